From an optimization exercise on the open Yosys and OpenROAD flow, aimed at small area; shortcuts taken in it are not production practice.
At most, simulation tests tie the RTL to the original design; equivalence was not proved.
The runs stand in the order in which they began. Some may have run side by side, so a run need not build on the results above it, and the first need not be the original design.
Not every run is shown, and edits may drop behaviour that the tests do not exercise.
Only the layout flow was run in runs 2 to 7; the RTL was not checked for function there.
In runs 7 to 10 and 12 to 16 the design's own scripts or RTL, not TritonCTS, make the clock network.
The flow treats the clock pin as an ideal source. Dropping or thinning the clock tree relies on that and would not hold on a real chip.
Power and IR drop assume default switching activity.

`design.v`:
```
`timescale 1ns / 1ps
module sr_flop(clk, reset, S, R, Q);
   input      clk, reset, S, R;
   output reg Q;
   always @ (posedge clk, posedge reset)
      if (reset)
         Q <= 1'b0; else 
      if (S)
         Q <= 1'b1; else
      if (R)
         Q <= 1'b0; else 
         Q <= Q;
endmodule
`timescale 1ns / 1ps
module sr_flop_txrdy(clk, reset, S, R, Q);
   input      clk, reset, S, R;
   output reg Q;
   always @ (posedge clk, posedge reset)
      if (reset)
         Q <= 1'b1; else 
      if (S)
         Q <= 1'b1; else
      if (R)
         Q <= 1'b0;
endmodule
`timescale 1ns / 1ps
module ld_reg_8bit(clk, reset, ld, D, Q);
   input            clk, reset, ld;
   input      [7:0] D;
   output reg [7:0] Q;
   always @(posedge clk, posedge reset)
      if (reset)
         Q <= 8'b0; else
      if (ld)
         Q <= D;
endmodule
`timescale 1ns / 1ps
module bit_9_10_decoder(ldata, eight, pen, ohel, bit_nine, bit_ten);
   input       eight, pen, ohel;
   input [7:0] ldata;
   output reg  bit_nine, bit_ten;
   wire        ep7, op7, ep8, op8;
   assign ep7 = (^ldata[6:0]);
   assign op7 = ~(^ldata[6:0]);
   assign ep8 = (^ldata);
   assign op8 = ~(^ldata);
   always @ (*)
      case ({eight,pen,ohel})
         3'b000: {bit_ten, bit_nine} = {1'b1, 1'b1};
         3'b001: {bit_ten, bit_nine} = {1'b1, 1'b1};
         3'b010: {bit_ten, bit_nine} = {1'b1, ep7};
         3'b011: {bit_ten, bit_nine} = {1'b1, op7};
         3'b100: {bit_ten, bit_nine} = {1'b1, ldata[7]};
         3'b101: {bit_ten, bit_nine} = {1'b1, ldata[7]};
         3'b110: {bit_ten, bit_nine} = {ep8, ldata[7]};
         3'b111: {bit_ten, bit_nine} = {op8, ldata[7]};
      endcase
endmodule
`timescale 1ns / 1ps
module shift_reg_11bit(clk, reset, data, ld, sh, sdi, sdo);
   input        clk, reset, ld, sh, sdi;
   input [10:0] data;
   output       sdo;
   reg   [10:0] sr;
   always @(posedge clk, posedge reset)
      if (reset)
         sr <= 11'b11111111111; else
      if (ld)
         sr <= data; else
      if (sh)
         sr <= {sdi,sr[10:1]};
      else
         sr <= sr;
   assign sdo = sr[0];
endmodule
`timescale 1ns / 1ps
module shift_reg_10bit(clk, reset, sh, sdi, sr);
   input            clk, reset, sh, sdi;
   output reg [9:0] sr;
   always @(posedge clk, posedge reset)
      if (reset)
         sr <= 10'b1111111111; else
      if (sh)
         sr <= {sdi,sr[9:1]};
      else
         sr <= sr;
endmodule
`timescale 1ns / 1ps
module remap_combo(eight, pen, data_in, remap7, remap8, remap9, remap_out);   
   input       eight, pen;
   input [9:0] data_in;
   output reg remap7, remap8, remap9;
   output reg [7:0] remap_out;
   always @(*)
      case ({eight, pen})
         2'b00:{remap9, remap8 ,remap7, remap_out} = {2'b0, data_in[9], {1'b0, data_in[8:2]}};
         2'b01:{remap9, remap8 ,remap7, remap_out} = {1'b0, data_in[9], data_in[8], {1'b0, data_in[7:1]}};
         2'b10:{remap9, remap8 ,remap7, remap_out} = {1'b0, data_in[9], data_in[8], data_in[7:1]};
         2'b11:{remap9, remap8 ,remap7, remap_out} = {data_in[9:7], data_in[7:0]};
      endcase
endmodule
`timescale 1ns / 1ps
module PED(clk, reset, in, out);
   input  clk, reset, in;
   output out;
   reg    edge_detect;
   always @ (posedge clk, posedge reset)
      if (reset)
         edge_detect <= 1'b0;
      else
         edge_detect <= in;
   assign out = (in & ~edge_detect);
endmodule
`timescale 1ns / 1ps
module baud_decoder(baud, k);
    input       [3:0] baud;
    output reg [18:0] k;
    always@(*)
      case (baud)
         4'b0000: k = 19'd333333;
         4'b0001: k = 19'd83333;
         4'b0010: k = 19'd41667;
         4'b0011: k = 19'd20833;
         4'b0100: k = 19'd10417;
         4'b0101: k = 19'd5208;
         4'b0110: k = 19'd2604;
         4'b0111: k = 19'd1736;
         4'b1000: k = 19'd868;
         4'b1001: k = 19'd434;
         4'b1010: k = 19'd217;
         4'b1011: k = 19'd109;
         default: k = 19'd109;
      endcase
endmodule
`timescale 1ns / 1ps
module tx(clk, reset, load, out_port, eight, pen, ohel, k, txrdy, tx);
   input        clk, reset, load, eight, pen, ohel;
   input  [7:0] out_port;
   input [18:0] k;                                   
   output       txrdy, tx;
   wire         btu,          done,    doit,   bit_nine, bit_ten , sr_to_tx;
   wire   [7:0] ldata;
   reg          loaddi;
   reg    [3:0] bit_counter_d, bit_counter_q;
   reg   [18:0] bit_time_counter_d, bit_time_counter_q;
   sr_flop_txrdy                                     
      TXRDY(.clk(clk), 
            .reset(reset), 
            .S(done), 
            .R(load), 
            .Q(txrdy));
   sr_flop      
      DOIT( .clk(clk), 
            .reset(reset), 
            .S(loaddi), 
            .R(done), 
            .Q(doit));
   ld_reg_8bit
      LR1(  .clk(clk), 
            .reset(reset), 
            .ld(load), 
            .D(out_port), 
            .Q(ldata));
   bit_9_10_decoder
      BDC(  .ldata(ldata), 
            .eight(eight), 
            .pen(pen), 
            .ohel(ohel), 
            .bit_nine(bit_nine), 
            .bit_ten(bit_ten));
   shift_reg_11bit
      SHR(  .clk(clk), 
            .reset(reset), 
            .data({bit_ten, bit_nine, ldata[6:0], 1'b0, 1'b1}),
            .ld(loaddi),
            .sh(btu),   
            .sdi(1'b1), 
            .sdo(sr_to_tx));
   always @ (posedge clk, posedge reset)
      if (reset)
         begin
         loaddi <= 1'b0;
         bit_time_counter_q <= 19'b0;
         bit_counter_q <= 4'b0;
         end
      else
         begin
         loaddi <= load;
         bit_time_counter_q <= bit_time_counter_d;
         bit_counter_q <= bit_counter_d;
         end
   always @(*)
      case({doit,btu})
         2'b00: {bit_time_counter_d, bit_counter_d} = {19'b0, 4'b0};
         2'b01: {bit_time_counter_d, bit_counter_d} = {19'b0, 4'b0};
         2'b10: {bit_time_counter_d, bit_counter_d} = {bit_time_counter_q + 19'b1,
                                                            bit_counter_q};
         2'b11: {bit_time_counter_d, bit_counter_d} = {19'b0, 
                                                      bit_counter_q + 4'b1};
      endcase
   assign btu = (bit_time_counter_q == k);           
   assign done = (bit_counter_q == 11);              
   assign tx = sr_to_tx;                             
endmodule
`timescale 1ns / 1ps
module rx(clk, reset, rx, eight, pen, ohel, reset_errors, k, kd2, uart_rdata, rx_status);
   input        clk, reset, rx, eight, pen, ohel, reset_errors;
   input  [18:0] k, kd2;
   output  [7:0] uart_rdata;
   output  [3:0] rx_status;
   wire          btu, done, ovf, ferr, perr, rxrdy, 
                 eighth_bit_parity, parity_bit, stop_bit_err, full_parity_data,
                 remap7, remap8, remap9;
   wire    [3:0] num_bits;
   wire    [9:0] remap_combo;
   wire    [7:0] remap_out;
   wire   [18:0] start_k;
   reg           start, doit;
   reg     [1:0] p_state, n_state, n_output;
   reg     [3:0] bit_counter_d, bit_counter_q;
   reg    [18:0] bit_time_counter_d, bit_time_counter_q;
   always @ (posedge clk, posedge reset)
      if (reset)
         begin
         {p_state, start, doit} <= 4'b0;
         bit_time_counter_q <= 19'b0;
         bit_counter_q <= 4'b0;
         end
      else
         begin
         {p_state, start, doit} <= {n_state, n_output};
         bit_time_counter_q <= bit_time_counter_d;
         bit_counter_q <= bit_counter_d;
         end
   always @(*)
      begin
      casex ({p_state, rx, btu, done})
         5'b00_1_x_x: {n_state, n_output} = {2'b00, 2'b00};
         5'b00_0_x_x: {n_state, n_output} = {2'b01, 2'b11};
         5'b01_1_x_x: {n_state, n_output} = {2'b00, 2'b00};
         5'b01_0_0_x: {n_state, n_output} = {2'b01, 2'b11};
         5'b01_0_1_x: {n_state, n_output} = {2'b10, 2'b01};
         5'b10_x_x_0: {n_state, n_output} = {2'b10, 2'b01};
         5'b10_x_x_1: {n_state, n_output} = {2'b00, 2'b00};
             default: {n_state, n_output} = {2'b00, 2'b00};
      endcase
      case({doit,btu})
            2'b00: {bit_time_counter_d, bit_counter_d} = {19'b0, 4'b0};
            2'b01: {bit_time_counter_d, bit_counter_d} = {19'b0, 4'b0};
            2'b10: {bit_time_counter_d, bit_counter_d} = {bit_time_counter_q + 19'b1,
                                                               bit_counter_q};
            2'b11: {bit_time_counter_d, bit_counter_d} = {19'b0, 
                                                         bit_counter_q + 4'b1};
      endcase
      end
   assign start_k = (start) ? kd2 : k;   
   assign btu = (bit_time_counter_q == start_k);           
   assign num_bits = ({eight, pen} == 2'b00) ?  4'b1001 :
                     ({eight, pen} == 2'b11) ?  4'b1011 :
                                                4'b1010;
   assign done = (bit_counter_q == num_bits);              
   shift_reg_10bit
      sr10b(.clk(clk), 
            .reset(reset), 
            .sh(btu && ~start),
            .sdi(rx),
            .sr(remap_combo));
   remap_combo
      rmpc (.eight(eight),
            .pen(pen),
            .data_in(remap_combo), 
            .remap7(remap7), 
            .remap8(remap8), 
            .remap9(remap9), 
            .remap_out(remap_out));   
   assign uart_rdata = remap_out;
   assign eighth_bit_parity = (eight) ? remap7 : 0;
   assign parity_bit = (eight) ? remap8 : remap7;
   assign full_parity_data = ((ohel == 1'b0)) ? 
  (^{eighth_bit_parity,remap_out[6:0]}) : ~((^{eighth_bit_parity,remap_out[6:0]}));
   assign stop_bit_err = ({eight,pen} == 2'b00) ? remap7 :
                         ({eight,pen} == 2'b11) ? remap9 : remap8;
   assign rx_status = {ovf, ferr, perr, rxrdy};
   sr_flop  
      RXRDY(.clk(clk), 
            .reset(reset), 
            .S(done), 
            .R(reset_errors), 
            .Q(rxrdy)),
      PERR (.clk(clk), 
            .reset(reset), 
            .S((pen & done & (parity_bit ^ full_parity_data))), 
            .R(reset_errors), 
            .Q(perr)),
      FERR (.clk(clk), 
            .reset(reset), 
            .S((done & ~stop_bit_err)), 
            .R(reset_errors), 
            .Q(ferr)),
      OVFER(.clk(clk), 
            .reset(reset), 
            .S((done & rxrdy)), 
            .R(reset_errors), 
            .Q(ovf));
endmodule
`timescale 1ns / 1ps
module UART(clk, reset, load, out_port, eight, pen, ohel, 
            baud, tx, rx, r_status, r_data, uart_int, uart_ds);
   input        clk, reset, load, eight, pen, ohel, rx, r_status, r_data;
   input  [3:0] baud;
   input  [7:0] out_port;
   output       tx, uart_int;
   output [7:0] uart_ds;
   wire         tx_rdy, txrdy, tx_rdy_PED, rx_rdy_PED;
   wire  [18:0] k, kd2;
   wire   [7:0] uart_rdata;
   wire   [3:0] rx_status;
   wire   [7:0] status;
   baud_decoder
      bd(.baud(baud), 
         .k(k));
   assign kd2 = k >> 1;              
   tx
      transmit(.clk(clk), 
               .reset(reset), 
               .load(load), 
               .out_port(out_port), 
               .eight(eight), 
               .pen(pen), 
               .ohel(ohel), 
               .k(k), 
               .txrdy(txrdy), 
               .tx(tx));
   rx
      receive (.clk(clk), 
               .reset(reset), 
               .rx(rx), 
               .eight(eight), 
               .pen(pen), 
               .ohel(ohel), 
               .reset_errors(r_data), 
               .k(k), 
               .kd2(kd2), 
               .uart_rdata(uart_rdata), 
               .rx_status(rx_status));
   assign status = {3'b0, rx_status[3:1], txrdy, rx_status[0]};
   PED
      TX_RDY(.clk(clk), 
             .reset(reset), 
             .in(txrdy), 
             .out(tx_rdy_PED)),
      RX_RDY(.clk(clk), 
             .reset(reset), 
             .in(rx_status[0]), 
             .out(rx_rdy_PED));
   assign uart_ds = (r_status) ? status : uart_rdata;    
   assign uart_int = tx_rdy_PED | rx_rdy_PED;
endmodule
```
`run.sh`:
```
#!/bin/bash
# synth_recipe.tcl (not shown) runs the flow's synth.tcl, then flattens the netlist and writes it again
# the make line also repeats each setting of config.mk as NAME=value (left out here)
make -C /OpenROAD-flow-scripts/flow DESIGN_CONFIG=/design/flow/config.mk WORK_HOME=/design/flow/orfs CLKGATE_MAP_FILE= SYNTH_SCRIPT=/design/flow/synth_recipe.tcl finish
```
`config.mk`:
```
export PLATFORM = sky130hd
export DESIGN_NAME = UART
export DESIGN_NICKNAME = UART
export VERILOG_FILES = /design/flow/design.v
export SDC_FILE = /design/flow/constraint.sdc
export NUM_CORES = 4
export LEC_CHECK = 0
export CAP_MARGIN = 20
export CORE_MARGIN = 2
export CORE_UTILIZATION = 40
export PLACE_DENSITY = 0.6
export SLEW_MARGIN = 20
```
`constraint.sdc`:
```
create_clock -name core_clock -period 10.0 [get_ports {clk}]
set_input_delay 2.0000 -clock core_clock [delete_from_list [all_inputs] [get_ports {clk}]]
set_output_delay 2.0000 -clock core_clock [all_outputs]
set_load 0.01 [all_outputs]
```
==> results by group, run 1 <==
Layout
  • # diodes: 0
  • Share of cells above drive strength 1: 0.119
  • Syn-to-layout area delta: 11.3%
  • Final Util: 0.450
  • Layout Nets: 702

Global route
  • Final global-route overflow total: 0
  • Vias in the first global route: 4728
  • First-pass GRT wire length: 23100 um
  • Largest net degree at the start of global routing: 74
  • GRT Total Usage: 0.174
  • Initial antenna violation count: 0

Logic synthesis
  • Post-synth EDFFs: 0
  • Leading area contributor after synthesis: dfrtp_1
  • Yosys reg bits: 87
  • Post-Syn Instances: 665
  • Largest cells by area after synthesis: dfrtp_1 (27%), dfstp_2 (9.5%), xnor2_1 (6.8%)
  • Cell Area, Synth: 6070 sq um
  • Post-synth top flop: dfrtp_1
  • Share of the synthesized area in the top cell type: 0.268
  • Post-Syn Area per Cell: 9.13 sq um
  • Register area share after synthesis: 0.363
  • Post-synth ARST share: 1.00
  • Yosys warnings: 11
  • Synthesized Nets: 699
  • Post-synthesis cell type count: 73

Timing
  • Hold Fails Final Rpt: 0
  • Worst-Margin Slew: 1.11 ns
  • Tcrit/Tclk final: 0.653
  • Minimum hold slack: 0.414 ns
  • Slew HR: 0.259
  • Min Tclk post-route: 6.53 ns
  • Setup violations, final: 0
  • Setup TNS: 0 ns
  • Slew Limit Fails: 0
  • Clk_skew: 0.00706 ns
  • Max Fclk: 0.153 GHz
  • Unrepaired setup endpoints after global routing: false

Floorplan
  • FP Rows: 45
  • Initial Util: 0.404
  • Core area: 15000 sq um
  • DIE AREA: 16200 sq um
  • Die W: 127 um
  • Die H: 127 um
  • Ports: 31

Pwr
  • Lkg Pwr: 0.00268 uW
  • Power per cell area: 144 nW/um^2
  • Worst ir drop on vdd: 0.0000853 V

Clock tree
  • Clock transition at path regs: 0.07 ns
  • # H-tree levels: 3
  • Clk Latency, worst-skew pair: 0.34 ns
  • Clock Root Buffer: clkbuf_16
  • Bufs on Longest Clock Path: 2
  • Post-cts gate resize count: 0
  • Postcts setup bufs: 0
  • CTS tree: done
  • Hold_buf cts: 0
  • CTS Buf Count: 9
  • Clock Sinks: 87

Critical path
  • CP max stage cell: clkdlybuf4s50_1
  • WS Path Type: input pin to primary output
  • WP data required: 8.00 ns
  • Buffers and inverters on the worst path: 3
  • Startpoint types: input pin
  • Cells along the critical path: clkdlybuf4s50_1 > inv_1 > ha_1 > or2_2 > a22oi_1 > nor2b_1 > a21oi_1 > nor2_1 > a21oi_1 > clkdlybuf4s50_1
  • Slowest stage delay, CP: 0.54 ns
  • Largest delay contributor family on the critical path: buffers and inverters
  • Instance count on the critical path: 10
  • Worst Path Arrival: 4.53 ns
  • Reg2reg path depth: 6
  • Worst setup EP type: primary output
  • Max FO, Critical Path: 8

Route
  • Met2 wire length: 6460 um
  • Wire per inst: 15.8 um
  • DR vias/cell: 5.61
  • DRT met1 WL: 6450 um
  • Routed wire length: 13600 um
  • Total length of routed met3 wires: 363 um
  • Total number of vias: 4827
  • 1st-pass router iterations: 5
  • DRC Markers: 0
  • Antenna viol nets, final: 0
  • Top Layer Used: met4
  • Detailed router's first-iteration violation count: 389

Job
  • Max-Cap Viols: 0

Placed design
  • Hpwl dp: 9640 um
  • Number of port buffers: 30
  • Gp weighted congestion: 0.830

Run status
  • Outcome: timing/DRC/antenna clean

Min path
  • Hold depth: 0
  • Hold Path Class: flip-flop to flip-flop
-- cells in the final DEF (no fill, tap or decap), drive strengths merged, types with 4 or more instances in the layout --
| cell type | synthesis | final |
|---|---|---|
| inv | 21 | 23 |
| a21oi | 17 | 17 |
| and4b | 6 | 6 |
| dfstp | 22 | 22 |
| a22oi | 13 | 13 |
| nand4 | 14 | 14 |
| o22ai | 4 | 4 |
| nor2b | 16 | 16 |
| or3 | 8 | 8 |
| nand3b | 4 | 4 |
| buf | 17 | 5 |
| ha | 13 | 13 |
| nand2 | 45 | 45 |
| a211oi | 4 | 4 |
| and2 | 6 | 6 |
| and3b | 4 | 4 |
| o21ai | 34 | 34 |
| and3 | 9 | 9 |
| mux2 | 21 | 21 |
| nor2 | 63 | 63 |
| nand3 | 18 | 18 |
| xnor2 | 47 | 47 |
| clkbuf | 26 | 10 |
| nand2b | 18 | 18 |
| o31ai | 4 | 4 |
| dfrtp | 65 | 65 |
| clkdlybuf4s50 | 0 | 30 |
| mux2i | 20 | 20 |
| a31oi | 6 | 6 |
| nor3 | 12 | 12 |
| nor3b | 18 | 18 |
| nor4 | 8 | 8 |
| or2 | 4 | 4 |
| xor2 | 28 | 28 |
-- state kept, by name, summed over array words and instances (netlist names) --
signal / count
RX_RDY.edge_detect: 1
TX_RDY.edge_detect: 1
receive.FERR.Q: 1
receive.OVFER.Q: 1
receive.PERR.Q: 1
receive.RXRDY.Q: 1
receive.bit_counter_q: 4
receive.bit_time_counter_q: 19
receive.doit: 1
receive.p_state: 2
receive.sr10b.sr: 10
transmit.DOIT.Q: 1
transmit.LR1.Q: 8
transmit.SHR.sr: 11
transmit.TXRDY.Q: 1
transmit.bit_counter_q: 4
transmit.bit_time_counter_q: 19
transmit.loaddi: 1
-- worst reg2reg max path, stage by stage (launching register included) --
cell and delay (ns):
dfrtp_1 0.93, inv_1 0.55, mux4_2 0.63, o32ai_1 0.31, o32ai_1 0.30, nor4_4 0.66, mux2_2 0.41
-- power breakdown --
group,total [uW],internal [uW],switching (uW)
combinational,197,89.2,107
clock,355,205,150
sequential,424,389,34.7
total,975,683,292
-- final timing paths --
kind                                              start                                        to  slack [ns]
max in group asynchronous                         reset  receive.bit_time_counter_q[13]$_DFF_PP0_        6.89
max                                               eight                                uart_ds[3]        3.47
min                        transmit.TXRDY.Q$_DFFE_PP1P_              TX_RDY.edge_detect$_DFF_PP0_        0.41
min in group asynchronous                         reset             transmit.LR1.Q[6]$_DFFE_PP0P_        1.91
max reg2reg                receive.p_state[0]$_DFF_PP0_           receive.sr10b.sr[3]$_DFFE_PP1P_        6.16
min reg2reg                transmit.TXRDY.Q$_DFFE_PP1P_              TX_RDY.edge_detect$_DFF_PP0_        0.41
-- layer usage --
metal	GRT usage	up-vias
li1	-	2358
met1	0.236	2361
met2	0.283	82
met3	0.0251	26
met4	0.0711	0
met5	0	-
-- cells by family after synthesis --
kind of cell               after synthesis  synth area share
and+or+nand+nor                        266             0.244
AOI/OAI and AO/OA                      116             0.127
DFF                                     87             0.363
xor gates and xnor gates                76             0.112
buffers and inverters                   64            0.0476
muxes                                   43            0.0793
adders and majority gates               13            0.0268
-- layout make-up --
type / instances / area (sq um)
flip-flops and latches: 87 / 2200
clock inverters: 6 / 76.3
well taps: 188 / 235
inverters: 21 / 80.1
repair buffers: 35 / 338
multi-input cells: 514 / 3590
fillers: 1448 / 8270
clock buffers: 10 / 239
-- per-stage QoR --
step                cells  power, uW  instance area, sq um  worst slack [ns]
detailed placement    845        626                  6440              3.51
global route          861       1030                  6760              3.30
floorplan             665        575                  6070              4.54
finish                861        975                  6760              3.47
global placement      845        619                  6440              3.59
CTS                   861        984                  6760              3.51
-- cells in the mapped netlist (all sizes together), types with 3 or more instances --
cell    number
and2         6
o32ai        3
dfrtp       65
mux2        21
and3         9
inv         21
nor4         8
nand4b       3
nand4       14
buf         17
a221oi       3
nand2       45
or3b         3
o31ai        4
and3b        4
xnor2       47
a211oi       4
nor3        12
o31a         3
nor2        63
and4b        6
nor3b       18
or2          4
a22oi       13
dfstp       22
a31oi        6
o22ai        4
o21ai       34
a21oi       17
xor2        28
nor2b       16
ha          13
nand2b      18
clkbuf      26
nor4bb       3
or3          8
nand3b       4
mux2i       20
nand3       18
==> run 2: changes to the inputs <==
==> design.v (replaced) <==
module UART(clk, reset, load, out_port, eight, pen, ohel,
            baud, tx, rx, r_status, r_data, uart_int, uart_ds);
   input        clk, reset, load, eight, pen, ohel, rx, r_status, r_data;
   input  [3:0] baud;
   input  [7:0] out_port;
   output       tx, uart_int;
   output [7:0] uart_ds;
   reg [18:0] k;
   always @(*)
      case (baud)
         4'd0:    k = 19'd333333;
         4'd1:    k = 19'd83333;
         4'd2:    k = 19'd41667;
         4'd3:    k = 19'd20833;
         4'd4:    k = 19'd10417;
         4'd5:    k = 19'd5208;
         4'd6:    k = 19'd2604;
         4'd7:    k = 19'd1736;
         4'd8:    k = 19'd868;
         4'd9:    k = 19'd434;
         4'd10:   k = 19'd217;
         default: k = 19'd109;
      endcase
   reg        loaddi, tdoit, txrdy;
   reg [11:0] tsr;             
   reg [18:0] tcnt;
   reg  [3:0] tbc;
   wire tbtu  = &(tcnt | ~k);
   wire tdone = (tbc == 4'd11);
   wire tsh   = loaddi | tbtu;
   wire p7    = ^out_port[6:0];
   wire p8    = p7 ^ out_port[7];
   wire b9    = eight ? out_port[7] : (pen ? p7 ^ ohel : 1'b1);
   wire b10   = (eight & pen) ? p8 ^ ohel : 1'b1;
   always @(posedge clk, posedge reset)
      if (reset) begin
         loaddi <= 1'b0;
         tdoit  <= 1'b0;
         txrdy  <= 1'b1;
         tsr    <= 12'hfff;
      end else begin
         loaddi <= load;
         if (loaddi)     tdoit <= 1'b1;
         else if (tdone) tdoit <= 1'b0;
         if (tdone)      txrdy <= 1'b1;
         else if (load)  txrdy <= 1'b0;
         if (tsh)        tsr[0] <= tsr[1];
         if (load)       tsr[11:1] <= {b10, b9, out_port[6:0], 2'b01};
         else if (tsh)   tsr[11:1] <= {1'b1, tsr[11:2]};
      end
   always @(posedge clk)
      if (!tdoit) begin
         tcnt <= 19'd0;
         tbc  <= 4'd0;
      end else if (tbtu) begin
         tcnt <= 19'd0;
         tbc  <= tbc + 4'd1;
      end else
         tcnt <= tcnt + 19'd1;
   assign tx = tsr[0];
   reg        rstart, rdoit;
   reg [18:0] rcnt;
   reg  [3:0] rbc;
   reg  [9:0] rsr;
   reg        rxrdy, perr, ferr, ovf;
   wire        rbtu = rdoit & (&(rcnt | ~{k[18:1], k[0] & ~rstart}));
   wire  [3:0] nbits = (eight & pen) ? 4'd11 : (eight | pen) ? 4'd10 : 4'd9;
   wire        rdone = (rbc == nbits);
   always @(posedge clk, posedge reset)
      if (reset) begin
         rstart <= 1'b0;
         rdoit  <= 1'b0;
      end else if (!rdoit) begin
         rstart <= ~rx;
         rdoit  <= ~rx;
      end else if (rstart) begin
         rstart <= ~rx & ~rbtu;
         rdoit  <= ~rx;
      end else if (rdone)
         rdoit  <= 1'b0;
   always @(posedge clk)
      if (!rdoit) begin
         rcnt <= 19'd0;
         rbc  <= 4'd0;
      end else if (rbtu) begin
         rcnt <= 19'd0;
         rbc  <= rbc + 4'd1;
      end else
         rcnt <= rcnt + {rstart, ~rstart};
   always @(posedge clk, posedge reset)
      if (reset)
         rsr <= 10'h3ff;
      else if (rbtu & ~rstart)
         rsr <= {rx, rsr[9:1]};
   wire [7:0] rdata = eight ? (pen ? rsr[7:0] : rsr[8:1])
                            : (pen ? {1'b0, rsr[7:1]} : {1'b0, rsr[8:2]});
   wire       perr_s = pen & rdone & (rsr[8] ^ ohel ^ (^rdata));
   wire       ferr_s = rdone & ~(rsr[9] & ~(eight & ~pen));
   always @(posedge clk, posedge reset)
      if (reset) begin
         rxrdy <= 1'b0;
         perr  <= 1'b0;
         ferr  <= 1'b0;
         ovf   <= 1'b0;
      end else begin
         if (rdone)              rxrdy <= 1'b1;
         else if (r_data)        rxrdy <= 1'b0;
         if (perr_s)             perr  <= 1'b1;
         else if (r_data)        perr  <= 1'b0;
         if (ferr_s)             ferr  <= 1'b1;
         else if (r_data)        ferr  <= 1'b0;
         if (rdone & rxrdy)      ovf   <= 1'b1;
         else if (r_data)        ovf   <= 1'b0;
      end
   reg ed_t, ed_r;
   always @(posedge clk, posedge reset)
      if (reset) begin
         ed_t <= 1'b0;
         ed_r <= 1'b0;
      end else begin
         ed_t <= txrdy;
         ed_r <= rxrdy;
      end
   assign uart_int = (txrdy & ~ed_t) | (rxrdy & ~ed_r);
   assign uart_ds  = r_status ? {3'b0, ovf, ferr, perr, txrdy, rxrdy} : rdata;
endmodule
==> run 2 against run 1 <==
  * Still clean on timing, DRC and antenna
  * Synthesized area is 27% lower
  * Die area is 26% lower
  * Fmax is 4.8% higher
  * Cell count is 26% lower
  * Synthesized cell count is 30% lower
  * Sequential power is 5.7% lower
  * Critical path depth is 5 lower
  * Combinational power is about 20% lower
  * Global-route usage is 1.7 points lower
  * Core utilization is 1.9 points higher
==> results by group, run 2 <==
Run status
  • Outcome: timing/DRC/antenna clean (unchanged)

Layout
  • Most frequent cells in the layout: nor2_1 (57), dfxtp_1 (46), mux2_2 (32), clkdlybuf4s50_1 (30), xnor2_1 (26) (was dfrtp_1 (65), nor2_1 (62), xnor2_1 (47), nand2_1 (45), o21ai_0 (32))
  • Syn-to-layout area delta: 14.0% (was 11.3%)
  • Share of cells above drive strength 1: 0.158 (was 0.119)
  • # diodes: 0 (unchanged)
  • Fillers: 1054 (was 1448)
  • Biggest regs: rcnt: 19 flops, tcnt: 19 flops, tsr: 12 flops (was receive.bit_time_counter_q: 19 flops, transmit.bit_time_counter_q: 19 flops, transmit.SHR.sr: 11 flops)
  • Reg area: 1780 sq um (was 2200 sq um)
  • Commonest non-fill, non-tap cell in the layout: nor2_1 (was dfrtp_1)
  • Multi-input logic area: 2500 sq um (was 3590 sq um)
  • Layout Nets: 525 (was 702)

Global route
  • First-pass GRT wire length: 15000 um (was 23100 um)
  • Initial antenna violation count: 0 (unchanged)
  • GRT Total Usage: 0.158 (was 0.174)
  • Vias in the first global route: 3117 (was 4728)
  • Largest net degree at the start of global routing: 34 (was 74)
  • Final global-route overflow total: 0 (unchanged)

Min path
  • Hold depth: 0 (unchanged)
  • Worst hold path startpoint: txrdy$_DFFE_PP1P_ (was transmit.TXRDY.Q$_DFFE_PP1P_)
  • Hold Path Class: flip-flop to flip-flop (unchanged)
  • Hold Path Sink: ed_t$_DFF_PP0_ (was TX_RDY.edge_detect$_DFF_PP0_)

Logic synthesis
  • Post-Syn Area per Cell: 9.54 sq um (was 9.13 sq um)
  • Share of the synthesized area in the top cell type: 0.207 (was 0.268)
  • Yosys warnings: 1 (was 11)
  • Cell Area, Synth: 4450 sq um (was 6070 sq um)
  • Leading area contributor after synthesis: dfxtp_1 (was dfrtp_1)
  • Post-synth top flop: dfxtp_1 (was dfrtp_1)
  • Yosys reg bits: 79 (was 87)
  • Post-synthesis cell type count: 64 (was 73)
  • Synth cell count leaders: nor2_1 (57), dfxtp_1 (46), mux2_2 (32) (was dfrtp_1 (65), nor2_1 (62), xnor2_1 (47))
  • Post-Syn Instances: 467 (was 665)
  • Post-synth EDFFs: 0 (unchanged)
  • Cell with the most instances after synthesis: nor2_1 (was dfrtp_1)
  • Synthesized Nets: 502 (was 699)
  • Post-synth ARST share: 0.418 (was 1.00)
  • Register area share after synthesis: 0.399 (was 0.363)
  • Largest cells by area after synthesis: dfxtp_1 (21%), dfstp_2 (14%), mux2_2 (8.1%) (was dfrtp_1 (27%), dfstp_2 (9.5%), xnor2_1 (6.8%))

Floorplan
  • Initial Util: 0.411 (was 0.404)
  • DIE AREA: 12000 sq um (was 16200 sq um)
  • FP Rows: 38 (was 45)
  • Ports: 31 (unchanged)
  • Die W: 110 um (was 127 um)
  • Die H: 110 um (was 127 um)
  • Core area: 10800 sq um (was 15000 sq um)

Clock tree
  • Clock Sinks: 79 (was 87)
  • Post-cts gate resize count: 0 (unchanged)
  • Clk Latency, worst-skew pair: 0.36 ns (was 0.34 ns)
  • Postcts setup bufs: 0 (unchanged)
  • Bufs on Longest Clock Path: 2 (unchanged)
  • Hold_buf cts: 0 (unchanged)
  • Clock transition at path regs: 0.09 ns (was 0.07 ns)
  • CTS Buf Count: 9 (unchanged)
  • CTS tree: done (unchanged)
  • # H-tree levels: 3 (unchanged)
  • Clock Root Buffer: clkbuf_8 (was clkbuf_16)

Critical path
  • Slowest stage delay, CP: 0.77 ns (was 0.54 ns)
  • Worst reg2reg path startpoint: tcnt[14]$_SDFF_PP0_ (was receive.p_state[0]$_DFF_PP0_)
  • Startpoint types: input pin (unchanged)
  • WP data required: 8.00 ns (about the same)
  • Worst Path Arrival: 4.23 ns (was 4.53 ns)
  • Reg2Reg Capture Point: tsr[4]$_DFFE_PP1P_ (was receive.sr10b.sr[3]$_DFFE_PP1P_)
  • WS Path Type: input pin to primary output (unchanged)
  • Reg2reg path depth: 6 (unchanged)
  • Register-to-Register Setup Slack: 7.30 ns (was 6.16 ns)
  • Cells along the critical path: clkdlybuf4s50_1 > clkinv_1 > mux2i_1 > mux2_2 > clkdlybuf4s50_1 (was clkdlybuf4s50_1 > inv_1 > ha_1 > or2_2 > a22oi_1 > nor2b_1 > a21oi_1 > nor2_1 > a21oi_1 > clkdlybuf4s50_1)
  • Buffers and inverters on the worst path: 3 (unchanged)
  • CP max stage cell: clkdlybuf4s50_1 (unchanged)
  • Worst setup EP type: primary output (unchanged)
  • Largest delay contributor family on the critical path: buffers and inverters (unchanged)
  • Max FO, Critical Path: 12 (was 8)
  • Critical path's most frequent cell: clkdlybuf4s50_1

Job
  • Max-Cap Viols: 0 (unchanged)

Route
  • Routed wire length: 8900 um (was 13600 um)
  • Total number of vias: 3294 (was 4827)
  • 1st-pass router iterations: 4 (was 5)
  • DRC Markers: 0 (unchanged)
  • DR vias/cell: 5.19 (was 5.61)
  • Antenna viol nets, final: 0 (unchanged)
  • Detailed router's first-iteration violation count: 129 (was 389)
  • Wire per inst: 14.0 um (was 15.8 um)

Pwr
  • Lkg Pwr: 0.00201 uW (was 0.00268 uW)
  • Power per cell area: 163 nW/um^2 (was 144 nW/um^2)
  • Worst ir drop on vdd: 0.0000617 V (was 0.0000853 V)

Placed design
  • Hpwl dp: 6460 um (was 9640 um)
  • Gp weighted congestion: 0.868 (was 0.830)
  • Number of port buffers: 30 (unchanged)

Timing
  • Tcrit/Tclk final: 0.623 (was 0.653)
  • Min Tclk post-route: 6.23 ns (was 6.53 ns)
  • Max Fclk: 0.161 GHz (was 0.153 GHz)
  • Slew Limit Fails: 0 (unchanged)
  • Clk_skew: 0.0149 ns (was 0.00706 ns)
  • Setup violations, final: 0 (unchanged)
  • Minimum hold slack: 0.439 ns (was 0.414 ns)
  • Unrepaired setup endpoints after global routing: false (unchanged)
  • Slew HR: 0.336 (was 0.259)
  • Hold Fails Final Rpt: 0 (unchanged)
  • Worst-Margin Slew: 0.993 ns (was 1.11 ns)
  • Setup TNS: 0 ns (unchanged)
-- run 2: stage by stage --
step	total power (uW)	utilization	setup WS (ns)	std cells	cell area [sq um]
3_5_place_dp	563	0.447	3.76	619	4850
2_1_floorplan	518	-	4.97	467	4450
3_3_place_gp	558	0.447	3.82	619	4850
4_1_cts	837	0.468	3.76	635	5080
6_report	828	0.468	3.77	635	5080
5_1_grt	879	0.468	3.66	635	5080
-- run 2: per-layer routing --
| metal | part of all wire | track usage | wire [um] | vias to the layer above |
|---|---|---|---|---|
| met5 | 0 | 0 | 0 | - |
| met4 | 0.0066 | 0.0497 | 59 | 0 |
| met3 | 0.027 | 0.0379 | 240 | 4 |
| met2 | 0.46 | 0.238 | 4100 | 29 |
| met1 | 0.51 | 0.223 | 4500 | 1571 |
| li1 | - | - | - | 1690 |
-- run 2: cell type report --
type                    instances  area share
clock buffers                  10      0.0271
clock inverters                 6      0.0182
well taps                     140      0.0345
repair buffers                 31      0.0606
flip-flops and latches         79       0.350
inverters                      24      0.0177
multi-input cells             345       0.492
-- run 2: power breakdown --
| part | switching [uW] | leakage [uW] | internal [uW] |
|---|---|---|---|
| clock network | 122 | 0.000109 | 149 |
| registers | 41.0 | 0.000741 | 359 |
| logic | 80.6 | 0.00116 | 76.1 |
-- run 2: worst max path at each step --
stage,start,endpoint,slack (ns),cells past startpoint
6_report,pen,uart_ds[2],3.77,5
3_3_place_gp,pen,uart_ds[6],3.82,5
3_5_place_dp,pen,uart_ds[2],3.76,5
4_1_cts,pen,uart_ds[2],3.76,5
5_1_grt,pen,uart_ds[6],3.66,5
2_1_floorplan,eight,uart_ds[1],4.97,4
-- run 2: kinds of logic (layout without fill, tap and decap cells) --
logic type               count (synthesis)  after routing  synth area share
AND/OR/NAND/NOR                        155            155             0.178
flip-flops                              79             79             0.399
AO/OA/AOI/OAI                           71             71             0.109
multiplexers                            53             53             0.128
XOR/XNOR                                52             52             0.105
buffers and inverters                   43             71            0.0404
adder cells (fa/ha/maj)                 14             14            0.0410
==> run 3: changes to the inputs <==
--- a/design.v
+++ b/design.v
@@ -37,7 +37,7 @@
          loaddi <= 1'b0;
          tdoit  <= 1'b0;
          txrdy  <= 1'b1;
-         tsr    <= 12'hfff;
+         tsr[0] <= 1'b1;
       end else begin
          loaddi <= load;
          if (loaddi)     tdoit <= 1'b1;
@@ -45,9 +45,10 @@
          if (tdone)      txrdy <= 1'b1;
          else if (load)  txrdy <= 1'b0;
          if (tsh)        tsr[0] <= tsr[1];
-         if (load)       tsr[11:1] <= {b10, b9, out_port[6:0], 2'b01};
-         else if (tsh)   tsr[11:1] <= {1'b1, tsr[11:2]};
       end
+   always @(posedge clk)
+      if (load)          tsr[11:1] <= {b10, b9, out_port[6:0], 2'b01};
+      else if (tsh)      tsr[11:1] <= {1'b1, tsr[11:2]};
    always @(posedge clk)
       if (!tdoit) begin
          tcnt <= 19'd0;
@@ -87,15 +88,22 @@
          rbc  <= rbc + 4'd1;
       end else
          rcnt <= rcnt + {rstart, ~rstart};
+   wire       e9 = eight & pen;
+   wire       e8 = eight ^ pen;
+   wire       rsh = rbtu & ~rstart;
    always @(posedge clk, posedge reset)
       if (reset)
          rsr <= 10'h3ff;
-      else if (rbtu & ~rstart)
-         rsr <= {rx, rsr[9:1]};
-   wire [7:0] rdata = eight ? (pen ? rsr[7:0] : rsr[8:1])
-                            : (pen ? {1'b0, rsr[7:1]} : {1'b0, rsr[8:2]});
-   wire       perr_s = pen & rdone & (rsr[8] ^ ohel ^ (^rdata));
-   wire       ferr_s = rdone & ~(rsr[9] & ~(eight & ~pen));
+      else if (rsh) begin
+         rsr[9]   <= rx;
+         rsr[8]   <= e9 ? rsr[9] : rx;
+         rsr[7]   <= (e9 | e8) ? rsr[8] : rx;
+         rsr[6:0] <= rsr[7:1];
+      end
+   wire [7:0] rdata  = {eight & rsr[7], rsr[6:0]};
+   wire       stopb  = e9 ? rsr[9] : (pen | ~eight) ? ((e8) ? rsr[8] : rsr[7]) : 1'b0;
+   wire       perr_s = pen & rdone & (ohel ^ (^rsr[7:0]) ^ (eight & rsr[8]));
+   wire       ferr_s = rdone & ~stopb;
    always @(posedge clk, posedge reset)
       if (reset) begin
          rxrdy <= 1'b0;
==> run 3 against run 2 <==
  * Highest routed layer unchanged
  * Via count is 4.9% lower
  * Critical path depth down 2
  * Sequential share of layout area is 1.7 points higher
  * First-iteration DRC count increased by 45%
  * Combinational power down 5%
  * Core utilization increased by 0.42 points
  * Routed wire length shrank 5.1%
  * Sequential power hardly changed
==> results by group, run 3 <==
Global route
  • Initial antenna violation count: 0 (unchanged)
  • Vias in the first global route: 3066 (was 3117)
  • Largest net degree at the start of global routing: 30 (was 34)
  • First-pass GRT wire length: 14600 um (was 15000 um)
  • GRT Total Usage: 0.158 (about the same)
  • Final global-route overflow total: 0 (unchanged)

Timing
  • Slew HR: 0.382 (was 0.336)
  • Setup TNS: 0 ns (unchanged)
  • Unrepaired setup endpoints after global routing: false (unchanged)
  • Min Tclk post-route: 5.51 ns (was 6.23 ns)
  • Max Fclk: 0.182 GHz (was 0.161 GHz)
  • Final WS setup: 4.49 ns (was 3.77 ns)
  • Worst-Margin Slew: 0.921 ns (was 0.993 ns)
  • Hold Fails Final Rpt: 0 (unchanged)
  • Clk_skew: 0.0138 ns (was 0.0149 ns)
  • Slew Limit Fails: 0 (unchanged)
  • Setup violations, final: 0 (unchanged)
  • Tcrit/Tclk final: 0.551 (was 0.623)

Critical path
  • Worst setup EP type: primary output (unchanged)
  • Slowest stage delay, CP: 0.65 ns (was 0.77 ns)
  • Buffers and inverters on the worst path: 2 (was 3)
  • Max FO, Critical Path: 8 (was 12)
  • Startpoint types: input pin (unchanged)
  • WS Path Type: input pin to primary output (unchanged)
  • CP max stage cell: clkdlybuf4s50_1 (unchanged)
  • Largest delay contributor family on the critical path: buffers and inverters (unchanged)
  • Reg2reg path depth: 6 (unchanged)
  • Worst Path Arrival: 3.51 ns (was 4.23 ns)
  • Instance count on the critical path: 3 (was 5)
  • Cells along the critical path: clkdlybuf4s50_1 > mux2_2 > clkdlybuf4s50_1 (was clkdlybuf4s50_1 > clkinv_1 > mux2i_1 > mux2_2 > clkdlybuf4s50_1)
  • Critical path's most frequent cell: clkdlybuf4s50_1 (unchanged)
  • WP data required: 8.00 ns (about the same)

Floorplan
  • Die W: 108 um (was 110 um)
  • Die H: 108 um (was 110 um)
  • FP Rows: 37 (was 38)
  • DIE AREA: 11600 sq um (was 12000 sq um)
  • Initial Util: 0.413 (was 0.411)
  • Core area: 10400 sq um (was 10800 sq um)
  • Ports: 31 (unchanged)

Placed design
  • Cell Area, Placed: 4680 sq um (was 4850 sq um)
  • Setup WS pre-CTS: 4.28 ns (was 3.76 ns)
  • Hpwl dp: 6270 um (was 6460 um)
  • Placed cell count: 608 (was 619)
  • Number of port buffers: 30 (unchanged)
  • Gp weighted congestion: 0.805 (was 0.868)

Logic synthesis
  • Post-synthesis simple-gate area fraction: 0.223 (was 0.178)
  • Compound-cell area share of the yosys netlist: 0.0805 (was 0.109)
  • Synthesized Nets: 491 (was 502)
  • Post-synth EDFFs: 9 (was 0)
  • Post-synth ARST share: 0.278 (was 0.418)
  • Post-Syn Instances: 456 (was 467)
  • Largest cells by area after synthesis: dfxtp_1 (22%), dfstp_2 (7.4%), xnor2_1 (6.7%) (was dfxtp_1 (21%), dfstp_2 (14%), mux2_2 (8.1%))
  • Yosys warnings: 1 (unchanged)
  • Synth cell count leaders: nor2_1 (70), dfxtp_1 (48), xnor2_1 (33) (was nor2_1 (57), dfxtp_1 (46), mux2_2 (32))
  • Multiplexer area fraction after synthesis: 0.0893 (was 0.128)
  • Post-Syn Area per Cell: 9.40 sq um (was 9.54 sq um)
  • Share of the synthesized area in the top cell type: 0.224 (was 0.207)
  • Leading area contributor after synthesis: dfxtp_1 (unchanged)
  • Register area share after synthesis: 0.419 (was 0.399)
  • Cell with the most instances after synthesis: nor2_1 (unchanged)
  • Post-synth top flop: dfxtp_1 (unchanged)
  • Yosys reg bits: 79 (unchanged)
  • Synth Area in XOR/XNOR: 0.108 (was 0.105)
  • Adder-Cell Fraction of Synth Area: 0.0426 (was 0.0410)
  • Largest family of logic cells by synthesized area: simple AND/OR/NAND/NOR gates (unchanged)
  • Cell Area, Synth: 4290 sq um (was 4450 sq um)
  • Post-synthesis cell type count: 59 (was 64)

Pwr
  • Worst ir drop on vdd: 0.000124 V (was 0.0000617 V)
  • Lkg Pwr: 0.00195 uW (was 0.00201 uW)
  • Power per cell area: 165 nW/um^2 (was 163 nW/um^2)
  • Power Total: 808 uW (was 828 uW)

Clock tree
  • CTS Buf Count: 9 (unchanged)
  • Clock Root Buffer: clkbuf_8 (unchanged)
  • Hold_buf cts: 0 (unchanged)
  • Bufs on Longest Clock Path: 2 (unchanged)
  • CTS tree: done (unchanged)
  • Post-cts gate resize count: 0 (unchanged)
  • Clk Latency, worst-skew pair: 0.36 ns (about the same)
  • Postcts setup bufs: 0 (unchanged)
  • Clock transition at path regs: 0.09 ns (about the same)
  • # H-tree levels: 3 (unchanged)
  • Clock Sinks: 79 (unchanged)

Layout
  • Layout Nets: 518 (was 525)
  • Commonest non-fill, non-tap cell in the layout: nor2_1 (unchanged)
  • Syn-to-layout area delta: 14.3% (was 14.0%)
  • Biggest regs: rcnt: 19 flops, tcnt: 19 flops, tsr: 12 flops (unchanged)
  • Fillers: 1003 (was 1054)
  • # diodes: 0 (unchanged)
  • Final Non-Filler Cells: 624 (was 635)
  • Share of cells above drive strength 1: 0.109 (was 0.158)
  • Final Cell Area: 4900 sq um (was 5080 sq um)
  • Most frequent cells in the layout: nor2_1 (70), dfxtp_1 (48), xnor2_1 (33), clkdlybuf4s50_1 (30), nand2_1 (25) (was nor2_1 (57), dfxtp_1 (46), mux2_2 (32), clkdlybuf4s50_1 (30), xnor2_1 (26))

Route
  • 1st-pass router iterations: 4 (unchanged)
  • Antenna viol nets, final: 0 (unchanged)
  • DR vias/cell: 5.02 (was 5.19)
  • Wire per inst: 13.5 um (was 14.0 um)
  • Total number of vias: 3131 (was 3294)
  • DRC Markers: 0 (unchanged)
  • Detailed router's first-iteration violation count: 187 (was 129)
  • Routed wire length: 8450 um (was 8900 um)

Job
  • Max-Cap Viols: 0 (unchanged)

Run status
  • Outcome: timing/DRC/antenna clean (unchanged)

Min path
  • Hold Path Class: flip-flop to flip-flop (unchanged)
  • Hold depth: 0 (unchanged)
-- run 3: changes by cell type after synthesis, moves of 4 or more --
cell	before	now
o22ai_1	6	2
o21ai_0	15	9
edfxtp_1	0	9
nand4_1	8	3
clkbuf_1	10	5
nor2_1	57	70
dfstp_2	23	12
xor2_1	25	20
mux2_2	32	18
nor2b_1	7	14
xnor2_1	26	33
nor4_1	2	7
nand2b_1	5	10
-- run 3: stage by stage --
step	utilization	hold slack, ns
2_1_floorplan	-	0.394
3_3_place_gp	0.451	0.408
3_5_place_dp	0.451	0.410
4_1_cts	0.473	0.422
5_1_grt	0.473	0.435
6_report	0.473	0.418
-- run 3: cell type report --
cell class | instances | area [sq um] | area share
tap | 136 | 170 | 0.0347
clock inverter | 6 | 71.3 | 0.0146
timing repair buffer | 31 | 308 | 0.0628
multi-input combinational | 342 | 2330 | 0.476
clock buffer | 10 | 149 | 0.0304
inverter | 20 | 75.1 | 0.0153
sequential | 79 | 1800 | 0.367
-- run 3: metal layers --
layer / part of all wire / track usage
met1: 0.51 / 0.226
met2: 0.45 / 0.239
met3: 0.027 / 0.0278
met4: 0.014 / 0.0568
met5: 0 / 0
-- run 3: kinds of logic after synthesis --
family | after synthesis
AOI/OAI and AO/OA | 50
xor gates and xnor gates | 53
adders and majority gates | 14
buffers and inverters | 35
DFF | 79
muxes | 36
and+or+nand+nor | 189
-- run 3: final timing paths --
path | start | to | slack [ns]
max | r_status | uart_ds[1] | 4.49
min | txrdy$_DFFE_PP1P_ | ed_t$_DFF_PP0_ | 0.42
max reg2reg | tcnt[16]$_SDFF_PP0_ | tsr[7]$_DFFE_PP_ | 7.35
min reg2reg | txrdy$_DFFE_PP1P_ | ed_t$_DFF_PP0_ | 0.42
max in group asynchronous | reset | tdoit$_DFFE_PP0P_ | 7.38
min in group asynchronous | reset | ed_r$_DFF_PP0_ | 2.10
-- run 3: worst register-to-register path: cells and delay by family, from the launching register on --
family,cells,cell delay [ns]
DFF,1,0.39
buffers and inverters,1,0.36
AOI/OAI and AO/OA,3,0.86
and+or+nand+nor,2,0.72
-- run 3: where the power goes --
group / switching [uW] / internal (uW) / leakage (uW)
logic: 76.7 / 72.8 / 0.00110
clock network: 127 / 134 / 0.000110
registers: 39.4 / 359 / 0.000737
total: 243 / 565 / 0.00195
==> run 4: changes to the inputs <==
--- a/design.v
+++ b/design.v
@@ -22,12 +22,11 @@
          default: k = 19'd109;
       endcase
    reg        loaddi, tdoit, txrdy;
-   reg [11:0] tsr;             
+   reg [10:0] tsr;             
    reg [18:0] tcnt;
    reg  [3:0] tbc;
    wire tbtu  = &(tcnt | ~k);
    wire tdone = (tbc == 4'd11);
-   wire tsh   = loaddi | tbtu;
    wire p7    = ^out_port[6:0];
    wire p8    = p7 ^ out_port[7];
    wire b9    = eight ? out_port[7] : (pen ? p7 ^ ohel : 1'b1);
@@ -44,11 +43,12 @@
          else if (tdone) tdoit <= 1'b0;
          if (tdone)      txrdy <= 1'b1;
          else if (load)  txrdy <= 1'b0;
-         if (tsh)        tsr[0] <= tsr[1];
+         if (loaddi)     tsr[0] <= 1'b1;
+         else if (tbtu)  tsr[0] <= tsr[1];
       end
    always @(posedge clk)
-      if (load)          tsr[11:1] <= {b10, b9, out_port[6:0], 2'b01};
-      else if (tsh)      tsr[11:1] <= {1'b1, tsr[11:2]};
+      if (load)                  tsr[10:1] <= {b10, b9, out_port[6:0], 1'b0};
+      else if (tbtu & ~loaddi)   tsr[10:1] <= {1'b1, tsr[10:2]};
    always @(posedge clk)
       if (!tdoit) begin
          tcnt <= 19'd0;
==> flow/run.sh (new file) <==
#!/bin/bash
# Layout flow: the standard flow (standard.sh) with
#  - ABC mapping the logic with an area script (flow/my_synth.tcl),
#  - the smallest buffer on the ports,
#  - a clock tree of small clock buffers without dummy loads.
set -euo pipefail
HERE=$(pwd)
export AREA_ABC_SCRIPT=$HERE/flow/abc_area.script
export FLOW_SYNTH_TCL=$HERE/synth_recipe.tcl
export BUFFER_PORTS_ARGS="-buffer_cell sky130_fd_sc_hd__buf_1"
export CTS_ARGS="-sink_clustering_enable -repair_clock_nets -buf_list {sky130_fd_sc_hd__clkbuf_8} -root_buf sky130_fd_sc_hd__clkbuf_8 -sink_clustering_size 25 -dont_use_dummy_load"
bash standard.sh SYNTH_SCRIPT=$HERE/flow/my_synth.tcl finish > $HERE/flow_make.log 2>&1
==> flow/abc_area.script (new file) <==
strash
scorr
balance -l
 resub -K 6 -l
 rewrite -l
 resub -K 6 -N 2 -l
 refactor -l
 resub -K 8 -l
 balance -l
 resub -K 8 -N 2 -l
 rewrite -l
 resub -K 10 -l
 rewrite -z -l
 resub -K 10 -N 2 -l
 balance -l
 resub -K 12 -l
 refactor -z -l
 resub -K 12 -N 2 -l
 rewrite -z -l
 balance -l
balance -l
 resub -K 6 -l
 rewrite -l
 resub -K 6 -N 2 -l
 refactor -l
 resub -K 8 -l
 balance -l
 resub -K 8 -N 2 -l
 rewrite -l
 resub -K 10 -l
 rewrite -z -l
 resub -K 10 -N 2 -l
 balance -l
 resub -K 12 -l
 refactor -z -l
 resub -K 12 -N 2 -l
 rewrite -z -l
 balance -l
dch -f
amap
==> flow/my_synth.tcl (new file) <==
# The standard flow's synthesis script (synth_recipe.tcl, unchanged), with ABC mapping the
# combinational logic by an area-oriented script. Registers are mapped by
# dfflibmap before ABC runs, so they are the standard synthesis's.
proc abc {args} {
  set i [lsearch -exact $args -script]
  if { $i >= 0 } { lset args [expr {$i + 1}] $::env(AREA_ABC_SCRIPT) }
  puts "abc (area script): $args"
  yosys abc {*}$args
}
source $::env(FLOW_SYNTH_TCL)
==> standard.sh (new file) <==
#!/bin/bash
# synth_recipe.tcl (not shown) runs the flow's synth.tcl, then flattens the netlist and writes it again
# the make line also repeats each setting of config.mk as NAME=value (left out here)
make -C /OpenROAD-flow-scripts/flow DESIGN_CONFIG=/design/flow/config.mk WORK_HOME=/design/flow/orfs CLKGATE_MAP_FILE= SYNTH_SCRIPT=/design/flow/synth_recipe.tcl "${@:-finish}"
removed: run.sh
==> run 4 against run 3 <==
  * Critical endpoint is now rsr[9]$_DFFE_PP1P_
  * Routed wire length is 3.3% lower
  * Sequential power grew 6.8%
  * First-iteration DRC count decreased by 30%
  * Critical path type is now input pin to flip-flop
  * Sequential share of layout area increased by 6.6 points
  * Register-to-register slack got worse by 0.59 ns
==> results by group, run 4 <==
Run status
  • Outcome: timing/DRC/antenna clean (unchanged)

Layout
  • Commonest non-fill, non-tap cell in the layout: nor2_1 (unchanged)
  • Layout Nets: 515 (was 518)
  • Biggest regs: rcnt: 19 flops, tcnt: 19 flops, tsr: 11 flops (was rcnt: 19 flops, tcnt: 19 flops, tsr: 12 flops)
  • Share of cells above drive strength 1: 0.0481 (was 0.109)
  • # diodes: 0 (unchanged)
  • Final Util: 0.449 (was 0.473)
  • Syn-to-layout area delta: 10.5% (was 14.3%)
  • Most frequent cells in the layout: nor2_1 (75), clkinv_1 (70), dfxtp_1 (47), nand2_1 (32), o22ai_1 (32) (was nor2_1 (70), dfxtp_1 (48), xnor2_1 (33), clkdlybuf4s50_1 (30), nand2_1 (25))

Critical path
  • Reg2reg path depth: 20 (was 6)
  • Startpoint types: input pin (unchanged)
  • WP data required: 10.28 ns (was 8.00 ns)
  • WS Path Type: input pin to flip-flop (was input pin to primary output)
  • Worst reg2reg path startpoint: rstart$_DFF_PP0_ (was tcnt[16]$_SDFF_PP0_)
  • Max FO, Critical Path: 11 (was 8)
  • Reg2Reg Capture Point: rcnt[18]$_SDFF_PP0_ (was tsr[7]$_DFFE_PP_)
  • Worst Path Arrival: 5.38 ns (was 3.51 ns)
  • Register-to-Register Setup Slack: 6.76 ns (was 7.35 ns)
  • Worst setup EP type: flip-flop (was primary output)
  • Worst setup endpoint: rsr[9]$_DFFE_PP1P_ (was uart_ds[1])
  • Critical Path Start: baud[3] (was r_status)

Global route
  • First-pass GRT wire length: 13800 um (was 14600 um)
  • Final global-route overflow total: 0 (unchanged)
  • Met3 usage: 0.0326 (was 0.0278)
  • Met1 Use GR: 0.230 (was 0.226)
  • Met2 GRT Util: 0.274 (was 0.239)
  • GR peak layer: met2 (unchanged)
  • Vias in the first global route: 3013 (was 3066)
  • GRT Total Usage: 0.172 (was 0.158)
  • Largest net degree at the start of global routing: 23 (was 30)
  • Initial antenna violation count: 0 (unchanged)

Clock tree
  • Bufs on Longest Clock Path: 2 (unchanged)
  • CTS Buf Count: 9 (unchanged)
  • Clock Root Buffer: clkbuf_8 (unchanged)
  • Postcts setup bufs: 0 (unchanged)
  • Hold_buf cts: 0 (unchanged)
  • # H-tree levels: 3 (unchanged)
  • Clock Sinks: 78 (was 79)
  • Clk Latency, worst-skew pair: 0.36 ns (about the same)
  • Clock transition at path regs: 0.08 ns (was 0.09 ns)
  • Post-cts gate resize count: 0 (unchanged)
  • CTS tree: done (unchanged)

Timing
  • Slew Limit Fails: 0 (unchanged)
  • Slew HR: 0.474 (was 0.382)
  • Minimum hold slack: 0.387 ns (was 0.418 ns)
  • Worst-Margin Slew: 0.784 ns (was 0.921 ns)
  • Min Tclk post-route: 5.10 ns (was 5.51 ns)
  • Final WS setup: 4.90 ns (was 4.49 ns)
  • Unrepaired setup endpoints after global routing: false (unchanged)
  • Hold Fails Final Rpt: 0 (unchanged)
  • Tcrit/Tclk final: 0.510 (was 0.551)
  • Clk_skew: 0.0239 ns (was 0.0138 ns)
  • Max Fclk: 0.196 GHz (was 0.182 GHz)
  • Setup TNS: 0 ns (unchanged)
  • Setup violations, final: 0 (unchanged)

Logic synthesis
  • Cell Area, Synth: 3720 sq um (was 4290 sq um)
  • Post-Syn Instances: 438 (was 456)
  • Yosys reg bits: 78 (was 79)
  • Yosys warnings: 1 (unchanged)
  • Leading area contributor after synthesis: dfxtp_1 (unchanged)
  • Cell with the most instances after synthesis: nor2_1 (unchanged)
  • Post-Syn Area per Cell: 8.50 sq um (was 9.40 sq um)
  • Register area share after synthesis: 0.477 (was 0.419)
  • Share of the synthesized area in the top cell type: 0.253 (was 0.224)
  • Post-synth top flop: dfxtp_1 (unchanged)
  • Synthesized Nets: 473 (was 491)
  • Post-synth ARST share: 0.282 (was 0.278)
  • Post-synth EDFFs: 9 (unchanged)
  • Largest cells by area after synthesis: dfxtp_1 (25%), dfstp_2 (8.5%), nor2_1 (7.6%) (was dfxtp_1 (22%), dfstp_2 (7.4%), xnor2_1 (6.7%))
  • Post-synthesis cell type count: 38 (was 59)
  • Synth cell count leaders: nor2_1 (75), clkinv_1 (70), dfxtp_1 (47) (was nor2_1 (70), dfxtp_1 (48), xnor2_1 (33))

Pwr
  • Power Total: 840 uW (was 808 uW)
  • Cell-internal power: 560 uW (was 565 uW)
  • Worst ir drop on vdd: 0.000114 V (was 0.000124 V)
  • Sw Ratio: 0.334 (was 0.300)
  • Clock power share: 0.216 (was 0.322)
  • Power per cell area: 204 nW/um^2 (was 165 nW/um^2)
  • Lkg Pwr: 0.00147 uW (was 0.00195 uW)
  • Comb power frac: 0.276 (was 0.185)
  • P_sw: 280 uW (was 243 uW)
  • Sequential cell fraction of total power: 0.508 (was 0.493)

Floorplan
  • Die W: 100 um (was 108 um)
  • DIE AREA: 10100 sq um (was 11600 sq um)
  • Ports: 31 (unchanged)
  • FP Rows: 35 (was 37)
  • Die H: 100 um (was 108 um)
  • Core area: 9150 sq um (was 10400 sq um)
  • Initial Util: 0.407 (was 0.413)

Placed design
  • Hpwl dp: 6140 um (was 6270 um)
  • Setup WS pre-CTS: 4.25 ns (was 4.28 ns)
  • Gp weighted congestion: 0.846 (was 0.805)
  • Number of port buffers: 30 (unchanged)

Route
  • Routed wire length: 8160 um (was 8450 um)
  • DR vias/cell: 5.37 (was 5.02)
  • Antenna viol nets, final: 0 (unchanged)
  • Wire per inst: 13.9 um (was 13.5 um)
  • DRC Markers: 0 (unchanged)
  • Total number of vias: 3161 (was 3131)
  • Detailed router's first-iteration violation count: 131 (was 187)
  • 1st-pass router iterations: 4 (unchanged)

Min path
  • Hold Path Class: flip-flop to flip-flop (unchanged)

Job
  • Max-Cap Viols: 0 (unchanged)
[run 4: changes by cell type in the layout (fill, tap and decap cells not counted), sizes merged, moves of 11 or more]
cell           change
clkinv            +69
xnor2             -33
buf               +30
clkdlybuf4s50     -30
o22ai             +30
inv               -23
mux2              -18
mux2i             -18
xor2              -16
a211oi            +13
a21oi             +13
nand3             -13
o21ai             +13
nand2b            -11
[run 4: routing by layer]
layer  vias up  wire, um
met5         -         0
met4         0       138
met3        12       246
met2        60      3710
met1      1450      4070
li1       1639         -
[run 4: kinds of logic after synthesis]
logic type / share of synthesized area
xor+xnor: 0.00941
flops: 0.477
compound gates: 0.229
fa+ha+maj: 0.0491
simple gates: 0.165
buf+inv: 0.0706
[run 4: how the worst min path moves through the flow]
stage	start	end	slack, ns	cells past startpoint
2_1_floorplan	rxrdy$_DFFE_PP0P_	ed_r$_DFF_PP0_	0.36	0
3_3_place_gp	rxrdy$_DFFE_PP0P_	ed_r$_DFF_PP0_	0.37	0
3_5_place_dp	rxrdy$_DFFE_PP0P_	ed_r$_DFF_PP0_	0.37	0
4_1_cts	rxrdy$_DFFE_PP0P_	ed_r$_DFF_PP0_	0.39	0
5_1_grt	rxrdy$_DFFE_PP0P_	ed_r$_DFF_PP0_	0.41	0
6_report	rxrdy$_DFFE_PP0P_	ed_r$_DFF_PP0_	0.39	0
[run 4: final cells by class]
type,instances,area [sq um]
Timing Repair Buffer,31,120
Fill cell,880,5040
Inverter,70,263
Clock buffer,9,124
Sequential cell,78,1780
Tap cell,111,139
Multi-Input combinational cell,290,1690
[run 4: power by group through the flow]
stage	logic (uW)	registers, uW	clock network (uW)
floorplan	180	422	0
global placement	227	433	0
detailed placement	231	434	0
CTS	233	427	186
global route	264	433	199
finish	232	426	182
[run 4: through the flow]
step / cell area (sq um) / instances
floorplan: 3720 / 438
global placement: 3980 / 580
detailed placement: 3980 / 580
CTS: 4110 / 589
global route: 4110 / 589
finish: 4110 / 589
[run 4: worst max-delay path: stages]
cell,delay (ns)
buf_1,0.33
clkinv_1,0.35
o21ai_0,0.21
clkinv_1,0.09
o21ai_0,0.28
nor2_1,0.07
nor4_1,0.18
o2111ai_1,0.14
nor3_1,0.26
nand2_1,0.17
nor2_1,0.56
clkinv_1,0.46
o22ai_1,0.27
==> run 5: changes to the inputs <==
--- a/flow/run.sh
+++ b/flow/run.sh
@@ -8,5 +8,5 @@
 export AREA_ABC_SCRIPT=$HERE/flow/abc_area.script
 export FLOW_SYNTH_TCL=$HERE/synth_recipe.tcl
 export BUFFER_PORTS_ARGS="-buffer_cell sky130_fd_sc_hd__buf_1"
-export CTS_ARGS="-sink_clustering_enable -repair_clock_nets -buf_list {sky130_fd_sc_hd__clkbuf_8} -root_buf sky130_fd_sc_hd__clkbuf_8 -sink_clustering_size 25 -dont_use_dummy_load"
+export CTS_ARGS="-sink_clustering_enable -repair_clock_nets -buf_list {sky130_fd_sc_hd__clkbuf_2 sky130_fd_sc_hd__clkbuf_4} -root_buf sky130_fd_sc_hd__clkbuf_8 -dont_use_dummy_load"
 bash standard.sh SYNTH_SCRIPT=$HERE/flow/my_synth.tcl finish > $HERE/flow_make.log 2>&1
==> run 5 against run 4 <==
  * Flip-flop and latch count did not move
  * Largest cell class unchanged
  * Critical path depth did not move
  * Still clean
  * Via count did not move
  * Core utilization did not move
  * Clock-buffer cell count did not move
  * First-iteration DRC count did not move
  * Total power did not move
  * Critical endpoint unchanged
  * Design area did not move
  * Synthesized area did not move
  * Highest routed layer unchanged
  * Hold slack did not move
  * Synthesized cell count did not move
==> results by group, run 5 <==
Run status
  • Outcome: timing/DRC/antenna clean (unchanged)

Timing
  • Final WS setup: 4.90 ns (unchanged)
  • Hold Fails Final Rpt: 0 (unchanged)
  • Slew HR: 0.474 (unchanged)
  • Setup TNS: 0 ns (unchanged)
  • Max Fclk: 0.196 GHz (unchanged)
  • Tcrit/Tclk final: 0.510 (unchanged)
  • Worst-Margin Slew: 0.784 ns (unchanged)
  • Unrepaired setup endpoints after global routing: false (unchanged)
  • Setup violations, final: 0 (unchanged)
  • Minimum hold slack: 0.387 ns (unchanged)
  • Clk_skew: 0.0239 ns (unchanged)
  • Min Tclk post-route: 5.10 ns (unchanged)
  • Slew Limit Fails: 0 (unchanged)

Route
  • Antenna viol nets, final: 0 (unchanged)
  • Detailed router's first-iteration violation count: 131 (unchanged)
  • DRC Markers: 0 (unchanged)
  • 1st-pass router iterations: 4 (unchanged)
  • DR vias/cell: 5.37 (unchanged)
  • Total number of vias: 3161 (unchanged)
  • Routed wire length: 8160 um (unchanged)
  • Wire per inst: 13.9 um (unchanged)

Logic synthesis
  • Post-synth EDFFs: 9 (unchanged)
  • Post-synthesis cell type count: 38 (unchanged)
  • Post-Syn Instances: 438 (unchanged)
  • Post-synth ARST share: 0.282 (unchanged)
  • Register area share after synthesis: 0.477 (unchanged)
  • Share of the synthesized area in the top cell type: 0.253 (unchanged)
  • Yosys reg bits: 78 (unchanged)
  • Yosys warnings: 1 (unchanged)
  • Synthesized Nets: 473 (unchanged)
  • Post-synth top flop: dfxtp_1 (unchanged)
  • Leading area contributor after synthesis: dfxtp_1 (unchanged)
  • Cell with the most instances after synthesis: nor2_1 (unchanged)
  • Synth cell count leaders: nor2_1 (75), clkinv_1 (70), dfxtp_1 (47) (unchanged)
  • Cell Area, Synth: 3720 sq um (unchanged)
  • Largest cells by area after synthesis: dfxtp_1 (25%), dfstp_2 (8.5%), nor2_1 (7.6%) (unchanged)
  • Post-Syn Area per Cell: 8.50 sq um (unchanged)

Layout
  • Share of cells above drive strength 1: 0.0481 (unchanged)
  • Final Non-Filler Cells: 589 (unchanged)
  • Fillers: 880 (unchanged)
  • Layout Nets: 515 (unchanged)
  • Biggest regs: rcnt: 19 flops, tcnt: 19 flops, tsr: 11 flops (unchanged)
  • # diodes: 0 (unchanged)
  • Most frequent cells in the layout: nor2_1 (75), clkinv_1 (70), dfxtp_1 (47), nand2_1 (32), o22ai_1 (32) (unchanged)
  • Commonest non-fill, non-tap cell in the layout: nor2_1 (unchanged)
  • Syn-to-layout area delta: 10.5% (unchanged)

Clock tree
  • Bufs on Longest Clock Path: 2 (unchanged)
  • Post-cts gate resize count: 0 (unchanged)
  • CTS Buf Count: 9 (unchanged)
  • Clk Latency, worst-skew pair: 0.36 ns (about the same)
  • Clock Sinks: 78 (unchanged)
  • CTS tree: done (unchanged)
  • Postcts setup bufs: 0 (unchanged)
  • Clock transition at path regs: 0.08 ns (about the same)
  • # H-tree levels: 3 (unchanged)
  • Clock Root Buffer: clkbuf_8 (unchanged)
  • Hold_buf cts: 0 (unchanged)

Pwr
  • Sw Ratio: 0.334 (unchanged)
  • Power per cell area: 204 nW/um^2 (unchanged)
  • P_sw: 280 uW (unchanged)
  • Sequential cell fraction of total power: 0.508 (about the same)
  • Cell-internal power: 560 uW (unchanged)
  • Comb power frac: 0.276 (about the same)
  • Power Total: 840 uW (unchanged)
  • Lkg Pwr: 0.00147 uW (unchanged)
  • Clock power share: 0.216 (about the same)
  • Worst ir drop on vdd: 0.000114 V (unchanged)

Critical path
  • WP data required: 10.28 ns (about the same)
  • Reg2reg path depth: 20 (unchanged)
  • WS Path Type: input pin to flip-flop (unchanged)
  • Worst Path Arrival: 5.38 ns (about the same)
  • Critical Path Start: baud[3] (unchanged)
  • Worst setup EP type: flip-flop (unchanged)
  • Worst reg2reg path startpoint: rstart$_DFF_PP0_ (unchanged)
  • Max FO, Critical Path: 11 (unchanged)
  • Startpoint types: input pin (unchanged)

Placed design
  • Setup WS pre-CTS: 4.25 ns (unchanged)
  • Hpwl dp: 6140 um (unchanged)
  • Number of port buffers: 30 (unchanged)
  • Placed cell count: 580 (unchanged)
  • Gp weighted congestion: 0.846 (unchanged)

Global route
  • Largest net degree at the start of global routing: 23 (unchanged)
  • Vias in the first global route: 3013 (unchanged)
  • First-pass GRT wire length: 13800 um (unchanged)
  • Final global-route overflow total: 0 (unchanged)
  • GRT Total Usage: 0.172 (unchanged)
  • Initial antenna violation count: 0 (unchanged)

Min path
  • Hold Path Class: flip-flop to flip-flop (unchanged)
  • Worst hold path startpoint: rxrdy$_DFFE_PP0P_ (unchanged)
  • Hold depth: 0 (unchanged)

Floorplan
  • Core area: 9150 sq um (unchanged)
  • Die W: 100 um (unchanged)
  • FP Rows: 35 (unchanged)
  • Ports: 31 (unchanged)
  • Die H: 100 um (unchanged)
  • Initial Util: 0.407 (unchanged)
  • DIE AREA: 10100 sq um (unchanged)

Job
  • Max-Cap Viols: 0 (unchanged)
## run 5: cell counts in the layout (fill, tap and decap cells not counted)
No cell type changed its count.
## run 5: stage by stage
| stage | instance area, sq um | utilization |
|---|---|---|
| final | 4110 | 0.449 |
| after global routing | 4110 | 0.449 |
| after CTS | 4110 | 0.449 |
| after detailed placement | 3980 | 0.435 |
| after global placement | 3980 | 0.435 |
| after floorplan | 3720 | - |
## run 5: cells by family (layout without fill, tap and decap cells)
family          Yosys count  count (layout)  synth area share
simple gates            144             144             0.165
compound gates          128             128             0.229
flops                    78              78             0.477
buf+inv                  70             110            0.0706
fa+ha+maj                14              14            0.0491
xor+xnor                  4               4           0.00941
## run 5: path summary, 6_finish.rpt
kind	endpoint	slack, ns
worst max register to register	rcnt[18]$_SDFF_PP0_	6.76
min in group asynchronous	rstart$_DFF_PP0_	1.66
worst min-delay path	ed_r$_DFF_PP0_	0.39
worst max-delay path	rsr[9]$_DFFE_PP1P_	4.90
max in group asynchronous	perr$_DFFE_PP0P_	7.96
worst min register to register	ed_r$_DFF_PP0_	0.39
## run 5: layout make-up
cell class | instances | area (sq um) | area share
clock buffers | 9 | 124 | 0.0301
inverters | 70 | 263 | 0.0639
multi-input cells | 290 | 1690 | 0.411
flip-flops and latches | 78 | 1780 | 0.432
well taps | 111 | 139 | 0.0338
repair buffers | 31 | 120 | 0.0292
## run 5: power by group through the flow
stage,Combinational (uW),Clock [uW],Sequential [uW]
2_1_floorplan,180,0,422
3_3_place_gp,227,0,433
3_5_place_dp,231,0,434
4_1_cts,233,186,427
5_1_grt,264,199,433
6_report,232,182,426
## run 5: layer usage
layer | GRT usage | up-vias | wire length, um
li1 | - | 1639 | -
met1 | 0.230 | 1450 | 4070
met2 | 0.274 | 60 | 3710
met3 | 0.0326 | 12 | 246
met4 | 0.0717 | 0 | 138
met5 | 0 | - | 0
## run 5: worst max-delay path: stages
cell and delay (ns):
buf_1 0.33, clkinv_1 0.35, o21ai_0 0.21, clkinv_1 0.09, o21ai_0 0.28, nor2_1 0.07, nor4_1 0.18, o2111ai_1 0.14
nor3_1 0.26, nand2_1 0.17, nor2_1 0.56, clkinv_1 0.46, o22ai_1 0.27
==> run 6: changes to the inputs <==
--- a/flow/run.sh
+++ b/flow/run.sh
@@ -8,5 +8,5 @@
 export AREA_ABC_SCRIPT=$HERE/flow/abc_area.script
 export FLOW_SYNTH_TCL=$HERE/synth_recipe.tcl
 export BUFFER_PORTS_ARGS="-buffer_cell sky130_fd_sc_hd__buf_1"
-export CTS_ARGS="-sink_clustering_enable -repair_clock_nets -buf_list {sky130_fd_sc_hd__clkbuf_2 sky130_fd_sc_hd__clkbuf_4} -root_buf sky130_fd_sc_hd__clkbuf_8 -dont_use_dummy_load"
+export CTS_ARGS="-sink_clustering_enable -repair_clock_nets -buf_list {sky130_fd_sc_hd__clkbuf_16} -root_buf sky130_fd_sc_hd__clkbuf_16 -sink_clustering_size 40 -sink_clustering_max_diameter 200 -dont_use_dummy_load"
 bash standard.sh SYNTH_SCRIPT=$HERE/flow/my_synth.tcl finish > $HERE/flow_make.log 2>&1
==> run 6 against run 5 <==
  * Still clean on timing, DRC and antenna
  * Non-clock buffer count is the same
  * Sequential share of layout area shrank 1.0 points
  * Clock-buffer cell count is the same
  * Register-to-register slack is essentially flat
  * Via count is essentially flat
==> results by group, run 6 <==
Logic synthesis
  • Largest cells by area after synthesis: dfxtp_1 (25%), dfstp_2 (8.5%), nor2_1 (7.6%) (unchanged)
  • Cell Area, Synth: 3720 sq um (unchanged)
  • Synthesized Nets: 473 (unchanged)
  • Yosys reg bits: 78 (unchanged)
  • Synth cell count leaders: nor2_1 (75), clkinv_1 (70), dfxtp_1 (47) (unchanged)
  • Post-synth EDFFs: 9 (unchanged)
  • Post-synth ARST share: 0.282 (unchanged)
  • Post-Syn Instances: 438 (unchanged)
  • Post-synthesis cell type count: 38 (unchanged)
  • Post-synth top flop: dfxtp_1 (unchanged)
  • Cell with the most instances after synthesis: nor2_1 (unchanged)
  • Share of the synthesized area in the top cell type: 0.253 (unchanged)
  • Yosys warnings: 1 (unchanged)
  • Register area share after synthesis: 0.477 (unchanged)
  • Post-Syn Area per Cell: 8.50 sq um (unchanged)
  • Leading area contributor after synthesis: dfxtp_1 (unchanged)

Pwr
  • Power per cell area: 220 nW/um^2 (was 204 nW/um^2)
  • Lkg Pwr: 0.00151 uW (was 0.00147 uW)
  • Worst ir drop on vdd: 0.000133 V (was 0.000114 V)

Route
  • Detailed router's first-iteration violation count: 145 (was 131)
  • DRT met1 WL: 4070 um (about the same)
  • DR vias/cell: 5.36 (was 5.37)
  • Wire per inst: 13.8 um (was 13.9 um)
  • DRC Markers: 0 (unchanged)
  • 1st-pass router iterations: 4 (unchanged)
  • Routed wire length: 8140 um (was 8160 um)
  • Total length of routed met3 wires: 264 um (was 246 um)
  • Top Layer Used: met4 (unchanged)
  • Antenna viol nets, final: 0 (unchanged)
  • Total number of vias: 3158 (was 3161)
  • Met2 wire length: 3740 um (was 3710 um)

Global route
  • Largest net degree at the start of global routing: 23 (unchanged)
  • Initial antenna violation count: 0 (unchanged)
  • GRT Total Usage: 0.172 (about the same)
  • First-pass GRT wire length: 13900 um (was 13800 um)
  • Vias in the first global route: 3014 (was 3013)
  • Final global-route overflow total: 0 (unchanged)

Critical path
  • WS Path Type: input pin to flip-flop (unchanged)
  • Startpoint types: input pin (unchanged)
  • Critical path's most frequent cell: clkinv_1 (unchanged)
  • Max FO, Critical Path: 11 (unchanged)
  • Worst Path Arrival: 5.38 ns (about the same)
  • Slowest stage delay, CP: 0.55 ns (was 0.56 ns)
  • Cells along the critical path: buf_1 > clkinv_1 > o21ai_0 > clkinv_1 > o21ai_0 > nor2_1 > nor4_1 > o2111ai_1 > nor3_1 > nand2_1 > nor2_1 > clkinv_1 > o22ai_1 (unchanged)
  • Register-to-Register Setup Slack: 6.76 ns (about the same)
  • Worst setup EP type: flip-flop (unchanged)
  • CP max stage cell: nor2_1 (unchanged)
  • WP data required: 10.25 ns (was 10.28 ns)

Job
  • Max-Cap Viols: 0 (unchanged)

Clock tree
  • CTS tree: done (unchanged)
  • Clk Latency, worst-skew pair: 0.33 ns (was 0.36 ns)
  • Bufs on Longest Clock Path: 2 (unchanged)
  • Clock Sinks: 78 (unchanged)
  • Clock transition at path regs: 0.06 ns (was 0.08 ns)
  • Post-cts gate resize count: 0 (unchanged)
  • # H-tree levels: 3 (unchanged)
  • CTS Buf Count: 9 (unchanged)
  • Clock Root Buffer: clkbuf_16 (was clkbuf_8)
  • Postcts setup bufs: 0 (unchanged)
  • Hold_buf cts: 0 (unchanged)

Layout
  • Final Cell Area: 4210 sq um (was 4110 sq um)
  • Most frequent cells in the layout: nor2_1 (75), clkinv_1 (70), dfxtp_1 (47), nand2_1 (32), o22ai_1 (32) (unchanged)
  • Biggest regs: rcnt: 19 flops, tcnt: 19 flops, tsr: 11 flops (unchanged)
  • Syn-to-layout area delta: 13.2% (was 10.5%)
  • Reg area: 1780 sq um (unchanged)
  • Share of cells above drive strength 1: 0.0481 (unchanged)
  • Final Util: 0.460 (was 0.449)
  • # diodes: 0 (unchanged)
  • Multi-input logic area: 1690 sq um (unchanged)
  • Commonest non-fill, non-tap cell in the layout: nor2_1 (unchanged)
  • Fillers: 874 (was 880)
  • Layout Nets: 515 (unchanged)

Floorplan
  • Die H: 100 um (unchanged)
  • Ports: 31 (unchanged)
  • FP Rows: 35 (unchanged)
  • Initial Util: 0.407 (unchanged)
  • DIE AREA: 10100 sq um (unchanged)
  • Die W: 100 um (unchanged)
  • Core area: 9150 sq um (unchanged)

Timing
  • Tcrit/Tclk final: 0.513 (was 0.510)
  • Slew HR: 0.475 (was 0.474)
  • Clk_skew: 0.0178 ns (was 0.0239 ns)
  • Worst-Margin Slew: 0.783 ns (was 0.784 ns)
  • Setup violations, final: 0 (unchanged)
  • Setup TNS: 0 ns (unchanged)
  • Unrepaired setup endpoints after global routing: false (unchanged)
  • Max Fclk: 0.195 GHz (was 0.196 GHz)
  • Min Tclk post-route: 5.13 ns (was 5.10 ns)
  • Slew Limit Fails: 0 (unchanged)
  • Hold Fails Final Rpt: 0 (unchanged)

Placed design
  • Gp weighted congestion: 0.846 (unchanged)
  • Cell Area, Placed: 3980 sq um (unchanged)
  • Hpwl dp: 6140 um (unchanged)
  • Number of port buffers: 30 (unchanged)

Run status
  • Outcome: timing/DRC/antenna clean (unchanged)

Min path
  • Hold Path Class: flip-flop to flip-flop (unchanged)
## run 6: cell type report
cell class,instances,share of cell area
well taps,111,0.0330
multi-input cells,290,0.401
flip-flops and latches,78,0.422
repair buffers,31,0.0285
inverters,70,0.0624
clock buffers,9,0.0535
## run 6: worst max-delay path: cells and delay by family
kind,cells,cell delay (ns)
compound gates,4,0.90
simple gates,5,1.24
buf+inv,4,1.22
## run 6: where the power goes
part           switching [uW]  internal (uW)
Clock                     109            158
Combinational             140           91.6
Sequential               39.0            388
Total                     289            638
## run 6: per-stage QoR
| step | setup WS [ns] | std cells | total power, uW | hold WS, ns |
|---|---|---|---|---|
| 3_3_place_gp | 4.47 | 580 | 660 | 0.365 |
| 2_1_floorplan | 4.96 | 438 | 601 | 0.361 |
| 4_1_cts | 4.55 | 589 | 934 | 0.387 |
| 6_report | 4.87 | 589 | 926 | 0.383 |
| 3_5_place_dp | 4.25 | 580 | 665 | 0.375 |
| 5_1_grt | 4.21 | 589 | 985 | 0.400 |
## run 6: cells by family (layout without fill, tap and decap cells)
logic type | count (synthesis) | in the layout | synth area share
AO/OA/AOI/OAI | 128 | 128 | 0.229
XOR/XNOR | 4 | 4 | 0.00941
adder cells (fa/ha/maj) | 14 | 14 | 0.0491
buffers and inverters | 70 | 110 | 0.0706
flip-flops | 78 | 78 | 0.477
AND/OR/NAND/NOR | 144 | 144 | 0.165
## run 6: routing by layer
layer	global-route usage	up-vias
li1	-	1638
met1	0.229	1454
met2	0.277	60
met3	0.0388	6
met4	0.0558	0
met5	0	-
## run 6: path summary, 6_finish.rpt
kind	endpoint	start	cells past startpoint
min in group asynchronous	rstart$_DFF_PP0_	reset	2
hold / removal	ed_r$_DFF_PP0_	rxrdy$_DFFE_PP0P_	0
hold reg to reg	ed_r$_DFF_PP0_	rxrdy$_DFFE_PP0P_	0
setup reg to reg	rcnt[18]$_SDFF_PP0_	rstart$_DFF_PP0_	20
setup / recovery	rsr[9]$_DFFE_PP1P_	baud[3]	13
max in group asynchronous	perr$_DFFE_PP0P_	reset	2
==> run 7: changes to the inputs <==
==> flow/run.sh (replaced) <==
#!/bin/bash
# Layout flow: the standard flow (standard.sh) with
#  - ABC mapping the logic with an area script (flow/my_synth.tcl),
#  - the smallest buffer on the ports,
#  - a one-level clock tree placed by hand (flow/clock_buffers.tcl).
set -euo pipefail
HERE=$(pwd)
export AREA_ABC_SCRIPT=$HERE/flow/abc_area.script
export FLOW_SYNTH_TCL=$HERE/synth_recipe.tcl
export BUFFER_PORTS_ARGS="-buffer_cell sky130_fd_sc_hd__buf_1"
export PRE_CTS_TCL=$HERE/flow/clock_buffers.tcl
export CLK_BUF=${CLK_BUF:-sky130_fd_sc_hd__clkbuf_8}
export CLK_GROUPS=${CLK_GROUPS:-4}
bash standard.sh SYNTH_SCRIPT=$HERE/flow/my_synth.tcl finish > $HERE/flow_make.log 2>&1
==> flow/clock_buffers.tcl (new file) <==
# Sourced before CTS (PRE_CTS_TCL). Builds a one-level clock tree by hand:
# the registers are split by position into $::env(CLK_GROUPS) groups, each
# driven by one $::env(CLK_BUF) placed at the group's centre and fed by the
# clock port. TritonCTS is then skipped; the rest of the CTS step (legalizing,
# timing repair) runs as usual.
set block [ord::get_db_block]
set db [ord::get_db]
set clk_net [$block findNet clk]
set master [$db findMaster $::env(CLK_BUF)]
set ngroups $::env(CLK_GROUPS)

set sinks {}
foreach it [$clk_net getITerms] {
  set box [[$it getInst] getBBox]
  set x [expr {([$box xMin] + [$box xMax]) / 2}]
  set y [expr {([$box yMin] + [$box yMax]) / 2}]
  lappend sinks [list $it $x $y]
}
set n [llength $sinks]
puts "clock_buffers: $n clock sinks, $ngroups groups of $::env(CLK_BUF)"

# split along the longer side of the sinks' bounding box, then the other
set xs [lmap s $sinks {lindex $s 1}]
set ys [lmap s $sinks {lindex $s 2}]
set w [expr {[tcl::mathfunc::max {*}$xs] - [tcl::mathfunc::min {*}$xs]}]
set h [expr {[tcl::mathfunc::max {*}$ys] - [tcl::mathfunc::min {*}$ys]}]

proc split_groups {sinks k axis} {
  if {$k <= 1} { return [list $sinks] }
  set sorted [lsort -real -index $axis $sinks]
  set k1 [expr {$k / 2}]
  set cut [expr {([llength $sorted] * $k1) / $k}]
  set other [expr {$axis == 1 ? 2 : 1}]
  return [concat [split_groups [lrange $sorted 0 [expr {$cut - 1}]] $k1 $other] \
                 [split_groups [lrange $sorted $cut end] [expr {$k - $k1}] $other]]
}
set groups [split_groups $sinks $ngroups [expr {$w >= $h ? 1 : 2}]]

set gi 0
foreach g $groups {
  set sx 0; set sy 0
  foreach s $g { set sx [expr {$sx + [lindex $s 1]}]; set sy [expr {$sy + [lindex $s 2]}] }
  set cx [expr {int($sx / [llength $g])}]
  set cy [expr {int($sy / [llength $g])}]
  set inst [odb::dbInst_create $block $master "clkbuf_hand_$gi"]
  set net [odb::dbNet_create $block "clknet_hand_$gi"]
  $net setSigType CLOCK
  [$inst findITerm A] connect $clk_net
  [$inst findITerm X] connect $net
  foreach s $g {
    set it [lindex $s 0]
    $it disconnect
    $it connect $net
  }
  $inst setLocation $cx $cy
  $inst setPlacementStatus PLACED
  puts "clock_buffers: clkbuf_hand_$gi at ($cx, $cy) drives [llength $g] sinks"
  incr gi
}

proc clock_tree_synthesis {args} {
  puts "clock_tree_synthesis skipped: the clock buffers were placed by clock_buffers.tcl"
}
==> run 7 against run 6 <==
  * Routed wire length shrank 2.2%
  * Clock skew shrank 0.012 ns
  * Sequential power is essentially flat
  * Core utilization shrank 1.9 points
  * Clock power shrank 57%
  * Setup slack lost 0.17 ns
  * Still clean
  * Fmax shrank 3.2%
  * Combinational power is essentially flat
==> results by group, run 7 <==
Global route
  • First-pass GRT wire length: 13500 um (was 13900 um)
  • Largest net degree at the start of global routing: 23 (unchanged)
  • Initial antenna violation count: 0 (unchanged)
  • Final global-route overflow total: 0 (unchanged)
  • Vias in the first global route: 2967 (was 3014)
  • GRT Total Usage: 0.157 (was 0.172)

Layout
  • Fillers: 894 (was 874)
  • Final Non-Filler Cells: 584 (was 589)
  • Multi-input logic area: 1690 sq um (unchanged)
  • Final Util: 0.442 (was 0.460)
  • Reg area: 1780 sq um (unchanged)
  • Syn-to-layout area delta: 8.61% (was 13.2%)
  • # diodes: 0 (unchanged)
  • Share of cells above drive strength 1: 0.0381 (was 0.0481)
  • Layout Nets: 510 (was 515)
  • Most frequent cells in the layout: nor2_1 (75), clkinv_1 (70), dfxtp_1 (47), nand2_1 (32), o22ai_1 (32) (unchanged)
  • Commonest non-fill, non-tap cell in the layout: nor2_1 (unchanged)
  • Biggest regs: rcnt: 19 flops, tcnt: 19 flops, tsr: 11 flops (unchanged)

Clock tree
  • Clock transition at path regs: 0.12 ns (was 0.06 ns)
  • Hold_buf cts: 0 (unchanged)
  • Post-cts gate resize count: 0 (unchanged)
  • Clk Latency, worst-skew pair: 0.17 ns (was 0.33 ns)
  • Postcts setup bufs: 0 (unchanged)

Timing
  • Tcrit/Tclk final: 0.530 (was 0.513)
  • Clk_skew: 0.00538 ns (was 0.0178 ns)
  • Setup TNS: 0 ns (unchanged)
  • Unrepaired setup endpoints after global routing: false (unchanged)
  • Setup violations, final: 0 (unchanged)
  • Slew HR: 0.474 (was 0.475)
  • Min Tclk post-route: 5.30 ns (was 5.13 ns)
  • Hold Fails Final Rpt: 0 (unchanged)
  • Slew Limit Fails: 0 (unchanged)
  • Minimum hold slack: 0.395 ns (was 0.383 ns)
  • Worst-Margin Slew: 0.784 ns (was 0.783 ns)
  • Max Fclk: 0.189 GHz (was 0.195 GHz)

Route
  • DR vias/cell: 5.31 (was 5.36)
  • Antenna viol nets, final: 0 (unchanged)
  • 1st-pass router iterations: 4 (unchanged)
  • Routed wire length: 7960 um (was 8140 um)
  • Detailed router's first-iteration violation count: 122 (was 145)
  • Wire per inst: 13.6 um (was 13.8 um)
  • Total number of vias: 3100 (was 3158)
  • DRC Markers: 0 (unchanged)

Logic synthesis
  • Synthesized Nets: 473 (unchanged)
  • Compound-cell area share of the yosys netlist: 0.229 (unchanged)
  • Post-synth EDFFs: 9 (unchanged)
  • Synth Area in XOR/XNOR: 0.00941 (unchanged)
  • Share of the synthesized area in the top cell type: 0.253 (unchanged)
  • Largest family of logic cells by synthesized area: compound AO/OA/AOI/OAI gates (unchanged)
  • Post-synth top flop: dfxtp_1 (unchanged)
  • Post-Syn Instances: 438 (unchanged)
  • Register area share after synthesis: 0.477 (unchanged)
  • Cell with the most instances after synthesis: nor2_1 (unchanged)
  • Post-synth ARST share: 0.282 (unchanged)
  • Post-Syn Area per Cell: 8.50 sq um (unchanged)
  • Largest cells by area after synthesis: dfxtp_1 (25%), dfstp_2 (8.5%), nor2_1 (7.6%) (unchanged)
  • Yosys reg bits: 78 (unchanged)
  • Yosys warnings: 1 (unchanged)
  • Adder-Cell Fraction of Synth Area: 0.0491 (unchanged)
  • Multiplexer area fraction after synthesis: 0 (unchanged)
  • Leading area contributor after synthesis: dfxtp_1 (unchanged)
  • Cell Area, Synth: 3720 sq um (unchanged)
  • Synth cell count leaders: nor2_1 (75), clkinv_1 (70), dfxtp_1 (47) (unchanged)
  • Post-synthesis cell type count: 38 (unchanged)
  • Post-synthesis simple-gate area fraction: 0.165 (unchanged)

Critical path
  • Worst reg2reg path startpoint: rstart$_DFF_PP0_ (unchanged)
  • Slowest stage delay, CP: 0.56 ns (was 0.55 ns)
  • Critical Path Start: baud[3] (unchanged)
  • Reg2reg path depth: 20 (unchanged)
  • Worst Path Arrival: 5.40 ns (was 5.38 ns)
  • WS Path Type: input pin to flip-flop (unchanged)
  • Max FO, Critical Path: 11 (unchanged)
  • Cells along the critical path: buf_1 > clkinv_1 > o21ai_0 > clkinv_1 > o21ai_0 > nor2_1 > nor4_1 > o2111ai_1 > nor3_1 > nand2_1 > nor2_1 > clkinv_1 > o22ai_1 (unchanged)
  • Critical path's most frequent cell: clkinv_1 (unchanged)
  • Register-to-Register Setup Slack: 6.73 ns (was 6.76 ns)
  • Worst setup EP type: flip-flop (unchanged)
  • Startpoint types: input pin (unchanged)
  • Reg2Reg Capture Point: rcnt[18]$_SDFF_PP0_ (unchanged)
  • CP max stage cell: nor2_1 (unchanged)
  • WP data required: 10.10 ns (was 10.25 ns)

Min path
  • Hold Path Sink: ed_r$_DFF_PP0_ (unchanged)
  • Hold depth: 0 (unchanged)
  • Hold Path Class: flip-flop to flip-flop (unchanged)
  • Worst hold path startpoint: rxrdy$_DFFE_PP0P_ (unchanged)

Floorplan
  • DIE AREA: 10100 sq um (unchanged)
  • Die H: 100 um (unchanged)
  • Initial Util: 0.407 (unchanged)
  • Core area: 9150 sq um (unchanged)
  • FP Rows: 35 (unchanged)
  • Die W: 100 um (unchanged)
  • Ports: 31 (unchanged)

Job
  • Max-Cap Viols: 0 (unchanged)

Placed design
  • Gp weighted congestion: 0.846 (unchanged)
  • Placed cell count: 580 (unchanged)
  • Hpwl dp: 6140 um (unchanged)
  • Number of port buffers: 30 (unchanged)

Pwr
  • Lkg Pwr: 0.00143 uW (was 0.00151 uW)
  • Worst ir drop on vdd: 0.000110 V (was 0.000133 V)
  • Power per cell area: 191 nW/um^2 (was 220 nW/um^2)

Run status
  • Outcome: timing/DRC/antenna clean (unchanged)
-- run 7: cell counts after synthesis --
No cell type changed its count.
-- run 7: through the flow --
step           area (sq um)  total power [uW]  setup slack, ns
2_1_floorplan          3720               601             4.96
3_3_place_gp           3980               660             4.47
3_5_place_dp           3980               665             4.25
4_1_cts                4040               750             4.21
5_1_grt                4040               826             4.05
6_report               4040               773             4.70
-- run 7: area by class of cell --
cell class,instances,area share
multi-input combinational,290,0.418
tap,111,0.0344
timing repair buffer,31,0.0297
sequential,78,0.439
buffer,4,0.0136
inverter,70,0.0650
-- run 7: how the worst max path moves through the flow --
stage,endpoint,slack (ns),depth (start not counted)
CTS,tsr[2]$_DFFE_PP_,4.21,10
global route,rsr[9]$_DFFE_PP1P_,4.05,13
finish,rsr[9]$_DFFE_PP1P_,4.70,13
global placement,tsr[9]$_DFFE_PP_,4.47,13
floorplan,tsr[10]$_DFFE_PP_,4.96,11
detailed placement,tsr[8]$_DFFE_PP_,4.25,10
-- run 7: report_power, final --
part,internal [uW],switching [uW]
sequential,387,38.9
clock,37.5,78.1
combinational,91.6,140
total,516,257
-- run 7: cells by family after synthesis --
| kind of cell | Yosys count |
|---|---|
| xor gates and xnor gates | 4 |
| adders and majority gates | 14 |
| and+or+nand+nor | 144 |
| AOI/OAI and AO/OA | 128 |
| DFF | 78 |
| buffers and inverters | 70 |
-- run 7: metal layers --
| layer | vias up | global-route usage | share of wire |
|---|---|---|---|
| li1 | 1628 | - | - |
| met1 | 1413 | 0.222 | 0.51 |
| met2 | 50 | 0.271 | 0.45 |
| met3 | 9 | 0.0139 | 0.032 |
| met4 | 0 | 0.0148 | 0.0096 |
| met5 | - | 0 | 0 |
-- run 7: critical path, delay by kind of cell --
kind            cells  cell delay (ns)
compound gates      4             0.90
buf+inv             4             1.25
simple gates        5             1.24
==> run 8: changes to the inputs <==
--- a/design.v
+++ b/design.v
@@ -21,7 +21,8 @@
          4'd10:   k = 19'd217;
          default: k = 19'd109;
       endcase
-   reg        loaddi, tdoit, txrdy;
+   reg        loaddi, tdoit, txbusy;    
+   wire       txrdy = ~txbusy;
    reg [10:0] tsr;             
    reg [18:0] tcnt;
    reg  [3:0] tbc;
@@ -35,14 +36,14 @@
       if (reset) begin
          loaddi <= 1'b0;
          tdoit  <= 1'b0;
-         txrdy  <= 1'b1;
+         txbusy <= 1'b0;
          tsr[0] <= 1'b1;
       end else begin
          loaddi <= load;
          if (loaddi)     tdoit <= 1'b1;
          else if (tdone) tdoit <= 1'b0;
-         if (tdone)      txrdy <= 1'b1;
-         else if (load)  txrdy <= 1'b0;
+         if (tdone)      txbusy <= 1'b0;
+         else if (load)  txbusy <= 1'b1;
          if (loaddi)     tsr[0] <= 1'b1;
          else if (tbtu)  tsr[0] <= tsr[1];
       end
@@ -91,15 +92,17 @@
    wire       e9 = eight & pen;
    wire       e8 = eight ^ pen;
    wire       rsh = rbtu & ~rstart;
+   reg  [9:0] rsr_n;
    always @(posedge clk, posedge reset)
       if (reset)
-         rsr <= 10'h3ff;
+         rsr_n <= 10'h000;
       else if (rsh) begin
-         rsr[9]   <= rx;
-         rsr[8]   <= e9 ? rsr[9] : rx;
-         rsr[7]   <= (e9 | e8) ? rsr[8] : rx;
-         rsr[6:0] <= rsr[7:1];
+         rsr_n[9]   <= ~rx;
+         rsr_n[8]   <= e9 ? rsr_n[9] : ~rx;
+         rsr_n[7]   <= (e9 | e8) ? rsr_n[8] : ~rx;
+         rsr_n[6:0] <= rsr_n[7:1];
       end
+   always @(*) rsr = ~rsr_n;
    wire [7:0] rdata  = {eight & rsr[7], rsr[6:0]};
    wire       stopb  = e9 ? rsr[9] : (pen | ~eight) ? ((e8) ? rsr[8] : rsr[7]) : 1'b0;
    wire       perr_s = pen & rdone & (ohel ^ (^rsr[7:0]) ^ (eight & rsr[8]));
--- a/flow/abc_area.script
+++ b/flow/abc_area.script
@@ -36,5 +36,7 @@
  resub -K 12 -N 2 -l
  rewrite -z -l
  balance -l
-dch -f
-amap
+&get -n
+&dch -f
+&nf -p -a -R 1000
+&put
==> run 8 against run 7 <==
  * Still clean
  * Total power down 12%
  * Combinational power down 34%
  * Global-route usage about the same
  * Routed wire length down 3.5%
  * Register-to-register slack better by 0.16 ns
  * Flip-flop and latch count unchanged
  * First-iteration DRC count down 25%
  * Clock skew up 0.00098 ns
  * Synthesized area down 1.5%
==> results by group, run 8 <==
Placed design
  • Number of port buffers: 30 (unchanged)
  • Hpwl dp: 5800 um (was 6140 um)
  • Gp weighted congestion: 0.894 (was 0.846)
  • Setup WS pre-CTS: 4.49 ns (was 4.25 ns)
  • Cell Area, Placed: 3920 sq um (was 3980 sq um)

Timing
  • Hold Fails Final Rpt: 0 (unchanged)
  • Setup TNS: 0 ns (unchanged)
  • Min Tclk post-route: 5.37 ns (was 5.30 ns)
  • Unrepaired setup endpoints after global routing: false (unchanged)
  • Final WS setup: 4.63 ns (was 4.70 ns)
  • Clk_skew: 0.00636 ns (was 0.00538 ns)
  • Max Fclk: 0.186 GHz (was 0.189 GHz)
  • Setup violations, final: 0 (unchanged)
  • Slew HR: 0.380 (was 0.474)
  • Tcrit/Tclk final: 0.537 (was 0.530)
  • Worst-Margin Slew: 0.918 ns (was 0.784 ns)
  • Slew Limit Fails: 0 (unchanged)

Floorplan
  • Initial Util: 0.416 (was 0.407)
  • Core area: 8810 sq um (was 9150 sq um)
  • FP Rows: 34 (was 35)
  • Die H: 99.7 um (was 100 um)
  • DIE AREA: 9950 sq um (was 10100 sq um)
  • Die W: 99.7 um (was 100 um)
  • Ports: 31 (unchanged)

Clock tree
  • Postcts setup bufs: 0 (unchanged)
  • Clk Latency, worst-skew pair: 0.17 ns (about the same)
  • Hold_buf cts: 0 (unchanged)
  • Post-cts gate resize count: 0 (unchanged)
  • Clock transition at path regs: 0.12 ns (about the same)

Layout
  • Final Cell Area: 3980 sq um (was 4040 sq um)
  • Share of cells above drive strength 1: 0.0144 (was 0.0381)
  • # diodes: 0 (unchanged)
  • Layout Nets: 455 (was 510)
  • Fillers: 877 (was 894)
  • Biggest regs: rcnt: 19 flops, tcnt: 19 flops, tsr: 11 flops (unchanged)
  • Commonest non-fill, non-tap cell in the layout: dfxtp_1 (was nor2_1)
  • Syn-to-layout area delta: 8.46% (was 8.61%)
  • Most frequent cells in the layout: dfxtp_1 (47), a21oi_1 (41), nor3_1 (39), and3_1 (30), buf_1 (30) (was nor2_1 (75), clkinv_1 (70), dfxtp_1 (47), nand2_1 (32), o22ai_1 (32))

Logic synthesis
  • Post-Syn Area per Cell: 9.57 sq um (was 8.50 sq um)
  • Largest cells by area after synthesis: dfxtp_1 (26%), dfrtp_1 (14%), edfxtp_1 (7.4%) (was dfxtp_1 (25%), dfstp_2 (8.5%), nor2_1 (7.6%))
  • Yosys reg bits: 78 (unchanged)
  • Post-synth top flop: dfxtp_1 (unchanged)
  • Cell with the most instances after synthesis: dfxtp_1 (was nor2_1)
  • Yosys warnings: 1 (unchanged)
  • Register area share after synthesis: 0.481 (was 0.477)
  • Cell Area, Synth: 3670 sq um (was 3720 sq um)
  • Synthesized Nets: 418 (was 473)
  • Synth cell count leaders: dfxtp_1 (47), a21oi_1 (41), nor3_1 (39) (was nor2_1 (75), clkinv_1 (70), dfxtp_1 (47))
  • Post-synthesis cell type count: 41 (was 38)
  • Leading area contributor after synthesis: dfxtp_1 (unchanged)
  • Post-synth EDFFs: 9 (unchanged)
  • Share of the synthesized area in the top cell type: 0.257 (was 0.253)
  • Post-Syn Instances: 383 (was 438)
  • Post-synth ARST share: 0.282 (unchanged)

Route
  • Antenna viol nets, final: 0 (unchanged)
  • DRC Markers: 0 (unchanged)
  • 1st-pass router iterations: 4 (unchanged)
  • Detailed router's first-iteration violation count: 92 (was 122)
  • Wire per inst: 14.6 um (was 13.6 um)
  • DR vias/cell: 5.56 (was 5.31)
  • Routed wire length: 7680 um (was 7960 um)
  • Total number of vias: 2927 (was 3100)

Run status
  • Outcome: timing/DRC/antenna clean (unchanged)

Min path
  • Hold depth: 1 (was 0)
  • Hold Path Class: flip-flop to flip-flop (unchanged)
  • Worst hold path startpoint: tbc[3]$_SDFFE_PN0P_ (was rxrdy$_DFFE_PP0P_)
  • Hold Path Sink: tbc[3]$_SDFFE_PN0P_ (was ed_r$_DFF_PP0_)

Critical path
  • Reg2reg path depth: 14 (was 20)
  • Worst Path Arrival: 5.43 ns (was 5.40 ns)
  • Slowest stage delay, CP: 0.67 ns (was 0.56 ns)
  • Buffers and inverters on the worst path: 2 (was 4)
  • Critical path's most frequent cell: nor3_1 (was clkinv_1)
  • Max FO, Critical Path: 16 (was 11)
  • Register-to-Register Setup Slack: 6.89 ns (was 6.73 ns)
  • Worst reg2reg path startpoint: rstart$_DFF_PP0_ (unchanged)
  • Reg2Reg Capture Point: rcnt[18]$_SDFF_PP0_ (unchanged)
  • Startpoint types: input pin (unchanged)
  • Worst setup EP type: flip-flop (unchanged)
  • CP max stage cell: nor2_1 (unchanged)
  • WS Path Type: input pin to flip-flop (unchanged)
  • Cells along the critical path: buf_1 > clkinv_1 > nand3_1 > and2_0 > o22ai_1 > nor3_1 > o2111ai_1 > nor3_1 > nand2_1 > nor2_1 > mux2_1 (was buf_1 > clkinv_1 > o21ai_0 > clkinv_1 > o21ai_0 > nor2_1 > nor4_1 > o2111ai_1 > nor3_1 > nand2_1 > nor2_1 > clkinv_1 > o22ai_1)
  • WP data required: 10.06 ns (was 10.10 ns)
  • Largest delay contributor family on the critical path: simple AND/OR/NAND/NOR gates (was buffers and inverters)

Global route
  • GRT Total Usage: 0.156 (was 0.157)
  • Initial antenna violation count: 0 (unchanged)
  • Vias in the first global route: 2748 (was 2967)
  • Largest net degree at the start of global routing: 23 (unchanged)
  • Final global-route overflow total: 0 (unchanged)
  • First-pass GRT wire length: 13200 um (was 13500 um)

Pwr
  • Worst ir drop on vdd: 0.0000856 V (was 0.000110 V)
  • Power per cell area: 172 nW/um^2 (was 191 nW/um^2)
  • Lkg Pwr: 0.00167 uW (was 0.00143 uW)

Job
  • Max-Cap Viols: 0 (unchanged)
[run 8: cell count changes after synthesis, sizes merged, moves of 10 or more]
cell,previous run,this run
nor3,12,39
clkinv,70,17
o22ai,32,12
dfstp,12,1
and3,6,30
a21oi,22,41
a22o,0,10
nand2,32,22
a211oi,17,1
nor2,75,20
dfrtp,10,21
xnor2,0,16
[run 8: cells by family after synthesis]
logic type               Yosys count  synth area share
AND/OR/NAND/NOR                  137             0.193
flip-flops                        78             0.481
buffers and inverters             17            0.0174
adder cells (fa/ha/maj)           14            0.0498
multiplexers                      11            0.0328
AO/OA/AOI/OAI                    104             0.173
XOR/XNOR                          22            0.0526
[run 8: worst max path at each step]
stage | cells past startpoint | end | startpoint
global route | 11 | rsr_n[1]$_DFFE_PP0P_ | baud[3]
CTS | 11 | rsr_n[1]$_DFFE_PP0P_ | baud[3]
finish | 11 | rsr_n[1]$_DFFE_PP0P_ | baud[3]
detailed placement | 11 | rsr_n[1]$_DFFE_PP0P_ | baud[3]
global placement | 11 | rsr_n[3]$_DFFE_PP0P_ | baud[3]
floorplan | 11 | tsr[2]$_DFFE_PP_ | baud[0]
[run 8: area by class of cell]
class | instances | area [sq um] | area share
multi-input combinational | 288 | 1840 | 0.463
inverter | 17 | 63.8 | 0.0160
tap | 108 | 135 | 0.0340
timing repair buffer | 31 | 120 | 0.0302
buffer | 4 | 55.1 | 0.0138
sequential | 78 | 1760 | 0.443
[run 8: stage by stage]
step,utilization,hold WS (ns),power [uW],cells
6_report,0.452,0.468,683,526
2_1_floorplan,-,0.421,529,383
3_3_place_gp,0.445,0.444,567,522
3_5_place_dp,0.445,0.450,574,522
5_1_grt,0.452,0.503,731,526
4_1_cts,0.452,0.450,659,526
[run 8: layer usage]
layer / part of all wire / track usage
met1: 0.52 / 0.243
met2: 0.44 / 0.248
met3: 0.025 / 0.00703
met4: 0.020 / 0.0200
met5: 0 / 0
[run 8: power by group]
group / total (uW) / internal, uW / switching, uW / leakage [uW]
Sequential: 415 / 365 / 49.6 / 0.000756
Combinational: 152 / 73.1 / 79.1 / 0.000890
Clock: 116 / 37.5 / 78.5 / 0.0000288
Total: 683 / 476 / 207 / 0.00167
==> run 9: changes to the inputs <==
--- a/flow/abc_area.script
+++ b/flow/abc_area.script
@@ -36,7 +36,6 @@
  resub -K 12 -N 2 -l
  rewrite -z -l
  balance -l
-&get -n
-&dch -f
-&nf -p -a -R 1000
-&put
+dc2
+dch -f
+amap
==> run 9 against run 8 <==
  * Still clean on timing, DRC and antenna
  * Global-route usage down 0.26 points
  * Clock skew down 0.00072 ns
  * Synthesized area up 0.14%
  * Cell count up 9.1%
  * Total power down 4.4%
  * Design area about the same
  * Sequential power down 6.3%
  * Critical path type unchanged
  * Largest power group unchanged
==> results by group, run 9 <==
Floorplan
  • Ports: 31 (unchanged)
  • DIE AREA: 9960 sq um (was 9950 sq um)
  • FP Rows: 34 (unchanged)
  • Die H: 99.8 um (was 99.7 um)
  • Die W: 99.8 um (was 99.7 um)
  • Initial Util: 0.417 (was 0.416)
  • Core area: 8810 sq um (unchanged)

Clock tree
  • Hold_buf cts: 0 (unchanged)
  • Clk Latency, worst-skew pair: 0.17 ns (about the same)
  • Postcts setup bufs: 0 (unchanged)
  • Post-cts gate resize count: 0 (unchanged)
  • Clock transition at path regs: 0.12 ns (about the same)

Global route
  • Vias in the first global route: 2787 (was 2748)
  • Initial antenna violation count: 0 (unchanged)
  • Final global-route overflow total: 0 (unchanged)
  • Largest net degree at the start of global routing: 23 (unchanged)
  • GRT Total Usage: 0.154 (was 0.156)
  • First-pass GRT wire length: 13100 um (was 13200 um)

Timing
  • Setup TNS: 0 ns (unchanged)
  • Slew Limit Fails: 0 (unchanged)
  • Tcrit/Tclk final: 0.533 (was 0.537)
  • Unrepaired setup endpoints after global routing: false (unchanged)
  • Min Tclk post-route: 5.33 ns (was 5.37 ns)
  • Max Fclk: 0.188 GHz (was 0.186 GHz)
  • Clk_skew: 0.00565 ns (was 0.00636 ns)
  • Slew HR: 0.465 (was 0.380)
  • Worst-Margin Slew: 0.797 ns (was 0.918 ns)
  • Hold Fails Final Rpt: 0 (unchanged)
  • Setup violations, final: 0 (unchanged)
  • Minimum hold slack: 0.395 ns (was 0.468 ns)

Critical path
  • Worst setup EP type: flip-flop (unchanged)
  • Cells along the critical path: buf_1 > clkinv_1 > ha_1 > nand2_1 > clkinv_1 > nor2_1 > o22ai_1 > nor4_1 > nand4b_1 > nor3_1 > nand2_1 > nor2_1 > clkinv_1 > o22ai_1 (was buf_1 > clkinv_1 > nand3_1 > and2_0 > o22ai_1 > nor3_1 > o2111ai_1 > nor3_1 > nand2_1 > nor2_1 > mux2_1)
  • Buffers and inverters on the worst path: 4 (was 2)
  • Startpoint types: input pin (unchanged)
  • Critical path's most frequent cell: clkinv_1 (was nor3_1)
  • Largest delay contributor family on the critical path: simple AND/OR/NAND/NOR gates (unchanged)
  • WS Path Type: input pin to flip-flop (unchanged)
  • WP data required: 10.09 ns (was 10.06 ns)
  • Worst Path Arrival: 5.42 ns (was 5.43 ns)
  • Slowest stage delay, CP: 0.51 ns (was 0.67 ns)
  • Max FO, Critical Path: 12 (was 16)
  • CP max stage cell: nor2_1 (unchanged)

Route
  • DRC Markers: 0 (unchanged)
  • Total number of vias: 3094 (was 2927)
  • Wire per inst: 13.4 um (was 14.6 um)
  • Top Layer Used: met4 (unchanged)
  • DR vias/cell: 5.39 (was 5.56)
  • Met2 wire length: 3370 um (was 3360 um)
  • Antenna viol nets, final: 0 (unchanged)
  • Total length of routed met3 wires: 356 um (was 190 um)
  • Detailed router's first-iteration violation count: 119 (was 92)
  • Routed wire length: 7690 um (was 7680 um)
  • DRT met1 WL: 3860 um (was 3990 um)
  • 1st-pass router iterations: 4 (unchanged)

Placed design
  • Hpwl dp: 5990 um (was 5800 um)
  • Gp weighted congestion: 0.840 (was 0.894)
  • Cell Area, Placed: 3920 sq um (about the same)
  • Number of port buffers: 30 (unchanged)

Logic synthesis
  • Synthesized Nets: 467 (was 418)
  • Post-synth top flop: dfxtp_1 (unchanged)
  • Share of the synthesized area in the top cell type: 0.256 (was 0.257)
  • Leading area contributor after synthesis: dfxtp_1 (unchanged)
  • Post-Syn Instances: 432 (was 383)
  • Cell Area, Synth: 3670 sq um (about the same)
  • Largest cells by area after synthesis: dfxtp_1 (26%), dfrtp_1 (14%), nor2_1 (8.2%) (was dfxtp_1 (26%), dfrtp_1 (14%), edfxtp_1 (7.4%))
  • Yosys reg bits: 78 (unchanged)
  • Yosys warnings: 1 (unchanged)
  • Post-synth ARST share: 0.282 (unchanged)
  • Synth cell count leaders: nor2_1 (80), clkinv_1 (54), dfxtp_1 (47) (was dfxtp_1 (47), a21oi_1 (41), nor3_1 (39))
  • Cell with the most instances after synthesis: nor2_1 (was dfxtp_1)
  • Post-synth EDFFs: 9 (unchanged)
  • Post-synthesis cell type count: 39 (was 41)
  • Register area share after synthesis: 0.480 (was 0.481)
  • Post-Syn Area per Cell: 8.50 sq um (was 9.57 sq um)

Run status
  • Outcome: timing/DRC/antenna clean (unchanged)

Layout
  • Final Cell Area: 3970 sq um (was 3980 sq um)
  • Most frequent cells in the layout: nor2_1 (80), clkinv_1 (54), dfxtp_1 (47), nand2_1 (36) (was dfxtp_1 (47), a21oi_1 (41), nor3_1 (39), and3_1 (30), buf_1 (30))
  • Syn-to-layout area delta: 8.25% (was 8.46%)
  • Share of cells above drive strength 1: 0.0107 (was 0.0144)
  • Reg area: 1760 sq um (unchanged)
  • Biggest regs: rcnt: 19 flops, tcnt: 19 flops, tsr: 11 flops (unchanged)
  • Layout Nets: 503 (was 455)
  • Final Util: 0.451 (was 0.452)
  • # diodes: 0 (unchanged)
  • Multi-input logic area: 1710 sq um (was 1840 sq um)
  • Commonest non-fill, non-tap cell in the layout: nor2_1 (was dfxtp_1)
  • Fillers: 869 (was 877)

Pwr
  • Power per cell area: 164 nW/um^2 (was 172 nW/um^2)
  • Lkg Pwr: 0.00141 uW (was 0.00167 uW)
  • Worst ir drop on vdd: 0.0000553 V (was 0.0000856 V)

Job
  • Max-Cap Viols: 0 (unchanged)

Min path
  • Hold Path Class: flip-flop to flip-flop (unchanged)
-- run 9: cell types whose count changed after synthesis, moves of 7 or more --
cell,delta
clkinv_1,+37
o21ai_0,+10
mux2_1,-8
a21oi_1,-16
nand2_1,+14
xnor2_1,-15
a211oi_1,+19
a32o_1,+7
nor2_1,+60
nor3_1,-31
and3_1,-23
a22o_1,-10
o22ai_1,+18
-- run 9: path summary, 6_finish.rpt --
kind                              startpoint                   end  slack [ns]  depth (start not counted)
max reg2reg                 rstart$_DFF_PP0_   rcnt[18]$_SDFF_PP0_        6.68                         21
max                                  baud[0]  rsr_n[5]$_DFFE_PP0P_        4.67                         14
max in group asynchronous              reset  rsr_n[2]$_DFFE_PP0P_        7.79                          2
min in group asynchronous              reset        ed_t$_DFF_PP0_        1.83                          2
min                        rxrdy$_DFFE_PP0P_        ed_r$_DFF_PP0_        0.39                          0
min reg2reg                rxrdy$_DFFE_PP0P_        ed_r$_DFF_PP0_        0.39                          0
-- run 9: cells by family (layout without fill, tap and decap cells) --
family | Yosys count | after routing | share of synthesized area
flops | 78 | 78 | 0.480
buf+inv | 54 | 88 | 0.0552
simple gates | 151 | 151 | 0.175
xor+xnor | 2 | 2 | 0.00477
compound gates | 133 | 133 | 0.235
fa+ha+maj | 14 | 14 | 0.0498
-- run 9: layout make-up --
class,instances,area share
sequential,78,0.444
multi-input combinational,300,0.429
inverter,54,0.0510
tap,108,0.0340
timing repair buffer,30,0.0283
buffer,4,0.0139
-- run 9: worst reg2reg max path: cells and delay by family, from the launching register on --
| kind | cells | cell delay, ns |
|---|---|---|
| buffers and inverters | 2 | 0.19 |
| adder cells (fa/ha/maj) | 2 | 0.57 |
| flip-flops | 1 | 0.44 |
| AND/OR/NAND/NOR | 15 | 1.74 |
| AO/OA/AOI/OAI | 2 | 0.30 |
-- run 9: per-stage QoR --
stage          total power, uW  std cells  setup WS [ns]
2_1_floorplan              500        432           5.50
3_3_place_gp               539        570           4.63
3_5_place_dp               544        570           4.55
4_1_cts                    629        574           4.54
5_1_grt                    696        574           4.23
6_report                   653        574           4.67
-- run 9: where the power goes --
| group | total [uW] | switching (uW) | internal (uW) |
|---|---|---|---|
| clock network | 118 | 80.2 | 37.6 |
| registers | 389 | 31.6 | 357 |
| logic | 147 | 89.8 | 56.8 |
| total | 653 | 202 | 452 |
-- run 9: metal layers --
layer  vias up  global-route usage
met3         7              0.0125
met5         -                   0
met2        64               0.248
li1       1626                   -
met1      1397               0.232
met4         0              0.0211
==> run 10: changes to the inputs <==
--- a/design.v
+++ b/design.v
@@ -105,7 +105,13 @@
    always @(*) rsr = ~rsr_n;
    wire [7:0] rdata  = {eight & rsr[7], rsr[6:0]};
    wire       stopb  = e9 ? rsr[9] : (pen | ~eight) ? ((e8) ? rsr[8] : rsr[7]) : 1'b0;
-   wire       perr_s = pen & rdone & (ohel ^ (^rsr[7:0]) ^ (eight & rsr[8]));
+   reg        rpar;
+   always @(posedge clk, posedge reset)
+      if (reset)
+         rpar <= 1'b0;
+      else if (rsh)
+         rpar <= rpar ^ (e9 ? rsr_n[9] : rsr_n[8]) ^ rsr_n[0];
+   wire       perr_s = pen & rdone & (ohel ^ rpar ^ e9);
    wire       ferr_s = rdone & ~stopb;
    always @(posedge clk, posedge reset)
       if (reset) begin
==> run 10 against run 9 <==
  * Critical path type unchanged
  * Combinational power down 4%
  * Global-route usage down 0.50 points
  * Cell count down 1.2%
  * Critical endpoint is now tsr[8]$_DFFE_PP_
  * First-iteration DRC count down 13%
  * Still clean
==> results by group, run 10 <==
Placed design
  • Gp weighted congestion: 0.943 (was 0.840)
  • Number of port buffers: 30 (unchanged)
  • Hpwl dp: 5620 um (was 5990 um)
  • Cell Area, Placed: 3910 sq um (was 3920 sq um)

Logic synthesis
  • Synth cell count leaders: nor2_1 (71), clkinv_1 (50), dfxtp_1 (47) (was nor2_1 (80), clkinv_1 (54), dfxtp_1 (47))
  • Synthesized Nets: 459 (was 467)
  • Yosys reg bits: 79 (was 78)
  • Post-Syn Area per Cell: 8.61 sq um (was 8.50 sq um)
  • Leading area contributor after synthesis: dfxtp_1 (unchanged)
  • Post-Syn Instances: 424 (was 432)
  • Post-synth EDFFs: 9 (unchanged)
  • Cell with the most instances after synthesis: nor2_1 (unchanged)
  • Post-synth top flop: dfxtp_1 (unchanged)
  • Yosys warnings: 1 (unchanged)
  • Cell Area, Synth: 3650 sq um (was 3670 sq um)
  • Register area share after synthesis: 0.490 (was 0.480)
  • Largest cells by area after synthesis: dfxtp_1 (26%), dfrtp_1 (15%), edfxtp_1 (7.4%) (was dfxtp_1 (26%), dfrtp_1 (14%), nor2_1 (8.2%))
  • Post-synthesis cell type count: 38 (was 39)
  • Post-synth ARST share: 0.291 (was 0.282)
  • Share of the synthesized area in the top cell type: 0.258 (was 0.256)

Layout
  • Biggest regs: rcnt: 19 flops, tcnt: 19 flops, tsr: 11 flops (unchanged)
  • Commonest non-fill, non-tap cell in the layout: nor2_1 (unchanged)
  • Syn-to-layout area delta: 8.54% (was 8.25%)
  • Share of cells above drive strength 1: 0.0131 (was 0.0107)
  • # diodes: 0 (unchanged)
  • Layout Nets: 496 (was 503)
  • Most frequent cells in the layout: nor2_1 (71), clkinv_1 (50), dfxtp_1 (47), nand2_1 (44), o21ai_0 (35) (was nor2_1 (80), clkinv_1 (54), dfxtp_1 (47), nand2_1 (36))
  • Final Cell Area: 3960 sq um (was 3970 sq um)

Critical path
  • Slowest stage delay, CP: 0.50 ns (was 0.51 ns)
  • Worst setup EP type: flip-flop (unchanged)
  • Worst Path Arrival: 5.35 ns (was 5.42 ns)
  • Register-to-Register Setup Slack: 6.73 ns (was 6.68 ns)
  • CP max stage cell: nor2_1 (unchanged)
  • Startpoint types: input pin (unchanged)
  • Cells along the critical path: buf_1 > clkinv_1 > ha_1 > nand2_1 > o211ai_1 > nor2_1 > nor4_1 > o21ai_0 > nor4_1 > o211ai_1 > a2111oi_1 > buf_4 > clkinv_1 > nor2_1 > nor2_1 > clkinv_1 (was buf_1 > clkinv_1 > ha_1 > nand2_1 > clkinv_1 > nor2_1 > o22ai_1 > nor4_1 > nand4b_1 > nor3_1 > nand2_1 > nor2_1 > clkinv_1 > o22ai_1)
  • WP data required: 9.87 ns (was 10.09 ns)
  • WS Path Type: input pin to flip-flop (unchanged)
  • Max FO, Critical Path: 10 (was 12)

Route
  • Antenna viol nets, final: 0 (unchanged)
  • Wire per inst: 13.0 um (was 13.4 um)
  • Detailed router's first-iteration violation count: 104 (was 119)
  • DR vias/cell: 5.34 (was 5.39)
  • 1st-pass router iterations: 4 (unchanged)
  • DRC Markers: 0 (unchanged)
  • Routed wire length: 7390 um (was 7690 um)
  • Total number of vias: 3025 (was 3094)

Pwr
  • Power per cell area: 166 nW/um^2 (was 164 nW/um^2)
  • Worst ir drop on vdd: 0.0000952 V (was 0.0000553 V)
  • Lkg Pwr: 0.00141 uW (about the same)

Min path
  • Hold Path Class: flip-flop to flip-flop (unchanged)

Floorplan
  • DIE AREA: 9900 sq um (was 9960 sq um)
  • Core area: 8810 sq um (unchanged)
  • Die H: 99.5 um (was 99.8 um)
  • Ports: 31 (unchanged)
  • Initial Util: 0.414 (was 0.417)
  • FP Rows: 34 (unchanged)
  • Die W: 99.5 um (was 99.8 um)

Timing
  • Hold Fails Final Rpt: 0 (unchanged)
  • Worst-Margin Slew: 0.820 ns (was 0.797 ns)
  • Unrepaired setup endpoints after global routing: false (unchanged)
  • Max Fclk: 0.183 GHz (was 0.188 GHz)
  • Slew Limit Fails: 0 (unchanged)
  • Setup TNS: 0 ns (unchanged)
  • Min Tclk post-route: 5.48 ns (was 5.33 ns)
  • Slew HR: 0.450 (was 0.465)
  • Clk_skew: 0.00851 ns (was 0.00565 ns)
  • Setup violations, final: 0 (unchanged)
  • Tcrit/Tclk final: 0.548 (was 0.533)

Global route
  • Largest net degree at the start of global routing: 24 (was 23)
  • Initial antenna violation count: 0 (unchanged)
  • First-pass GRT wire length: 12700 um (was 13100 um)
  • Final global-route overflow total: 0 (unchanged)
  • GRT Total Usage: 0.149 (was 0.154)
  • Vias in the first global route: 2816 (was 2787)

Clock tree
  • Hold_buf cts: 0 (unchanged)
  • Post-cts gate resize count: 0 (unchanged)
  • Clk Latency, worst-skew pair: 0.17 ns (about the same)
  • Clock transition at path regs: 0.12 ns (about the same)
  • Postcts setup bufs: 0 (unchanged)

Run status
  • Outcome: timing/DRC/antenna clean (unchanged)

Job
  • Max-Cap Viols: 0 (unchanged)
## run 10: changes by cell type after synthesis, moves of 4 or more
cell,previous run,this run
nand2_1,36,44
o21ai_0,28,35
o22ai_1,30,24
a21oi_1,25,21
clkinv_1,54,50
nor2_1,80,71
## run 10: layout make-up
type	count	area [sq um]
multi-input combinational	295	1680
buffer	4	55.1
timing repair buffer	31	120
sequential	79	1790
tap	108	135
fill	890	4840
inverter	50	188
## run 10: worst max-delay path: cells and delay by family
| kind | cells | cell delay (ns) |
|---|---|---|
| adders and majority gates | 1 | 0.40 |
| buffers and inverters | 5 | 0.93 |
| and+or+nand+nor | 6 | 1.26 |
| AOI/OAI and AO/OA | 4 | 0.75 |
## run 10: worst paths after layout
kind                              startpoint                    to  depth (start not counted)
max reg2reg                 rstart$_DFF_PP0_   rcnt[18]$_SDFF_PP0_                         19
min in group asynchronous              reset  rsr_n[7]$_DFFE_PP0P_                          2
max                                  baud[1]      tsr[8]$_DFFE_PP_                         16
max in group asynchronous              reset        ed_r$_DFF_PP0_                          2
min reg2reg                rxrdy$_DFFE_PP0P_        ed_r$_DFF_PP0_                          0
min                        rxrdy$_DFFE_PP0P_        ed_r$_DFF_PP0_                          0
## run 10: per-layer routing
layer	wire length, um	vias to the layer above	share of wire	GRT usage
met4	171	0	0.023	0.0285
met3	319	17	0.043	0.0148
met1	3710	1342	0.50	0.208
met2	3190	67	0.43	0.252
li1	-	1599	-	-
met5	0	-	0	0
## run 10: through the flow
stage,std cells,util,hold slack (ns),power [uW],setup slack (ns)
final,567,0.450,0.407,657,4.52
after global routing,567,0.450,0.430,701,4.01
after CTS,567,0.450,0.379,634,4.34
after detailed placement,563,0.444,0.379,548,4.35
after global placement,563,0.444,0.378,546,4.49
after floorplan,424,-,0.361,503,4.30
## run 10: where the power goes
| group | switching, uW | leakage (uW) | internal, uW | total (uW) |
|---|---|---|---|---|
| Clock | 79.7 | 0.0000288 | 37.6 | 117 |
| Sequential | 35.6 | 0.000737 | 364 | 399 |
| Combinational | 85.4 | 0.000640 | 55.2 | 141 |
| Total | 201 | 0.00141 | 457 | 657 |
## run 10: kinds of logic after synthesis
kind of cell,share of synthesized area
AND/OR/NAND/NOR,0.174
adder cells (fa/ha/maj),0.0501
buffers and inverters,0.0514
flip-flops,0.490
AO/OA/AOI/OAI,0.232
XOR/XNOR,0.00240
==> run 11: changes to the inputs <==
==> run.sh (new file) <==
#!/bin/bash
# synth_recipe.tcl (not shown) runs the flow's synth.tcl, then flattens the netlist and writes it again
# the make line also repeats each setting of config.mk as NAME=value (left out here)
make -C /OpenROAD-flow-scripts/flow DESIGN_CONFIG=/design/flow/config.mk WORK_HOME=/design/flow/orfs CLKGATE_MAP_FILE= SYNTH_SCRIPT=/design/flow/synth_recipe.tcl finish
removed: flow/run.sh
removed: flow/abc_area.script
removed: flow/clock_buffers.tcl
removed: flow/my_synth.tcl
removed: standard.sh
==> run 11 against run 10 <==
  * Global-route usage rose by 1.8 points
  * Register-to-register slack improved by 0.51 ns
  * Largest cell class is now multi-input gates
  * Critical endpoint is now uart_ds[2]
  * Synthesized area rose by 15%
  * Die area rose by 15%
  * Clock power rose to 2.7 times the previous value
  * Design area rose by 23%
==> results by group, run 11 <==
Timing
  • Minimum hold slack: 0.476 ns (was 0.407 ns)
  • Setup TNS: 0 ns (unchanged)
  • Hold Fails Final Rpt: 0 (unchanged)
  • Unrepaired setup endpoints after global routing: false (unchanged)
  • Slew HR: 0.305 (was 0.450)
  • Setup violations, final: 0 (unchanged)
  • Tcrit/Tclk final: 0.552 (was 0.548)
  • Clk_skew: 0.00830 ns (was 0.00851 ns)
  • Max Fclk: 0.181 GHz (was 0.183 GHz)
  • Slew Limit Fails: 0 (unchanged)
  • Final WS setup: 4.48 ns (was 4.52 ns)
  • Min Tclk post-route: 5.52 ns (was 5.48 ns)
  • Worst-Margin Slew: 1.04 ns (was 0.820 ns)

Pwr
  • Clock power share: 0.364 (was 0.178)
  • Comb power frac: 0.185 (was 0.214)
  • Sequential cell fraction of total power: 0.452 (was 0.608)
  • Cell-internal power: 622 uW (was 457 uW)
  • Sw Ratio: 0.279 (was 0.305)
  • Power per cell area: 176 nW/um^2 (was 166 nW/um^2)
  • Power Total: 863 uW (was 657 uW)
  • Lkg Pwr: 0.00198 uW (was 0.00141 uW)
  • P_sw: 241 uW (was 201 uW)
  • Worst ir drop on vdd: 0.0000777 V (was 0.0000952 V)

Logic synthesis
  • Yosys warnings: 1 (unchanged)
  • Post-synth top flop: dfxtp_1 (unchanged)
  • Register area share after synthesis: 0.425 (was 0.490)
  • Adder-Cell Fraction of Synth Area: 0.0434 (was 0.0501)
  • Synth cell count leaders: nor2_1 (60), dfxtp_1 (47), nand2_1 (26) (was nor2_1 (71), clkinv_1 (50), dfxtp_1 (47))
  • Post-synth EDFFs: 9 (unchanged)
  • Multiplexer area fraction after synthesis: 0.0674 (was 0)
  • Compound-cell area share of the yosys netlist: 0.118 (was 0.232)
  • Yosys reg bits: 79 (unchanged)
  • Post-Syn Instances: 447 (was 424)
  • Post-synthesis cell type count: 55 (was 38)
  • Largest cells by area after synthesis: dfxtp_1 (22%), dfrtp_1 (13%), edfxtp_1 (6.4%) (was dfxtp_1 (26%), dfrtp_1 (15%), edfxtp_1 (7.4%))
  • Synth Area in XOR/XNOR: 0.0998 (was 0.00240)
  • Synthesized Nets: 482 (was 459)
  • Post-synth ARST share: 0.291 (unchanged)
  • Cell with the most instances after synthesis: nor2_1 (unchanged)
  • Largest family of logic cells by synthesized area: simple AND/OR/NAND/NOR gates (was compound AO/OA/AOI/OAI gates)
  • Post-Syn Area per Cell: 9.42 sq um (was 8.61 sq um)
  • Cell Area, Synth: 4210 sq um (was 3650 sq um)
  • Post-synthesis simple-gate area fraction: 0.209 (was 0.174)
  • Share of the synthesized area in the top cell type: 0.223 (was 0.258)
  • Leading area contributor after synthesis: dfxtp_1 (unchanged)

Placed design
  • Gp weighted congestion: 0.801 (was 0.943)
  • Hpwl dp: 6340 um (was 5620 um)
  • Setup WS pre-CTS: 4.33 ns (was 4.35 ns)
  • Cell Area, Placed: 4620 sq um (was 3910 sq um)
  • Number of port buffers: 30 (unchanged)

Critical path
  • WS Path Type: input pin to primary output (was input pin to flip-flop)
  • Register-to-Register Setup Slack: 7.24 ns (was 6.73 ns)
  • Worst setup EP type: primary output (was flip-flop)
  • Max FO, Critical Path: 11 (was 10)
  • Worst reg2reg path startpoint: rcnt[13]$_SDFF_PP0_ (was rstart$_DFF_PP0_)
  • Worst Path Arrival: 3.52 ns (was 5.35 ns)
  • Reg2reg path depth: 6 (was 19)
  • WP data required: 8.00 ns (was 9.87 ns)
  • Startpoint types: input pin (unchanged)
  • Reg2Reg Capture Point: rsr_n[4]$_DFFE_PP0P_ (was rcnt[18]$_SDFF_PP0_)

Clock tree
  • Clock transition at path regs: 0.08 ns (was 0.12 ns)
  • Bufs on Longest Clock Path: 2
  • # H-tree levels: 3
  • CTS tree: done
  • Postcts setup bufs: 0 (unchanged)
  • Clock Sinks: 79
  • Post-cts gate resize count: 0 (unchanged)
  • Hold_buf cts: 0 (unchanged)
  • CTS Buf Count: 9
  • Clk Latency, worst-skew pair: 0.35 ns (was 0.17 ns)
  • Clock Root Buffer: clkbuf_8

Global route
  • Initial antenna violation count: 0 (unchanged)
  • First-pass GRT wire length: 15100 um (was 12700 um)
  • GRT Total Usage: 0.167 (was 0.149)
  • Largest net degree at the start of global routing: 29 (was 24)
  • Final global-route overflow total: 0 (unchanged)
  • Vias in the first global route: 3125 (was 2816)

Route
  • Antenna viol nets, final: 0 (unchanged)
  • DR vias/cell: 5.15 (was 5.34)
  • Wire per inst: 14.3 um (was 13.0 um)
  • Routed wire length: 8800 um (was 7390 um)
  • Total length of routed met3 wires: 269 um (was 319 um)
  • DRT met1 WL: 4470 um (was 3710 um)
  • Total number of vias: 3167 (was 3025)
  • Detailed router's first-iteration violation count: 145 (was 104)
  • Met2 wire length: 3920 um (was 3190 um)
  • 1st-pass router iterations: 4 (unchanged)
  • Top Layer Used: met4 (unchanged)
  • DRC Markers: 0 (unchanged)

Layout
  • Layout Nets: 509 (was 496)
  • Biggest regs: rcnt: 19 flops, tcnt: 19 flops, tsr: 11 flops (unchanged)
  • Multi-input logic area: 2270 sq um (was 1680 sq um)
  • Commonest non-fill, non-tap cell in the layout: nor2_1 (unchanged)
  • # diodes: 0 (unchanged)
  • Reg area: 1790 sq um (unchanged)
  • Final Cell Area: 4890 sq um (was 3960 sq um)
  • Fillers: 1006 (was 890)
  • Syn-to-layout area delta: 16.1% (was 8.54%)
  • Most frequent cells in the layout: nor2_1 (60), dfxtp_1 (47), clkdlybuf4s50_1 (30), nand2_1 (26), xnor2_1 (25) (was nor2_1 (71), clkinv_1 (50), dfxtp_1 (47), nand2_1 (44), o21ai_0 (35))
  • Share of cells above drive strength 1: 0.0793 (was 0.0131)

Floorplan
  • Initial Util: 0.410 (was 0.414)
  • Ports: 31 (unchanged)
  • Die H: 107 um (was 99.5 um)
  • FP Rows: 37 (was 34)
  • DIE AREA: 11400 sq um (was 9900 sq um)
  • Core area: 10300 sq um (was 8810 sq um)
  • Die W: 107 um (was 99.5 um)

Job
  • Max-Cap Viols: 0 (unchanged)

Min path
  • Hold Path Class: flip-flop to flip-flop (unchanged)
  • Hold depth: 1 (was 0)
  • Hold Path Sink: tcnt[0]$_SDFF_PP0_ (was ed_r$_DFF_PP0_)
  • Worst hold path startpoint: tcnt[0]$_SDFF_PP0_ (was rxrdy$_DFFE_PP0P_)

Run status
  • Outcome: timing/DRC/antenna clean (unchanged)
==> run 11: cell types whose count changed after synthesis, moves of 20 or more <==
cell	change
clkinv_1	-50
xnor2_1	+25
inv_1	+23
o21ai_0	-22
xor2_1	+22
o22ai_1	-20
==> run 11: how the worst max path moves through the flow <==
stage               slack [ns]     start                   end
global placement          4.40   baud[0]  rsr_n[6]$_DFFE_PP0P_
floorplan                 5.41   baud[0]  rsr_n[0]$_DFFE_PP0P_
finish                    4.48  r_status            uart_ds[2]
detailed placement        4.33   baud[0]  rsr_n[4]$_DFFE_PP0P_
CTS                       4.47  r_status            uart_ds[2]
global route              4.38  r_status            uart_ds[2]
==> run 11: cell type report <==
class | instances | area share
Clock inverter | 7 | 0.0292
Multi-Input combinational cell | 330 | 0.464
Clock buffer | 9 | 0.0253
Inverter | 23 | 0.0177
Tap cell | 136 | 0.0348
Sequential cell | 79 | 0.366
Timing Repair Buffer | 31 | 0.0630
==> run 11: stage by stage <==
step | util | instances
floorplan | - | 447
global placement | 0.449 | 599
detailed placement | 0.449 | 599
CTS | 0.475 | 615
global route | 0.476 | 615
finish | 0.476 | 615
==> run 11: power by group through the flow <==
stage / clock network, uW / logic, uW / registers, uW
4_1_cts: 321 / 160 / 390
6_report: 314 / 159 / 390
3_5_place_dp: 0 / 158 / 397
3_3_place_gp: 0 / 155 / 396
5_1_grt: 335 / 187 / 394
2_1_floorplan: 0 / 124 / 385
==> run 11: metal layers <==
layer,up-vias,track usage
met1,1500,0.241
li1,1619,-
met3,11,0.0334
met5,-,0
met4,0,0.0594
met2,37,0.248
==> run 11: cells by family after synthesis <==
logic type	count (synthesis)
flops	79
xor+xnor	48
fa+ha+maj	14
buf+inv	38
simple gates	173
mux	27
compound gates	68
==> run 11: critical path, cell delays in order <==
cell and delay (ns):
clkdlybuf4s50_1 0.72, mux2i_1 0.25, clkdlybuf4s50_1 0.56
==> run 12: changes to the inputs <==
--- a/design.v
+++ b/design.v
@@ -129,15 +129,12 @@
          if (rdone & rxrdy)      ovf   <= 1'b1;
          else if (r_data)        ovf   <= 1'b0;
       end
-   reg ed_t, ed_r;
+   reg int_q;
    always @(posedge clk, posedge reset)
-      if (reset) begin
-         ed_t <= 1'b0;
-         ed_r <= 1'b0;
-      end else begin
-         ed_t <= txrdy;
-         ed_r <= rxrdy;
-      end
-   assign uart_int = (txrdy & ~ed_t) | (rxrdy & ~ed_r);
+      if (reset)
+         int_q <= 1'b1;
+      else
+         int_q <= (~txrdy & tdone) | (~rxrdy & rdone);
+   assign uart_int = int_q;
    assign uart_ds  = r_status ? {3'b0, ovf, ferr, perr, txrdy, rxrdy} : rdata;
 endmodule
==> flow/run.sh (new file) <==
#!/bin/bash
# Layout flow: the standard flow (standard.sh) with
#  - ABC mapping the logic with area scripts, keeping the smallest
#    result (flow/my_synth.tcl),
#  - the smallest buffer on the ports,
#  - a one-level clock tree placed by hand (flow/clock_buffers.tcl):
#    four clkbuf_8, each driving the registers of one quarter.
set -euo pipefail
HERE=$(pwd)
export AREA_ABC_SCRIPTS="$HERE/flow/abc_b2.script $HERE/flow/abc_c4.script $HERE/flow/abc_d3.script $HERE/flow/abc_c1.script"
export FLOW_SYNTH_TCL=$HERE/synth_recipe.tcl
export BUFFER_PORTS_ARGS="-buffer_cell sky130_fd_sc_hd__buf_1"
export PRE_CTS_TCL=$HERE/flow/clock_buffers.tcl
export CLK_BUF=sky130_fd_sc_hd__clkbuf_8
export CLK_GROUPS=4
bash standard.sh SYNTH_SCRIPT=$HERE/flow/my_synth.tcl finish > $HERE/flow_make.log 2>&1
==> flow/abc_b2.script (new file) <==
strash
scorr
balance -l
 resub -K 6 -l
 rewrite -l
 resub -K 6 -N 2 -l
 refactor -l
 resub -K 8 -l
 balance -l
 resub -K 8 -N 2 -l
 rewrite -l
 resub -K 10 -l
 rewrite -z -l
 resub -K 10 -N 2 -l
 balance -l
 resub -K 12 -l
 refactor -z -l
 resub -K 12 -N 2 -l
 rewrite -z -l
 balance -l
balance -l
 resub -K 6 -l
 rewrite -l
 resub -K 6 -N 2 -l
 refactor -l
 resub -K 8 -l
 balance -l
 resub -K 8 -N 2 -l
 rewrite -l
 resub -K 10 -l
 rewrite -z -l
 resub -K 10 -N 2 -l
 balance -l
 resub -K 12 -l
 refactor -z -l
 resub -K 12 -N 2 -l
 rewrite -z -l
 balance -l
dch -f
amap
==> flow/abc_c1.script (new file) <==
strash
scorr
balance -l
 resub -K 6 -l
 rewrite -l
 resub -K 6 -N 2 -l
 refactor -l
 resub -K 8 -l
 balance -l
 resub -K 8 -N 2 -l
 rewrite -l
 resub -K 10 -l
 rewrite -z -l
 resub -K 10 -N 2 -l
 balance -l
 resub -K 12 -l
 refactor -z -l
 resub -K 12 -N 2 -l
 rewrite -z -l
 balance -l
balance -l
 resub -K 6 -l
 rewrite -l
 resub -K 6 -N 2 -l
 refactor -l
 resub -K 8 -l
 balance -l
 resub -K 8 -N 2 -l
 rewrite -l
 resub -K 10 -l
 rewrite -z -l
 resub -K 10 -N 2 -l
 balance -l
 resub -K 12 -l
 refactor -z -l
 resub -K 12 -N 2 -l
 rewrite -z -l
 balance -l
balance -l
 resub -K 6 -l
 rewrite -l
 resub -K 6 -N 2 -l
 refactor -l
 resub -K 8 -l
 balance -l
 resub -K 8 -N 2 -l
 rewrite -l
 resub -K 10 -l
 rewrite -z -l
 resub -K 10 -N 2 -l
 balance -l
 resub -K 12 -l
 refactor -z -l
 resub -K 12 -N 2 -l
 rewrite -z -l
 balance -l
balance -l
 resub -K 6 -l
 rewrite -l
 resub -K 6 -N 2 -l
 refactor -l
 resub -K 8 -l
 balance -l
 resub -K 8 -N 2 -l
 rewrite -l
 resub -K 10 -l
 rewrite -z -l
 resub -K 10 -N 2 -l
 balance -l
 resub -K 12 -l
 refactor -z -l
 resub -K 12 -N 2 -l
 rewrite -z -l
 balance -l
dch -f
amap
==> flow/abc_c4.script (new file) <==
strash
scorr
balance -l
 resub -K 6 -l
 rewrite -l
 resub -K 6 -N 2 -l
 refactor -l
 resub -K 8 -l
 balance -l
 resub -K 8 -N 2 -l
 rewrite -l
 resub -K 10 -l
 rewrite -z -l
 resub -K 10 -N 2 -l
 balance -l
 resub -K 12 -l
 refactor -z -l
 resub -K 12 -N 2 -l
 rewrite -z -l
 balance -l
balance -l
 resub -K 6 -l
 rewrite -l
 resub -K 6 -N 2 -l
 refactor -l
 resub -K 8 -l
 balance -l
 resub -K 8 -N 2 -l
 rewrite -l
 resub -K 10 -l
 rewrite -z -l
 resub -K 10 -N 2 -l
 balance -l
 resub -K 12 -l
 refactor -z -l
 resub -K 12 -N 2 -l
 rewrite -z -l
 balance -l
dc2
dch -f
amap
==> flow/abc_d3.script (new file) <==
strash
scorr
balance -l
 resub -K 6 -l
 rewrite -l
 resub -K 6 -N 2 -l
 refactor -l
 resub -K 8 -l
 balance -l
 resub -K 8 -N 2 -l
 rewrite -l
 resub -K 10 -l
 rewrite -z -l
 resub -K 10 -N 2 -l
 balance -l
 resub -K 12 -l
 refactor -z -l
 resub -K 12 -N 2 -l
 rewrite -z -l
 balance -l
balance -l
 resub -K 6 -l
 rewrite -l
 resub -K 6 -N 2 -l
 refactor -l
 resub -K 8 -l
 balance -l
 resub -K 8 -N 2 -l
 rewrite -l
 resub -K 10 -l
 rewrite -z -l
 resub -K 10 -N 2 -l
 balance -l
 resub -K 12 -l
 refactor -z -l
 resub -K 12 -N 2 -l
 rewrite -z -l
 balance -l
&get -n
&dch -f
&nf -p -a -R 1000
&put
==> flow/clock_buffers.tcl (new file) <==
# Sourced before CTS (PRE_CTS_TCL). Builds a one-level clock tree by hand:
# the registers are split by position into $::env(CLK_GROUPS) groups, each
# driven by one $::env(CLK_BUF) placed at the group's centre and fed by the
# clock port. TritonCTS is then skipped; the rest of the CTS step (legalizing,
# timing repair) runs as usual.
set block [ord::get_db_block]
set db [ord::get_db]
set clk_net [$block findNet clk]
set master [$db findMaster $::env(CLK_BUF)]
set ngroups $::env(CLK_GROUPS)

set sinks {}
foreach it [$clk_net getITerms] {
  set box [[$it getInst] getBBox]
  set x [expr {([$box xMin] + [$box xMax]) / 2}]
  set y [expr {([$box yMin] + [$box yMax]) / 2}]
  lappend sinks [list $it $x $y]
}
set n [llength $sinks]
puts "clock_buffers: $n clock sinks, $ngroups groups of $::env(CLK_BUF)"

# split along the longer side of the sinks' bounding box, then the other
set xs [lmap s $sinks {lindex $s 1}]
set ys [lmap s $sinks {lindex $s 2}]
set w [expr {[tcl::mathfunc::max {*}$xs] - [tcl::mathfunc::min {*}$xs]}]
set h [expr {[tcl::mathfunc::max {*}$ys] - [tcl::mathfunc::min {*}$ys]}]

proc split_groups {sinks k axis} {
  if {$k <= 1} { return [list $sinks] }
  set sorted [lsort -real -index $axis $sinks]
  set k1 [expr {$k / 2}]
  set cut [expr {([llength $sorted] * $k1) / $k}]
  set other [expr {$axis == 1 ? 2 : 1}]
  return [concat [split_groups [lrange $sorted 0 [expr {$cut - 1}]] $k1 $other] \
                 [split_groups [lrange $sorted $cut end] [expr {$k - $k1}] $other]]
}
set groups [split_groups $sinks $ngroups [expr {$w >= $h ? 1 : 2}]]

set gi 0
foreach g $groups {
  set sx 0; set sy 0
  foreach s $g { set sx [expr {$sx + [lindex $s 1]}]; set sy [expr {$sy + [lindex $s 2]}] }
  set cx [expr {int($sx / [llength $g])}]
  set cy [expr {int($sy / [llength $g])}]
  set inst [odb::dbInst_create $block $master "clkbuf_hand_$gi"]
  set net [odb::dbNet_create $block "clknet_hand_$gi"]
  $net setSigType CLOCK
  [$inst findITerm A] connect $clk_net
  [$inst findITerm X] connect $net
  foreach s $g {
    set it [lindex $s 0]
    $it disconnect
    $it connect $net
  }
  $inst setLocation $cx $cy
  $inst setPlacementStatus PLACED
  puts "clock_buffers: clkbuf_hand_$gi at ($cx, $cy) drives [llength $g] sinks"
  incr gi
}

proc clock_tree_synthesis {args} {
  puts "clock_tree_synthesis skipped: the clock buffers were placed by clock_buffers.tcl"
}
==> flow/my_synth.tcl (new file) <==
# The standard flow's synthesis script (synth_recipe.tcl, unchanged), with ABC mapping the
# combinational logic by area-oriented scripts: each script in
# AREA_ABC_SCRIPTS maps the same logic and the smallest result is kept.
# Registers are mapped by dfflibmap before ABC runs, so they are the
# standard synthesis's.
proc abc {args} {
  set si [lsearch -exact $args -script]
  set li [lsearch -exact $args -liberty]
  set lib [lindex $args [expr {$li + 1}]]
  yosys design -save pre_abc
  set best_area ""
  set best_script ""
  foreach s $::env(AREA_ABC_SCRIPTS) {
    yosys design -load pre_abc
    lset args [expr {$si + 1}] $s
    puts "abc (area script $s): $args"
    yosys abc {*}$args
    yosys tee -q -o $::env(OBJECTS_DIR)/abc_try_area.txt stat -liberty $lib
    set f [open $::env(OBJECTS_DIR)/abc_try_area.txt r]
    set txt [read $f]
    close $f
    regexp {Chip area for module[^:]*:\s*([0-9.]+)} $txt -> area
    puts "abc script $s: area $area"
    if { $best_area eq "" || $area < $best_area } {
      set best_area $area
      set best_script $s
      yosys design -save best_abc
    }
  }
  puts "abc: keeping $best_script (area $best_area)"
  yosys design -load best_abc
}
source $::env(FLOW_SYNTH_TCL)
==> standard.sh (new file) <==
#!/bin/bash
# synth_recipe.tcl (not shown) runs the flow's synth.tcl, then flattens the netlist and writes it again
# the make line also repeats each setting of config.mk as NAME=value (left out here)
make -C /OpenROAD-flow-scripts/flow DESIGN_CONFIG=/design/flow/config.mk WORK_HOME=/design/flow/orfs CLKGATE_MAP_FILE= SYNTH_SCRIPT=/design/flow/synth_recipe.tcl "${@:-finish}"
removed: run.sh
==> run 12 against run 11 <==
  * Sequential share of layout area is 8.1 points higher
  * Synthesized cell count down 11%
  * Register-to-register slack got worse by 0.39 ns
  * Total power decreased by 24%
  * Fmax is 5.0% higher
  * Design area is 19% lower
  * Critical path type is now input pin to flip-flop
==> results by group, run 12 <==
Run status
  • Outcome: timing/DRC/antenna clean (unchanged)

Layout
  • Commonest non-fill, non-tap cell in the layout: dfxtp_1 (was nor2_1)
  • Share of cells above drive strength 1: 0.0162 (was 0.0793)
  • # diodes: 0 (unchanged)
  • Fillers: 873 (was 1006)
  • Layout Nets: 469 (was 509)
  • Syn-to-layout area delta: 8.52% (was 16.1%)
  • Reg area: 1760 sq um (was 1790 sq um)
  • Biggest regs: rcnt: 19 flops, tcnt: 19 flops, tsr: 11 flops (unchanged)
  • Multi-input logic area: 1810 sq um (was 2270 sq um)
  • Most frequent cells in the layout: dfxtp_1 (47), nor2_1 (42), a21oi_1 (41), nor3_1 (38) (was nor2_1 (60), dfxtp_1 (47), clkdlybuf4s50_1 (30), nand2_1 (26), xnor2_1 (25))

Logic synthesis
  • Share of the synthesized area in the top cell type: 0.258 (was 0.223)
  • Post-synthesis cell type count: 40 (was 55)
  • Yosys warnings: 1 (unchanged)
  • Leading area contributor after synthesis: dfxtp_1 (unchanged)
  • Post-synthesis simple-gate area fraction: 0.220 (was 0.209)
  • Post-synth EDFFs: 9 (unchanged)
  • Largest family of logic cells by synthesized area: simple AND/OR/NAND/NOR gates (unchanged)
  • Yosys reg bits: 78 (was 79)
  • Post-Syn Area per Cell: 9.17 sq um (was 9.42 sq um)
  • Multiplexer area fraction after synthesis: 0.00824 (was 0.0674)
  • Compound-cell area share of the yosys netlist: 0.183 (was 0.118)
  • Post-Syn Instances: 397 (was 447)
  • Post-synth ARST share: 0.282 (was 0.291)
  • Synth cell count leaders: dfxtp_1 (47), nor2_1 (42), a21oi_1 (41) (was nor2_1 (60), dfxtp_1 (47), nand2_1 (26))
  • Cell with the most instances after synthesis: dfxtp_1 (was nor2_1)
  • Register area share after synthesis: 0.484 (was 0.425)
  • Cell Area, Synth: 3640 sq um (was 4210 sq um)
  • Largest cells by area after synthesis: dfxtp_1 (26%), dfrtp_1 (14%), edfxtp_1 (7.4%) (was dfxtp_1 (22%), dfrtp_1 (13%), edfxtp_1 (6.4%))
  • Synth Area in XOR/XNOR: 0.0361 (was 0.0998)
  • Post-synth top flop: dfxtp_1 (unchanged)
  • Synthesized Nets: 432 (was 482)
  • Adder-Cell Fraction of Synth Area: 0.0502 (was 0.0434)

Critical path
  • WP data required: 10.04 ns (was 8.00 ns)
  • WS Path Type: input pin to flip-flop (was input pin to primary output)
  • Worst Path Arrival: 5.30 ns (was 3.52 ns)
  • Critical path's most frequent cell: nor2b_1 (was clkdlybuf4s50_1)
  • Register-to-Register Setup Slack: 6.85 ns (was 7.24 ns)
  • CP max stage cell: nor3_1 (was clkdlybuf4s50_1)
  • Slowest stage delay, CP: 0.70 ns (was 0.72 ns)
  • Worst setup EP type: flip-flop (was primary output)
  • Startpoint types: input pin (unchanged)
  • Cells along the critical path: buf_1 > clkinv_1 > ha_1 > nand2_1 > a21boi_0 > o221ai_1 > nor4_1 > o211ai_1 > nor3_1 > nor2b_1 > nor2b_1 > a22o_1 (was clkdlybuf4s50_1 > mux2i_1 > clkdlybuf4s50_1)
  • Reg2Reg Capture Point: rcnt[18]$_SDFF_PP0_ (was rsr_n[4]$_DFFE_PP0P_)
  • Worst reg2reg path startpoint: rstart$_DFF_PP0_ (was rcnt[13]$_SDFF_PP0_)
  • Max FO, Critical Path: 11 (unchanged)
  • Reg2reg path depth: 14 (was 6)

Timing
  • Setup TNS: 0 ns (unchanged)
  • Slew HR: 0.390 (was 0.305)
  • Unrepaired setup endpoints after global routing: false (unchanged)
  • Worst-Margin Slew: 0.907 ns (was 1.04 ns)
  • Clk_skew: 0.00601 ns (was 0.00830 ns)
  • Tcrit/Tclk final: 0.526 (was 0.552)
  • Setup violations, final: 0 (unchanged)
  • Slew Limit Fails: 0 (unchanged)
  • Max Fclk: 0.190 GHz (was 0.181 GHz)
  • Hold Fails Final Rpt: 0 (unchanged)
  • Min Tclk post-route: 5.26 ns (was 5.52 ns)
  • Minimum hold slack: 0.465 ns (was 0.476 ns)

Min path
  • Worst hold path startpoint: tbc[3]$_SDFFE_PN0P_ (was tcnt[0]$_SDFF_PP0_)
  • Hold Path Class: flip-flop to flip-flop (unchanged)
  • Hold depth: 1 (unchanged)
  • Hold Path Sink: tbc[3]$_SDFFE_PN0P_ (was tcnt[0]$_SDFF_PP0_)

Route
  • Wire per inst: 13.7 um (was 14.3 um)
  • 1st-pass router iterations: 4 (unchanged)
  • Detailed router's first-iteration violation count: 76 (was 145)
  • DR vias/cell: 5.52 (was 5.15)
  • Total number of vias: 2979 (was 3167)
  • DRC Markers: 0 (unchanged)
  • Antenna viol nets, final: 0 (unchanged)
  • Routed wire length: 7400 um (was 8800 um)

Clock tree
  • Clock transition at path regs: 0.11 ns (was 0.08 ns)
  • Post-cts gate resize count: 0 (unchanged)
  • Postcts setup bufs: 0 (unchanged)
  • Clk Latency, worst-skew pair: 0.17 ns (was 0.35 ns)
  • Hold_buf cts: 0 (unchanged)

Pwr
  • Lkg Pwr: 0.00164 uW (was 0.00198 uW)
  • Power per cell area: 166 nW/um^2 (was 176 nW/um^2)
  • Worst ir drop on vdd: 0.0000762 V (was 0.0000777 V)

Job
  • Max-Cap Viols: 0 (unchanged)

Floorplan
  • DIE AREA: 9890 sq um (was 11400 sq um)
  • Die W: 99.4 um (was 107 um)
  • Initial Util: 0.416 (was 0.410)
  • Core area: 8760 sq um (was 10300 sq um)
  • Die H: 99.4 um (was 107 um)
  • FP Rows: 34 (was 37)
  • Ports: 31 (unchanged)

Placed design
  • Number of port buffers: 30 (unchanged)
  • Gp weighted congestion: 0.834 (was 0.801)
  • Hpwl dp: 5520 um (was 6340 um)

Global route
  • First-pass GRT wire length: 12600 um (was 15100 um)
  • Largest net degree at the start of global routing: 23 (was 29)
  • Initial antenna violation count: 0 (unchanged)
  • Vias in the first global route: 2746 (was 3125)
  • Final global-route overflow total: 0 (unchanged)
  • GRT Total Usage: 0.148 (was 0.167)
run 12: layer usage:
metal | global-route usage | share of wire | vias to the layer above
li1 | - | - | 1524
met4 | 0.0200 | 0.017 | 0
met3 | 0.00914 | 0.036 | 11
met1 | 0.208 | 0.47 | 1385
met2 | 0.257 | 0.47 | 59
met5 | 0 | 0 | -
run 12: worst max path at each step:
stage / start / depth (start not counted) / end / slack [ns]
finish: baud[1] / 12 / tsr[6]$_DFFE_PP_ / 4.74
CTS: baud[1] / 12 / tsr[4]$_DFFE_PP_ / 4.57
global route: baud[1] / 12 / tsr[4]$_DFFE_PP_ / 4.29
floorplan: baud[1] / 11 / tsr[2]$_DFFE_PP_ / 5.39
global placement: baud[2] / 11 / tsr[5]$_DFFE_PP_ / 4.70
detailed placement: baud[1] / 12 / tsr[6]$_DFFE_PP_ / 4.58
run 12: report_power, final:
group	switching [uW]	leakage, uW	internal, uW	total [uW]
Sequential	43.1	0.000750	362	405
Combinational	73.4	0.000863	63.2	137
Clock	78.0	0.0000288	37.5	115
run 12: kinds of logic (layout without fill, tap and decap cells):
group | after synthesis | in the layout
DFF | 78 | 78
and+or+nand+nor | 160 | 160
adders and majority gates | 14 | 14
muxes | 3 | 3
AOI/OAI and AO/OA | 109 | 109
buffers and inverters | 18 | 53
xor gates and xnor gates | 15 | 15
run 12: cell type report:
| type | instances | area share |
|---|---|---|
| flip-flops and latches | 78 | 0.446 |
| multi-input cells | 301 | 0.458 |
| well taps | 108 | 0.0342 |
| inverters | 18 | 0.0171 |
| repair buffers | 31 | 0.0304 |
| plain buffers | 4 | 0.0139 |
run 12: worst max-delay path: cells and delay by family:
family / cells / cell delay [ns]
buffers and inverters: 2 / 0.39
adder cells (fa/ha/maj): 1 / 0.37
AND/OR/NAND/NOR: 5 / 1.74
AO/OA/AOI/OAI: 4 / 0.80
run 12: per-stage QoR:
stage,area (sq um),util,power (uW),instances,setup WS [ns]
floorplan,3640,-,506,397,5.39
global placement,3900,0.445,543,536,4.70
detailed placement,3900,0.445,549,536,4.58
CTS,3950,0.451,634,540,4.57
global route,3950,0.451,703,540,4.29
finish,3950,0.451,657,540,4.74
==> run 13: changes to the inputs <==
--- a/flow/run.sh
+++ b/flow/run.sh
@@ -7,7 +7,7 @@
 #    four clkbuf_8, each driving the registers of one quarter.
 set -euo pipefail
 HERE=$(pwd)
-export AREA_ABC_SCRIPTS="$HERE/flow/abc_b2.script $HERE/flow/abc_c4.script $HERE/flow/abc_d3.script $HERE/flow/abc_c1.script"
+export AREA_ABC_SCRIPTS="$(ls $HERE/flow/abc_*.script | tr "\n" " ")"
 export FLOW_SYNTH_TCL=$HERE/synth_recipe.tcl
 export BUFFER_PORTS_ARGS="-buffer_cell sky130_fd_sc_hd__buf_1"
 export PRE_CTS_TCL=$HERE/flow/clock_buffers.tcl
==> flow/abc_e1.script (new file) <==
strash
scorr
balance -l
 resub -K 6 -l
 rewrite -l
 resub -K 6 -N 2 -l
 refactor -l
 resub -K 8 -l
 balance -l
 resub -K 8 -N 2 -l
 rewrite -l
 resub -K 10 -l
 rewrite -z -l
 resub -K 10 -N 2 -l
 balance -l
 resub -K 12 -l
 refactor -z -l
 resub -K 12 -N 2 -l
 rewrite -z -l
 balance -l
balance -l
 resub -K 6 -l
 rewrite -l
 resub -K 6 -N 2 -l
 refactor -l
 resub -K 8 -l
 balance -l
 resub -K 8 -N 2 -l
 rewrite -l
 resub -K 10 -l
 rewrite -z -l
 resub -K 10 -N 2 -l
 balance -l
 resub -K 12 -l
 refactor -z -l
 resub -K 12 -N 2 -l
 rewrite -z -l
 balance -l
balance -l
 resub -K 6 -l
 rewrite -l
 resub -K 6 -N 2 -l
 refactor -l
 resub -K 8 -l
 balance -l
 resub -K 8 -N 2 -l
 rewrite -l
 resub -K 10 -l
 rewrite -z -l
 resub -K 10 -N 2 -l
 balance -l
 resub -K 12 -l
 refactor -z -l
 resub -K 12 -N 2 -l
 rewrite -z -l
 balance -l
&get -n
&dch -f
&nf -p -a -R 1000
&put
==> flow/abc_e5.script (new file) <==
strash
scorr
balance -l
 resub -K 6 -l
 rewrite -l
 resub -K 6 -N 2 -l
 refactor -l
 resub -K 8 -l
 balance -l
 resub -K 8 -N 2 -l
 rewrite -l
 resub -K 10 -l
 rewrite -z -l
 resub -K 10 -N 2 -l
 balance -l
 resub -K 12 -l
 refactor -z -l
 resub -K 12 -N 2 -l
 rewrite -z -l
 balance -l
balance -l
 resub -K 6 -l
 rewrite -l
 resub -K 6 -N 2 -l
 refactor -l
 resub -K 8 -l
 balance -l
 resub -K 8 -N 2 -l
 rewrite -l
 resub -K 10 -l
 rewrite -z -l
 resub -K 10 -N 2 -l
 balance -l
 resub -K 12 -l
 refactor -z -l
 resub -K 12 -N 2 -l
 rewrite -z -l
 balance -l
&get -n
&dch
&nf -p -a -R 1000
&put
==> flow/abc_f1.script (new file) <==
strash
scorr
balance -l
 resub -K 6 -l
 rewrite -l
 resub -K 6 -N 2 -l
 refactor -l
 resub -K 8 -l
 balance -l
 resub -K 8 -N 2 -l
 rewrite -l
 resub -K 10 -l
 rewrite -z -l
 resub -K 10 -N 2 -l
 balance -l
 resub -K 12 -l
 refactor -z -l
 resub -K 12 -N 2 -l
 rewrite -z -l
 balance -l
balance -l
 resub -K 6 -l
 rewrite -l
 resub -K 6 -N 2 -l
 refactor -l
 resub -K 8 -l
 balance -l
 resub -K 8 -N 2 -l
 rewrite -l
 resub -K 10 -l
 rewrite -z -l
 resub -K 10 -N 2 -l
 balance -l
 resub -K 12 -l
 refactor -z -l
 resub -K 12 -N 2 -l
 rewrite -z -l
 balance -l
balance -l
 resub -K 6 -l
 rewrite -l
 resub -K 6 -N 2 -l
 refactor -l
 resub -K 8 -l
 balance -l
 resub -K 8 -N 2 -l
 rewrite -l
 resub -K 10 -l
 rewrite -z -l
 resub -K 10 -N 2 -l
 balance -l
 resub -K 12 -l
 refactor -z -l
 resub -K 12 -N 2 -l
 rewrite -z -l
 balance -l
&get -n
&dch
&nf -p -a -R 1000
&put
==> run 13 against run 12 <==
  * Synthesized area is 0.34% lower
  * Flip-flop and latch count unchanged
  * Hold slack worse by 0.0016 ns
  * Sequential share of layout area grew 0.14 points
  * First-iteration DRC count grew 72%
  * Cell count fell by 0.19%
  * Sequential power decreased by 2%
  * Combinational power shrank 6%
  * Clock power about the same
  * Setup slack improved by 0.10 ns
  * Design area down 0.32%
==> results by group, run 13 <==
Run status
  • Outcome: timing/DRC/antenna clean (unchanged)

Global route
  • Initial antenna violation count: 0 (unchanged)
  • First-pass GRT wire length: 12900 um (was 12600 um)
  • GR peak layer: met2 (unchanged)
  • Vias in the first global route: 2745 (was 2746)
  • Final global-route overflow total: 0 (unchanged)
  • GRT Total Usage: 0.152 (was 0.148)
  • Met3 usage: 0.0105 (was 0.00914)
  • Largest net degree at the start of global routing: 23 (unchanged)
  • Met2 GRT Util: 0.260 (was 0.257)
  • Met1 Use GR: 0.218 (was 0.208)

Floorplan
  • Die W: 99.3 um (was 99.4 um)
  • Ports: 31 (unchanged)
  • Core area: 8760 sq um (unchanged)
  • Die H: 99.3 um (was 99.4 um)
  • FP Rows: 34 (unchanged)
  • Initial Util: 0.414 (was 0.416)
  • DIE AREA: 9850 sq um (was 9890 sq um)

Placed design
  • Hpwl dp: 5620 um (was 5520 um)
  • Setup WS pre-CTS: 4.72 ns (was 4.58 ns)
  • Placed cell count: 535 (was 536)
  • Number of port buffers: 30 (unchanged)
  • Gp weighted congestion: 0.898 (was 0.834)

Layout
  • Syn-to-layout area delta: 8.55% (was 8.52%)
  • Commonest non-fill, non-tap cell in the layout: dfxtp_1 (unchanged)
  • Share of cells above drive strength 1: 0.0162 (about the same)
  • Reg area: 1760 sq um (unchanged)
  • Final Non-Filler Cells: 539 (was 540)
  • Biggest regs: rcnt: 19 flops, tcnt: 19 flops, tsr: 11 flops (unchanged)
  • Fillers: 870 (was 873)
  • Multi-input logic area: 1800 sq um (was 1810 sq um)
  • Most frequent cells in the layout: dfxtp_1 (47), nor2_1 (45), a21oi_1 (40), nor3_1 (36), and3_1 (31) (was dfxtp_1 (47), nor2_1 (42), a21oi_1 (41), nor3_1 (38))
  • Layout Nets: 468 (was 469)
  • # diodes: 0 (unchanged)

Critical path
  • WS Path Type: input pin to flip-flop (unchanged)
  • Reg2reg path depth: 14 (unchanged)
  • WP data required: 10.05 ns (was 10.04 ns)
  • Max FO, Critical Path: 15 (was 11)
  • Startpoint types: input pin (unchanged)
  • Worst Path Arrival: 5.21 ns (was 5.30 ns)
  • Worst setup EP type: flip-flop (unchanged)

Logic synthesis
  • Cell Area, Synth: 3630 sq um (was 3640 sq um)
  • Post-Syn Area per Cell: 9.17 sq um (about the same)
  • Synth cell count leaders: dfxtp_1 (47), nor2_1 (45), a21oi_1 (40) (was dfxtp_1 (47), nor2_1 (42), a21oi_1 (41))
  • Synthesized Nets: 431 (was 432)
  • Post-synth EDFFs: 9 (unchanged)
  • Post-synth ARST share: 0.282 (unchanged)
  • Post-Syn Instances: 396 (was 397)
  • Post-synth top flop: dfxtp_1 (unchanged)
  • Post-synthesis cell type count: 39 (was 40)
  • Largest cells by area after synthesis: dfxtp_1 (26%), dfrtp_1 (14%), edfxtp_1 (7.4%) (unchanged)
  • Leading area contributor after synthesis: dfxtp_1 (unchanged)
  • Share of the synthesized area in the top cell type: 0.259 (was 0.258)
  • Yosys warnings: 1 (unchanged)
  • Register area share after synthesis: 0.486 (was 0.484)
  • Cell with the most instances after synthesis: dfxtp_1 (unchanged)
  • Yosys reg bits: 78 (unchanged)

Timing
  • Min Tclk post-route: 5.16 ns (was 5.26 ns)
  • Worst-Margin Slew: 0.916 ns (was 0.907 ns)
  • Clk_skew: 0.00801 ns (was 0.00601 ns)
  • Unrepaired setup endpoints after global routing: false (unchanged)
  • Slew Limit Fails: 0 (unchanged)
  • Tcrit/Tclk final: 0.516 (was 0.526)
  • Setup violations, final: 0 (unchanged)
  • Hold Fails Final Rpt: 0 (unchanged)
  • Final WS setup: 4.84 ns (was 4.74 ns)
  • Slew HR: 0.385 (was 0.390)
  • Minimum hold slack: 0.463 ns (was 0.465 ns)
  • Max Fclk: 0.194 GHz (was 0.190 GHz)
  • Setup TNS: 0 ns (unchanged)

Clock tree
  • Post-cts gate resize count: 0 (unchanged)
  • Clock transition at path regs: 0.12 ns (was 0.11 ns)
  • Hold_buf cts: 0 (unchanged)
  • Clk Latency, worst-skew pair: 0.17 ns (about the same)
  • Postcts setup bufs: 0 (unchanged)

Pwr
  • Power per cell area: 163 nW/um^2 (was 166 nW/um^2)
  • Power Total: 643 uW (was 657 uW)
  • Lkg Pwr: 0.00165 uW (was 0.00164 uW)
  • Worst ir drop on vdd: 0.0000606 V (was 0.0000762 V)

Min path
  • Hold depth: 1 (unchanged)
  • Hold Path Class: flip-flop to flip-flop (unchanged)

Route
  • DRC Markers: 0 (unchanged)
  • Antenna viol nets, final: 0 (unchanged)
  • Detailed router's first-iteration violation count: 131 (was 76)
  • DR vias/cell: 5.54 (was 5.52)
  • Total number of vias: 2986 (was 2979)
  • 1st-pass router iterations: 4 (unchanged)
  • Routed wire length: 7560 um (was 7400 um)
  • Wire per inst: 14.0 um (was 13.7 um)

Job
  • Max-Cap Viols: 0 (unchanged)
[run 13: cell types whose count changed after synthesis, sizes merged, moves of 2 or more]
cell	previous run	this run
nand3	5	7
and2	3	6
o22a	0	2
nand2	21	19
nor2b	9	7
nor2	42	45
nor3	38	36
[run 13: critical path: stages]
cell      delay, ns
buf_1          0.32
clkinv_1       0.31
nand3_1        0.25
and2_0         0.20
nor2_1         0.05
nor4_1         0.29
o211ai_1       0.13
nor3_1         0.71
nand3_1        0.57
a21oi_1        0.28
o31ai_1        0.10
[run 13: final cells by class]
cell class                 instances  area share
tap                              108      0.0343
buffer                             4      0.0140
timing repair buffer              31      0.0305
inverter                          18      0.0171
multi-input combinational        300       0.456
sequential                        78       0.448
[run 13: per-layer routing]
layer  part of all wire  routed length [um]  vias up
li1                   -                   -     1526
met3              0.040                 302        9
met4              0.015                 114        0
met5                  0                   0        -
met1               0.49                3680     1393
met2               0.46                3470       58
[run 13: stage by stage]
step | util | instance area, sq um
after global routing | 0.450 | 3940
after CTS | 0.450 | 3940
final | 0.450 | 3940
after detailed placement | 0.443 | 3880
after global placement | 0.443 | 3880
after floorplan | - | 3630
[run 13: path summary, 6_finish.rpt]
path | startpoint | end | slack (ns)
min in group asynchronous | reset | rstart$_DFF_PP0_ | 1.84
worst max register to register | rstart$_DFF_PP0_ | rcnt[18]$_SDFF_PP0_ | 6.83
worst min register to register | tbc[3]$_SDFFE_PN0P_ | tbc[3]$_SDFFE_PN0P_ | 0.46
worst max-delay path | baud[3] | rsr_n[8]$_DFFE_PP0P_ | 4.84
worst min-delay path | tbc[3]$_SDFFE_PN0P_ | tbc[3]$_SDFFE_PN0P_ | 0.46
max in group asynchronous | reset | rsr_n[6]$_DFFE_PP0P_ | 7.79
[run 13: report_power, final]
group	switching, uW	internal, uW	leakage (uW)
registers	39.4	358	0.000756
logic	70.2	58.4	0.000868
clock network	79.5	37.6	0.0000288
[run 13: cells by family after synthesis]
family          after synthesis  share of synthesized area
compound gates              108                      0.182
xor+xnor                     15                     0.0362
mux                           2                    0.00552
flops                        78                      0.486
buf+inv                      18                     0.0186
fa+ha+maj                    14                     0.0503
simple gates                161                      0.221
==> run 14: changes to the inputs <==
--- a/design.v
+++ b/design.v
@@ -60,26 +60,22 @@
       end else
          tcnt <= tcnt + 19'd1;
    assign tx = tsr[0];
-   reg        rstart, rdoit;
+   reg        rdoit;
    reg [18:0] rcnt;
    reg  [3:0] rbc;
+   wire       rstart = rdoit & (rbc == 4'd0);
    reg  [9:0] rsr;
    reg        rxrdy, perr, ferr, ovf;
    wire        rbtu = rdoit & (&(rcnt | ~{k[18:1], k[0] & ~rstart}));
    wire  [3:0] nbits = (eight & pen) ? 4'd11 : (eight | pen) ? 4'd10 : 4'd9;
    wire        rdone = (rbc == nbits);
    always @(posedge clk, posedge reset)
-      if (reset) begin
-         rstart <= 1'b0;
-         rdoit  <= 1'b0;
-      end else if (!rdoit) begin
-         rstart <= ~rx;
-         rdoit  <= ~rx;
-      end else if (rstart) begin
-         rstart <= ~rx & ~rbtu;
-         rdoit  <= ~rx;
-      end else if (rdone)
-         rdoit  <= 1'b0;
+      if (reset)
+         rdoit <= 1'b0;
+      else if (!rdoit | rstart)
+         rdoit <= ~rx;
+      else if (rdone)
+         rdoit <= 1'b0;
    always @(posedge clk)
       if (!rdoit) begin
          rcnt <= 19'd0;
--- a/flow/run.sh
+++ b/flow/run.sh
@@ -1,6 +1,7 @@
 #!/bin/bash
 # Layout flow: the standard flow (standard.sh) with
-#  - ABC mapping the logic with area scripts, keeping the smallest
+#  - no separate half/full adder extraction (ADDER_MAP_FILE empty), so
+#    that ABC maps all the logic, with area scripts, keeping the smallest
 #    result (flow/my_synth.tcl),
 #  - the smallest buffer on the ports,
 #  - a one-level clock tree placed by hand (flow/clock_buffers.tcl):
@@ -13,4 +14,4 @@
 export PRE_CTS_TCL=$HERE/flow/clock_buffers.tcl
 export CLK_BUF=sky130_fd_sc_hd__clkbuf_8
 export CLK_GROUPS=4
-bash standard.sh SYNTH_SCRIPT=$HERE/flow/my_synth.tcl finish > $HERE/flow_make.log 2>&1
+bash standard.sh SYNTH_SCRIPT=$HERE/flow/my_synth.tcl ADDER_MAP_FILE= finish > $HERE/flow_make.log 2>&1
==> run 14 against run 13 <==
  * Highest routed layer unchanged
  * Critical path type unchanged
  * Flip-flop and latch count fell by 1
  * Clock skew rose by 0.00060 ns
  * Die area fell by 6.9%
  * First-iteration DRC count rose by 11%
  * Cell count fell by 0.74%
  * Global-route usage rose by 1.2 points
  * Synthesized cell count did not move
  * Combinational power fell by 31%
  * Core utilization fell by 0.10 points
  * Routed wire length fell by 3.5%
==> results by group, run 14 <==
Logic synthesis
  • Synth cell count leaders: nor2_1 (90), dfxtp_1 (47), nor3_1 (40) (was dfxtp_1 (47), nor2_1 (45), a21oi_1 (40))
  • Post-synthesis cell type count: 32 (was 39)
  • Post-Syn Area per Cell: 8.51 sq um (was 9.17 sq um)
  • Cell Area, Synth: 3370 sq um (was 3630 sq um)
  • Post-synth ARST share: 0.273 (was 0.282)
  • Register area share after synthesis: 0.516 (was 0.486)
  • Post-Syn Instances: 396 (unchanged)
  • Yosys warnings: 1 (unchanged)
  • Cell with the most instances after synthesis: nor2_1 (was dfxtp_1)
  • Yosys reg bits: 77 (was 78)
  • Leading area contributor after synthesis: dfxtp_1 (unchanged)
  • Post-synth top flop: dfxtp_1 (unchanged)
  • Post-synth EDFFs: 9 (unchanged)
  • Synthesized Nets: 417 (was 431)
  • Share of the synthesized area in the top cell type: 0.279 (was 0.259)
  • Largest cells by area after synthesis: dfxtp_1 (28%), dfrtp_1 (14%), nor2_1 (10%) (was dfxtp_1 (26%), dfrtp_1 (14%), edfxtp_1 (7.4%))

Layout
  • Fillers: 853 (was 870)
  • # diodes: 0 (unchanged)
  • Syn-to-layout area delta: 8.88% (was 8.55%)
  • Multi-input logic area: 1500 sq um (was 1800 sq um)
  • Share of cells above drive strength 1: 0.0140 (was 0.0162)
  • Reg area: 1740 sq um (was 1760 sq um)
  • Most frequent cells in the layout: nor2_1 (90), dfxtp_1 (47), nor3_1 (40), clkinv_1 (35), buf_1 (30) (was dfxtp_1 (47), nor2_1 (45), a21oi_1 (40), nor3_1 (36), and3_1 (31))
  • Final Cell Area: 3670 sq um (was 3940 sq um)
  • Biggest regs: rcnt: 19 flops, tcnt: 19 flops, tsr: 11 flops (unchanged)
  • Final Non-Filler Cells: 535 (was 539)
  • Layout Nets: 453 (was 468)
  • Commonest non-fill, non-tap cell in the layout: nor2_1 (was dfxtp_1)

Pwr
  • Lkg Pwr: 0.00138 uW (was 0.00165 uW)
  • Worst ir drop on vdd: 0.0000939 V (was 0.0000606 V)
  • Power per cell area: 156 nW/um^2 (was 163 nW/um^2)

Clock tree
  • Post-cts gate resize count: 0 (unchanged)
  • Postcts setup bufs: 0 (unchanged)
  • Hold_buf cts: 0 (unchanged)
  • Clk Latency, worst-skew pair: 0.17 ns (about the same)
  • Clock transition at path regs: 0.11 ns (was 0.12 ns)

Timing
  • Tcrit/Tclk final: 0.547 (was 0.516)
  • Max Fclk: 0.183 GHz (was 0.194 GHz)
  • Slew Limit Fails: 0 (unchanged)
  • Setup TNS: 0 ns (unchanged)
  • Worst-Margin Slew: 0.767 ns (was 0.916 ns)
  • Setup violations, final: 0 (unchanged)
  • Hold Fails Final Rpt: 0 (unchanged)
  • Clk_skew: 0.00861 ns (was 0.00801 ns)
  • Slew HR: 0.486 (was 0.385)
  • Min Tclk post-route: 5.47 ns (was 5.16 ns)
  • Unrepaired setup endpoints after global routing: false (unchanged)

Global route
  • Final global-route overflow total: 0 (unchanged)
  • GRT Total Usage: 0.164 (was 0.152)
  • Vias in the first global route: 2654 (was 2745)
  • Largest net degree at the start of global routing: 22 (was 23)
  • First-pass GRT wire length: 12400 um (was 12900 um)
  • Initial antenna violation count: 0 (unchanged)
  • Met3 usage: 0.00783 (was 0.0105)
  • GR peak layer: met1 (was met2)
  • Met1 Use GR: 0.261 (was 0.218)
  • Met2 GRT Util: 0.255 (was 0.260)

Floorplan
  • DIE AREA: 9170 sq um (was 9850 sq um)
  • Core area: 8180 sq um (was 8760 sq um)
  • Die W: 95.8 um (was 99.3 um)
  • Initial Util: 0.412 (was 0.414)
  • Die H: 95.8 um (was 99.3 um)
  • Ports: 31 (unchanged)
  • FP Rows: 33 (was 34)

Run status
  • Outcome: timing/DRC/antenna clean (unchanged)

Critical path
  • Worst setup EP type: flip-flop (unchanged)
  • Max FO, Critical Path: 12 (was 15)
  • Worst Path Arrival: 5.57 ns (was 5.21 ns)
  • CP max stage cell: nor2_1 (was nor3_1)
  • Cells along the critical path: buf_1 > clkinv_1 > nor2_1 > nor2_1 > o21ai_0 > o22ai_1 > nor2_1 > o2111ai_1 > or4_1 > nor3_1 > nand2_1 > nor2_1 > clkinv_1 > a211oi_1 > nor2_1 > a21oi_1 (was buf_1 > clkinv_1 > nand3_1 > and2_0 > nor2_1 > nor4_1 > o211ai_1 > nor3_1 > nand3_1 > a21oi_1 > o31ai_1)
  • Startpoint types: input pin (unchanged)
  • WP data required: 10.10 ns (was 10.05 ns)
  • Critical path's most frequent cell: nor2_1 (was nand3_1)
  • WS Path Type: input pin to flip-flop (unchanged)
  • Slowest stage delay, CP: 0.49 ns (was 0.71 ns)

Route
  • Routed wire length: 7290 um (was 7560 um)
  • Total number of vias: 2855 (was 2986)
  • Detailed router's first-iteration violation count: 146 (was 131)
  • DR vias/cell: 5.34 (was 5.54)
  • Wire per inst: 13.6 um (was 14.0 um)
  • DRC Markers: 0 (unchanged)
  • Antenna viol nets, final: 0 (unchanged)
  • 1st-pass router iterations: 4 (unchanged)

Placed design
  • Placed cell count: 531 (was 535)
  • Hpwl dp: 5630 um (was 5620 um)
  • Cell Area, Placed: 3610 sq um (was 3880 sq um)
  • Gp weighted congestion: 0.909 (was 0.898)
  • Number of port buffers: 30 (unchanged)

Job
  • Max-Cap Viols: 0 (unchanged)

Min path
  • Hold Path Class: flip-flop to flip-flop (unchanged)
## run 14: cell count changes in the layout (fill, tap and decap cells not counted), sizes merged, moves of 4 or more
| cell | delta |
|---|---|
| o22ai | +10 |
| clkinv | +17 |
| nor2b | -5 |
| ha | -13 |
| and3 | -4 |
| a22o | -11 |
| a32o | +7 |
| xnor2 | -10 |
| nor2 | +45 |
| a21oi | -27 |
| nor3 | +4 |
| or2 | +4 |
## run 14: cell families (layout without fill, tap and decap cells)
family / count (synthesis) / in the layout / share of synthesized area
flops: 77 / 77 / 0.516
xor+xnor: 2 / 2 / 0.00520
buf+inv: 35 / 69 / 0.0390
compound gates: 85 / 85 / 0.171
simple gates: 197 / 197 / 0.269
## run 14: final timing paths
check	slack, ns	cells after the start	endpoint	from
max in group asynchronous	7.80	2	tsr[0]$_DFFE_PP1P_	reset
min reg2reg	0.46	1	tbc[3]$_SDFFE_PN0P_	tbc[3]$_SDFFE_PN0P_
max reg2reg	6.31	12	rpar$_DFFE_PP0P_	rbc[1]$_SDFFE_PN0P_
min	0.46	1	tbc[3]$_SDFFE_PN0P_	tbc[3]$_SDFFE_PN0P_
min in group asynchronous	1.82	2	perr$_DFFE_PP0P_	reset
max	4.53	16	rpar$_DFFE_PP0P_	baud[2]
## run 14: final cells by class
| cell class | count | area share |
|---|---|---|
| tap | 105 | 0.0358 |
| sequential | 77 | 0.474 |
| multi-input combinational | 284 | 0.408 |
| timing repair buffer | 30 | 0.0307 |
| inverter | 35 | 0.0358 |
| buffer | 4 | 0.0150 |
## run 14: metrics by stage
stage,utilization,total power (uW),hold WS (ns),setup WS [ns]
after floorplan,-,434,0.410,5.29
after detailed placement,0.442,464,0.447,4.39
after global placement,0.442,462,0.443,4.46
after global routing,0.449,609,0.499,4.02
final,0.449,571,0.457,4.53
after CTS,0.449,548,0.446,4.38
## run 14: power by group
part | total (uW) | internal [uW] | leakage (uW) | switching (uW)
Clock | 114 | 37.5 | 0.0000288 | 76.6
Sequential | 367 | 344 | 0.000717 | 23.6
Combinational | 89.3 | 37.0 | 0.000631 | 52.3
## run 14: critical path: cells and delay by family
kind / cells / cell delay (ns)
and+or+nand+nor: 8 / 1.77
buffers and inverters: 3 / 0.84
AOI/OAI and AO/OA: 5 / 0.96
## run 14: per-layer routing
metal,up-vias,wire length (um),share of wire
met1,1329,3820,0.52
li1,1497,-,-
met4,0,78,0.011
met5,-,0,0
met3,5,171,0.023
met2,24,3220,0.44
==> run 15: changes to the inputs <==
--- a/design.v
+++ b/design.v
@@ -101,13 +101,7 @@
    always @(*) rsr = ~rsr_n;
    wire [7:0] rdata  = {eight & rsr[7], rsr[6:0]};
    wire       stopb  = e9 ? rsr[9] : (pen | ~eight) ? ((e8) ? rsr[8] : rsr[7]) : 1'b0;
-   reg        rpar;
-   always @(posedge clk, posedge reset)
-      if (reset)
-         rpar <= 1'b0;
-      else if (rsh)
-         rpar <= rpar ^ (e9 ? rsr_n[9] : rsr_n[8]) ^ rsr_n[0];
-   wire       perr_s = pen & rdone & (ohel ^ rpar ^ e9);
+   wire       perr_s = pen & rdone & (ohel ^ (^rsr[7:0]) ^ (eight & rsr[8]));
    wire       ferr_s = rdone & ~stopb;
    always @(posedge clk, posedge reset)
       if (reset) begin
==> run 15 against run 14 <==
  * Cell count increased by 1.5%
  * Synthesized area about the same
  * Largest power group unchanged
  * Critical path type unchanged
  * Total power is 30% higher
  * Highest routed layer unchanged
  * Routed wire length up 1.7%
  * Clock power about the same
  * Flip-flop and latch count shrank 1
  * Setup slack gained 0.14 ns
  * Global-route usage decreased by 0.14 points
==> results by group, run 15 <==
Route
  • Wire per inst: 13.7 um (was 13.6 um)
  • DRC Markers: 0 (unchanged)
  • Detailed router's first-iteration violation count: 134 (was 146)
  • Antenna viol nets, final: 0 (unchanged)
  • Routed wire length: 7420 um (was 7290 um)
  • 1st-pass router iterations: 4 (unchanged)
  • Total number of vias: 2985 (was 2855)
  • DR vias/cell: 5.50 (was 5.34)

Logic synthesis
  • Post-synth top flop: dfxtp_1 (unchanged)
  • Cell Area, Synth: 3370 sq um (about the same)
  • Share of the synthesized area in the top cell type: 0.279 (about the same)
  • Largest cells by area after synthesis: dfxtp_1 (28%), dfrtp_1 (13%), nor2_1 (10%) (was dfxtp_1 (28%), dfrtp_1 (14%), nor2_1 (10%))
  • Post-synth EDFFs: 9 (unchanged)
  • Post-Syn Instances: 404 (was 396)
  • Post-synth ARST share: 0.263 (was 0.273)
  • Cell with the most instances after synthesis: nor2_1 (unchanged)
  • Post-synthesis cell type count: 37 (was 32)
  • Post-Syn Area per Cell: 8.33 sq um (was 8.51 sq um)
  • Leading area contributor after synthesis: dfxtp_1 (unchanged)
  • Register area share after synthesis: 0.509 (was 0.516)
  • Yosys warnings: 1 (unchanged)
  • Yosys reg bits: 76 (was 77)
  • Synth cell count leaders: nor2_1 (93), dfxtp_1 (47), nor3_1 (41) (was nor2_1 (90), dfxtp_1 (47), nor3_1 (40))
  • Synthesized Nets: 425 (was 417)

Pwr
  • Power per cell area: 202 nW/um^2 (was 156 nW/um^2)
  • Worst ir drop on vdd: 0.0000669 V (was 0.0000939 V)
  • Lkg Pwr: 0.00141 uW (was 0.00138 uW)
  • Power Total: 740 uW (was 571 uW)

Critical path
  • CP max stage cell: nor2_1 (unchanged)
  • Slowest stage delay, CP: 0.63 ns (was 0.49 ns)
  • Max FO, Critical Path: 10 (was 12)
  • Cells along the critical path: buf_1 > clkinv_1 > nor2_1 > clkinv_1 > a32oi_1 > nor2_1 > nor4_1 > nand4_1 > nor4_1 > clkinv_1 > nor2_1 > nor2_1 > clkinv_1 (was buf_1 > clkinv_1 > nor2_1 > nor2_1 > o21ai_0 > o22ai_1 > nor2_1 > o2111ai_1 > or4_1 > nor3_1 > nand2_1 > nor2_1 > clkinv_1 > a211oi_1 > nor2_1 > a21oi_1)
  • WS Path Type: input pin to flip-flop (unchanged)
  • WP data required: 9.87 ns (was 10.10 ns)
  • Worst setup EP type: flip-flop (unchanged)
  • Reg2reg path depth: 8 (was 12)
  • Worst reg2reg path startpoint: tcnt[16]$_SDFF_PP0_ (was rbc[1]$_SDFFE_PN0P_)
  • Worst Path Arrival: 5.19 ns (was 5.57 ns)
  • Reg2Reg Capture Point: tsr[2]$_DFFE_PP_ (was rpar$_DFFE_PP0P_)
  • Register-to-Register Setup Slack: 7.12 ns (was 6.31 ns)
  • Startpoint types: input pin (unchanged)

Placed design
  • Hpwl dp: 5600 um (was 5630 um)
  • Number of port buffers: 30 (unchanged)
  • Gp weighted congestion: 0.909 (about the same)
  • Setup WS pre-CTS: 4.46 ns (was 4.39 ns)

Layout
  • Layout Nets: 461 (was 453)
  • # diodes: 0 (unchanged)
  • Syn-to-layout area delta: 8.88% (about the same)
  • Most frequent cells in the layout: nor2_1 (93), dfxtp_1 (47), nor3_1 (41), clkinv_1 (37) (was nor2_1 (90), dfxtp_1 (47), nor3_1 (40), clkinv_1 (35), buf_1 (30))
  • Fillers: 844 (was 853)
  • Commonest non-fill, non-tap cell in the layout: nor2_1 (unchanged)
  • Share of cells above drive strength 1: 0.0137 (was 0.0140)
  • Biggest regs: rcnt: 19 flops, tcnt: 19 flops, tsr: 11 flops (unchanged)

Timing
  • Slew Limit Fails: 0 (unchanged)
  • Clk_skew: 0.00604 ns (was 0.00861 ns)
  • Min Tclk post-route: 5.33 ns (was 5.47 ns)
  • Slew HR: 0.496 (was 0.486)
  • Tcrit/Tclk final: 0.533 (was 0.547)
  • Setup TNS: 0 ns (unchanged)
  • Final WS setup: 4.67 ns (was 4.53 ns)
  • Unrepaired setup endpoints after global routing: false (unchanged)
  • Hold Fails Final Rpt: 0 (unchanged)
  • Minimum hold slack: 0.462 ns (was 0.457 ns)
  • Setup violations, final: 0 (unchanged)
  • Worst-Margin Slew: 0.753 ns (was 0.767 ns)
  • Max Fclk: 0.188 GHz (was 0.183 GHz)

Min path
  • Hold depth: 1 (unchanged)
  • Hold Path Class: flip-flop to flip-flop (unchanged)
  • Hold Path Sink: int_q$_DFF_PP1_ (was tbc[3]$_SDFFE_PN0P_)
  • Worst hold path startpoint: rxrdy$_DFFE_PP0P_ (was tbc[3]$_SDFFE_PN0P_)

Run status
  • Outcome: timing/DRC/antenna clean (unchanged)

Clock tree
  • Clk Latency, worst-skew pair: 0.17 ns (about the same)
  • Post-cts gate resize count: 0 (unchanged)
  • Clock transition at path regs: 0.12 ns (was 0.11 ns)
  • Hold_buf cts: 0 (unchanged)
  • Postcts setup bufs: 0 (unchanged)

Job
  • Max-Cap Viols: 0 (unchanged)

Floorplan
  • DIE AREA: 9170 sq um (about the same)
  • FP Rows: 33 (unchanged)
  • Die H: 95.7 um (was 95.8 um)
  • Die W: 95.7 um (was 95.8 um)
  • Core area: 8180 sq um (unchanged)
  • Ports: 31 (unchanged)
  • Initial Util: 0.412 (about the same)

Global route
  • Final global-route overflow total: 0 (unchanged)
  • GRT Total Usage: 0.162 (was 0.164)
  • Initial antenna violation count: 0 (unchanged)
  • Largest net degree at the start of global routing: 21 (was 22)
  • Vias in the first global route: 2621 (was 2654)
  • First-pass GRT wire length: 12300 um (was 12400 um)
## run 15: cell type report
type / count / area (sq um) / area share
buffer: 4 / 55.1 / 0.0150
inverter: 37 / 139 / 0.0379
multi-input combinational: 291 / 1510 / 0.413
sequential: 76 / 1710 / 0.468
tap: 105 / 131 / 0.0358
timing repair buffer: 30 / 113 / 0.0307
## run 15: cells by family after synthesis
kind of cell    Yosys count  share of synthesized area
simple gates            203                      0.274
compound gates           88                      0.176
flops                    76                      0.509
buf+inv                  37                     0.0412
## run 15: worst max-delay path by stage
stage | cells past startpoint | endpoint | slack, ns | start
floorplan | 2 | uart_ds[7] | 5.54 | eight
global placement | 13 | tsr[7]$_DFFE_PP_ | 4.43 | baud[0]
detailed placement | 13 | tsr[4]$_DFFE_PP_ | 4.46 | baud[0]
CTS | 13 | tsr[4]$_DFFE_PP_ | 4.46 | baud[0]
global route | 13 | tsr[8]$_DFFE_PP_ | 4.35 | baud[0]
finish | 13 | tsr[2]$_DFFE_PP_ | 4.67 | baud[0]
## run 15: worst max-delay path: cells and delay by family
kind                   cells  cell delay [ns]
AO/OA/AOI/OAI              1             0.34
AND/OR/NAND/NOR            7             1.82
buffers and inverters      5             1.03
## run 15: report_power, final
group | switching (uW) | internal, uW
Sequential | 53.8 | 374
Clock | 76.6 | 37.5
Combinational | 113 | 84.7
Total | 244 | 496
## run 15: per-stage QoR
stage	area (sq um)	utilization	instances
after floorplan	3370	-	404
after global placement	3610	0.442	539
after detailed placement	3610	0.442	539
after CTS	3670	0.448	543
after global routing	3670	0.448	543
final	3670	0.448	543
## run 15: layer usage
layer	part of all wire	GRT usage
met1	0.53	0.261
met2	0.41	0.245
met3	0.035	0.00940
met4	0.016	0.0226
met5	0	0
==> run 16: changes to the inputs <==
==> flow/run.sh (replaced) <==
#!/bin/bash
# Layout flow: the standard flow (standard.sh) with
#  - no separate half/full adder extraction (ADDER_MAP_FILE empty), so
#    that ABC maps all the logic, with area scripts, keeping the smallest
#    result (flow/my_synth.tcl),
#  - the standard port buffers,
#  - a one-level clock tree placed by hand (flow/clock_buffers.tcl):
#    four clkbuf_8, each driving the registers of one quarter.
set -euo pipefail
HERE=$(pwd)
export AREA_ABC_SCRIPTS="$(ls $HERE/flow/abc_*.script | tr "\n" " ")"
export FLOW_SYNTH_TCL=$HERE/synth_recipe.tcl
export PRE_CTS_TCL=$HERE/flow/clock_buffers.tcl
export CLK_BUF=sky130_fd_sc_hd__clkbuf_8
export CLK_GROUPS=4
bash standard.sh SYNTH_SCRIPT=$HERE/flow/my_synth.tcl ADDER_MAP_FILE= finish > $HERE/flow_make.log 2>&1
==> run 16 against run 15 <==
  * Design area rose by 5.1%
  * Largest cell class unchanged
  * Combinational power is 7% higher
  * Still clean on timing, DRC and antenna
  * Highest routed layer unchanged
  * Cell count unchanged
  * First-iteration DRC count is 31% higher
==> results by group, run 16 <==
Run status
  • Outcome: timing/DRC/antenna clean (unchanged)

Clock tree
  • Clock transition at path regs: 0.11 ns (was 0.12 ns)
  • Clk Latency, worst-skew pair: 0.17 ns (about the same)
  • Post-cts gate resize count: 0 (unchanged)
  • Hold_buf cts: 0 (unchanged)
  • Postcts setup bufs: 0 (unchanged)

Global route
  • Largest net degree at the start of global routing: 21 (unchanged)
  • Vias in the first global route: 2632 (was 2621)
  • GRT Total Usage: 0.161 (was 0.162)
  • Initial antenna violation count: 0 (unchanged)
  • Final global-route overflow total: 0 (unchanged)
  • First-pass GRT wire length: 12100 um (was 12300 um)

Layout
  • # diodes: 0 (unchanged)
  • Biggest regs: rcnt: 19 flops, tcnt: 19 flops, tsr: 11 flops (unchanged)
  • Final Util: 0.471 (was 0.448)
  • Multi-input logic area: 1510 sq um (unchanged)
  • Fillers: 804 (was 844)
  • Layout Nets: 461 (unchanged)
  • Most frequent cells in the layout: nor2_1 (93), dfxtp_1 (47), nor3_1 (41), clkinv_1 (37) (unchanged)
  • Share of cells above drive strength 1: 0.0137 (unchanged)
  • Commonest non-fill, non-tap cell in the layout: nor2_1 (unchanged)
  • Reg area: 1710 sq um (unchanged)
  • Syn-to-layout area delta: 14.5% (was 8.88%)

Logic synthesis
  • Largest cells by area after synthesis: dfxtp_1 (28%), dfrtp_1 (13%), nor2_1 (10%) (unchanged)
  • Leading area contributor after synthesis: dfxtp_1 (unchanged)
  • Post-Syn Area per Cell: 8.33 sq um (unchanged)
  • Synth cell count leaders: nor2_1 (93), dfxtp_1 (47), nor3_1 (41) (unchanged)
  • Post-synth EDFFs: 9 (unchanged)
  • Yosys warnings: 1 (unchanged)
  • Cell Area, Synth: 3370 sq um (unchanged)
  • Share of the synthesized area in the top cell type: 0.279 (unchanged)
  • Yosys reg bits: 76 (unchanged)
  • Synthesized Nets: 425 (unchanged)
  • Post-Syn Instances: 404 (unchanged)
  • Cell with the most instances after synthesis: nor2_1 (unchanged)
  • Post-synth ARST share: 0.263 (unchanged)
  • Post-synth top flop: dfxtp_1 (unchanged)
  • Post-synthesis cell type count: 37 (unchanged)
  • Register area share after synthesis: 0.509 (unchanged)

Pwr
  • Worst ir drop on vdd: 0.000120 V (was 0.0000669 V)
  • Power per cell area: 195 nW/um^2 (was 202 nW/um^2)
  • Lkg Pwr: 0.00149 uW (was 0.00141 uW)

Floorplan
  • Core area: 8180 sq um (unchanged)
  • Ports: 31 (unchanged)
  • Die H: 95.7 um (unchanged)
  • DIE AREA: 9170 sq um (unchanged)
  • FP Rows: 33 (unchanged)
  • Initial Util: 0.412 (unchanged)
  • Die W: 95.7 um (unchanged)

Timing
  • Slew Limit Fails: 0 (unchanged)
  • Slew HR: 0.518 (was 0.496)
  • Min Tclk post-route: 5.63 ns (was 5.33 ns)
  • Hold Fails Final Rpt: 0 (unchanged)
  • Clk_skew: 0.00714 ns (was 0.00604 ns)
  • Unrepaired setup endpoints after global routing: false (unchanged)
  • Setup TNS: 0 ns (unchanged)
  • Setup violations, final: 0 (unchanged)
  • Max Fclk: 0.177 GHz (was 0.188 GHz)
  • Tcrit/Tclk final: 0.563 (was 0.533)
  • Worst-Margin Slew: 0.720 ns (was 0.753 ns)

Critical path
  • Register-to-Register Setup Slack: 7.12 ns (about the same)
  • Worst Path Arrival: 3.63 ns (was 5.19 ns)
  • Max FO, Critical Path: 9 (was 10)
  • Worst reg2reg path startpoint: rdoit$_DFFE_PP0P_ (was tcnt[16]$_SDFF_PP0_)
  • WS Path Type: input pin to primary output (was input pin to flip-flop)
  • Worst setup endpoint: uart_ds[4] (was tsr[2]$_DFFE_PP_)
  • Critical Path Start: r_status (was baud[0])
  • Reg2reg path depth: 14 (was 8)
  • Reg2Reg Capture Point: rcnt[17]$_SDFF_PP0_ (was tsr[2]$_DFFE_PP_)
  • WP data required: 8.00 ns (was 9.87 ns)
  • Startpoint types: input pin (unchanged)
  • Worst setup EP type: primary output (was flip-flop)

Min path
  • Worst hold path startpoint: rxrdy$_DFFE_PP0P_ (unchanged)
  • Hold Path Class: flip-flop to flip-flop (unchanged)

Route
  • Total number of vias: 2973 (was 2985)
  • DRC Markers: 0 (unchanged)
  • Antenna viol nets, final: 0 (unchanged)
  • Wire per inst: 13.5 um (was 13.7 um)
  • DR vias/cell: 5.48 (was 5.50)
  • 1st-pass router iterations: 5 (was 4)
  • Routed wire length: 7330 um (was 7420 um)
  • Detailed router's first-iteration violation count: 175 (was 134)

Placed design
  • Number of port buffers: 30 (unchanged)
  • Gp weighted congestion: 1.02 (was 0.909)
  • Hpwl dp: 5600 um (about the same)

Job
  • Max-Cap Viols: 0 (unchanged)
-- run 16: where the power goes --
| group | switching, uW | total [uW] | internal [uW] |
|---|---|---|---|
| sequential | 54.5 | 428 | 374 |
| combinational | 114 | 212 | 98.1 |
| clock | 75.4 | 113 | 37.4 |
| total | 244 | 753 | 509 |
-- run 16: area by class of cell --
| class | count | area share |
|---|---|---|
| well taps | 105 | 0.0341 |
| plain buffers | 4 | 0.0143 |
| flip-flops and latches | 76 | 0.445 |
| inverters | 37 | 0.0360 |
| repair buffers | 30 | 0.0779 |
| multi-input cells | 291 | 0.393 |
-- run 16: worst min-delay path by stage --
stage	to	slack, ns	cells after the start
2_1_floorplan	int_q$_DFF_PP1_	0.41	1
5_1_grt	int_q$_DFF_PP1_	0.49	1
3_5_place_dp	tbc[3]$_SDFFE_PN0P_	0.46	1
6_report	int_q$_DFF_PP1_	0.47	1
3_3_place_gp	int_q$_DFF_PP1_	0.44	1
4_1_cts	tbc[3]$_SDFFE_PN0P_	0.46	1
-- run 16: worst max-delay path, stage by stage --
cell and delay, ns:
clkdlybuf4s50_1 0.63, clkinv_1 0.21, o22ai_1 0.23, clkdlybuf4s50_1 0.57
-- run 16: kinds of logic after synthesis --
logic type	count (synthesis)	synth area share
compound gates	88	0.176
buf+inv	37	0.0412
flops	76	0.509
simple gates	203	0.274
-- run 16: stage by stage --
| step | setup slack [ns] | power, uW | std cells | hold slack (ns) | area (sq um) |
|---|---|---|---|---|---|
| floorplan | 5.54 | 576 | 404 | 0.413 | 3370 |
| global placement | 4.37 | 642 | 539 | 0.437 | 3800 |
| detailed placement | 4.22 | 647 | 539 | 0.455 | 3800 |
| CTS | 4.23 | 732 | 543 | 0.455 | 3850 |
| global route | 3.97 | 809 | 543 | 0.492 | 3850 |
| finish | 4.37 | 753 | 543 | 0.467 | 3850 |
-- run 16: per-layer routing --
metal | global-route usage | wire (um) | up-vias
met3 | 0.0102 | 213 | 16
li1 | - | - | 1537
met2 | 0.247 | 3140 | 53
met5 | 0 | 0 | -
met1 | 0.252 | 3840 | 1367
met4 | 0.0310 | 135 | 0

re-timing with driven ports:
No port has a modelled driver above. Below, the same layouts with a new extraction and two added sets of constraints.
Step 1 (the two cells are an assumption about what drives the block):
set clk [get_ports {clk}]
set_driving_cell -lib_cell sky130_fd_sc_hd__clkbuf_16 $clk
set_driving_cell -lib_cell sky130_fd_sc_hd__buf_2 [delete_from_list [all_inputs] $clk]
Step 2, shift: input delay + t, output delay - t, t = (earliest + latest rising clock arrival at the registers) / 2. This alone moves slack from input paths to output paths.
a / b / c = ideal ports / drivers / drivers and shift; a / b = the first two.
| run | t (ns) | setup WS [ns] | worst hold slack (ns) | worst setup path at the end |
|---|---|---|---|---|
| run 1 | 0.380 | 3.475 / 3.444 / 3.444 | 0.414 / 0.414 / 0.414 | input to output |
| run 2 | 0.384 | 3.771 / 3.735 / 3.735 | 0.439 / 0.439 / 0.439 | input to output |
| run 3 | 0.380 | 4.493 / 4.465 / 4.293 | 0.418 / 0.418 / 0.418 | input to register |
| run 4 | 0.375 | 4.902 / 4.906 / 4.531 | 0.387 / 0.387 / 0.387 | input to register |
| run 5 | 0.375 | 4.902 / 4.906 / 4.531 | 0.387 / 0.387 / 0.387 | input to register |
| run 6 | 0.352 | 4.870 / 4.878 / 4.526 | 0.383 / 0.383 / 0.383 | input to register |
| run 7 | 0.232 | 4.701 / 4.739 / 4.507 | 0.395 / 0.395 / 0.395 | input to register |
| run 8 | 0.228 | 4.633 / 4.669 / 4.441 | 0.468 / 0.468 / 0.468 | input to register |
| run 9 | 0.234 | 4.668 / 4.711 / 4.477 | 0.395 / 0.395 / 0.395 | input to register |
| run 10 | 0.233 | 4.524 / 4.566 / 4.332 | 0.407 / 0.407 / 0.407 | input to register |
| run 11 | 0.383 | 4.478 / 4.455 / 4.316 | 0.476 / 0.476 / 0.476 | input to register |
| run 12 | 0.231 | 4.742 / 4.781 / 4.549 | 0.465 / 0.465 / 0.465 | input to register |
| run 13 | 0.235 | 4.843 / 4.886 / 4.651 | 0.463 / 0.463 / 0.463 | input to register |
| run 14 | 0.230 | 4.535 / 4.575 / 4.345 | 0.457 / 0.457 / 0.457 | input to register |
| run 15 | 0.227 | 4.675 / 4.712 / 4.485 | 0.462 / 0.462 / 0.462 | input to register |
| run 16 | 0.226 | 4.365 / 4.342 / 4.220 | 0.467 / 0.467 / 0.467 | input to register |
After both steps setup and hold are still met in every run listed.
